This design comes from an exercise in tuning for small area on the open sky130 flow, not from production work.
Where RTL was checked, it was by simulation tests only, not by an equivalence proof against the original.
The runs stand in the order in which they began. Some may have run side by side, so a run need not build on the results above it, and the first need not be the original design.
Some runs may be left out. An edit can pass the tests and still lose a function that they never use.
The RTL of runs 1 to 5 and 8 to 10 was laid out without a check of its function.
Power figures rest on the tool's default switching activity, not on a simulated workload.

**flow/config.mk**
```make
export PLATFORM = sky130hd
export DESIGN_NAME = router_top
export DESIGN_NICKNAME = router_top
export VERILOG_FILES = /design/flow/design.v
export SDC_FILE = /design/flow/constraint.sdc
export NUM_CORES = 4
export LEC_CHECK = 0
export CAP_MARGIN = 20
export CORE_MARGIN = 2
export CORE_UTILIZATION = 40
export SLEW_MARGIN = 20
```
**flow/constraint.sdc**
```tcl
create_clock -name core_clock -period 5.0 [get_ports {clock}]
set_input_delay 1.0000 -clock core_clock [delete_from_list [all_inputs] [get_ports {clock}]]
set_output_delay 1.0000 -clock core_clock [all_outputs]
set_load 0.01 [all_outputs]
```
**flow/design.v**
```verilog
module fifo_router (
    input           clock,
    input           resetn,
    input           write_enb,
    input           soft_reset,
    input           read_enb,
    input           lfd_state,
    input [7:0]     data_in,
    output          empty,
    output          full,
    output reg [7:0]data_out
);
    reg [8:0] mem [0:15];
    reg [4:0] wr_ptr, re_ptr;
    reg [7:0] fifo_counter;
    reg lfd_state_s;
    integer i;
    always @(posedge clock) begin
        if (!resetn) 
            lfd_state_s <= 1'b0;
        else
            lfd_state_s <= lfd_state;
    end
    always @(posedge clock) begin
        if (!resetn) 
            {wr_ptr, re_ptr} <= 0;
        else if (soft_reset) 
            {wr_ptr, re_ptr} <= 0;
        else begin
            if (write_enb && !full)
                wr_ptr <= wr_ptr + 1; 
            else
                wr_ptr <= wr_ptr;
            if (read_enb && !empty) 
                re_ptr <= re_ptr + 1;
            else
                re_ptr <= re_ptr;
        end
    end
    always @(posedge clock) begin
        if (!resetn) begin
            fifo_counter <= 0;
        end
        else if (soft_reset) begin
            fifo_counter <= 0;
        end
        else if (read_enb && ! empty) begin
            if (mem[re_ptr[3:0]][8] == 1) begin
                fifo_counter <= mem [re_ptr[3:0]][7:2] + 1;
            end
            else if (fifo_counter != 0) begin
                fifo_counter <= fifo_counter - 1;
            end
        end
    end
    always @(posedge clock) begin
        if (!resetn) begin
            data_out <= 0;
        end
        else if (soft_reset) begin
            data_out <= 8'h00;
        end
        else if (fifo_counter == 0 && data_out != 0) begin
            data_out <= 8'h00;
        end
        else if (read_enb && !empty) begin
            data_out <= mem[re_ptr[3:0]];
        end
    end
    always @(posedge clock) begin
        if (!resetn) begin
            for (i = 0; i < 16; i = i + 1) begin
                mem[i] <= 0;
            end
        end
        else if (soft_reset) begin
            for (i = 0; i < 16; i = i + 1) begin
                mem[i] <= 0;
            end
        end
        else if (write_enb && !full) begin
            mem [wr_ptr[3:0]] <= {lfd_state_s, data_in};
        end
    end
    assign full = (wr_ptr == {~re_ptr[4], re_ptr[3:0]});
    assign empty = (wr_ptr == re_ptr);
endmodule
module router_sync(input [1:0]data_in,input detect_add,write_enb_reg,clk,rst,read_enb_0,read_enb_1,read_enb_2,
empty_1,empty_0,empty_2,full_0,full_1,full_2, 
			output reg[2:0] write_enb,
			output reg fifo_full,
			output vld_out_0,vld_out_1,vld_out_2,
			output reg soft_reset_0,soft_reset_1,soft_reset_2);
reg[1:0] fifo_address;       
reg [4:0] count_fifo_0_sft_rst,
			count_fifo_1_sft_rst,
			count_fifo_2_sft_rst;
always@(posedge clk)
begin
if(!rst)
fifo_address <= 2'd0;
else if(detect_add)
fifo_address<=data_in;
end
always@(posedge clk)
begin
if(write_enb_reg)
begin
case(fifo_address)
	 2'b00: write_enb<=3'b001;
         2'b01: write_enb<=3'b010;
         2'b10: write_enb<=3'b100;
         default: write_enb<=3'b000;
	endcase
	end
else
	write_enb <= 3'b000;
	end
	always@(*)
begin
case(fifo_address)
	2'b00:fifo_full = full_0;
	2'b01:fifo_full = full_1;
	2'b10:fifo_full = full_2;
	default:fifo_full = 0;
	endcase
	end
 assign vld_out_0 = !empty_0;
 assign vld_out_1 = !empty_1;
 assign vld_out_2 = !empty_2;
always@(posedge clk)
begin
if(!rst)
begin
soft_reset_0 <= 0;
count_fifo_0_sft_rst<=0;
end
else if(!vld_out_0)
begin
soft_reset_0 <= 0;
count_fifo_0_sft_rst<=0;
end
else if(read_enb_0)
begin
soft_reset_0 <= 0;
count_fifo_0_sft_rst<=0;
end
else if (count_fifo_0_sft_rst <= 5'd29)
begin
soft_reset_0 <=0;
count_fifo_0_sft_rst <= count_fifo_0_sft_rst+1;
end 
else
begin
soft_reset_0 <= 1;
count_fifo_0_sft_rst <= 0;
end
end
always@(posedge clk)
begin
if(!rst)
begin
soft_reset_1 <= 0;
count_fifo_1_sft_rst<=0;
end
else if(!vld_out_1)
begin
soft_reset_1 <= 0;
count_fifo_1_sft_rst<=0;
end
else if(read_enb_1)
begin
soft_reset_1 <= 0;
count_fifo_1_sft_rst<=0;
end
else if (count_fifo_1_sft_rst <= 5'd29)
begin
soft_reset_1 <=0;
count_fifo_1_sft_rst <= count_fifo_1_sft_rst+1;
end 
else
begin
soft_reset_1 <= 1;
count_fifo_1_sft_rst <= 0;
end
end
	always@(posedge clk)
begin
if(!rst)
begin
soft_reset_2 <= 0;
count_fifo_2_sft_rst<=0;
end
else if(!vld_out_2)
begin
soft_reset_2 <= 0;
count_fifo_2_sft_rst<=0;
end
else if(read_enb_2)
begin
soft_reset_2 <= 0;
count_fifo_2_sft_rst<=0;
end
else if (count_fifo_2_sft_rst <= 5'd29)
begin
soft_reset_2 <=0;
count_fifo_2_sft_rst <= count_fifo_2_sft_rst+1;
end 
else
begin
soft_reset_2 <= 1;
count_fifo_2_sft_rst <= 0;
end
end
endmodule	
module router_reg(
    clk, rst, pkt_valid, data_in, fifo_full, rst_int_reg, detect_add, ld_state, 
    laf_state, full_state, lfd_state, parity_done, low_pkt_valid, error, dout
);
    input [7:0] data_in;
    input clk, rst, pkt_valid, fifo_full, rst_int_reg, detect_add, ld_state, laf_state, full_state, lfd_state;
    output reg parity_done, low_pkt_valid, error;
    output reg [7:0] dout;
    reg [7:0] header_byte, fifo_full_state_byte, internal_parity, packet_parity_byte;
    always @(posedge clk) begin
        if (!rst) begin
            header_byte <= 0;
            fifo_full_state_byte <= 0;
        end else if (detect_add && pkt_valid && data_in[1:0] != 2'b11) begin
            header_byte <= data_in;
        end else if (ld_state && fifo_full) begin
            fifo_full_state_byte <= data_in;
        end
    end
    always @(posedge clk) begin
        if (!rst) begin
            dout <= 0;
        end else if (lfd_state) begin
            dout <= header_byte;
        end else if (ld_state && !fifo_full) begin
            dout <= data_in;  
        end else if (laf_state) begin
            dout <= fifo_full_state_byte;
        end else begin
            dout <= dout;
        end
    end
    always @(posedge clk) begin
        if (!rst) begin
            packet_parity_byte <= 0;
            parity_done <= 0;
        end else if (detect_add) begin
            packet_parity_byte <= 0;
            parity_done <= 0;
        end else if (rst_int_reg) begin
            packet_parity_byte <= 0;
            parity_done <= 0;
        end else if ((ld_state && !fifo_full && !pkt_valid) || (laf_state && !parity_done && low_pkt_valid)) begin
            packet_parity_byte <= data_in;
            parity_done <= 1;
        end
    end
    always @(posedge clk) begin
        if (!rst) begin
            low_pkt_valid <= 0;
        end else if (ld_state && !pkt_valid) begin
            low_pkt_valid <= 1;
        end
    end
    always @(posedge clk) begin
        if (!rst) begin
            internal_parity <= 0;
        end else if (detect_add) begin
            internal_parity <= 0;
        end else if (rst_int_reg) begin
            internal_parity <= 0;   
        end else if (lfd_state) begin
            internal_parity <= internal_parity ^ header_byte;   
        end else if (ld_state && !fifo_full && pkt_valid) begin
            internal_parity <= internal_parity ^ data_in;   
        end else begin
            internal_parity <= internal_parity;   
        end
    end
    always @(posedge clk) begin
        if (!rst) begin
            error <= 0;
        end else if (!parity_done) begin
            error <= 0;
        end else if (internal_parity != packet_parity_byte) begin
            error <= 1;
        end else begin
            error <= 0;
        end
    end
endmodule
module router_fsm (
    input           clock,              
    input           resetn,
    input           pkt_valid,
    input           parity_done,
    input           soft_reset_0,
    input           soft_reset_1,
    input           soft_reset_2,
    input           fifo_full,
    input           low_pkt_valid,
    input           fifo_empty_0,
    input           fifo_empty_1,
    input           fifo_empty_2,
    input [1:0]     data_in,
    output          busy,
    output          detect_add,
    output          ld_state,
    output          laf_state,
    output          full_state,
    output          write_enb_reg,
    output          rst_int_reg,
    output          lfd_state);
    reg [2:0]       present_state, next_state;
    reg [1:0]       fsm_addr;
    parameter       DECODE_ADDRESS      =   3'b000;
    parameter       LOAD_FIRST_DATA     =   3'b001;
    parameter       LOAD_DATA           =   3'b010;
    parameter       FIFO_FULL_STATE     =   3'b011;
    parameter       LOAD_AFTER_FULL     =   3'b100;
    parameter       LOAD_PARITY         =   3'b101;
    parameter       CHECK_PARITY_ERROR  =   3'b110;
    parameter       WAIT_TILL_EMPTY     =   3'b111;
    always @(posedge clock) begin
        if (!resetn) begin
            fsm_addr <= 2'b00;
        end
        else if (detect_add) begin
            fsm_addr <= data_in;
        end
    end
    always @(posedge clock) begin
        if (!resetn) begin
            present_state <= DECODE_ADDRESS;
        end
        else if ((soft_reset_0 && fsm_addr == 2'b00) ||
                 (soft_reset_1 && fsm_addr == 2'b01) ||
                 (soft_reset_2 && fsm_addr == 2'b10)  ) begin
            present_state <= DECODE_ADDRESS;
        end
        else
            present_state <= next_state;
    end
    always @(*) begin
        case (present_state)
            DECODE_ADDRESS    : begin
                                    if ((pkt_valid && (data_in[1:0] == 0) && fifo_empty_0) ||
                                        (pkt_valid && (data_in[1:0] == 1) && fifo_empty_1) ||
                                        (pkt_valid && (data_in[1:0] == 2) && fifo_empty_2) ) begin
                                        next_state     =   LOAD_FIRST_DATA;
                                    end
                                    else if ((pkt_valid && (data_in[1:0] == 0) && !fifo_empty_0) ||
                                        (pkt_valid && (data_in[1:0] == 1) && !fifo_empty_1) ||
                                        (pkt_valid && (data_in[1:0] == 2) && !fifo_empty_2) ) begin
                                        next_state     =   WAIT_TILL_EMPTY;
                                    end
                                    else
                                        next_state     =   DECODE_ADDRESS;
                                end 
            LOAD_FIRST_DATA   : begin
                                    next_state         =  LOAD_DATA;
                                end
            LOAD_DATA         : begin
                                    if (fifo_full) begin
                                        next_state     =   FIFO_FULL_STATE;
                                    end
                                    else if (!fifo_full && !pkt_valid) begin
                                        next_state     =   LOAD_PARITY;
                                    end
                                    else
                                        next_state     =   LOAD_DATA;
                                end
            FIFO_FULL_STATE   : begin
                                    if (!fifo_full) begin
                                        next_state     =   LOAD_AFTER_FULL;
                                    end
                                    else
                                        next_state     =   FIFO_FULL_STATE;
                                end
            LOAD_AFTER_FULL   : begin
                                    if (parity_done) begin
                                        next_state     =   DECODE_ADDRESS;
                                    end
                                    else if (!parity_done && low_pkt_valid) begin
                                        next_state     =   LOAD_PARITY;
                                    end
                                    else if (!parity_done && !low_pkt_valid) begin
                                        next_state     =   LOAD_DATA;
                                    end
                                    else
                                        next_state     =   LOAD_AFTER_FULL;
                                end
            LOAD_PARITY       : begin
                                        next_state     =   CHECK_PARITY_ERROR;
                                end 
            CHECK_PARITY_ERROR: begin
                                    if (!fifo_full) begin
                                        next_state     =   DECODE_ADDRESS;
                                    end
                                    else
                                        next_state     =   CHECK_PARITY_ERROR;
                                end 
            WAIT_TILL_EMPTY   : begin
                                    if ((fifo_empty_0 && (fsm_addr == 0)) ||
                                        (fifo_empty_1 && (fsm_addr == 1)) ||
                                        (fifo_empty_2 && (fsm_addr == 2)) ) begin
                                        next_state     =   LOAD_FIRST_DATA;
                                    end
                                    else
                                        next_state     =   WAIT_TILL_EMPTY;
                                end 
            default           :         next_state     =   DECODE_ADDRESS;
        endcase
    end
    assign  busy        =   ((present_state ==  LOAD_FIRST_DATA) ||
                             (present_state ==  LOAD_PARITY) ||
                             (present_state ==  FIFO_FULL_STATE) ||
                             (present_state ==  LOAD_AFTER_FULL) ||
                             (present_state ==  WAIT_TILL_EMPTY) ||
                             (present_state ==  CHECK_PARITY_ERROR))    ? 1 : 0;
    assign  detect_add  =   ((present_state ==  DECODE_ADDRESS))        ? 1 : 0;
    assign  lfd_state   =   ((present_state ==  LOAD_FIRST_DATA))       ? 1 : 0;
    assign  ld_state    =   ((present_state ==  LOAD_DATA))             ? 1 : 0;
    assign  write_enb_reg=  ((present_state ==  LOAD_DATA) ||
                             (present_state ==  LOAD_AFTER_FULL) ||
                             (present_state ==  LOAD_PARITY))           ? 1 : 0;
    assign  full_state  =   ((present_state ==  FIFO_FULL_STATE))       ? 1 : 0;
    assign  laf_state   =   ((present_state ==  LOAD_AFTER_FULL))       ? 1 : 0;
    assign  rst_int_reg =   ((present_state ==  CHECK_PARITY_ERROR))    ? 1 : 0;
endmodule
module router_top (
    input           clock,
    input           resetn,
    input           read_enb_0,
    input           read_enb_1,
    input           read_enb_2,
    input           pkt_valid,
    input[7:0]      data_in,
    output          valid_out_0,
    output          valid_out_1,
    output          valid_out_2,
    output          error,
    output          busy,
    output[7:0]     data_out_0,
    output[7:0]     data_out_1,
    output[7:0]     data_out_2
);
    wire            fifo_full, rst_int_reg, detect_add, ld_state, laf_state, full_0, full_1, full_2;
    wire            full_state, lfd_state, parity_done, low_pkt_valid, write_enb_reg;
    wire [7:0]      dout;
    wire            soft_reset_0, soft_reset_1, soft_reset_2, fifo_empty_0, fifo_empty_1, fifo_empty_2;
    wire [2:0]      write_enb;
    router_reg register (
        .clk          (clock),
        .rst         (resetn),
        .pkt_valid      (pkt_valid),
        .fifo_full      (fifo_full),
        .rst_int_reg    (rst_int_reg),
        .detect_add     (detect_add),
        .ld_state       (ld_state),
        .laf_state      (laf_state),
        .full_state     (full_state),
        .lfd_state      (lfd_state),
        .data_in        (data_in),
        .parity_done    (parity_done),
        .low_pkt_valid  (low_pkt_valid),
        .error            (error),
        .dout           (dout)
    );
    router_fsm fsm (
        .clock          (clock),
        .resetn         (resetn),
        .pkt_valid      (pkt_valid),
        .parity_done    (parity_done),
        .soft_reset_0   (soft_reset_0),
        .soft_reset_1   (soft_reset_1),
        .soft_reset_2   (soft_reset_2),
        .fifo_full      (fifo_full),
        .low_pkt_valid  (low_pkt_valid),
        .fifo_empty_0   (fifo_empty_0),
        .fifo_empty_1   (fifo_empty_1),
        .fifo_empty_2   (fifo_empty_2),
        .data_in        (data_in[1:0]),
        .busy           (busy),
        .detect_add     (detect_add),
        .ld_state       (ld_state),
        .laf_state      (laf_state),
        .full_state     (full_state),
        .write_enb_reg  (write_enb_reg),
        .rst_int_reg    (rst_int_reg),
        .lfd_state      (lfd_state)
    );
    router_sync synchronizer (
        .detect_add     (detect_add),
        .write_enb_reg  (write_enb_reg),
        .clk         (clock),
        .rst         (resetn),
        .read_enb_0     (read_enb_0),
        .read_enb_1     (read_enb_1),
        .read_enb_2     (read_enb_2),
        .empty_0        (fifo_empty_0),
        .empty_1        (fifo_empty_1),
        .empty_2        (fifo_empty_2),
        .full_0         (full_0),
        .full_1         (full_1),
        .full_2         (full_2),
        .data_in        (data_in[1:0]),
        .vld_out_0      (valid_out_0),
        .vld_out_1      (valid_out_1),
        .vld_out_2      (valid_out_2),
        .soft_reset_0   (soft_reset_0),
        .soft_reset_1   (soft_reset_1),
        .soft_reset_2   (soft_reset_2),
        .fifo_full      (fifo_full),
        .write_enb      (write_enb)
    );
    fifo_router fifo_0 (
        .clock          (clock),
        .resetn         (resetn),
        .write_enb      (write_enb[0]),
        .soft_reset     (soft_reset_0),
        .read_enb       (read_enb_0),
        .lfd_state      (lfd_state),
        .data_in        (dout),
        .full           (full_0),
        .empty          (fifo_empty_0),
        .data_out       (data_out_0)
    );
    fifo_router fifo_1 (
        .clock          (clock),
        .resetn         (resetn),
        .write_enb      (write_enb[1]),
        .soft_reset     (soft_reset_1),
        .read_enb       (read_enb_1),
        .lfd_state      (lfd_state),
        .data_in        (dout),
        .full           (full_1),
        .empty          (fifo_empty_1),
        .data_out       (data_out_1)
    );
    fifo_router fifo_2 (
        .clock          (clock),
        .resetn         (resetn),
        .write_enb      (write_enb[2]),
        .soft_reset     (soft_reset_2),
        .read_enb       (read_enb_2),
        .lfd_state      (lfd_state),
        .data_in        (dout),
        .full           (full_2),
        .empty          (fifo_empty_2),
        .data_out       (data_out_2)
    );
endmodule
```
**flow/run.sh**
```bash
#!/bin/bash
# synth_recipe.tcl (not shown) runs the flow's synth.tcl, then flattens the netlist and writes it again
# the make line also repeats each setting of config.mk as NAME=value (left out here)
make -C /OpenROAD-flow-scripts/flow DESIGN_CONFIG=/design/flow/config.mk WORK_HOME=/design/flow/orfs CLKGATE_MAP_FILE= SYNTH_SCRIPT=/design/flow/synth_recipe.tcl finish
```
==> flow_summary.json, run 1 <==
{
  "r2r_end": "fifo_1.fifo_counter[4]",
  "final.min_clock_period_ns": 3.892,
  "cts_max_level": 2,
  "comb_power_share": 0.146,
  "finalSetupViolCount": 0,
  "synth_cells": 2111,
  "slowest_delay_ns": 0.61,
  "leakagePower_uw": 0.01101,
  "crit_family": "simple AND/OR/NAND/NOR gates",
  "grt_usage": 0.1865,
  "clockPowerShare": 0.388,
  "clock_skew_ns": 0.01323,
  "rsz0062_at_grt": "no",
  "start_util": 0.4040,
  "final_cells": 3091,
  "critPathMaxFanout": 10,
  "antenna_found_initial": 0,
  "placed_cells": 2974,
  "clock-root-buffer": "clkbuf_16",
  "overflow": 0,
  "ys_ff_latch": 592,
  "port_buffers": 42,
  "die_x_um": 264.5,
  "ff_latch_area_mm2": 0.01620,
  "clockBufferDepth": 3,
  "synth_edf_count": 432,
  "vias": 16650,
  "cts_setup_buffers": 0,
  "syn-num-nets": 2155,
  "ys.flop_type": "edfxtp_1",
  "critPathLaunchType": "flip-flop",
  "tightestPinTransition_ns": 1.054,
  "synthArstFlopShare": 0,
  "seq_area_frac_synth": 0.5961,
  "grt_max_degree": 50,
  "cts.sinks": 592,
  "ys.warnings.count": 4,
  "p_per_area_mw_per_mm2": 404.5,
  "die_h_um": 264.5,
  "tritoncts": "built",
  "avgRoutedWirePerCell_um": 20.86,
  "cts.clk_slew.worst_paths_ns": 0.06,
  "finish.utilization": 0.4591,
  "syn_area_per_cell_um2": 12.85,
  "synth_cell_type_count": 61,
  "num-nets-final": 2209,
  "cts-buffers-inserted": 61,
  "grt_pass1_vias": 16840,
  "p_int_uw": 9143,
  "drt_iter0_drc": 1287,
  "viasPerCell": 5.387,
  "hold_buffers": 0,
  "place_congestion": 0.8343,
  "path_depth": 5,
  "n_fill_cell": 5912,
  "dieArea_mm2": 0.06993,
  "rows": 95,
  "max_freq_ghz": 0.2569,
  "cts_resized": 0,
  "layout-drive-gt1-share": 0.1402,
  "syn-cell-area_mm2": 0.02713,
  "multi_input_area_mm2": 0.01034,
  "ir_drop_v": 0.0003240,
  "area_growth_pct": 13.64,
  "cp.required_ns": 4.00,
  "endpoint_kind": "output port",
  "reg2reg_slack_ns": 1.51,
  "switching_power_uw": 3328,
  "period_share": 0.7784,
  "maxSlewViolCount": 0,
  "path_cells": "xnor2_1 > nand4_1 > nor2_1 > inv_1 > clkdlybuf4s50_1",
  "drc_errors": 0,
  "cp-endpoint": "valid_out_1",
  "dp_hpwl_um": 41980,
  "drtAntennaViolNets": 0,
  "insertion_delay_ns": 0.63,
  "cp_data_arrival_time_ns": 2.89,
  "p_seq_frac": 0.466,
  "drt_wl_total_um": 64480,
  "top_regs": "fifo_0.mem: 144 flops, fifo_1.mem: 144 flops, fifo_2.mem: 144 flops",
  "swShare": 0.2669,
  "worstSetupPathType": "reg -> out",
  "hold_viol_final": 0,
  "antennaDiodeCount": 0,
  "cp.buffers_inverters": 2,
  "cp_slowest_cell": "dfxtp_1",
  "drv_cap": 0,
  "maxSlewHeadroom": 0.2775,
  "status": "timing/DRC/antenna clean",
  "fin_tns_setup_ns": 0,
  "core_area_mm2": 0.06716,
  "worst_r2r_path_depth": 7,
  "grt_pass1_wl_um": 100700,
  "dr.pass1.iters": 5,
  "crit_start": "fifo_1.wr_ptr[2]",
  "holdCritPathClass": "reg -> reg",
  "io_pins": 43
}
-- cell families (layout without fill, tap and decap cells) --
group,after synthesis,after routing,synth area share
simple gates,883,883,0.1775
flops,592,592,0.5961
compound gates,218,218,0.04989
mux,161,161,0.1143
buf+inv,149,256,0.02319
xor+xnor,78,78,0.02518
fa+ha+maj,30,30,0.01383
-- final cells by class --
cell class	count	share of cell area
multi-input combinational	1370	0.3353
clock inverter	46	0.01794
inverter	28	0.003409
clock buffer	70	0.05125
timing repair buffer	112	0.03133
tap	873	0.03543
sequential	592	0.5253
-- worst reg2reg max path: cells and delay by family (launching register included) --
kind	cells	cell delay, ns
AO/OA/AOI/OAI	3	0.82
flip-flops	1	1.02
multiplexers	3	1.38
AND/OR/NAND/NOR	1	0.18
-- power by group through the flow --
stage	Combinational [uW]	Clock (uW)	Sequential [uW]
after floorplan	1390	0	5700
after global placement	1780	0	5910
after detailed placement	1810	0	5920
after CTS	1820	4930	5820
after global routing	2000	5100	5850
final	1820	4840	5810
-- metrics by stage --
| step | area (um2) | total power [uW] | hold slack, ns | worst slack, ns |
|---|---|---|---|---|
| after floorplan | 27130 | 7085 | 0.4368 | 2.294 |
| after global placement | 28660 | 7690 | 0.4583 | 0.9866 |
| after detailed placement | 28660 | 7735 | 0.4615 | 0.8152 |
| after CTS | 30790 | 12570 | 0.4709 | 1.092 |
| after global routing | 30830 | 12960 | 0.4903 | 0.9266 |
| final | 30830 | 12470 | 0.4684 | 1.108 |
-- worst min-delay path by stage --
stage,startpoint,to,slack (ns),cells after the start
final,fifo_2.data_out[7],fifo_2.data_out[7],0.47,2
after global routing,fifo_0.wr_ptr[4],fifo_0.wr_ptr[4],0.49,1
after CTS,fifo_2.data_out[7],fifo_2.data_out[7],0.47,2
after detailed placement,fifo_2.data_out[7],fifo_2.data_out[7],0.46,2
after global placement,fifo_0.data_out[7],fifo_0.data_out[7],0.46,2
after floorplan,register.low_pkt_valid,register.low_pkt_valid,0.44,2
-- synthesized netlist by cell type (5+ instances only) --
cell type / number / area [um2]
nand2b_1: 24 / 150.1
a22oi_1: 30 / 225.2
xor2_1: 54 / 473.0
ha_1: 30 / 375.4
nor2b_1: 10 / 62.56
or4_1: 8 / 60.06
o21ai_0: 50 / 250.2
edfxtp_1: 432 / 12970
and2_1: 438 / 2740
mux4_2: 119 / 2680
dfxtp_1: 160 / 3203
buf_4: 6 / 45.04
nor3_1: 38 / 190.2
nand3_1: 30 / 150.1
nand4_1: 18 / 112.6
buf_1: 6 / 22.52
nor4_1: 5 / 31.28
nor2_1: 166 / 623.1
nand4b_1: 7 / 61.31
o21a_1: 6 / 45.04
inv_1: 28 / 105.1
a22o_1: 8 / 70.07
a32oi_1: 9 / 78.83
clkbuf_1: 81 / 304.0
o21ai_1: 19 / 95.09
xnor2_1: 24 / 210.2
a21oi_1: 57 / 285.3
mux2i_1: 42 / 420.4
buf_2: 26 / 130.1
nand2_1: 114 / 427.9
a31oi_1: 12 / 75.07
-- cell usage in the layout (no fill, tap or decap), drive strengths merged, types with 6 or more instances in the layout --
cell             n
nand2          114
dfxtp          160
buf             70
mux2i           42
nand2b          25
nand4b           7
nor2b           10
nor3            39
edfxtp         432
nor2           167
nand3           30
a32oi            9
xnor2           24
bufinv          12
or4              8
nand4           18
and2           440
clkdlybuf4s50   42
a31oi           12
clkbuf          70
nor4             6
o21ai           70
o21a             6
a22o             8
inv             31
ha              30
a22oi           30
mux4           119
a21oi           57
xor2            54
clkinv          28
-- routing by layer --
layer / global-route usage / vias up / wire length, um
li1: - / 7756 / -
met1: 0.2598 / 8365 / 28810
met2: 0.3064 / 432 / 30780
met3: 0.02387 / 97 / 3301
met4: 0.05482 / 0 / 1591
met5: 0 / - / 0
==> inputs of run 2 (changes only) <==
==> flow/design.v (replaced) <==
module fifo_router (
    input            clock,
    input            resetn,
    input            write_enb,
    input            soft_reset,
    input            read_enb,
    input      [7:0] data_in,
    output           empty,
    output           full,
    output     [7:0] data_out
);
    reg [7:0] mem [0:15];
    reg [4:0] wr_ptr, rd_ptr;
    reg       out_vld;
    assign empty = (wr_ptr == rd_ptr);
    assign full  = (wr_ptr == {~rd_ptr[4], rd_ptr[3:0]});
    wire push = write_enb & ~full;
    wire pop  = read_enb & ~empty;
    wire [7:0] rd_data = mem[rd_ptr[3:0]];
    assign data_out = out_vld ? rd_data : 8'h00;
    always @(posedge clock) begin
        if (!resetn || soft_reset) begin
            wr_ptr <= 5'h1f;
            rd_ptr <= 5'h1f;
        end else begin
            wr_ptr <= wr_ptr + push;
            rd_ptr <= rd_ptr + pop;
        end
    end
    always @(posedge clock) begin
        if (!resetn || soft_reset)
            out_vld <= 1'b0;
        else
            out_vld <= pop & ~(|data_out);
    end
    integer i;
    always @(posedge clock) begin
        for (i = 0; i < 16; i = i + 1)
            if (push && wr_ptr[3:0] == ((i + 15) % 16))
                mem[i] <= data_in;
    end
endmodule
module router_sync (
    input      clock,
    input      resetn,
    input      vld,
    input      read_enb,
    output reg soft_reset
);
    reg [4:0] count;
    always @(posedge clock) begin
        if (!resetn || !vld || read_enb) begin
            soft_reset <= 1'b0;
            count      <= 5'd0;
        end else if (count <= 5'd29) begin
            soft_reset <= 1'b0;
            count      <= count + 5'd1;
        end else begin
            soft_reset <= 1'b1;
            count      <= 5'd0;
        end
    end
endmodule
module router_reg (
    input            clock,
    input            resetn,
    input            pkt_valid,
    input      [7:0] data_in,
    input            fifo_full,
    input            detect_add,
    input            ld_state,
    input            laf_state,
    input            rst_int_reg,
    output reg       parity_done,
    output reg       low_pkt_valid,
    output reg       error,
    output reg [7:0] dout
);
    reg [7:0] full_byte, parity;
    wire ld_ok   = ld_state & ~fifo_full;
    wire par_in  = (ld_ok & ~pkt_valid) | (laf_state & ~parity_done & low_pkt_valid);
    always @(posedge clock)
        if (ld_state && fifo_full)
            full_byte <= data_in;
    always @(posedge clock) begin
        if (!resetn)
            dout <= 8'h00;
        else if (ld_ok)
            dout <= data_in;
        else if (laf_state)
            dout <= full_byte;
    end
    always @(posedge clock) begin
        if (detect_add)
            parity <= data_in;
        else if (ld_ok || par_in)
            parity <= parity ^ data_in;
    end
    always @(posedge clock) begin
        if (!resetn || detect_add || rst_int_reg)
            parity_done <= 1'b0;
        else if (par_in)
            parity_done <= 1'b1;
    end
    always @(posedge clock) begin
        if (!resetn)
            low_pkt_valid <= 1'b0;
        else if (ld_state && !pkt_valid)
            low_pkt_valid <= 1'b1;
    end
    always @(posedge clock) begin
        if (!resetn)
            error <= 1'b0;
        else
            error <= parity_done & (|parity);
    end
endmodule
module router_fsm (
    input        clock,
    input        resetn,
    input        pkt_valid,
    input        parity_done,
    input  [2:0] soft_reset,
    input        low_pkt_valid,
    input  [2:0] fifo_empty,
    input  [2:0] fifo_full_n,
    input  [1:0] data_in,
    output       busy,
    output       detect_add,
    output       ld_state,
    output       laf_state,
    output       rst_int_reg,
    output       fifo_full,
    output reg [1:0] wr_sel
);
    localparam DECODE_ADDRESS     = 3'b000;
    localparam LOAD_FIRST_DATA    = 3'b001;
    localparam LOAD_DATA          = 3'b010;
    localparam FIFO_FULL_STATE    = 3'b011;
    localparam LOAD_AFTER_FULL    = 3'b100;
    localparam LOAD_PARITY        = 3'b101;
    localparam CHECK_PARITY_ERROR = 3'b110;
    localparam WAIT_TILL_EMPTY    = 3'b111;
    reg [2:0] state, next_state;
    reg [1:0] addr;
    wire addr_empty = (addr == 2'd0) ? fifo_empty[0] :
                      (addr == 2'd1) ? fifo_empty[1] :
                      (addr == 2'd2) ? fifo_empty[2] : 1'b0;
    assign fifo_full = (addr == 2'd0) ? fifo_full_n[0] :
                       (addr == 2'd1) ? fifo_full_n[1] :
                       (addr == 2'd2) ? fifo_full_n[2] : 1'b0;
    wire addr_sr    = (addr == 2'd0) ? soft_reset[0] :
                      (addr == 2'd1) ? soft_reset[1] :
                      (addr == 2'd2) ? soft_reset[2] : 1'b0;
    wire in_empty   = (data_in == 2'd0) ? fifo_empty[0] :
                      (data_in == 2'd1) ? fifo_empty[1] : fifo_empty[2];
    assign detect_add  = (state == DECODE_ADDRESS);
    assign ld_state    = (state == LOAD_DATA);
    assign laf_state   = (state == LOAD_AFTER_FULL);
    assign rst_int_reg = (state == CHECK_PARITY_ERROR);
    assign busy        = !(detect_add || ld_state);
    wire write_enb_reg = ld_state || laf_state || (state == LOAD_PARITY);
    always @(posedge clock) begin
        if (!resetn)
            addr <= 2'b00;
        else if (detect_add)
            addr <= data_in;
    end
    always @(posedge clock)
        wr_sel <= write_enb_reg ? addr : 2'b11;
    always @(posedge clock) begin
        if (!resetn || addr_sr)
            state <= DECODE_ADDRESS;
        else
            state <= next_state;
    end
    always @(*) begin
        case (state)
            DECODE_ADDRESS:
                if (pkt_valid && data_in != 2'b11)
                    next_state = in_empty ? LOAD_FIRST_DATA : WAIT_TILL_EMPTY;
                else
                    next_state = DECODE_ADDRESS;
            LOAD_FIRST_DATA:
                next_state = LOAD_DATA;
            LOAD_DATA:
                if (fifo_full)
                    next_state = FIFO_FULL_STATE;
                else if (!pkt_valid)
                    next_state = LOAD_PARITY;
                else
                    next_state = LOAD_DATA;
            FIFO_FULL_STATE:
                next_state = fifo_full ? FIFO_FULL_STATE : LOAD_AFTER_FULL;
            LOAD_AFTER_FULL:
                if (parity_done)
                    next_state = DECODE_ADDRESS;
                else if (low_pkt_valid)
                    next_state = LOAD_PARITY;
                else
                    next_state = LOAD_DATA;
            LOAD_PARITY:
                next_state = CHECK_PARITY_ERROR;
            CHECK_PARITY_ERROR:
                next_state = fifo_full ? CHECK_PARITY_ERROR : DECODE_ADDRESS;
            default:  
                next_state = addr_empty ? LOAD_FIRST_DATA : WAIT_TILL_EMPTY;
        endcase
    end
endmodule
module router_top (
    input           clock,
    input           resetn,
    input           read_enb_0,
    input           read_enb_1,
    input           read_enb_2,
    input           pkt_valid,
    input  [7:0]    data_in,
    output          valid_out_0,
    output          valid_out_1,
    output          valid_out_2,
    output          error,
    output          busy,
    output [7:0]    data_out_0,
    output [7:0]    data_out_1,
    output [7:0]    data_out_2
);
    wire       fifo_full, detect_add, ld_state, laf_state, rst_int_reg;
    wire       parity_done, low_pkt_valid;
    wire [7:0] dout;
    wire [1:0] wr_sel;
    wire [2:0] empty, full, soft_reset;
    assign valid_out_0 = ~empty[0];
    assign valid_out_1 = ~empty[1];
    assign valid_out_2 = ~empty[2];
    router_reg register (
        .clock(clock), .resetn(resetn), .pkt_valid(pkt_valid), .data_in(data_in),
        .fifo_full(fifo_full), .detect_add(detect_add), .ld_state(ld_state),
        .laf_state(laf_state), .rst_int_reg(rst_int_reg), .parity_done(parity_done),
        .low_pkt_valid(low_pkt_valid), .error(error), .dout(dout));
    router_fsm fsm (
        .clock(clock), .resetn(resetn), .pkt_valid(pkt_valid), .parity_done(parity_done),
        .soft_reset(soft_reset), .low_pkt_valid(low_pkt_valid), .fifo_empty(empty),
        .fifo_full_n(full), .data_in(data_in[1:0]), .busy(busy), .detect_add(detect_add),
        .ld_state(ld_state), .laf_state(laf_state), .rst_int_reg(rst_int_reg),
        .fifo_full(fifo_full), .wr_sel(wr_sel));
    router_sync sync_0 (.clock(clock), .resetn(resetn), .vld(~empty[0]), .read_enb(read_enb_0), .soft_reset(soft_reset[0]));
    router_sync sync_1 (.clock(clock), .resetn(resetn), .vld(~empty[1]), .read_enb(read_enb_1), .soft_reset(soft_reset[1]));
    router_sync sync_2 (.clock(clock), .resetn(resetn), .vld(~empty[2]), .read_enb(read_enb_2), .soft_reset(soft_reset[2]));
    fifo_router fifo_0 (.clock(clock), .resetn(resetn), .write_enb(wr_sel == 2'd0), .soft_reset(soft_reset[0]),
        .read_enb(read_enb_0), .data_in(dout), .empty(empty[0]), .full(full[0]), .data_out(data_out_0));
    fifo_router fifo_1 (.clock(clock), .resetn(resetn), .write_enb(wr_sel == 2'd1), .soft_reset(soft_reset[1]),
        .read_enb(read_enb_1), .data_in(dout), .empty(empty[1]), .full(full[1]), .data_out(data_out_1));
    fifo_router fifo_2 (.clock(clock), .resetn(resetn), .write_enb(wr_sel == 2'd2), .soft_reset(soft_reset[2]),
        .read_enb(read_enb_2), .data_in(dout), .empty(empty[2]), .full(full[2]), .data_out(data_out_2));
endmodule
==> run 2 against run 1 <==
  * Still clean on timing, DRC and antenna
  * Wire length down 23%
  * Core utilization is 0.48 points higher
  * Area after synthesis fell by 27%
  * Clock skew grew 0.0067 ns
  * Synthesized cell count is 32% lower
  * Register-to-register slack worse by 0.22 ns
  * Sequential power about the same
  * Clock-buffer cell count is 7 lower
  * Design area fell by 26%
  * Combinational power increased by 74%
  * Flip-flop and latch count decreased by 123
==> flow_summary.json, run 2 <==
{
  "status": "timing/DRC/antenna clean",
  "maxSlewHeadroom": 0.2838,
  "top_regs": "fifo_0.mem: 128 flops, fifo_1.mem: 128 flops, fifo_2.mem: 128 flops",
  "final_common_cell": "edfxtp_1",
  "hold_buffers": 0,
  "core_area_mm2": 0.04885,
  "max_freq_ghz": 0.2219,
  "synthTopCellsByArea": "edfxtp_1 (61%), dfxtp_1 (7.0%), mux2i_1 (3.2%), nand3_1 (1.7%), nand2_1 (1.6%)",
  "cts.clk_slew.worst_paths_ns": 0.06,
  "grt_max_degree": 50,
  "hold_viol_final": 0,
  "p_seq_frac": 0.456,
  "vias": 12300,
  "syn_area_per_cell_um2": 13.76,
  "holdCritPathClass": "reg -> reg",
  "finalSetupViolCount": 0,
  "die_x_um": 226.5,
  "clockPowerShare": 0.296,
  "avgRoutedWirePerCell_um": 22.73,
  "drt_iter0_drc": 1312,
  "r2r-start": "fifo_1.rd_ptr[3]",
  "switching_power_uw": 4211,
  "swShare": 0.3312,
  "worstSetupPathType": "reg -> out",
  "cp.required_ns": 4.00,
  "endpoint_kind": "output port",
  "cts.sinks": 469,
  "clock_skew_ns": 0.01990,
  "port_buffers": 42,
  "drt_wl_total_um": 49820,
  "grt_pass1_wl_um": 74810,
  "place_congestion": 0.9149,
  "hold_path_startpoint": "register.parity_done",
  "p_per_area_mw_per_mm2": 560.9,
  "drv_cap": 0,
  "clockBufferDepth": 3,
  "die_h_um": 226.5,
  "synth_most_common_cell": "edfxtp_1",
  "cp_data_arrival_time_ns": 3.51,
  "start_util": 0.4053,
  "rsz0062_at_grt": "no",
  "maxSlewViolCount": 0,
  "dieArea_mm2": 0.05129,
  "worst_r2r_path_depth": 7,
  "grt_usage": 0.1943,
  "period_share": 0.9013,
  "p_int_uw": 8502,
  "synth_cell_type_count": 81,
  "cts_max_level": 2,
  "critPathLaunchType": "flip-flop",
  "synth_cells": 1439,
  "crit_start": "fifo_2.rd_ptr[1]",
  "fin_tns_setup_ns": 0,
  "finish.utilization": 0.4639,
  "ys.warnings.count": 5,
  "antenna_found_initial": 0,
  "synth_top_area_cell": "edfxtp_1",
  "synth_edf_count": 400,
  "whs_path_depth": 2,
  "insertion_delay_ns": 0.59,
  "overflow": 0,
  "dp_hpwl_um": 30850,
  "post-synth-top-area-fraction": 0.6068,
  "syn-cell-area_mm2": 0.01980,
  "comb_power_share": 0.248,
  "ys_ff_latch": 469,
  "rows": 81,
  "mostFrequentLayoutCells": "edfxtp_1 (400), nand2_1 (84), nor2_1 (82), nand3_1 (66), mux2i_1 (64)",
  "cts_resized": 0,
  "leakagePower_uw": 0.007743,
  "antennaDiodeCount": 0,
  "syn-num-nets": 1471,
  "ir_drop_v": 0.0002850,
  "synthArstFlopShare": 0,
  "tightestPinTransition_ns": 1.074,
  "drc_errors": 0,
  "seq_area_frac_synth": 0.6765,
  "tritoncts": "built",
  "cts-buffers-inserted": 50,
  "dr.pass1.iters": 5,
  "io_pins": 43,
  "drtAntennaViolNets": 0,
  "viasPerCell": 5.612,
  "clock-root-buffer": "clkbuf_16",
  "num-nets-final": 1522,
  "synthTopCellsByCount": "edfxtp_1 (400), nand2_1 (84), nor2_1 (83)",
  "layout-drive-gt1-share": 0.1243,
  "grt_pass1_vias": 12230,
  "reg2reg_slack_ns": 1.29,
  "critPathMaxFanout": 35,
  "cts_setup_buffers": 0,
  "worst_hold_slack_ns": 0.4731,
  "ys.flop_type": "edfxtp_1",
  "final.min_clock_period_ns": 4.506,
  "area_growth_pct": 14.48
}
run 2: critical path: stages, from the launching register on:
cell,delay (ns)
dfxtp_2,0.84
nor2b_1,0.54
a221oi_1,0.15
or3_1,0.39
a41oi_1,0.35
clkdlybuf4s50_1,0.61
run 2: power by group through the flow:
stage          combinational (uW)  clock [uW]  sequential [uW]
2_1_floorplan                2290           0             5390
4_1_cts                      3160        3840             5800
3_3_place_gp                 3110           0             5850
6_report                     3160        3770             5790
3_5_place_dp                 3130           0             5890
5_1_grt                      3440        3970             5880
run 2: final cells by class:
type | instances | area (um2)
Clock buffer | 63 | 1446
Clock inverter | 27 | 242.7
Fill cell | 4293 | 26190
Inverter | 23 | 86.33
Multi-Input combinational cell | 867 | 5939
Sequential cell | 469 | 13420
Tap cell | 664 | 830.8
Timing Repair Buffer | 79 | 698.2
run 2: worst paths after layout:
check | to
max | data_out_2[7]
min reg2reg | register.error
min | register.error
max reg2reg | fifo_1.mem[9][6]
run 2: logic make-up (layout without fill, tap and decap cells):
family          Yosys count  after routing  share of synthesized area
flops                   469            469                     0.6765
simple gates            441            441                     0.1212
compound gates          268            268                    0.09626
buf+inv                 103            192                    0.02408
mux                      91             91                    0.04886
xor+xnor                 49             49                    0.02168
fa+ha+maj                18             18                    0.01138
run 2: metal layers:
metal / share of wire / global-route usage / vias up
li1: - / - / 5650
met1: 0.43 / 0.2630 / 6128
met2: 0.48 / 0.3160 / 442
met3: 0.064 / 0.03240 / 82
met4: 0.025 / 0.07025 / 0
met5: 0 / 0 / -
run 2: stage by stage:
| step | power [uW] | setup slack (ns) | instances | instance area, um2 |
|---|---|---|---|---|
| 2_1_floorplan | 7685 | 2.172 | 1439 | 19800 |
| 3_3_place_gp | 8962 | 1.197 | 2102 | 20960 |
| 3_5_place_dp | 9018 | 1.167 | 2102 | 20960 |
| 4_1_cts | 12790 | 0.4976 | 2192 | 22650 |
| 5_1_grt | 13290 | 0.3061 | 2192 | 22660 |
| 6_report | 12710 | 0.4937 | 2192 | 22660 |
==> inputs of run 3 (changes only) <==
--- a/flow/design.v
+++ b/flow/design.v
@@ -11,19 +11,24 @@
 );
     reg [7:0] mem [0:15];
-    reg [4:0] wr_ptr, rd_ptr;
+    reg [3:0] wr_ptr, rd_ptr;
+    reg       last_push;
     reg       out_vld;
-    assign empty = (wr_ptr == rd_ptr);
-    assign full  = (wr_ptr == {~rd_ptr[4], rd_ptr[3:0]});
+    wire same = (wr_ptr == rd_ptr);
+    assign empty = same & ~last_push;
+    assign full  = same & last_push;
     wire push = write_enb & ~full;
     wire pop  = read_enb & ~empty;
-    wire [7:0] rd_data = mem[rd_ptr[3:0]];
+    wire [7:0] rd_data = mem[rd_ptr];
     assign data_out = out_vld ? rd_data : 8'h00;
     always @(posedge clock) begin
         if (!resetn || soft_reset) begin
-            wr_ptr <= 5'h1f;
-            rd_ptr <= 5'h1f;
+            wr_ptr    <= 4'h0;
+            rd_ptr    <= 4'h0;
+            last_push <= 1'b0;
         end else begin
             wr_ptr <= wr_ptr + push;
             rd_ptr <= rd_ptr + pop;
+            if (push != pop)
+                last_push <= push;
         end
     end
@@ -37,5 +42,5 @@
     always @(posedge clock) begin
         for (i = 0; i < 16; i = i + 1)
-            if (push && wr_ptr[3:0] == ((i + 15) % 16))
+            if (push && wr_ptr == ((i + 15) % 16))
                 mem[i] <= data_in;
     end
--- a/flow/config.mk
+++ b/flow/config.mk
@@ -6,4 +6,5 @@
 export NUM_CORES = 4
 export LEC_CHECK = 0
+export ABC_AREA = 1
 export CAP_MARGIN = 20
 export CORE_MARGIN = 2
==> run 3 against run 2 <==
  * Wire length is 5.8% lower
  * Non-clock buffer count fell by 30
  * Critical endpoint is now data_out_2[1]
  * Clock power down 9.3%
  * Area after synthesis shrank 4.9%
  * Critical path depth grew 5
==> flow_summary.json, run 3 <==
{
  "grt_usage": 0.1916,
  "top_regs": "fifo_0.mem: 128 flops, fifo_1.mem: 128 flops, fifo_2.mem: 128 flops",
  "antenna_found_initial": 0,
  "maxSlewHeadroom": 0.3002,
  "seq_area_frac_synth": 0.7079,
  "cts.clk_slew.worst_paths_ns": 0.06,
  "maxSlewViolCount": 0,
  "slowest_delay_ns": 0.60,
  "drt_iter0_drc": 1280,
  "avgRoutedWirePerCell_um": 18.98,
  "drtAntennaViolNets": 0,
  "dieArea_mm2": 0.04884,
  "holdPathEnd": "register.low_pkt_valid",
  "path_cells": "nand2_1 > nor2_1 > nand2_1 > nand2_1 > nor2_1 > nand4_1 > nor2_1 > or2_1 > inv_1 > clkdlybuf4s50_1",
  "r2r-start": "fifo_0.wr_ptr[2]",
  "ys.flop_type": "edfxtp_1",
  "status": "timing/DRC/antenna clean",
  "power_uw": 9727,
  "area_growth_pct": 14.30,
  "start_util": 0.4046,
  "synth_top_area_cell": "edfxtp_1",
  "rows": 79,
  "leakagePower_uw": 0.008045,
  "hold_viol_final": 0,
  "whs_path_depth": 2,
  "cts.sinks": 466,
  "synth_edf_count": 400,
  "overflow": 0,
  "n_fill_cell": 4276,
  "place_area_mm2": 0.02001,
  "grt_pass1_vias": 12220,
  "syn_area_per_cell_um2": 10.87,
  "synth_cells": 1733,
  "dp_hpwl_um": 30700,
  "layout-drive-gt1-share": 0.05359,
  "cp.buffers_inverters": 2,
  "core_area_mm2": 0.04656,
  "post-synth-top-area-fraction": 0.6377,
  "ys.warnings.count": 5,
  "die_x_um": 221.0,
  "ir_drop_v": 0.0003008,
  "grt_pass1_wl_um": 71890,
  "mostFrequentLayoutCells": "nand2_1 (591), edfxtp_1 (400), nor2_1 (270), inv_1 (135), dfxtp_1 (58)",
  "fin_area_mm2": 0.02153,
  "insertion_delay_ns": 0.60,
  "antennaDiodeCount": 0,
  "cts_resized": 0,
  "synth_most_common_cell": "nand2_1",
  "die_h_um": 221.0,
  "num-nets-final": 1856,
  "r2r_end": "fifo_0.mem[2][4]",
  "period_share": 0.8450,
  "p_per_area_mw_per_mm2": 451.8,
  "crit_family": "simple AND/OR/NAND/NOR gates",
  "cts_setup_buffers": 0,
  "io_pins": 43,
  "critPathLaunchType": "flip-flop",
  "critPathMaxFanout": 8,
  "viasPerCell": 5.080,
  "worstSetupPathType": "reg -> out",
  "cp.required_ns": 4.00,
  "syn-num-nets": 1765,
  "hold_buffers": 0,
  "synthTopCellsByArea": "edfxtp_1 (64%), nand2_1 (12%), dfxtp_1 (7.0%), nor2_1 (5.4%), inv_1 (2.7%)",
  "hold_path_startpoint": "register.low_pkt_valid",
  "max_freq_ghz": 0.2367,
  "endpoint_kind": "output port",
  "tightestPinTransition_ns": 1.046,
  "synth_cell_type_count": 38,
  "cp_slowest_cell": "nor2_1",
  "reg2reg_slack_ns": 2.54,
  "syn-cell-area_mm2": 0.01883,
  "rsz0062_at_grt": "no",
  "drv_cap": 0,
  "drt_wl_total_um": 46940,
  "pre_cts_ws_ns": 1.447,
  "holdCritPathClass": "reg -> reg",
  "final_common_cell": "nand2_1",
  "finalSetupViolCount": 0,
  "dr.pass1.iters": 5,
  "clockBufferDepth": 3,
  "ys_ff_latch": 466,
  "tritoncts": "built",
  "worst_r2r_path_depth": 9,
  "cts-buffers-inserted": 50,
  "cp_data_arrival_time_ns": 3.23,
  "port_buffers": 42,
  "finish.utilization": 0.4624,
  "clock-root-buffer": "clkbuf_16",
  "clock_skew_ns": 0.04498,
  "cts_max_level": 2,
  "setup_ws_ns": 0.7750,
  "vias": 12560,
  "place_congestion": 0.8939,
  "fin_tns_setup_ns": 0,
  "synthArstFlopShare": 0,
  "drc_errors": 0,
  "synthTopCellsByCount": "nand2_1 (591), edfxtp_1 (400), nor2_1 (270)",
  "grt_max_degree": 50,
  "final.min_clock_period_ns": 4.225
}
run 3: cell types whose count changed after synthesis, moves of 35 or more:
cell	change
inv_1	+118
nor2b_1	-35
nand4_1	+42
mux2i_1	-64
nand2_1	+507
nand2b_1	-38
nor2_1	+187
run 3: power breakdown:
part | total, uW | switching (uW) | internal (uW)
combinational | 1390 | 1020 | 367
sequential | 4910 | 204 | 4710
clock | 3420 | 1490 | 1930
total | 9730 | 2720 | 7010
run 3: worst max-delay path by stage:
stage	cells after the start	slack, ns	startpoint	endpoint
finish	10	0.77	fifo_2.rd_ptr[2]	data_out_2[1]
detailed placement	10	1.45	fifo_2.rd_ptr[2]	data_out_2[1]
global route	10	0.61	fifo_2.rd_ptr[2]	data_out_2[1]
CTS	10	0.79	fifo_2.rd_ptr[2]	data_out_2[1]
floorplan	9	2.59	fifo_2.rd_ptr[1]	data_out_2[1]
global placement	10	1.41	fifo_2.rd_ptr[2]	data_out_2[1]
run 3: cell families after synthesis:
group	synth area share
fa+ha+maj	0.01196
compound gates	0.02358
buf+inv	0.03162
xor+xnor	0.01302
flops	0.7079
mux	0.0005978
simple gates	0.2113
run 3: per-layer routing:
layer / GRT usage / wire length, um / vias to the layer above
met5: 0 / 0 / -
met4: 0.05845 / 1027 / 0
met3: 0.03320 / 3506 / 65
met2: 0.3089 / 21850 / 477
met1: 0.2656 / 20560 / 6025
li1: - / - / 5997
run 3: worst min-delay path: stages (launching register included):
cell and delay (ns):
dfxtp_1 0.31, inv_1 0.06, a21oi_1 0.06
run 3: layout make-up:
cell class | count | area, um2 | area share
clock buffer | 73 | 1388 | 0.06445
clock inverter | 21 | 130.1 | 0.006044
inverter | 140 | 526.8 | 0.02447
tap | 607 | 759.5 | 0.03528
sequential | 466 | 13350 | 0.6199
multi-input combinational | 1117 | 4906 | 0.2279
timing repair buffer | 49 | 473.0 | 0.02197
run 3: stage by stage:
| step | std cells | hold WS (ns) |
|---|---|---|
| finish | 2473 | 0.4774 |
| global route | 2473 | 0.5131 |
| CTS | 2473 | 0.4817 |
| detailed placement | 2379 | 0.4736 |
| global placement | 2379 | 0.4593 |
| floorplan | 1733 | 0.4450 |
==> inputs of run 4 (changes only) <==
--- a/flow/design.v
+++ b/flow/design.v
@@ -11,25 +11,19 @@
 );
     reg [7:0] mem [0:15];
-    reg [3:0] wr_ptr, rd_ptr;
-    reg       last_push;
+    reg [4:0] count;
     reg       out_vld;
-    wire same = (wr_ptr == rd_ptr);
-    assign empty = same & ~last_push;
-    assign full  = same & last_push;
+    assign empty = (count == 5'd0);
+    assign full  = count[4];
     wire push = write_enb & ~full;
     wire pop  = read_enb & ~empty;
-    wire [7:0] rd_data = mem[rd_ptr];
+    wire [7:0] rd_data = mem[count[3:0]];
     assign data_out = out_vld ? rd_data : 8'h00;
     always @(posedge clock) begin
-        if (!resetn || soft_reset) begin
-            wr_ptr    <= 4'h0;
-            rd_ptr    <= 4'h0;
-            last_push <= 1'b0;
-        end else begin
-            wr_ptr <= wr_ptr + push;
-            rd_ptr <= rd_ptr + pop;
-            if (push != pop)
-                last_push <= push;
-        end
+        if (!resetn || soft_reset)
+            count <= 5'd0;
+        else if (push && !pop)
+            count <= count + 5'd1;
+        else if (pop && !push)
+            count <= count - 5'd1;
     end
     always @(posedge clock) begin
@@ -41,7 +35,9 @@
     integer i;
     always @(posedge clock) begin
-        for (i = 0; i < 16; i = i + 1)
-            if (push && wr_ptr == ((i + 15) % 16))
-                mem[i] <= data_in;
+        if (push) begin
+            mem[0] <= data_in;
+            for (i = 1; i < 16; i = i + 1)
+                mem[i] <= mem[i - 1];
+        end
     end
 endmodule
@@ -58,10 +54,7 @@
             soft_reset <= 1'b0;
             count      <= 5'd0;
-        end else if (count <= 5'd29) begin
-            soft_reset <= 1'b0;
-            count      <= count + 5'd1;
         end else begin
-            soft_reset <= 1'b1;
-            count      <= 5'd0;
+            soft_reset <= (count == 5'b10000);
+            count      <= {count[3:0], ~(count[4] ^ count[2])};
         end
     end
--- a/flow/config.mk
+++ b/flow/config.mk
@@ -10,3 +10,4 @@
 export CORE_MARGIN = 2
 export CORE_UTILIZATION = 40
+export CTS_BUF_LIST = sky130_fd_sc_hd__clkbuf_4 sky130_fd_sc_hd__clkbuf_8 sky130_fd_sc_hd__clkbuf_16
 export SLEW_MARGIN = 20
==> run 4 against run 3 <==
  * Still clean
  * Synthesized cell count is 4.3% lower
  * Sequential share of layout area is 0.10 points higher
  * Power is 25% higher
  * Design area is 2.0% lower
  * Clock power is 6% higher
  * Setup slack worse by 0.071 ns
  * Flip-flop and latch count is 12 lower
  * Critical path type unchanged
  * Critical endpoint is now data_out_2[3]
  * Largest cell class unchanged
==> flow_summary.json, run 4 <==
{
  "status": "timing/DRC/antenna clean",
  "max_freq_ghz": 0.2328,
  "leakagePower_uw": 0.008182,
  "rows": 78,
  "antennaDiodeCount": 0,
  "final_common_cell": "nand2_1",
  "swShare": 0.3321,
  "antenna_found_initial": 0,
  "top_regs": "fifo_0.mem: 128 flops, fifo_1.mem: 128 flops, fifo_2.mem: 128 flops",
  "critPathLaunchType": "flip-flop",
  "fin_area_mm2": 0.02109,
  "drtAntennaViolNets": 0,
  "layout-drive-gt1-share": 0.05826,
  "syn_area_per_cell_um2": 11.00,
  "ir_drop_v": 0.0003064,
  "port_buffers": 42,
  "num-nets-final": 1775,
  "maxSlewViolCount": 0,
  "p_per_area_mw_per_mm2": 577.2,
  "place_congestion": 0.8464,
  "clockBufferDepth": 3,
  "dr.pass1.iters": 8,
  "p_int_uw": 8130,
  "drt_iter0_drc": 1199,
  "cts_resized": 0,
  "dieArea_mm2": 0.04737,
  "cp.required_ns": 4.00,
  "synth_top_area_cell": "edfxtp_1",
  "synth_most_common_cell": "nand2_1",
  "reg2reg_slack_ns": 1.51,
  "clock-root-buffer": "clkbuf_16",
  "die_h_um": 217.6,
  "viasPerCell": 5.079,
  "avgRoutedWirePerCell_um": 17.61,
  "grt_pass1_vias": 11540,
  "ys.flop_type": "edfxtp_1",
  "rsz0062_at_grt": "no",
  "syn-cell-area_mm2": 0.01826,
  "io_pins": 43,
  "worstSetupPathType": "reg -> out",
  "comb_power_share": 0.256,
  "syn-num-nets": 1688,
  "dp_hpwl_um": 27570,
  "grt_max_degree": 86,
  "hold_buffers": 0,
  "cp_data_arrival_time_ns": 3.30,
  "final.min_clock_period_ns": 4.296,
  "period_share": 0.8591,
  "post-synth-top-area-fraction": 0.6579,
  "cts_max_level": 2,
  "tightestPinTransition_ns": 1.089,
  "endpoint_kind": "output port",
  "grt_pass1_wl_um": 65260,
  "ys.warnings.count": 5,
  "cts.clk_slew.worst_paths_ns": 0.06,
  "worst_hold_slack_ns": 0.4348,
  "tritoncts": "built",
  "start_util": 0.4040,
  "insertion_delay_ns": 0.58,
  "finalSetupViolCount": 0,
  "maxSlewHeadroom": 0.2738,
  "mostFrequentLayoutCells": "nand2_1 (580), edfxtp_1 (400), nor2_1 (237), nand3_1 (123), inv_1 (88)",
  "synth_cell_type_count": 33,
  "drt_wl_total_um": 42010,
  "drc_errors": 0,
  "grt_usage": 0.1783,
  "hold_viol_final": 0,
  "clockPowerShare": 0.296,
  "cts_setup_buffers": 0,
  "synthTopCellsByCount": "nand2_1 (580), edfxtp_1 (400), nor2_1 (238)",
  "synthArstFlopShare": 0,
  "clock_skew_ns": 0.01743,
  "ys_ff_latch": 454,
  "seq_area_frac_synth": 0.7172,
  "drv_cap": 0,
  "place_area_mm2": 0.01949,
  "p_seq_frac": 0.448,
  "die_x_um": 217.6,
  "cts.sinks": 454,
  "synth_cells": 1659,
  "vias": 12110,
  "overflow": 0,
  "cts-buffers-inserted": 48,
  "critPathMaxFanout": 16,
  "area_growth_pct": 15.52,
  "switching_power_uw": 4043,
  "core_area_mm2": 0.04519,
  "synth_edf_count": 400,
  "synthTopCellsByArea": "edfxtp_1 (66%), nand2_1 (12%), dfxtp_1 (5.9%), nor2_1 (4.9%), nand3_1 (3.4%)",
  "holdCritPathClass": "reg -> reg"
}
-- run 4: cell types whose count changed in the layout (fill, tap and decap cells not counted), sizes merged, moves of 13 or more --
cell | previous run | this run
xor2 | 18 | 5
nor2 | 275 | 242
nand4 | 47 | 6
inv | 142 | 93
nand3 | 57 | 123
nand2 | 595 | 580
-- run 4: area by class of cell --
class	instances	area [um2]
sequential	454	13100
multi-input combinational	1098	4807
fill	4088	24100
clock buffer	64	1351
timing repair buffer	51	488.0
inverter	93	349.1
tap	600	750.7
clock inverter	25	247.7
-- run 4: worst max-delay path: stages, from the launching register on --
cell	delay (ns)
dfxtp_1	0.36
nor2_1	0.60
nand2_1	0.56
nand2_1	0.23
nor2_1	0.05
nand2_1	0.05
nor2_1	0.05
nor2_1	0.22
clkdlybuf4s50_1	0.59
-- run 4: worst paths after layout --
check / start / end / cells after the start
max: fifo_2.count[3] / data_out_2[3] / 8
min: sync_1.count[1] / sync_1.count[2] / 2
max reg2reg: fifo_1.count[1] / fifo_1.count[4] / 17
min reg2reg: sync_1.count[1] / sync_1.count[2] / 2
-- run 4: per-stage QoR --
| stage | util | worst slack, ns | total power, uW | setup TNS (ns) | cells |
|---|---|---|---|---|---|
| after floorplan | - | -0.1299 | 7503 | -0.2148 | 1659 |
| after global placement | 0.4313 | 1.391 | 8567 | 0 | 2296 |
| after detailed placement | 0.4313 | 1.331 | 8612 | 0 | 2296 |
| after CTS | 0.4667 | 0.6895 | 12250 | 0 | 2385 |
| after global routing | 0.4667 | 0.4722 | 12870 | 0 | 2385 |
| final | 0.4667 | 0.7043 | 12170 | 0 | 2385 |
-- run 4: routing by layer --
| layer | global-route usage | vias up | wire length (um) |
|---|---|---|---|
| met5 | 0 | - | 0 |
| met4 | 0.05548 | 0 | 991 |
| met3 | 0.03529 | 71 | 2819 |
| met2 | 0.2638 | 416 | 18330 |
| met1 | 0.2645 | 5823 | 19870 |
| li1 | - | 5804 | - |
-- run 4: kinds of logic (layout without fill, tap and decap cells) --
kind of cell | count (synthesis) | in the layout | share of synthesized area
compound gates | 93 | 93 | 0.02831
xor+xnor | 14 | 14 | 0.006717
fa+ha+maj | 15 | 15 | 0.01151
buf+inv | 107 | 233 | 0.02303
flops | 454 | 454 | 0.7172
simple gates | 976 | 976 | 0.2133
-- run 4: power groups by stage --
stage / combinational, uW / sequential (uW) / clock, uW
CTS: 3110 / 5450 / 3680
global route: 3510 / 5530 / 3830
detailed placement: 3090 / 5520 / 0
finish: 3120 / 5450 / 3610
global placement: 3060 / 5510 / 0
floorplan: 2130 / 5370 / 0
==> inputs of run 5 (changes only) <==
--- a/flow/config.mk
+++ b/flow/config.mk
@@ -10,4 +10,6 @@
 export CORE_MARGIN = 2
 export CORE_UTILIZATION = 40
-export CTS_BUF_LIST = sky130_fd_sc_hd__clkbuf_4 sky130_fd_sc_hd__clkbuf_8 sky130_fd_sc_hd__clkbuf_16
+export CTS_BUF_LIST = sky130_fd_sc_hd__clkbuf_8
+export CTS_CLUSTER_DIAMETER = 60
+export CTS_CLUSTER_SIZE = 16
 export SLEW_MARGIN = 20
==> run 5 against run 4 <==
  * Sequential power is essentially flat
  * Still clean on timing, DRC and antenna
  * Clock-buffer cell count shrank 25
  * Flip-flop and latch count stayed put
  * Die area unchanged
  * Synthesized cell count is the same
  * Core utilization is 1.9 points lower
  * Register-to-register slack hardly changed
  * Largest cell class unchanged
  * Sequential share of layout area increased by 2.7 points
  * Global-route usage down 0.090 points
  * Via count decreased by 0.84%
==> flow_summary.json, run 5 <==
{
  "status": "timing/DRC/antenna clean",
  "drv_cap": 0,
  "cp_slowest_cell": "nor2_1",
  "die_h_um": 217.6,
  "crit_start": "fifo_1.count[2]",
  "clock_skew_ns": 0.04351,
  "grt_usage": 0.1774,
  "path_cells": "nand2_1 > nor2_1 > nand2_1 > nand2_1 > nor2_1 > nand2_1 > nor2_1 > nor2_1 > clkdlybuf4s50_1",
  "max_freq_ghz": 0.2310,
  "worstSetupPathType": "reg -> out",
  "dp_hpwl_um": 27570,
  "synthArstFlopShare": 0,
  "cp_data_arrival_time_ns": 3.33,
  "drc_errors": 0,
  "cts-buffers-inserted": 38,
  "die_x_um": 217.6,
  "clockBufferDepth": 3,
  "area_growth_pct": 10.75,
  "slowest_delay_ns": 0.82,
  "rsz0062_at_grt": "no",
  "syn-cell-area_mm2": 0.01826,
  "cp.required_ns": 4.00,
  "cts.sinks": 454,
  "synthTopCellsByArea": "edfxtp_1 (66%), nand2_1 (12%), dfxtp_1 (5.9%), nor2_1 (4.9%), nand3_1 (3.4%)",
  "antennaDiodeCount": 0,
  "core_area_mm2": 0.04519,
  "cts_resized": 0,
  "drt_wl_total_um": 41600,
  "grt_pass1_vias": 11380,
  "fin_tns_setup_ns": 0,
  "post-synth-top-area-fraction": 0.6579,
  "rows": 78,
  "avgRoutedWirePerCell_um": 17.60,
  "final_common_cell": "nand2_1",
  "cts_max_level": 2,
  "synth_most_common_cell": "nand2_1",
  "hold_buffers": 0,
  "critPathLaunchType": "flip-flop",
  "clock-root-buffer": "clkbuf_8",
  "ys_ff_latch": 454,
  "vias": 12010,
  "reg2reg_slack_ns": 1.52,
  "num-nets-final": 1765,
  "ir_drop_v": 0.0002296,
  "port_buffers": 42,
  "synth_cell_type_count": 33,
  "dr.pass1.iters": 5,
  "final.min_clock_period_ns": 4.329,
  "cts.clk_slew.worst_paths_ns": 0.09,
  "ys.warnings.count": 5,
  "synthTopCellsByCount": "nand2_1 (580), edfxtp_1 (400), nor2_1 (238)",
  "start_util": 0.4040,
  "hold_path_startpoint": "sync_1.count[1]",
  "finalSetupViolCount": 0,
  "n_fill_cell": 4197,
  "critPathMaxFanout": 7,
  "drt_iter0_drc": 1172,
  "antenna_found_initial": 0,
  "synth_top_area_cell": "edfxtp_1",
  "power_uw": 10640,
  "dieArea_mm2": 0.04737,
  "endpoint_kind": "output port",
  "top_regs": "fifo_0.mem: 128 flops, fifo_1.mem: 128 flops, fifo_2.mem: 128 flops",
  "insertion_delay_ns": 0.64,
  "layout-drive-gt1-share": 0.04535,
  "grt_max_degree": 86,
  "period_share": 0.8658,
  "tightestPinTransition_ns": 1.084,
  "holdCritPathClass": "reg -> reg",
  "hold_viol_final": 0,
  "overflow": 0,
  "multi_input_area_mm2": 0.004807,
  "synth_cells": 1659,
  "io_pins": 43,
  "place_congestion": 0.8464,
  "syn_area_per_cell_um2": 11.00,
  "seq_area_frac_synth": 0.7172,
  "leakagePower_uw": 0.007785,
  "synth_edf_count": 400,
  "drtAntennaViolNets": 0,
  "cts_setup_buffers": 0,
  "maxSlewHeadroom": 0.2774,
  "tritoncts": "built",
  "mostFrequentLayoutCells": "nand2_1 (580), edfxtp_1 (400), nor2_1 (237), nand3_1 (123), inv_1 (100)",
  "syn-num-nets": 1688,
  "grt_pass1_wl_um": 64870,
  "r2r-start": "fifo_1.count[1]",
  "ys.flop_type": "edfxtp_1",
  "viasPerCell": 5.081,
  "ff_latch_area_mm2": 0.01310,
  "maxSlewViolCount": 0,
  "p_per_area_mw_per_mm2": 526.4
}
[run 5: cell counts after synthesis]
Identical to the previous run, type by type.
[run 5: cells by family (layout without fill, tap and decap cells)]
group	after synthesis	after routing	share of synthesized area
AO/OA/AOI/OAI	93	93	0.02831
XOR/XNOR	14	14	0.006717
adder cells (fa/ha/maj)	15	15	0.01151
buffers and inverters	107	212	0.02303
flip-flops	454	454	0.7172
AND/OR/NAND/NOR	976	976	0.2133
[run 5: cell type report]
cell class,instances,share of cell area
clock inverters,29,0.009468
flip-flops and latches,454,0.6477
multi-input cells,1098,0.2378
inverters,93,0.01727
clock buffers,39,0.02655
repair buffers,51,0.02414
well taps,600,0.03713
[run 5: path summary, 6_finish.rpt]
kind / end / cells past startpoint
worst min register to register: sync_1.count[2] / 2
worst min-delay path: sync_1.count[2] / 2
worst max-delay path: data_out_1[3] / 9
worst max register to register: fifo_1.count[4] / 17
[run 5: layer usage]
metal / GRT usage / wire [um] / vias to the layer above / share of wire
met3: 0.02762 / 3002 / 70 / 0.072
li1: - / - / 5760 / -
met1: 0.2637 / 19300 / 5736 / 0.46
met4: 0.06119 / 1051 / 0 / 0.025
met2: 0.2648 / 18240 / 446 / 0.44
met5: 0 / 0 / - / 0
[run 5: per-stage QoR]
stage,worst slack [ns],hold WS [ns],std cells,utilization,area (um2)
floorplan,-0.1299,0.4153,1659,-,18320
global placement,1.391,0.4214,2296,0.4313,19490
detailed placement,1.331,0.4281,2296,0.4313,19490
CTS,0.6418,0.4419,2364,0.4474,20220
global route,0.4139,0.4608,2364,0.4474,20220
finish,0.6711,0.4402,2364,0.4474,20220
[run 5: worst max-delay path: cells and delay by family, from the launching register on]
family / cells / cell delay (ns)
and+or+nand+nor: 8 / 1.62
buffers and inverters: 1 / 0.60
DFF: 1 / 0.47
[run 5: where the power goes]
part           total (uW)  internal [uW]  switching [uW]
clock network        2100            812            1290
logic                3110            956            2150
registers            5440           5010             431
total               10600           6770            3870
==> inputs of run 6 (changes only) <==
--- a/flow/design.v
+++ b/flow/design.v
@@ -130,5 +130,5 @@
     output       rst_int_reg,
     output       fifo_full,
-    output reg [1:0] wr_sel
+    output [2:0] write_enb
 );
     localparam DECODE_ADDRESS     = 3'b000;
@@ -159,12 +159,13 @@
     assign busy        = !(detect_add || ld_state);
     wire write_enb_reg = ld_state || laf_state || (state == LOAD_PARITY);
-    always @(posedge clock) begin
-        if (!resetn)
-            addr <= 2'b00;
-        else if (detect_add)
+    always @(posedge clock)
+        if (detect_add)
             addr <= data_in;
-    end
+    reg write_d;
     always @(posedge clock)
-        wr_sel <= write_enb_reg ? addr : 2'b11;
+        write_d <= write_enb_reg;
+    assign write_enb[0] = write_d && addr == 2'd0;
+    assign write_enb[1] = write_d && addr == 2'd1;
+    assign write_enb[2] = write_d && addr == 2'd2;
     always @(posedge clock) begin
         if (!resetn || addr_sr)
@@ -227,5 +228,5 @@
     wire       parity_done, low_pkt_valid;
     wire [7:0] dout;
-    wire [1:0] wr_sel;
+    wire [2:0] write_enb;
     wire [2:0] empty, full, soft_reset;
     assign valid_out_0 = ~empty[0];
@@ -242,13 +243,13 @@
         .fifo_full_n(full), .data_in(data_in[1:0]), .busy(busy), .detect_add(detect_add),
         .ld_state(ld_state), .laf_state(laf_state), .rst_int_reg(rst_int_reg),
-        .fifo_full(fifo_full), .wr_sel(wr_sel));
+        .fifo_full(fifo_full), .write_enb(write_enb));
     router_sync sync_0 (.clock(clock), .resetn(resetn), .vld(~empty[0]), .read_enb(read_enb_0), .soft_reset(soft_reset[0]));
     router_sync sync_1 (.clock(clock), .resetn(resetn), .vld(~empty[1]), .read_enb(read_enb_1), .soft_reset(soft_reset[1]));
     router_sync sync_2 (.clock(clock), .resetn(resetn), .vld(~empty[2]), .read_enb(read_enb_2), .soft_reset(soft_reset[2]));
-    fifo_router fifo_0 (.clock(clock), .resetn(resetn), .write_enb(wr_sel == 2'd0), .soft_reset(soft_reset[0]),
+    fifo_router fifo_0 (.clock(clock), .resetn(resetn), .write_enb(write_enb[0]), .soft_reset(soft_reset[0]),
         .read_enb(read_enb_0), .data_in(dout), .empty(empty[0]), .full(full[0]), .data_out(data_out_0));
-    fifo_router fifo_1 (.clock(clock), .resetn(resetn), .write_enb(wr_sel == 2'd1), .soft_reset(soft_reset[1]),
+    fifo_router fifo_1 (.clock(clock), .resetn(resetn), .write_enb(write_enb[1]), .soft_reset(soft_reset[1]),
         .read_enb(read_enb_1), .data_in(dout), .empty(empty[1]), .full(full[1]), .data_out(data_out_1));
-    fifo_router fifo_2 (.clock(clock), .resetn(resetn), .write_enb(wr_sel == 2'd2), .soft_reset(soft_reset[2]),
+    fifo_router fifo_2 (.clock(clock), .resetn(resetn), .write_enb(write_enb[2]), .soft_reset(soft_reset[2]),
         .read_enb(read_enb_2), .data_in(dout), .empty(empty[2]), .full(full[2]), .data_out(data_out_2));
 endmodule
==> flow/flow/run.sh (new file) <==
#!/bin/bash
# Standard layout, with plain buf_1 port buffers and a clock tree of its own settings.
export BUFFER_PORTS_ARGS="-buffer_cell sky130_fd_sc_hd__buf_1"
export CTS_ARGS="-sink_clustering_enable -repair_clock_nets -dont_use_dummy_load -buf_list sky130_fd_sc_hd__clkbuf_16 -sink_clustering_size 30 -sink_clustering_max_diameter 100"
bash standard.sh > standard.log 2>&1
==> flow/standard.sh (new file) <==
#!/bin/bash
# synth_recipe.tcl (not shown) runs the flow's synth.tcl, then flattens the netlist and writes it again
# the make line also repeats each setting of config.mk as NAME=value (left out here)
make -C /OpenROAD-flow-scripts/flow DESIGN_CONFIG=/design/flow/config.mk WORK_HOME=/design/flow/orfs CLKGATE_MAP_FILE= SYNTH_SCRIPT=/design/flow/synth_recipe.tcl "${@:-finish}"
--- a/flow/config.mk
+++ b/flow/config.mk
@@ -10,6 +10,3 @@
 export CORE_MARGIN = 2
 export CORE_UTILIZATION = 40
-export CTS_BUF_LIST = sky130_fd_sc_hd__clkbuf_8
-export CTS_CLUSTER_DIAMETER = 60
-export CTS_CLUSTER_SIZE = 16
 export SLEW_MARGIN = 20
removed: flow/run.sh
==> run 6 against run 5 <==
  * Combinational power shrank 9.0%
  * Critical endpoint is now data_out_0[3]
  * Clock power shrank 15%
  * Cell count shrank 3.2%
  * Non-clock buffer count shrank 3
  * First-iteration DRC count shrank 13%
  * Sequential share of layout area grew 2.0 points
  * Die area shrank 0.45%
  * Wire length shrank 0.93%
  * Clock-buffer cell count shrank 20
  * Worst hold slack lost 0.066 ns
==> flow_summary.json, run 6 <==
{
  "status": "timing/DRC/antenna clean",
  "die_h_um": 217.2,
  "rows": 78,
  "critPathLaunchType": "flip-flop",
  "finish.utilization": 0.4347,
  "critPathMaxFanout": 16,
  "synthTopCellsByCount": "nand2_1 (586), edfxtp_1 (402), nor2_1 (225)",
  "drtAntennaViolNets": 0,
  "drv_cap": 0,
  "viasPerCell": 5.069,
  "n_fill_cell": 4200,
  "clock_skew_ns": 0.06106,
  "synthTopCellsByArea": "edfxtp_1 (66%), nand2_1 (12%), dfxtp_1 (5.6%), nor2_1 (4.6%), nand3_1 (2.9%)",
  "dp_hpwl_um": 27610,
  "tritoncts": "built",
  "synth_most_common_cell": "nand2_1",
  "port_buffers": 42,
  "cp.buffers_inverters": 1,
  "r2r_end": "fifo_0.count[4]",
  "ff_latch_area_mm2": 0.01309,
  "fin_area_mm2": 0.01960,
  "grt_pass1_wl_um": 63360,
  "clockBufferDepth": 3,
  "tightestPinTransition_ns": 1.068,
  "path_cells": "nor2_1 > nand2_1 > nand2_1 > nor2_1 > nand2_1 > nor2_1 > nor2_1 > buf_1",
  "maxSlewViolCount": 0,
  "endpoint_kind": "output port",
  "mostFrequentLayoutCells": "nand2_1 (585), edfxtp_1 (402), nor2_1 (225), nand3_1 (106), inv_1 (83)",
  "period_share": 0.8159,
  "overflow": 0,
  "leakagePower_uw": 0.007376,
  "core_area_mm2": 0.04509,
  "ir_drop_v": 0.0002332,
  "place_congestion": 0.8585,
  "crit_path_frequent_cell": "nor2_1",
  "syn-cell-area_mm2": 0.01817,
  "drt_wl_total_um": 41210,
  "grt_max_degree": 69,
  "crit_family": "simple AND/OR/NAND/NOR gates",
  "hold_path_startpoint": "fifo_0.mem[5][7]",
  "area_growth_pct": 7.842,
  "seq_area_frac_synth": 0.7204,
  "dr.pass1.iters": 5,
  "cp_data_arrival_time_ns": 3.08,
  "clock-root-buffer": "clkbuf_16",
  "crit_start": "fifo_0.count[2]",
  "max_freq_ghz": 0.2451,
  "post-synth-top-area-fraction": 0.6642,
  "p_per_area_mw_per_mm2": 501.3,
  "ys.warnings.count": 5,
  "grt_pass1_vias": 11090,
  "hold_viol_final": 0,
  "hold_buffers": 0,
  "cp.required_ns": 4.00,
  "die_x_um": 217.2,
  "cts_setup_buffers": 0,
  "final.min_clock_period_ns": 4.079,
  "layout-drive-gt1-share": 0.02784,
  "io_pins": 43,
  "cp_slowest_cell": "nor2_1",
  "cts.sinks": 453,
  "maxSlewHeadroom": 0.2851,
  "place_area_mm2": 0.01912,
  "top_regs": "fifo_0.mem: 128 flops, fifo_1.mem: 128 flops, fifo_2.mem: 128 flops",
  "syn-num-nets": 1663,
  "worst_hold_slack_ns": 0.3746,
  "num-nets-final": 1719,
  "vias": 11600,
  "dieArea_mm2": 0.04715,
  "drt_iter0_drc": 1014,
  "holdPathEnd": "fifo_0.mem[6][7]",
  "multi_input_area_mm2": 0.004748,
  "drc_errors": 0,
  "synth_cells": 1634,
  "cts_max_level": 1,
  "cts.clk_slew.worst_paths_ns": 0.12,
  "cts-buffers-inserted": 19,
  "whs_path_depth": 0,
  "slowest_delay_ns": 0.69,
  "insertion_delay_ns": 0.55,
  "rsz0062_at_grt": "no",
  "ys.flop_type": "edfxtp_1",
  "avgRoutedWirePerCell_um": 18.00,
  "grt_usage": 0.1731,
  "ys_ff_latch": 453,
  "reg2reg_slack_ns": 1.36,
  "cts_resized": 0,
  "synth_edf_count": 402,
  "worstSetupPathType": "reg -> out",
  "synthArstFlopShare": 0,
  "finalSetupViolCount": 0,
  "holdCritPathClass": "reg -> reg",
  "synth_cell_type_count": 33,
  "antenna_found_initial": 1,
  "final_common_cell": "nand2_1",
  "worst_r2r_path_depth": 14,
  "synth_top_area_cell": "edfxtp_1",
  "r2r-start": "fifo_0.count[2]",
  "start_util": 0.4031,
  "syn_area_per_cell_um2": 11.12
}
## run 6: cell types whose count changed after synthesis, moves of 3 or more
cell     delta
a21oi_1     -6
dfxtp_1     -3
nand3_1    -17
inv_1       -5
nor2_1     -13
nand2_1     +6
nor2_2      +6
buf_2       -3
## run 6: worst max path at each step
stage / endpoint / slack [ns] / depth (start not counted)
5_1_grt: data_out_0[7] / 0.60 / 6
3_5_place_dp: fifo_0.count[3] / 1.38 / 14
3_3_place_gp: fifo_0.count[4] / 1.45 / 14
2_1_floorplan: fifo_2.count[4] / -0.35 / 13
6_report: data_out_0[3] / 0.92 / 8
4_1_cts: data_out_0[3] / 0.87 / 8
## run 6: area by class of cell
class / count / share of cell area
clock buffers: 19 / 0.02426
inverters: 87 / 0.01666
repair buffers: 48 / 0.01034
multi-input cells: 1081 / 0.2423
well taps: 600 / 0.03830
flip-flops and latches: 453 / 0.6680
diodes: 1 / 0.0001277
## run 6: report_power, final
part           internal [uW]  total, uW  switching, uW
Clock                    691       1790           1100
Sequential              4820       5210            391
Combinational            803       2830           2020
## run 6: kinds of logic (layout without fill, tap and decap cells)
logic type,count (synthesis),in the layout,synth area share
buffers and inverters,100,154,0.02162
AO/OA/AOI/OAI,91,91,0.02816
XOR/XNOR,16,16,0.007711
AND/OR/NAND/NOR,959,959,0.2105
other,0,1,0
flip-flops,453,453,0.7204
adder cells (fa/ha/maj),15,15,0.01157
## run 6: metal layers
metal	GRT usage	wire length, um	vias up
li1	-	-	5609
met3	0.02739	2481	60
met5	0	0	-
met1	0.2425	18580	5591
met2	0.2784	19140	343
met4	0.05342	1011	0
## run 6: per-stage QoR
step                      TNS (ns)  cells  setup WS [ns]  total power, uW
after floorplan             -2.060   1634        -0.3532             7190
after global placement           0   2269          1.450             8050
after detailed placement         0   2269          1.377             8104
after CTS                        0   2288         0.8678             9879
after global routing             0   2289         0.5989            10390
final                            0   2289         0.9207             9825
==> inputs of run 7 (changes only) <==
==> flow/flow/run.sh (replaced) <==
#!/bin/bash
# Standard layout, with plain buf_1 port buffers and a clock tree of its own settings.
export BUFFER_PORTS_ARGS="-buffer_cell sky130_fd_sc_hd__buf_1"
export CTS_ARGS="-sink_clustering_enable -repair_clock_nets -dont_use_dummy_load -buf_list sky130_fd_sc_hd__clkbuf_8 -sink_clustering_size 16 -sink_clustering_max_diameter 60"
bash standard.sh > standard.log 2>&1
==> run 7 against run 6 <==
  * Wire length grew 0.81%
  * Clock-buffer cell count grew 19
  * Cell count grew 0.83%
  * Combinational power is essentially flat
  * Critical path depth is the same
  * Largest power group unchanged
==> flow_summary.json, run 7 <==
{
  "drc_errors": 0,
  "endpoint_kind": "output port",
  "max_freq_ghz": 0.2419,
  "placed_cells": 2269,
  "viasPerCell": 5.087,
  "fin_tns_setup_ns": 0,
  "rsz0062_at_grt": "no",
  "met3_usage": 0.03354,
  "clock_skew_ns": 0.08010,
  "ir_drop_v": 0.0002641,
  "vias": 11740,
  "syn-cell-area_mm2": 0.01817,
  "place_congestion": 0.8585,
  "cp.required_ns": 4.00,
  "synth_top_area_cell": "edfxtp_1",
  "slowest_delay_ns": 0.71,
  "critPathLaunchType": "flip-flop",
  "drt_wl_total_um": 41540,
  "ys.flop_type": "edfxtp_1",
  "critPathMaxFanout": 16,
  "cts-buffers-inserted": 38,
  "use_met1": 0.2435,
  "hold_buffers": 0,
  "synth_cell_type_count": 33,
  "grtUsageMet2": 0.2798,
  "final.min_clock_period_ns": 4.134,
  "core_area_mm2": 0.04509,
  "drtAntennaViolNets": 0,
  "busiest_layer": "met2",
  "final_cells": 2308,
  "num-nets-final": 1738,
  "synthArstFlopShare": 0,
  "grt_pass1_vias": 11240,
  "rows": 78,
  "die_x_um": 217.2,
  "overflow": 0,
  "layout-drive-gt1-share": 0.03866,
  "grt_usage": 0.1767,
  "tightestPinTransition_ns": 1.073,
  "synth_edf_count": 402,
  "die_h_um": 217.2,
  "grt_pass1_wl_um": 64020,
  "post-synth-top-area-fraction": 0.6642,
  "cts_resized": 0,
  "dr.pass1.iters": 5,
  "hold_viol_final": 0,
  "port_buffers": 42,
  "crit_path_frequent_cell": "nor2_1",
  "period_share": 0.8268,
  "synthTopCellsByCount": "nand2_1 (586), edfxtp_1 (402), nor2_1 (225)",
  "drv_cap": 0,
  "tritoncts": "built",
  "synth_most_common_cell": "nand2_1",
  "dieArea_mm2": 0.04715,
  "cp_data_arrival_time_ns": 3.13,
  "io_pins": 43,
  "top_regs": "fifo_0.mem: 128 flops, fifo_1.mem: 128 flops, fifo_2.mem: 128 flops",
  "start_util": 0.4031,
  "cts_max_level": 2,
  "status": "timing/DRC/antenna clean",
  "holdCritPathClass": "reg -> reg",
  "antenna_found_initial": 1,
  "clock-root-buffer": "clkbuf_8",
  "mostFrequentLayoutCells": "nand2_1 (585), edfxtp_1 (402), nor2_1 (225), nand3_1 (106), inv_1 (83)",
  "insertion_delay_ns": 0.62,
  "cts.clk_slew.worst_paths_ns": 0.09,
  "cts_setup_buffers": 0,
  "dp_hpwl_um": 27610,
  "avgRoutedWirePerCell_um": 18.00,
  "cts.sinks": 453,
  "grt_max_degree": 69,
  "maxSlewViolCount": 0,
  "syn-num-nets": 1663,
  "cp_slowest_cell": "nor2_1",
  "worstSetupPathType": "reg -> out",
  "p_per_area_mw_per_mm2": 502.4,
  "ys_ff_latch": 453,
  "seq_area_frac_synth": 0.7204,
  "finalSetupViolCount": 0,
  "area_growth_pct": 8.103,
  "clockBufferDepth": 3,
  "ys.warnings.count": 5,
  "final_common_cell": "nand2_1",
  "synthTopCellsByArea": "edfxtp_1 (66%), nand2_1 (12%), dfxtp_1 (5.6%), nor2_1 (4.6%), nand3_1 (2.9%)",
  "finish.utilization": 0.4357,
  "path_cells": "nor2_1 > nand2_1 > nand2_1 > nor2_1 > nand2_1 > nor2_1 > nor2_1 > buf_1",
  "syn_area_per_cell_um2": 11.12,
  "maxSlewHeadroom": 0.2823,
  "leakagePower_uw": 0.007415,
  "drt_iter0_drc": 1069,
  "synth_cells": 1634
}
run 7: cells by family (layout without fill, tap and decap cells):
logic type | count (synthesis) | after routing | share of synthesized area
XOR/XNOR | 16 | 16 | 0.007711
buffers and inverters | 100 | 173 | 0.02162
AND/OR/NAND/NOR | 959 | 959 | 0.2105
other | 0 | 1 | 0
adder cells (fa/ha/maj) | 15 | 15 | 0.01157
flip-flops | 453 | 453 | 0.7204
AO/OA/AOI/OAI | 91 | 91 | 0.02816
run 7: final cells by class:
type,count,area [um2]
Timing Repair Buffer,48,202.7
Fill cell,4205,25440
Antenna cell,1,2.502
Sequential cell,453,13090
Clock buffer,38,523.0
Multi-Input combinational cell,1081,4748
Tap cell,600,750.7
Inverter,87,326.6
run 7: power by group:
group / internal, uW / leakage (uW) / total (uW) / switching (uW)
combinational: 803 / 0.00307 / 2820 / 2020
sequential: 4820 / 0.00408 / 5210 / 394
clock: 684 / 0.000273 / 1830 / 1150
run 7: through the flow:
step	power, uW	area [um2]	hold slack, ns	setup slack, ns
CTS	9946	19640	0.4196	0.7997
finish	9870	19650	0.4207	0.8661
global route	10460	19650	0.4336	0.5541
floorplan	7190	18230	0.4153	-0.3532
global placement	8050	19120	0.4234	1.450
detailed placement	8104	19120	0.4326	1.377
run 7: worst paths after layout:
| check | startpoint | end | slack (ns) | depth (start not counted) |
|---|---|---|---|---|
| worst max-delay path | fifo_0.count[2] | data_out_0[3] | 0.87 | 8 |
| worst min-delay path | sync_2.count[0] | sync_2.count[1] | 0.42 | 2 |
| worst max register to register | fifo_0.count[2] | fifo_0.count[4] | 1.33 | 14 |
| worst min register to register | sync_2.count[0] | sync_2.count[1] | 0.42 | 2 |
run 7: layer usage:
layer / part of all wire / vias up / wire length, um
li1: - / 5653 / -
met1: 0.44 / 5628 / 18350
met2: 0.46 / 383 / 19160
met3: 0.070 / 77 / 2894
met4: 0.027 / 0 / 1134
met5: 0 / - / 0
run 7: worst max-delay path: cells and delay by family (launching register included):
family | cells | cell delay [ns]
buffers and inverters | 1 | 0.19
AND/OR/NAND/NOR | 7 | 1.97
flip-flops | 1 | 0.37
==> inputs of run 8 (changes only) <==
--- a/flow/design.v
+++ b/flow/design.v
@@ -17,5 +17,10 @@
     wire push = write_enb & ~full;
     wire pop  = read_enb & ~empty;
-    wire [7:0] rd_data = mem[count[3:0]];
+    wire [3:0] a = count[3:0];
+    wire [7:0] m0 = a[1] ? (a[0] ? mem[3]  : mem[2])  : (a[0] ? mem[1]  : mem[0]);
+    wire [7:0] m1 = a[1] ? (a[0] ? mem[7]  : mem[6])  : (a[0] ? mem[5]  : mem[4]);
+    wire [7:0] m2 = a[1] ? (a[0] ? mem[11] : mem[10]) : (a[0] ? mem[9]  : mem[8]);
+    wire [7:0] m3 = a[1] ? (a[0] ? mem[15] : mem[14]) : (a[0] ? mem[13] : mem[12]);
+    wire [7:0] rd_data = a[3] ? (a[2] ? m3 : m2) : (a[2] ? m1 : m0);
     assign data_out = out_vld ? rd_data : 8'h00;
     always @(posedge clock) begin
==> flow/flow/run.sh (replaced) <==
#!/bin/bash
# The standard layout with three changes:
#  - synthesis covers multiplexer trees with 4:1 multiplexer cells before ABC maps
#    the rest (registers are mapped exactly as in the standard synthesis);
#  - port buffers are plain buf_1 cells;
#  - the clock tree uses clkbuf_8 buffers in small clusters, without dummy loads.
# Each tool's output goes to a log file here; ORFS keeps its own logs under orfs/logs.
set -uo pipefail
HERE=$PWD

# Synthesis script: synth_recipe.tcl with ORFS's synth.tcl replaced by a copy
# that runs muxcover before ABC.
sed 's|^  log_cmd abc {\*}\$abc_args$|  muxcover -mux4\n  techmap -map '"$HERE"'/flow/mux4_map.v\n  log_cmd abc {*}$abc_args|' \
    "$FLOW_HOME/scripts/synth.tcl" > "$HERE/flow_synth.tcl"
if ! grep -q '^  muxcover -mux4$' "$HERE/flow_synth.tcl"; then
    echo "run.sh: could not patch synth.tcl" >&2
    exit 1
fi
sed 's|^source \$::env(SCRIPTS_DIR)/synth.tcl$|source '"$HERE"'/flow_synth.tcl|' synth_recipe.tcl > "$HERE/flow_synth_recipe.tcl"
if ! grep -q "flow_synth.tcl" "$HERE/flow_synth_recipe.tcl"; then
    echo "run.sh: could not patch synth_recipe.tcl" >&2
    exit 1
fi
sed 's|SYNTH_SCRIPT=[^ ]*synth_recipe.tcl|SYNTH_SCRIPT='"$HERE"'/flow_synth_recipe.tcl|' standard.sh > "$HERE/flow_standard.sh"
if ! grep -q "flow_synth_recipe.tcl" "$HERE/flow_standard.sh"; then
    echo "run.sh: could not patch standard.sh" >&2
    exit 1
fi

export BUFFER_PORTS_ARGS="-buffer_cell sky130_fd_sc_hd__buf_1"
export CTS_ARGS="-sink_clustering_enable -repair_clock_nets -dont_use_dummy_load -buf_list sky130_fd_sc_hd__clkbuf_8 -sink_clustering_size 16 -sink_clustering_max_diameter 60"
bash "$HERE/flow_standard.sh" > "$HERE/flow_standard.log" 2>&1
==> flow/flow/mux4_map.v (new file) <==
// Maps Yosys's 4:1 multiplexer cell (from muxcover) to the platform's mux4.
module \$_MUX4_ (A, B, C, D, S, T, Y);
    input A, B, C, D, S, T;
    output Y;
    sky130_fd_sc_hd__mux4_2 _TECHMAP_REPLACE_ (.A0(A), .A1(B), .A2(C), .A3(D), .S0(S), .S1(T), .X(Y));
endmodule
==> run 8 against run 7 <==
  * Worst hold slack better by 0.0060 ns
  * Still clean on timing, DRC and antenna
  * Wire length fell by 27%
  * Flip-flop and latch count did not move
  * Synthesized cell count decreased by 42%
  * Clock power fell by 3%
==> flow_summary.json, run 8 <==
{
  "status": "timing/DRC/antenna clean",
  "clock-root-buffer": "clkbuf_8",
  "crit_family": "multiplexers",
  "cts-buffers-inserted": 37,
  "p_int_uw": 6884,
  "ff_latch_area_mm2": 0.01310,
  "cts.sinks": 453,
  "slowest_delay_ns": 0.57,
  "insertion_delay_ns": 0.60,
  "cp_data_arrival_time_ns": 3.01,
  "multi_input_area_mm2": 0.004359,
  "area_growth_pct": 9.304,
  "cp.required_ns": 4.00,
  "synth_most_common_cell": "edfxtp_1",
  "clockPowerShare": 0.177,
  "leakagePower_uw": 0.006260,
  "die_h_um": 214.2,
  "maxSlewHeadroom": 0.3333,
  "tightestPinTransition_ns": 0.9987,
  "layout-drive-gt1-share": 0.1927,
  "grt_pass1_wl_um": 48690,
  "final_cells": 1632,
  "ys_ff_latch": 453,
  "max_freq_ghz": 0.2493,
  "critPathLaunchType": "flip-flop",
  "rows": 77,
  "swShare": 0.3109,
  "n_fill_cell": 3845,
  "cp.buffers_inverters": 3,
  "pre_cts_ws_ns": 1.536,
  "synth_top_area_cell": "edfxtp_1",
  "overflow": 0,
  "top_regs": "fifo_0.mem: 128 flops, fifo_1.mem: 128 flops, fifo_2.mem: 128 flops",
  "p_seq_frac": 0.539,
  "core_area_mm2": 0.04393,
  "final_common_cell": "edfxtp_1",
  "dr.pass1.iters": 5,
  "clock_skew_ns": 0.05094,
  "switching_power_uw": 3106,
  "cts_setup_buffers": 0,
  "synthTopCellsByCount": "edfxtp_1 (402), mux4_2 (120), nand2_1 (111)",
  "dp_hpwl_um": 19070,
  "period_share": 0.8022,
  "endpoint_kind": "output port",
  "seq_area_frac_synth": 0.7409,
  "mostFrequentLayoutCells": "edfxtp_1 (402), mux4_2 (120), nand2_1 (111), inv_1 (71), nor2_1 (51)",
  "die_x_um": 214.2,
  "cts.clk_slew.worst_paths_ns": 0.10,
  "place_congestion": 0.7868,
  "tritoncts": "built",
  "synth_cells": 951,
  "path_cells": "buf_4 > mux4_2 > mux4_2 > nand2_1 > inv_1 > buf_1",
  "worst_hold_slack_ns": 0.4266,
  "syn-num-nets": 981,
  "synth_cell_type_count": 28,
  "hold_buffers": 0,
  "cp_slowest_cell": "mux4_2",
  "drt_iter0_drc": 725,
  "synth_edf_count": 402,
  "cts_max_level": 2,
  "post-synth-top-area-fraction": 0.6831,
  "drv_cap": 0,
  "comb_power_share": 0.284,
  "maxSlewViolCount": 0,
  "finalSetupViolCount": 0,
  "drtAntennaViolNets": 0,
  "port_buffers": 42,
  "cts_resized": 0,
  "p_per_area_mw_per_mm2": 517.2,
  "finish.utilization": 0.4397,
  "antenna_found_initial": 1,
  "hold_viol_final": 0,
  "syn_area_per_cell_um2": 18.58,
  "grt_max_degree": 97,
  "ir_drop_v": 0.0001787,
  "critPathMaxFanout": 29,
  "holdCritPathClass": "reg -> reg",
  "grt_pass1_vias": 8378,
  "synthTopCellsByArea": "edfxtp_1 (68%), mux4_2 (15%), dfxtp_1 (5.8%), nand2_1 (2.4%), inv_1 (1.7%)",
  "num-nets-final": 1070,
  "syn-cell-area_mm2": 0.01767,
  "ys.flop_type": "edfxtp_1",
  "synthArstFlopShare": 0,
  "final.min_clock_period_ns": 4.011,
  "drt_wl_total_um": 30400,
  "crit_path_frequent_cell": "mux4_2",
  "worstSetupPathType": "reg -> out",
  "vias": 8350,
  "io_pins": 43,
  "setup_ws_ns": 0.9890,
  "fin_tns_setup_ns": 0,
  "placed_cells": 1593,
  "clockBufferDepth": 3,
  "drc_errors": 0,
  "start_util": 0.4022,
  "viasPerCell": 5.116,
  "grt_usage": 0.1347,
  "ys.warnings.count": 5,
  "rsz0062_at_grt": "no",
  "dieArea_mm2": 0.04587,
  "avgRoutedWirePerCell_um": 18.63
}
[run 8: changes by cell type after synthesis, sizes merged, moves of 6 or more]
cell,delta
nor3,-11
nand3,-81
o21ai,-38
buf,-6
nand2,-474
nor2,-180
mux4,+120
[run 8: worst paths after layout]
| path | startpoint | endpoint | slack [ns] | cells past startpoint |
|---|---|---|---|---|
| worst max-delay path | fifo_0.count[0] | data_out_0[1] | 0.99 | 6 |
| worst max register to register | fifo_0.count[0] | fifo_0.count[4] | 1.96 | 13 |
| worst min-delay path | sync_1.count[0] | sync_1.count[1] | 0.43 | 2 |
| worst min register to register | sync_1.count[0] | sync_1.count[1] | 0.43 | 2 |
[run 8: worst register-to-register path: cells and delay by family (launching register included)]
family,cells,cell delay [ns]
DFF,1,0.52
and+or+nand+nor,6,0.87
xor gates and xnor gates,1,0.15
buffers and inverters,2,0.64
adders and majority gates,2,0.49
AOI/OAI and AO/OA,2,0.28
[run 8: per-stage QoR]
stage | cell area (um2) | total power [uW]
2_1_floorplan | 17790 | 7540
3_3_place_gp | 18800 | 8330
3_5_place_dp | 18800 | 8374
4_1_cts | 19310 | 10180
5_1_grt | 19310 | 10610
6_report | 19310 | 9990
[run 8: layer usage]
metal  track usage  share of wire  up-vias
li1              -              -     3862
met1        0.2020           0.48     4294
met2        0.2006           0.46      153
met3       0.02340          0.041       41
met4       0.04491          0.020        0
met5             0              0        -
[run 8: area by class of cell]
class | count | share of cell area
flip-flops and latches | 453 | 0.6780
well taps | 592 | 0.03835
repair buffers | 55 | 0.01535
multi-input cells | 411 | 0.2257
clock buffers | 37 | 0.02637
inverters | 82 | 0.01594
diodes | 2 | 0.0002591
[run 8: cell families (layout without fill, tap and decap cells)]
kind of cell | after synthesis | in the layout | share of synthesized area
simple gates | 217 | 217 | 0.05318
fa+ha+maj | 16 | 16 | 0.01260
buf+inv | 87 | 174 | 0.01890
flops | 453 | 453 | 0.7409
mux | 120 | 120 | 0.1529
other cells | 0 | 2 | 0
compound gates | 41 | 41 | 0.01303
xor+xnor | 17 | 17 | 0.008426
[run 8: power by group through the flow]
stage / combinational, uW / sequential, uW / clock [uW]
after global routing: 3130 / 5480 / 2000
after CTS: 2900 / 5410 / 1880
after global placement: 2850 / 5480 / 0
after detailed placement: 2890 / 5490 / 0
after floorplan: 2110 / 5430 / 0
final: 2840 / 5380 / 1770
==> inputs of run 9 (changes only) <==
--- a/flow/design.v
+++ b/flow/design.v
@@ -17,11 +17,12 @@
     wire push = write_enb & ~full;
     wire pop  = read_enb & ~empty;
-    wire [3:0] a = count[3:0];
-    wire [7:0] m0 = a[1] ? (a[0] ? mem[3]  : mem[2])  : (a[0] ? mem[1]  : mem[0]);
-    wire [7:0] m1 = a[1] ? (a[0] ? mem[7]  : mem[6])  : (a[0] ? mem[5]  : mem[4]);
-    wire [7:0] m2 = a[1] ? (a[0] ? mem[11] : mem[10]) : (a[0] ? mem[9]  : mem[8]);
-    wire [7:0] m3 = a[1] ? (a[0] ? mem[15] : mem[14]) : (a[0] ? mem[13] : mem[12]);
-    wire [7:0] rd_data = a[3] ? (a[2] ? m3 : m2) : (a[2] ? m1 : m0);
-    assign data_out = out_vld ? rd_data : 8'h00;
+    wire [127:0] mem_flat;
+    genvar g;
+    generate
+        for (g = 0; g < 16; g = g + 1) begin : flat
+            assign mem_flat[g*8 +: 8] = mem[g];
+        end
+    endgenerate
+    fifo_rdmux rdmux (.d(mem_flat), .sel(count[3:0]), .en(out_vld), .y(data_out));
     always @(posedge clock) begin
         if (!resetn || soft_reset)
@@ -46,4 +47,12 @@
         end
     end
+endmodule
+module fifo_rdmux (
+    input  [127:0] d,
+    input  [3:0]   sel,
+    input          en,
+    output [7:0]   y
+);
+    assign y = en ? d[sel*8 +: 8] : 8'h00;
 endmodule
 module router_sync (
--- a/flow/flow/run.sh
+++ b/flow/flow/run.sh
@@ -1,6 +1,8 @@
 #!/bin/bash
 # The standard layout with three changes:
-#  - synthesis covers multiplexer trees with 4:1 multiplexer cells before ABC maps
-#    the rest (registers are mapped exactly as in the standard synthesis);
+#  - synthesis replaces the FIFO read multiplexer module (fifo_rdmux) with the
+#    gate-level version in flow/fifo_rdmux_gates.v (same function, made by
+#    gen/gen_rdmux.py); everything else, registers included, is synthesized
+#    exactly as in the standard synthesis;
 #  - port buffers are plain buf_1 cells;
 #  - the clock tree uses clkbuf_8 buffers in small clusters, without dummy loads.
@@ -10,8 +12,8 @@
 
 # Synthesis script: synth_recipe.tcl with ORFS's synth.tcl replaced by a copy
-# that runs muxcover before ABC.
-sed 's|^  log_cmd abc {\*}\$abc_args$|  muxcover -mux4\n  techmap -map '"$HERE"'/flow/mux4_map.v\n  log_cmd abc {*}$abc_args|' \
+# that reads the gate-level multiplexer over the RTL one.
+sed 's|^read_checkpoint \$::env(RESULTS_DIR)/1_1_yosys_canonicalize.rtlil$|&\nread_verilog -overwrite '"$HERE"'/flow/fifo_rdmux_gates.v|' \
     "$FLOW_HOME/scripts/synth.tcl" > "$HERE/flow_synth.tcl"
-if ! grep -q '^  muxcover -mux4$' "$HERE/flow_synth.tcl"; then
+if ! grep -q 'fifo_rdmux_gates.v' "$HERE/flow_synth.tcl"; then
     echo "run.sh: could not patch synth.tcl" >&2
     exit 1
==> flow/flow/fifo_rdmux_gates.v (new file) <==
// Generated by gen/gen_rdmux.py; gate-level version of fifo_rdmux.
module fifo_rdmux (
    input  [127:0] d,
    input  [3:0]   sel,
    input          en,
    output [7:0]   y
);
    wire [3:0] nsel;
    wire [3:0] nlo, nhi;
    wire [15:0] s;
    wire [47:0] t;
    wire [15:0] u;
    sky130_fd_sc_hd__inv_1 g1 (.A(sel[0]), .Y(nsel[0]));
    sky130_fd_sc_hd__inv_1 g2 (.A(sel[1]), .Y(nsel[1]));
    sky130_fd_sc_hd__inv_1 g3 (.A(sel[2]), .Y(nsel[2]));
    sky130_fd_sc_hd__inv_1 g4 (.A(sel[3]), .Y(nsel[3]));
    sky130_fd_sc_hd__nand2_1 g5 (.A(nsel[0]), .B(nsel[1]), .Y(nlo[0]));
    sky130_fd_sc_hd__nand2_1 g6 (.A(sel[0]), .B(nsel[1]), .Y(nlo[1]));
    sky130_fd_sc_hd__nand2_1 g7 (.A(nsel[0]), .B(sel[1]), .Y(nlo[2]));
    sky130_fd_sc_hd__nand2_1 g8 (.A(sel[0]), .B(sel[1]), .Y(nlo[3]));
    sky130_fd_sc_hd__nand3_1 g9 (.A(en), .B(nsel[2]), .C(nsel[3]), .Y(nhi[0]));
    sky130_fd_sc_hd__nand3_1 g10 (.A(en), .B(sel[2]), .C(nsel[3]), .Y(nhi[1]));
    sky130_fd_sc_hd__nand3_1 g11 (.A(en), .B(nsel[2]), .C(sel[3]), .Y(nhi[2]));
    sky130_fd_sc_hd__nand3_1 g12 (.A(en), .B(sel[2]), .C(sel[3]), .Y(nhi[3]));
    sky130_fd_sc_hd__nor2_1 g13 (.A(nhi[0]), .B(nlo[0]), .Y(s[0]));
    sky130_fd_sc_hd__nor2_1 g14 (.A(nhi[0]), .B(nlo[1]), .Y(s[1]));
    sky130_fd_sc_hd__nor2_1 g15 (.A(nhi[0]), .B(nlo[2]), .Y(s[2]));
    sky130_fd_sc_hd__nor2_1 g16 (.A(nhi[0]), .B(nlo[3]), .Y(s[3]));
    sky130_fd_sc_hd__nor2_1 g17 (.A(nhi[1]), .B(nlo[0]), .Y(s[4]));
    sky130_fd_sc_hd__nor2_1 g18 (.A(nhi[1]), .B(nlo[1]), .Y(s[5]));
    sky130_fd_sc_hd__nor2_1 g19 (.A(nhi[1]), .B(nlo[2]), .Y(s[6]));
    sky130_fd_sc_hd__nor2_1 g20 (.A(nhi[1]), .B(nlo[3]), .Y(s[7]));
    sky130_fd_sc_hd__nor2_1 g21 (.A(nhi[2]), .B(nlo[0]), .Y(s[8]));
    sky130_fd_sc_hd__nor2_1 g22 (.A(nhi[2]), .B(nlo[1]), .Y(s[9]));
    sky130_fd_sc_hd__nor2_1 g23 (.A(nhi[2]), .B(nlo[2]), .Y(s[10]));
    sky130_fd_sc_hd__nor2_1 g24 (.A(nhi[2]), .B(nlo[3]), .Y(s[11]));
    sky130_fd_sc_hd__nor2_1 g25 (.A(nhi[3]), .B(nlo[0]), .Y(s[12]));
    sky130_fd_sc_hd__nor2_1 g26 (.A(nhi[3]), .B(nlo[1]), .Y(s[13]));
    sky130_fd_sc_hd__nor2_1 g27 (.A(nhi[3]), .B(nlo[2]), .Y(s[14]));
    sky130_fd_sc_hd__nor2_1 g28 (.A(nhi[3]), .B(nlo[3]), .Y(s[15]));
    sky130_fd_sc_hd__a222oi_1 g29 (.A1(s[0]), .A2(d[0]), .B1(s[1]), .B2(d[8]), .C1(s[2]), .C2(d[16]), .Y(t[0]));
    sky130_fd_sc_hd__a222oi_1 g30 (.A1(s[3]), .A2(d[24]), .B1(s[4]), .B2(d[32]), .C1(s[5]), .C2(d[40]), .Y(t[1]));
    sky130_fd_sc_hd__a222oi_1 g31 (.A1(s[6]), .A2(d[48]), .B1(s[7]), .B2(d[56]), .C1(s[8]), .C2(d[64]), .Y(t[2]));
    sky130_fd_sc_hd__a222oi_1 g32 (.A1(s[9]), .A2(d[72]), .B1(s[10]), .B2(d[80]), .C1(s[11]), .C2(d[88]), .Y(t[3]));
    sky130_fd_sc_hd__a222oi_1 g33 (.A1(s[12]), .A2(d[96]), .B1(s[13]), .B2(d[104]), .C1(s[14]), .C2(d[112]), .Y(t[4]));
    sky130_fd_sc_hd__nand2_1 g34 (.A(s[15]), .B(d[120]), .Y(t[5]));
    sky130_fd_sc_hd__nand3_1 g35 (.A(t[0]), .B(t[1]), .C(t[2]), .Y(u[0]));
    sky130_fd_sc_hd__nand3_1 g36 (.A(t[3]), .B(t[4]), .C(t[5]), .Y(u[1]));
    sky130_fd_sc_hd__or2_1 g37 (.A(u[0]), .B(u[1]), .X(y[0]));
    sky130_fd_sc_hd__a222oi_1 g38 (.A1(s[0]), .A2(d[1]), .B1(s[1]), .B2(d[9]), .C1(s[2]), .C2(d[17]), .Y(t[6]));
    sky130_fd_sc_hd__a222oi_1 g39 (.A1(s[3]), .A2(d[25]), .B1(s[4]), .B2(d[33]), .C1(s[5]), .C2(d[41]), .Y(t[7]));
    sky130_fd_sc_hd__a222oi_1 g40 (.A1(s[6]), .A2(d[49]), .B1(s[7]), .B2(d[57]), .C1(s[8]), .C2(d[65]), .Y(t[8]));
    sky130_fd_sc_hd__a222oi_1 g41 (.A1(s[9]), .A2(d[73]), .B1(s[10]), .B2(d[81]), .C1(s[11]), .C2(d[89]), .Y(t[9]));
    sky130_fd_sc_hd__a222oi_1 g42 (.A1(s[12]), .A2(d[97]), .B1(s[13]), .B2(d[105]), .C1(s[14]), .C2(d[113]), .Y(t[10]));
    sky130_fd_sc_hd__nand2_1 g43 (.A(s[15]), .B(d[121]), .Y(t[11]));
    sky130_fd_sc_hd__nand3_1 g44 (.A(t[6]), .B(t[7]), .C(t[8]), .Y(u[2]));
    sky130_fd_sc_hd__nand3_1 g45 (.A(t[9]), .B(t[10]), .C(t[11]), .Y(u[3]));
    sky130_fd_sc_hd__or2_1 g46 (.A(u[2]), .B(u[3]), .X(y[1]));
    sky130_fd_sc_hd__a222oi_1 g47 (.A1(s[0]), .A2(d[2]), .B1(s[1]), .B2(d[10]), .C1(s[2]), .C2(d[18]), .Y(t[12]));
    sky130_fd_sc_hd__a222oi_1 g48 (.A1(s[3]), .A2(d[26]), .B1(s[4]), .B2(d[34]), .C1(s[5]), .C2(d[42]), .Y(t[13]));
    sky130_fd_sc_hd__a222oi_1 g49 (.A1(s[6]), .A2(d[50]), .B1(s[7]), .B2(d[58]), .C1(s[8]), .C2(d[66]), .Y(t[14]));
    sky130_fd_sc_hd__a222oi_1 g50 (.A1(s[9]), .A2(d[74]), .B1(s[10]), .B2(d[82]), .C1(s[11]), .C2(d[90]), .Y(t[15]));
    sky130_fd_sc_hd__a222oi_1 g51 (.A1(s[12]), .A2(d[98]), .B1(s[13]), .B2(d[106]), .C1(s[14]), .C2(d[114]), .Y(t[16]));
    sky130_fd_sc_hd__nand2_1 g52 (.A(s[15]), .B(d[122]), .Y(t[17]));
    sky130_fd_sc_hd__nand3_1 g53 (.A(t[12]), .B(t[13]), .C(t[14]), .Y(u[4]));
    sky130_fd_sc_hd__nand3_1 g54 (.A(t[15]), .B(t[16]), .C(t[17]), .Y(u[5]));
    sky130_fd_sc_hd__or2_1 g55 (.A(u[4]), .B(u[5]), .X(y[2]));
    sky130_fd_sc_hd__a222oi_1 g56 (.A1(s[0]), .A2(d[3]), .B1(s[1]), .B2(d[11]), .C1(s[2]), .C2(d[19]), .Y(t[18]));
    sky130_fd_sc_hd__a222oi_1 g57 (.A1(s[3]), .A2(d[27]), .B1(s[4]), .B2(d[35]), .C1(s[5]), .C2(d[43]), .Y(t[19]));
    sky130_fd_sc_hd__a222oi_1 g58 (.A1(s[6]), .A2(d[51]), .B1(s[7]), .B2(d[59]), .C1(s[8]), .C2(d[67]), .Y(t[20]));
    sky130_fd_sc_hd__a222oi_1 g59 (.A1(s[9]), .A2(d[75]), .B1(s[10]), .B2(d[83]), .C1(s[11]), .C2(d[91]), .Y(t[21]));
    sky130_fd_sc_hd__a222oi_1 g60 (.A1(s[12]), .A2(d[99]), .B1(s[13]), .B2(d[107]), .C1(s[14]), .C2(d[115]), .Y(t[22]));
    sky130_fd_sc_hd__nand2_1 g61 (.A(s[15]), .B(d[123]), .Y(t[23]));
    sky130_fd_sc_hd__nand3_1 g62 (.A(t[18]), .B(t[19]), .C(t[20]), .Y(u[6]));
    sky130_fd_sc_hd__nand3_1 g63 (.A(t[21]), .B(t[22]), .C(t[23]), .Y(u[7]));
    sky130_fd_sc_hd__or2_1 g64 (.A(u[6]), .B(u[7]), .X(y[3]));
    sky130_fd_sc_hd__a222oi_1 g65 (.A1(s[0]), .A2(d[4]), .B1(s[1]), .B2(d[12]), .C1(s[2]), .C2(d[20]), .Y(t[24]));
    sky130_fd_sc_hd__a222oi_1 g66 (.A1(s[3]), .A2(d[28]), .B1(s[4]), .B2(d[36]), .C1(s[5]), .C2(d[44]), .Y(t[25]));
    sky130_fd_sc_hd__a222oi_1 g67 (.A1(s[6]), .A2(d[52]), .B1(s[7]), .B2(d[60]), .C1(s[8]), .C2(d[68]), .Y(t[26]));
    sky130_fd_sc_hd__a222oi_1 g68 (.A1(s[9]), .A2(d[76]), .B1(s[10]), .B2(d[84]), .C1(s[11]), .C2(d[92]), .Y(t[27]));
    sky130_fd_sc_hd__a222oi_1 g69 (.A1(s[12]), .A2(d[100]), .B1(s[13]), .B2(d[108]), .C1(s[14]), .C2(d[116]), .Y(t[28]));
    sky130_fd_sc_hd__nand2_1 g70 (.A(s[15]), .B(d[124]), .Y(t[29]));
    sky130_fd_sc_hd__nand3_1 g71 (.A(t[24]), .B(t[25]), .C(t[26]), .Y(u[8]));
    sky130_fd_sc_hd__nand3_1 g72 (.A(t[27]), .B(t[28]), .C(t[29]), .Y(u[9]));
    sky130_fd_sc_hd__or2_1 g73 (.A(u[8]), .B(u[9]), .X(y[4]));
    sky130_fd_sc_hd__a222oi_1 g74 (.A1(s[0]), .A2(d[5]), .B1(s[1]), .B2(d[13]), .C1(s[2]), .C2(d[21]), .Y(t[30]));
    sky130_fd_sc_hd__a222oi_1 g75 (.A1(s[3]), .A2(d[29]), .B1(s[4]), .B2(d[37]), .C1(s[5]), .C2(d[45]), .Y(t[31]));
    sky130_fd_sc_hd__a222oi_1 g76 (.A1(s[6]), .A2(d[53]), .B1(s[7]), .B2(d[61]), .C1(s[8]), .C2(d[69]), .Y(t[32]));
    sky130_fd_sc_hd__a222oi_1 g77 (.A1(s[9]), .A2(d[77]), .B1(s[10]), .B2(d[85]), .C1(s[11]), .C2(d[93]), .Y(t[33]));
    sky130_fd_sc_hd__a222oi_1 g78 (.A1(s[12]), .A2(d[101]), .B1(s[13]), .B2(d[109]), .C1(s[14]), .C2(d[117]), .Y(t[34]));
    sky130_fd_sc_hd__nand2_1 g79 (.A(s[15]), .B(d[125]), .Y(t[35]));
    sky130_fd_sc_hd__nand3_1 g80 (.A(t[30]), .B(t[31]), .C(t[32]), .Y(u[10]));
    sky130_fd_sc_hd__nand3_1 g81 (.A(t[33]), .B(t[34]), .C(t[35]), .Y(u[11]));
    sky130_fd_sc_hd__or2_1 g82 (.A(u[10]), .B(u[11]), .X(y[5]));
    sky130_fd_sc_hd__a222oi_1 g83 (.A1(s[0]), .A2(d[6]), .B1(s[1]), .B2(d[14]), .C1(s[2]), .C2(d[22]), .Y(t[36]));
    sky130_fd_sc_hd__a222oi_1 g84 (.A1(s[3]), .A2(d[30]), .B1(s[4]), .B2(d[38]), .C1(s[5]), .C2(d[46]), .Y(t[37]));
    sky130_fd_sc_hd__a222oi_1 g85 (.A1(s[6]), .A2(d[54]), .B1(s[7]), .B2(d[62]), .C1(s[8]), .C2(d[70]), .Y(t[38]));
    sky130_fd_sc_hd__a222oi_1 g86 (.A1(s[9]), .A2(d[78]), .B1(s[10]), .B2(d[86]), .C1(s[11]), .C2(d[94]), .Y(t[39]));
    sky130_fd_sc_hd__a222oi_1 g87 (.A1(s[12]), .A2(d[102]), .B1(s[13]), .B2(d[110]), .C1(s[14]), .C2(d[118]), .Y(t[40]));
    sky130_fd_sc_hd__nand2_1 g88 (.A(s[15]), .B(d[126]), .Y(t[41]));
    sky130_fd_sc_hd__nand3_1 g89 (.A(t[36]), .B(t[37]), .C(t[38]), .Y(u[12]));
    sky130_fd_sc_hd__nand3_1 g90 (.A(t[39]), .B(t[40]), .C(t[41]), .Y(u[13]));
    sky130_fd_sc_hd__or2_1 g91 (.A(u[12]), .B(u[13]), .X(y[6]));
    sky130_fd_sc_hd__a222oi_1 g92 (.A1(s[0]), .A2(d[7]), .B1(s[1]), .B2(d[15]), .C1(s[2]), .C2(d[23]), .Y(t[42]));
    sky130_fd_sc_hd__a222oi_1 g93 (.A1(s[3]), .A2(d[31]), .B1(s[4]), .B2(d[39]), .C1(s[5]), .C2(d[47]), .Y(t[43]));
    sky130_fd_sc_hd__a222oi_1 g94 (.A1(s[6]), .A2(d[55]), .B1(s[7]), .B2(d[63]), .C1(s[8]), .C2(d[71]), .Y(t[44]));
    sky130_fd_sc_hd__a222oi_1 g95 (.A1(s[9]), .A2(d[79]), .B1(s[10]), .B2(d[87]), .C1(s[11]), .C2(d[95]), .Y(t[45]));
    sky130_fd_sc_hd__a222oi_1 g96 (.A1(s[12]), .A2(d[103]), .B1(s[13]), .B2(d[111]), .C1(s[14]), .C2(d[119]), .Y(t[46]));
    sky130_fd_sc_hd__nand2_1 g97 (.A(s[15]), .B(d[127]), .Y(t[47]));
    sky130_fd_sc_hd__nand3_1 g98 (.A(t[42]), .B(t[43]), .C(t[44]), .Y(u[14]));
    sky130_fd_sc_hd__nand3_1 g99 (.A(t[45]), .B(t[46]), .C(t[47]), .Y(u[15]));
    sky130_fd_sc_hd__or2_1 g100 (.A(u[14]), .B(u[15]), .X(y[7]));
endmodule
removed: flow/flow/mux4_map.v
==> run 9 against run 8 <==
  * Highest routed layer unchanged
  * Still clean on timing, DRC and antenna
  * Non-clock buffer count shrank 7
  * Critical path type unchanged
  * Global-route usage rose by 2.1 points
  * Worst hold slack lost 0.064 ns
  * Clock skew grew 0.024 ns
  * Sequential power fell by 3%
  * Largest power group unchanged
  * Via count up 16%
  * Core utilization about the same
  * Critical endpoint is now data_out_0[5]
==> flow_summary.json, run 9 <==
{
  "rows": 75,
  "clockPowerShare": 0.202,
  "hold_path_startpoint": "sync_1.count[1]",
  "rsz0062_at_grt": "no",
  "cts.clk_slew.worst_paths_ns": 0.10,
  "comb_power_share": 0.209,
  "cts.sinks": 453,
  "start_util": 0.4035,
  "tightestPinTransition_ns": 0.9951,
  "grt_pass1_wl_um": 53610,
  "place_congestion": 0.8402,
  "grt_usage": 0.1554,
  "worst_hold_slack_ns": 0.3628,
  "hold_viol_final": 0,
  "grt_max_degree": 91,
  "core_area_mm2": 0.04185,
  "period_share": 0.7587,
  "insertion_delay_ns": 0.62,
  "seq_area_frac_synth": 0.7753,
  "clock_skew_ns": 0.07509,
  "max_freq_ghz": 0.2636,
  "synthArstFlopShare": 0,
  "fin_tns_setup_ns": 0,
  "layout-drive-gt1-share": 0.07732,
  "port_buffers": 42,
  "area_growth_pct": 8.861,
  "drt_wl_total_um": 34310,
  "r2r-start": "fifo_0.count[2]",
  "synth_top_area_cell": "edfxtp_1",
  "drv_cap": 0,
  "tritoncts": "built",
  "worstSetupPathType": "reg -> out",
  "finalSetupViolCount": 0,
  "cts-buffers-inserted": 37,
  "holdCritPathClass": "reg -> reg",
  "syn_area_per_cell_um2": 15.61,
  "place_area_mm2": 0.01787,
  "io_pins": 43,
  "grt_pass1_vias": 9303,
  "avgRoutedWirePerCell_um": 20.15,
  "synth_most_common_cell": "edfxtp_1",
  "drtAntennaViolNets": 0,
  "maxSlewViolCount": 0,
  "fin_area_mm2": 0.01838,
  "synth_cell_type_count": 35,
  "dieArea_mm2": 0.04388,
  "critPathLaunchType": "flip-flop",
  "n_fill_cell": 3743,
  "crit_start": "fifo_0.count[2]",
  "syn-num-nets": 1112,
  "syn-cell-area_mm2": 0.01689,
  "p_seq_frac": 0.589,
  "die_h_um": 209.5,
  "drt_iter0_drc": 1403,
  "dp_hpwl_um": 22720,
  "cts_max_level": 2,
  "ys.warnings.count": 5,
  "final.min_clock_period_ns": 3.793,
  "multi_input_area_mm2": 0.003654,
  "clockBufferDepth": 3,
  "swShare": 0.3138,
  "ys.flop_type": "edfxtp_1",
  "final_common_cell": "edfxtp_1",
  "maxSlewHeadroom": 0.3366,
  "antennaDiodeCount": 0,
  "dr.pass1.iters": 9,
  "synthTopCellsByCount": "edfxtp_1 (402), a222oi_1 (120), nand2_1 (112)",
  "clock-root-buffer": "clkbuf_8",
  "cp_data_arrival_time_ns": 2.79,
  "cts_resized": 0,
  "overflow": 0,
  "die_x_um": 209.5,
  "power_uw": 8870,
  "status": "timing/DRC/antenna clean",
  "ys_ff_latch": 453,
  "drc_errors": 0,
  "synth_cells": 1082,
  "mostFrequentLayoutCells": "edfxtp_1 (402), a222oi_1 (120), nand2_1 (109), nor2_1 (103), nand3_1 (81)",
  "viasPerCell": 5.681,
  "cts_setup_buffers": 0,
  "post-synth-top-area-fraction": 0.7148,
  "synth_edf_count": 402,
  "vias": 9675,
  "finish.utilization": 0.4393,
  "leakagePower_uw": 0.005988,
  "cp.required_ns": 4.00,
  "critPathMaxFanout": 8,
  "synthTopCellsByArea": "edfxtp_1 (71%), a222oi_1 (7.1%), dfxtp_1 (6.0%), nand2_1 (2.5%), nand3_1 (2.4%)",
  "endpoint_kind": "output port",
  "hold_buffers": 0,
  "switching_power_uw": 2783,
  "num-nets-final": 1196,
  "ff_latch_area_mm2": 0.01309,
  "top_regs": "fifo_0.mem: 128 flops, fifo_1.mem: 128 flops, fifo_2.mem: 128 flops",
  "p_per_area_mw_per_mm2": 482.5,
  "antenna_found_initial": 0,
  "ir_drop_v": 0.0002478,
  "p_int_uw": 6086
}
[run 9: power groups by stage]
stage / logic, uW / registers, uW / clock network (uW)
after CTS: 1870 / 5240 / 1880
final: 1850 / 5230 / 1790
after detailed placement: 1860 / 5310 / 0
after floorplan: 1360 / 5180 / 0
after global placement: 1830 / 5300 / 0
after global routing: 2080 / 5300 / 2020
[run 9: layout make-up]
class	instances	share of cell area
timing repair buffer	48	0.01123
tap	539	0.03668
inverter	66	0.01348
clock buffer	37	0.02770
multi-input combinational	560	0.1987
sequential	453	0.7122
[run 9: worst paths after layout]
kind	to	cells after the start	slack (ns)
worst max-delay path	data_out_0[5]	7	1.21
worst min-delay path	sync_1.count[2]	2	0.36
worst max register to register	fifo_0.out_vld	9	2.18
worst min register to register	sync_1.count[2]	2	0.36
[run 9: per-layer routing]
layer | GRT usage | part of all wire
met5 | 0 | 0
met1 | 0.2349 | 0.47
met3 | 0.03202 | 0.067
met2 | 0.2307 | 0.45
met4 | 0.03815 | 0.017
[run 9: cells by family (layout without fill, tap and decap cells)]
logic type               Yosys count  count (layout)  share of synthesized area
flip-flops                       453             453                     0.7753
AND/OR/NAND/NOR                  362             362                     0.1001
adder cells (fa/ha/maj)           16              16                    0.01319
AO/OA/AOI/OAI                    160             160                    0.08402
buffers and inverters             69             151                    0.01600
XOR/XNOR                          22              22                    0.01141
[run 9: through the flow]
step           worst slack (ns)  std cells
2_1_floorplan           -0.2242       1082
6_report                  1.207       1703
3_5_place_dp              1.915       1666
3_3_place_gp              1.921       1666
4_1_cts                   1.231       1703
5_1_grt                   1.123       1703
[run 9: worst max-delay path, cell delays in order, from the launching register on]
cell      delay (ns)
dfxtp_1         0.56
inv_1           0.11
nand3_1         0.18
nor2_1          0.19
a222oi_1        0.52
nand3_1         0.19
or2_1           0.31
buf_1           0.14
==> inputs of run 10 (changes only) <==
--- a/flow/design.v
+++ b/flow/design.v
@@ -91,5 +91,5 @@
     reg [7:0] full_byte, parity;
     wire ld_ok   = ld_state & ~fifo_full;
-    wire par_in  = (ld_ok & ~pkt_valid) | (laf_state & ~parity_done & low_pkt_valid);
+    wire par_in  = (ld_ok & ~pkt_valid) | (laf_state & low_pkt_valid);
     always @(posedge clock)
         if (ld_state && fifo_full)
@@ -207,10 +207,5 @@
                 next_state = fifo_full ? FIFO_FULL_STATE : LOAD_AFTER_FULL;
             LOAD_AFTER_FULL:
-                if (parity_done)
-                    next_state = DECODE_ADDRESS;
-                else if (low_pkt_valid)
-                    next_state = LOAD_PARITY;
-                else
-                    next_state = LOAD_DATA;
+                next_state = low_pkt_valid ? LOAD_PARITY : LOAD_DATA;
             LOAD_PARITY:
                 next_state = CHECK_PARITY_ERROR;
==> flow/flow/fifo_rdmux_gates.v (replaced) <==
// Generated by gen/gen_rdmux.py; gate-level version of fifo_rdmux.
module fifo_rdmux (
    input  [127:0] d,
    input  [3:0]   sel,
    input          en,
    output [7:0]   y
);
    wire [3:0] nsel;
    wire [3:0] nlo, nhi;
    wire [15:0] s;
    wire [47:0] t;
    wire [7:0] u;
    sky130_fd_sc_hd__inv_1 g1 (.A(sel[0]), .Y(nsel[0]));
    sky130_fd_sc_hd__inv_1 g2 (.A(sel[1]), .Y(nsel[1]));
    sky130_fd_sc_hd__inv_1 g3 (.A(sel[2]), .Y(nsel[2]));
    sky130_fd_sc_hd__inv_1 g4 (.A(sel[3]), .Y(nsel[3]));
    sky130_fd_sc_hd__nand2_1 g5 (.A(nsel[0]), .B(nsel[1]), .Y(nlo[0]));
    sky130_fd_sc_hd__nand2_1 g6 (.A(sel[0]), .B(nsel[1]), .Y(nlo[1]));
    sky130_fd_sc_hd__nand2_1 g7 (.A(nsel[0]), .B(sel[1]), .Y(nlo[2]));
    sky130_fd_sc_hd__nand2_1 g8 (.A(sel[0]), .B(sel[1]), .Y(nlo[3]));
    sky130_fd_sc_hd__nand3_1 g9 (.A(en), .B(nsel[2]), .C(nsel[3]), .Y(nhi[0]));
    sky130_fd_sc_hd__nand3_1 g10 (.A(en), .B(sel[2]), .C(nsel[3]), .Y(nhi[1]));
    sky130_fd_sc_hd__nand3_1 g11 (.A(en), .B(nsel[2]), .C(sel[3]), .Y(nhi[2]));
    sky130_fd_sc_hd__nand3_1 g12 (.A(en), .B(sel[2]), .C(sel[3]), .Y(nhi[3]));
    sky130_fd_sc_hd__nor2_1 g13 (.A(nhi[0]), .B(nlo[0]), .Y(s[0]));
    sky130_fd_sc_hd__nor2_1 g14 (.A(nhi[0]), .B(nlo[1]), .Y(s[1]));
    sky130_fd_sc_hd__nor2_1 g15 (.A(nhi[0]), .B(nlo[2]), .Y(s[2]));
    sky130_fd_sc_hd__nor2_1 g16 (.A(nhi[0]), .B(nlo[3]), .Y(s[3]));
    sky130_fd_sc_hd__nor2_1 g17 (.A(nhi[1]), .B(nlo[0]), .Y(s[4]));
    sky130_fd_sc_hd__nor2_1 g18 (.A(nhi[1]), .B(nlo[1]), .Y(s[5]));
    sky130_fd_sc_hd__nor2_1 g19 (.A(nhi[1]), .B(nlo[2]), .Y(s[6]));
    sky130_fd_sc_hd__nor2_1 g20 (.A(nhi[1]), .B(nlo[3]), .Y(s[7]));
    sky130_fd_sc_hd__nor2_1 g21 (.A(nhi[2]), .B(nlo[0]), .Y(s[8]));
    sky130_fd_sc_hd__nor2_1 g22 (.A(nhi[2]), .B(nlo[1]), .Y(s[9]));
    sky130_fd_sc_hd__nor2_1 g23 (.A(nhi[2]), .B(nlo[2]), .Y(s[10]));
    sky130_fd_sc_hd__nor2_1 g24 (.A(nhi[2]), .B(nlo[3]), .Y(s[11]));
    sky130_fd_sc_hd__nor2_1 g25 (.A(nhi[3]), .B(nlo[0]), .Y(s[12]));
    sky130_fd_sc_hd__nor2_1 g26 (.A(nhi[3]), .B(nlo[1]), .Y(s[13]));
    sky130_fd_sc_hd__nor2_1 g27 (.A(nhi[3]), .B(nlo[2]), .Y(s[14]));
    sky130_fd_sc_hd__nor2_1 g28 (.A(nhi[3]), .B(nlo[3]), .Y(s[15]));
    sky130_fd_sc_hd__a222oi_1 g29 (.A1(s[0]), .A2(d[0]), .B1(s[1]), .B2(d[8]), .C1(s[2]), .C2(d[16]), .Y(t[0]));
    sky130_fd_sc_hd__a222oi_1 g30 (.A1(s[3]), .A2(d[24]), .B1(s[4]), .B2(d[32]), .C1(s[5]), .C2(d[40]), .Y(t[1]));
    sky130_fd_sc_hd__a222oi_1 g31 (.A1(s[6]), .A2(d[48]), .B1(s[7]), .B2(d[56]), .C1(s[8]), .C2(d[64]), .Y(t[2]));
    sky130_fd_sc_hd__a222oi_1 g32 (.A1(s[9]), .A2(d[72]), .B1(s[10]), .B2(d[80]), .C1(s[11]), .C2(d[88]), .Y(t[3]));
    sky130_fd_sc_hd__a222oi_1 g33 (.A1(s[12]), .A2(d[96]), .B1(s[13]), .B2(d[104]), .C1(s[14]), .C2(d[112]), .Y(t[4]));
    sky130_fd_sc_hd__nand2_1 g34 (.A(s[15]), .B(d[120]), .Y(t[5]));
    sky130_fd_sc_hd__and3_1 g35 (.A(t[0]), .B(t[1]), .C(t[2]), .X(u[0]));
    sky130_fd_sc_hd__nand4_1 g36 (.A(t[3]), .B(t[4]), .C(t[5]), .D(u[0]), .Y(y[0]));
    sky130_fd_sc_hd__a222oi_1 g37 (.A1(s[0]), .A2(d[1]), .B1(s[1]), .B2(d[9]), .C1(s[2]), .C2(d[17]), .Y(t[6]));
    sky130_fd_sc_hd__a222oi_1 g38 (.A1(s[3]), .A2(d[25]), .B1(s[4]), .B2(d[33]), .C1(s[5]), .C2(d[41]), .Y(t[7]));
    sky130_fd_sc_hd__a222oi_1 g39 (.A1(s[6]), .A2(d[49]), .B1(s[7]), .B2(d[57]), .C1(s[8]), .C2(d[65]), .Y(t[8]));
    sky130_fd_sc_hd__a222oi_1 g40 (.A1(s[9]), .A2(d[73]), .B1(s[10]), .B2(d[81]), .C1(s[11]), .C2(d[89]), .Y(t[9]));
    sky130_fd_sc_hd__a222oi_1 g41 (.A1(s[12]), .A2(d[97]), .B1(s[13]), .B2(d[105]), .C1(s[14]), .C2(d[113]), .Y(t[10]));
    sky130_fd_sc_hd__nand2_1 g42 (.A(s[15]), .B(d[121]), .Y(t[11]));
    sky130_fd_sc_hd__and3_1 g43 (.A(t[6]), .B(t[7]), .C(t[8]), .X(u[1]));
    sky130_fd_sc_hd__nand4_1 g44 (.A(t[9]), .B(t[10]), .C(t[11]), .D(u[1]), .Y(y[1]));
    sky130_fd_sc_hd__a222oi_1 g45 (.A1(s[0]), .A2(d[2]), .B1(s[1]), .B2(d[10]), .C1(s[2]), .C2(d[18]), .Y(t[12]));
    sky130_fd_sc_hd__a222oi_1 g46 (.A1(s[3]), .A2(d[26]), .B1(s[4]), .B2(d[34]), .C1(s[5]), .C2(d[42]), .Y(t[13]));
    sky130_fd_sc_hd__a222oi_1 g47 (.A1(s[6]), .A2(d[50]), .B1(s[7]), .B2(d[58]), .C1(s[8]), .C2(d[66]), .Y(t[14]));
    sky130_fd_sc_hd__a222oi_1 g48 (.A1(s[9]), .A2(d[74]), .B1(s[10]), .B2(d[82]), .C1(s[11]), .C2(d[90]), .Y(t[15]));
    sky130_fd_sc_hd__a222oi_1 g49 (.A1(s[12]), .A2(d[98]), .B1(s[13]), .B2(d[106]), .C1(s[14]), .C2(d[114]), .Y(t[16]));
    sky130_fd_sc_hd__nand2_1 g50 (.A(s[15]), .B(d[122]), .Y(t[17]));
    sky130_fd_sc_hd__and3_1 g51 (.A(t[12]), .B(t[13]), .C(t[14]), .X(u[2]));
    sky130_fd_sc_hd__nand4_1 g52 (.A(t[15]), .B(t[16]), .C(t[17]), .D(u[2]), .Y(y[2]));
    sky130_fd_sc_hd__a222oi_1 g53 (.A1(s[0]), .A2(d[3]), .B1(s[1]), .B2(d[11]), .C1(s[2]), .C2(d[19]), .Y(t[18]));
    sky130_fd_sc_hd__a222oi_1 g54 (.A1(s[3]), .A2(d[27]), .B1(s[4]), .B2(d[35]), .C1(s[5]), .C2(d[43]), .Y(t[19]));
    sky130_fd_sc_hd__a222oi_1 g55 (.A1(s[6]), .A2(d[51]), .B1(s[7]), .B2(d[59]), .C1(s[8]), .C2(d[67]), .Y(t[20]));
    sky130_fd_sc_hd__a222oi_1 g56 (.A1(s[9]), .A2(d[75]), .B1(s[10]), .B2(d[83]), .C1(s[11]), .C2(d[91]), .Y(t[21]));
    sky130_fd_sc_hd__a222oi_1 g57 (.A1(s[12]), .A2(d[99]), .B1(s[13]), .B2(d[107]), .C1(s[14]), .C2(d[115]), .Y(t[22]));
    sky130_fd_sc_hd__nand2_1 g58 (.A(s[15]), .B(d[123]), .Y(t[23]));
    sky130_fd_sc_hd__and3_1 g59 (.A(t[18]), .B(t[19]), .C(t[20]), .X(u[3]));
    sky130_fd_sc_hd__nand4_1 g60 (.A(t[21]), .B(t[22]), .C(t[23]), .D(u[3]), .Y(y[3]));
    sky130_fd_sc_hd__a222oi_1 g61 (.A1(s[0]), .A2(d[4]), .B1(s[1]), .B2(d[12]), .C1(s[2]), .C2(d[20]), .Y(t[24]));
    sky130_fd_sc_hd__a222oi_1 g62 (.A1(s[3]), .A2(d[28]), .B1(s[4]), .B2(d[36]), .C1(s[5]), .C2(d[44]), .Y(t[25]));
    sky130_fd_sc_hd__a222oi_1 g63 (.A1(s[6]), .A2(d[52]), .B1(s[7]), .B2(d[60]), .C1(s[8]), .C2(d[68]), .Y(t[26]));
    sky130_fd_sc_hd__a222oi_1 g64 (.A1(s[9]), .A2(d[76]), .B1(s[10]), .B2(d[84]), .C1(s[11]), .C2(d[92]), .Y(t[27]));
    sky130_fd_sc_hd__a222oi_1 g65 (.A1(s[12]), .A2(d[100]), .B1(s[13]), .B2(d[108]), .C1(s[14]), .C2(d[116]), .Y(t[28]));
    sky130_fd_sc_hd__nand2_1 g66 (.A(s[15]), .B(d[124]), .Y(t[29]));
    sky130_fd_sc_hd__and3_1 g67 (.A(t[24]), .B(t[25]), .C(t[26]), .X(u[4]));
    sky130_fd_sc_hd__nand4_1 g68 (.A(t[27]), .B(t[28]), .C(t[29]), .D(u[4]), .Y(y[4]));
    sky130_fd_sc_hd__a222oi_1 g69 (.A1(s[0]), .A2(d[5]), .B1(s[1]), .B2(d[13]), .C1(s[2]), .C2(d[21]), .Y(t[30]));
    sky130_fd_sc_hd__a222oi_1 g70 (.A1(s[3]), .A2(d[29]), .B1(s[4]), .B2(d[37]), .C1(s[5]), .C2(d[45]), .Y(t[31]));
    sky130_fd_sc_hd__a222oi_1 g71 (.A1(s[6]), .A2(d[53]), .B1(s[7]), .B2(d[61]), .C1(s[8]), .C2(d[69]), .Y(t[32]));
    sky130_fd_sc_hd__a222oi_1 g72 (.A1(s[9]), .A2(d[77]), .B1(s[10]), .B2(d[85]), .C1(s[11]), .C2(d[93]), .Y(t[33]));
    sky130_fd_sc_hd__a222oi_1 g73 (.A1(s[12]), .A2(d[101]), .B1(s[13]), .B2(d[109]), .C1(s[14]), .C2(d[117]), .Y(t[34]));
    sky130_fd_sc_hd__nand2_1 g74 (.A(s[15]), .B(d[125]), .Y(t[35]));
    sky130_fd_sc_hd__and3_1 g75 (.A(t[30]), .B(t[31]), .C(t[32]), .X(u[5]));
    sky130_fd_sc_hd__nand4_1 g76 (.A(t[33]), .B(t[34]), .C(t[35]), .D(u[5]), .Y(y[5]));
    sky130_fd_sc_hd__a222oi_1 g77 (.A1(s[0]), .A2(d[6]), .B1(s[1]), .B2(d[14]), .C1(s[2]), .C2(d[22]), .Y(t[36]));
    sky130_fd_sc_hd__a222oi_1 g78 (.A1(s[3]), .A2(d[30]), .B1(s[4]), .B2(d[38]), .C1(s[5]), .C2(d[46]), .Y(t[37]));
    sky130_fd_sc_hd__a222oi_1 g79 (.A1(s[6]), .A2(d[54]), .B1(s[7]), .B2(d[62]), .C1(s[8]), .C2(d[70]), .Y(t[38]));
    sky130_fd_sc_hd__a222oi_1 g80 (.A1(s[9]), .A2(d[78]), .B1(s[10]), .B2(d[86]), .C1(s[11]), .C2(d[94]), .Y(t[39]));
    sky130_fd_sc_hd__a222oi_1 g81 (.A1(s[12]), .A2(d[102]), .B1(s[13]), .B2(d[110]), .C1(s[14]), .C2(d[118]), .Y(t[40]));
    sky130_fd_sc_hd__nand2_1 g82 (.A(s[15]), .B(d[126]), .Y(t[41]));
    sky130_fd_sc_hd__and3_1 g83 (.A(t[36]), .B(t[37]), .C(t[38]), .X(u[6]));
    sky130_fd_sc_hd__nand4_1 g84 (.A(t[39]), .B(t[40]), .C(t[41]), .D(u[6]), .Y(y[6]));
    sky130_fd_sc_hd__a222oi_1 g85 (.A1(s[0]), .A2(d[7]), .B1(s[1]), .B2(d[15]), .C1(s[2]), .C2(d[23]), .Y(t[42]));
    sky130_fd_sc_hd__a222oi_1 g86 (.A1(s[3]), .A2(d[31]), .B1(s[4]), .B2(d[39]), .C1(s[5]), .C2(d[47]), .Y(t[43]));
    sky130_fd_sc_hd__a222oi_1 g87 (.A1(s[6]), .A2(d[55]), .B1(s[7]), .B2(d[63]), .C1(s[8]), .C2(d[71]), .Y(t[44]));
    sky130_fd_sc_hd__a222oi_1 g88 (.A1(s[9]), .A2(d[79]), .B1(s[10]), .B2(d[87]), .C1(s[11]), .C2(d[95]), .Y(t[45]));
    sky130_fd_sc_hd__a222oi_1 g89 (.A1(s[12]), .A2(d[103]), .B1(s[13]), .B2(d[111]), .C1(s[14]), .C2(d[119]), .Y(t[46]));
    sky130_fd_sc_hd__nand2_1 g90 (.A(s[15]), .B(d[127]), .Y(t[47]));
    sky130_fd_sc_hd__and3_1 g91 (.A(t[42]), .B(t[43]), .C(t[44]), .X(u[7]));
    sky130_fd_sc_hd__nand4_1 g92 (.A(t[45]), .B(t[46]), .C(t[47]), .D(u[7]), .Y(y[7]));
endmodule
==> run 10 against run 9 <==
  * Worst hold slack gained 0.026 ns
  * Largest power group unchanged
  * Highest routed layer unchanged
  * Synthesized cell count shrank 1.3%
  * Still clean
  * Flip-flop and latch count is the same
  * Die area shrank 0.86%
==> flow_summary.json, run 10 <==
{
  "status": "timing/DRC/antenna clean",
  "critPathMaxFanout": 8,
  "tritoncts": "built",
  "worstSetupPathType": "reg -> out",
  "wl_met3_um": 2358,
  "drt-met1-wl_um": 15950,
  "cts.sinks": 453,
  "final.min_clock_period_ns": 3.822,
  "synth_most_common_cell": "edfxtp_1",
  "syn-cell-area_mm2": 0.01674,
  "rows": 74,
  "cts-buffers-inserted": 38,
  "avgRoutedWirePerCell_um": 19.83,
  "drc_errors": 0,
  "core_area_mm2": 0.04111,
  "holdCritPathClass": "reg -> reg",
  "grt_max_degree": 79,
  "cts_resized": 0,
  "synth_cell_type_count": 31,
  "syn-num-nets": 1098,
  "cp.required_ns": 4.00,
  "ys.flop_type": "edfxtp_1",
  "rsz0062_at_grt": "no",
  "tightestPinTransition_ns": 0.9719,
  "p_int_uw": 6044,
  "grt_usage": 0.1504,
  "cts_setup_buffers": 0,
  "ir_drop_v": 0.0001929,
  "ys_ff_latch": 453,
  "swShare": 0.3045,
  "hold_viol_final": 0,
  "maxSlewHeadroom": 0.3521,
  "die_h_um": 208.6,
  "comb_power_share": 0.200,
  "slowest_delay_ns": 0.57,
  "finalSetupViolCount": 0,
  "synth_edf_count": 402,
  "p_per_area_mw_per_mm2": 475.2,
  "clockPowerShare": 0.206,
  "post-synth-top-area-fraction": 0.7211,
  "wl_met2_um": 14430,
  "clock-root-buffer": "clkbuf_8",
  "layout-drive-gt1-share": 0.07478,
  "clockBufferDepth": 3,
  "cts_max_level": 2,
  "cts.clk_slew.worst_paths_ns": 0.10,
  "switching_power_uw": 2646,
  "viasPerCell": 5.703,
  "max_freq_ghz": 0.2616,
  "insertion_delay_ns": 0.61,
  "syn_area_per_cell_um2": 15.67,
  "synthTopCellsByArea": "edfxtp_1 (72%), a222oi_1 (7.2%), dfxtp_1 (6.1%), nand2_1 (2.6%), nor2_1 (2.6%)",
  "drt_wl_total_um": 33360,
  "num-nets-final": 1182,
  "top_layer": "met4",
  "final_common_cell": "edfxtp_1",
  "synthTopCellsByCount": "edfxtp_1 (402), a222oi_1 (120), nand2_1 (115)",
  "synth_top_area_cell": "edfxtp_1",
  "leakagePower_uw": 0.005763,
  "cp_slowest_cell": "dfxtp_1",
  "io_pins": 43,
  "fin_area_mm2": 0.01829,
  "hold_buffers": 0,
  "port_buffers": 42,
  "antennaDiodeCount": 0,
  "overflow": 0,
  "pre_cts_ws_ns": 1.857,
  "p_seq_frac": 0.594,
  "synth_cells": 1068,
  "die_x_um": 208.6,
  "critPathLaunchType": "flip-flop",
  "dr.pass1.iters": 10,
  "place_area_mm2": 0.01776,
  "path_cells": "inv_1 > nand3_1 > nor2_1 > a222oi_1 > and3_1 > nand4_1 > buf_1",
  "top_regs": "fifo_0.mem: 128 flops, fifo_1.mem: 128 flops, fifo_2.mem: 128 flops",
  "start_util": 0.4072,
  "period_share": 0.7645,
  "mostFrequentLayoutCells": "edfxtp_1 (402), a222oi_1 (120), nor2_1 (113), nand2_1 (111), inv_1 (66)",
  "maxSlewViolCount": 0,
  "antenna_found_initial": 0,
  "grt_pass1_vias": 9067,
  "cp_data_arrival_time_ns": 2.82,
  "drv_cap": 0,
  "drt_iter0_drc": 1374,
  "vias": 9592,
  "clock_skew_ns": 0.08891,
  "area_growth_pct": 9.246,
  "synthArstFlopShare": 0,
  "place_congestion": 0.7927,
  "setup_ws_ns": 1.178,
  "dp_hpwl_um": 21970,
  "grt_pass1_wl_um": 51850,
  "endpoint_kind": "output port",
  "ys.warnings.count": 5,
  "seq_area_frac_synth": 0.7821,
  "dieArea_mm2": 0.04350,
  "drtAntennaViolNets": 0
}
[run 10: cell types whose count changed in the layout (fill, tap and decap cells not counted), sizes merged, moves of 7 or more]
cell	change
or2	-24
nor2	+11
inv	+10
nand3	-53
xnor2	-7
nand4	+27
and3	+24
[run 10: layout make-up]
class	count	area (um2)
Fill cell	3699	22820
Sequential cell	453	13090
Multi-Input combinational cell	536	3522
Tap cell	532	665.6
Clock buffer	38	523.0
Inverter	75	281.5
Timing Repair Buffer	48	202.7
[run 10: path summary, 6_finish.rpt]
check                   from              end  slack, ns  depth (start not counted)
max          fifo_0.count[2]    data_out_0[5]       1.18                          7
min          sync_2.count[3]  sync_2.count[4]       0.39                          2
max reg2reg      fsm.addr[1]  fifo_0.count[4]       2.06                         13
min reg2reg  sync_2.count[3]  sync_2.count[4]       0.39                          2
[run 10: cell families after synthesis]
group,Yosys count,synth area share
flip-flops,453,0.7821
AND/OR/NAND/NOR,339,0.09089
buffers and inverters,79,0.01846
AO/OA/AOI/OAI,163,0.08581
XOR/XNOR,18,0.009418
adder cells (fa/ha/maj),16,0.01330
[run 10: per-stage QoR]
step                power [uW]  hold WS [ns]  utilization  setup TNS, ns  instances
finish                    8690        0.3890       0.4449              0       1682
global route              9178        0.4105       0.4449              0       1682
CTS                       8793        0.3893       0.4449              0       1682
detailed placement        6993        0.4326       0.4321              0       1644
global placement          6934        0.4227       0.4321              0       1644
floorplan                 6406        0.4153            -        -0.9960       1068
[run 10: power by group through the flow]
| stage | Combinational (uW) | Sequential [uW] | Clock [uW] |
|---|---|---|---|
| floorplan | 1280 | 5130 | 0 |
| global placement | 1710 | 5230 | 0 |
| detailed placement | 1750 | 5240 | 0 |
| CTS | 1750 | 5160 | 1880 |
| global route | 1940 | 5230 | 2010 |
| finish | 1740 | 5160 | 1790 |
[run 10: per-layer routing]
metal,global-route usage,up-vias
li1,-,4414
met1,0.2347,4783
met2,0.2124,354
met3,0.02825,41
met4,0.04704,0
met5,0,-
[run 10: worst max-delay path: cells and delay by family, from the launching register on]
family                 cells  cell delay [ns]
AND/OR/NAND/NOR            4             0.83
AO/OA/AOI/OAI              1             0.53
buffers and inverters      2             0.29
flip-flops                 1             0.57
==> inputs of run 11 (changes only) <==
--- a/flow/design.v
+++ b/flow/design.v
@@ -25,11 +25,17 @@
     endgenerate
     fifo_rdmux rdmux (.d(mem_flat), .sel(count[3:0]), .en(out_vld), .y(data_out));
+    wire up = push & ~pop;
+    wire dn = pop & ~push;
+    wire [4:0] tog;
+    assign tog[0] = up | dn;
+    assign tog[1] = (up & count[0]) | (dn & ~count[0]);
+    assign tog[2] = (up & &count[1:0]) | (dn & ~|count[1:0]);
+    assign tog[3] = (up & &count[2:0]) | (dn & ~|count[2:0]);
+    assign tog[4] = (up & &count[3:0]) | (dn & ~|count[3:0]);
     always @(posedge clock) begin
         if (!resetn || soft_reset)
             count <= 5'd0;
-        else if (push && !pop)
-            count <= count + 5'd1;
-        else if (pop && !push)
-            count <= count - 5'd1;
+        else
+            count <= count ^ tog;
     end
     always @(posedge clock) begin
==> run 11 against run 10 <==
  * Clock skew decreased by 0.031 ns
  * Area after synthesis fell by 1.2%
  * Worst hold slack better by 0.0089 ns
  * Wire length is 0.65% lower
  * Die area shrank 1.2%
  * Power decreased by 3.2%
  * First-iteration DRC count down 7.2%
  * Clock-buffer cell count shrank 1
  * Non-clock buffer count fell by 1
  * Design area is 1.9% lower
  * Fmax is 5.4% higher
==> flow_summary.json, run 11 <==
{
  "maxSlewViolCount": 0,
  "p_int_uw": 5891,
  "vias": 9411,
  "synth_cells": 1042,
  "dr.pass1.iters": 10,
  "clock_skew_ns": 0.05832,
  "dieArea_mm2": 0.04300,
  "cts_max_level": 2,
  "io_pins": 43,
  "tightestPinTransition_ns": 0.9731,
  "p_per_area_mw_per_mm2": 468.7,
  "hold_viol_final": 0,
  "synth_top_area_cell": "edfxtp_1",
  "drtAntennaViolNets": 0,
  "cts.sinks": 453,
  "num-nets-final": 1145,
  "post-synth-top-area-fraction": 0.7297,
  "clockBufferDepth": 3,
  "core_area_mm2": 0.04083,
  "max_freq_ghz": 0.2757,
  "ir_drop_v": 0.0001620,
  "fin_tns_setup_ns": 0,
  "cts_setup_buffers": 0,
  "comb_power_share": 0.182,
  "avgRoutedWirePerCell_um": 20.03,
  "clock-root-buffer": "clkbuf_8",
  "p_seq_frac": 0.610,
  "grt_pass1_wl_um": 52150,
  "drt_wl_total_um": 33140,
  "area_growth_pct": 8.487,
  "insertion_delay_ns": 0.58,
  "worstSetupPathType": "reg -> out",
  "holdCritPathClass": "reg -> reg",
  "syn-num-nets": 1062,
  "overflow": 0,
  "synthTopCellsByArea": "edfxtp_1 (73%), a222oi_1 (7.3%), dfxtp_1 (6.2%), nand2_1 (2.5%), nor2_1 (2.3%)",
  "port_buffers": 42,
  "drv_cap": 0,
  "grt_usage": 0.1516,
  "cts.clk_slew.worst_paths_ns": 0.10,
  "ys.warnings.count": 5,
  "reg2reg_slack_ns": 2.18,
  "placed_cells": 1618,
  "place_congestion": 0.7856,
  "switching_power_uw": 2520,
  "synthArstFlopShare": 0,
  "critPathMaxFanout": 8,
  "start_util": 0.4051,
  "tritoncts": "built",
  "clockPowerShare": 0.209,
  "layout-drive-gt1-share": 0.05966,
  "finalSetupViolCount": 0,
  "synthTopCellsByCount": "edfxtp_1 (402), a222oi_1 (120), nand2_1 (111)",
  "antenna_found_initial": 0,
  "rows": 74,
  "status": "timing/DRC/antenna clean",
  "ys_ff_latch": 453,
  "synth_most_common_cell": "edfxtp_1",
  "final.min_clock_period_ns": 3.627,
  "mostFrequentLayoutCells": "edfxtp_1 (402), a222oi_1 (120), nand2_1 (111), nor2_1 (102), inv_1 (66)",
  "grt_max_degree": 131,
  "endpoint_kind": "output port",
  "critPathLaunchType": "flip-flop",
  "drc_errors": 0,
  "ys.flop_type": "edfxtp_1",
  "syn_area_per_cell_um2": 15.88,
  "synth_edf_count": 402,
  "final_common_cell": "edfxtp_1",
  "viasPerCell": 5.686,
  "cp.required_ns": 4.00,
  "swShare": 0.2996,
  "leakagePower_uw": 0.005570,
  "final_cells": 1655,
  "rsz0062_at_grt": "no",
  "power_uw": 8412,
  "cts-buffers-inserted": 37,
  "antennaDiodeCount": 0,
  "cts_resized": 0,
  "hold_buffers": 0,
  "seq_area_frac_synth": 0.7915,
  "top_regs": "fifo_0.mem: 128 flops, fifo_1.mem: 128 flops, fifo_2.mem: 128 flops",
  "synth_cell_type_count": 35,
  "die_h_um": 207.4,
  "maxSlewHeadroom": 0.3489,
  "syn-cell-area_mm2": 0.01654,
  "cp_data_arrival_time_ns": 2.63,
  "grt_pass1_vias": 9105,
  "dp_hpwl_um": 21360,
  "die_x_um": 207.4,
  "drt_iter0_drc": 1275,
  "period_share": 0.7254
}
-- run 11: logic make-up (layout without fill, tap and decap cells) --
family                     Yosys count  after routing  share of synthesized area
adders and majority gates            6              6                   0.004538
AOI/OAI and AO/OA                  167            167                    0.08857
buffers and inverters               74            155                    0.01709
and+or+nand+nor                    332            332                    0.09303
xor gates and xnor gates            10             10                   0.005295
DFF                                453            453                     0.7915
-- run 11: power groups by stage --
stage | logic [uW] | registers [uW] | clock network [uW]
floorplan | 1080 | 5100 | 0
global placement | 1520 | 5190 | 0
detailed placement | 1550 | 5210 | 0
CTS | 1550 | 5130 | 1840
global route | 1720 | 5200 | 1970
finish | 1530 | 5130 | 1760
-- run 11: stage by stage --
step	utilization	setup WS (ns)	cell area (um2)	hold slack, ns
after floorplan	-	0.1429	16580	0.4153
after global placement	0.4269	2.083	17430	0.4226
after detailed placement	0.4270	2.032	17440	0.4279
after CTS	0.4395	1.370	17950	0.3968
after global routing	0.4395	1.183	17950	0.4256
final	0.4395	1.373	17950	0.3979
-- run 11: critical path: stages (launching register included) --
cell	delay [ns]
dfxtp_1	0.48
nand2_1	0.17
nor2_1	0.59
a222oi_1	0.25
and3_1	0.26
nand4_1	0.13
buf_1	0.16
-- run 11: area by class of cell --
class                      count  area [um2]
fill                        3580       22890
tap                          532       665.6
timing repair buffer          47       211.5
inverter                      71       266.5
sequential                   453       13090
multi-input combinational    515        3201
clock buffer                  37       509.2
-- run 11: metal layers --
layer  track usage  share of wire  routed length, um
met1        0.2287           0.46              15320
met4       0.04729          0.024                785
met3       0.02496          0.074               2455
met2        0.2252           0.44              14580
met5             0              0                  0
-- run 11: worst paths after layout --
path | start | cells past startpoint | to
worst min register to register | sync_1.count[0] | 2 | sync_1.count[1]
worst min-delay path | sync_1.count[0] | 2 | sync_1.count[1]
worst max register to register | fifo_0.count[3] | 9 | fifo_0.out_vld
worst max-delay path | fifo_2.count[0] | 6 | data_out_2[1]
==> inputs of run 12 (changes only) <==
--- a/flow/config.mk
+++ b/flow/config.mk
@@ -9,4 +9,4 @@
 export CAP_MARGIN = 20
 export CORE_MARGIN = 2
-export CORE_UTILIZATION = 40
+export CORE_UTILIZATION = 60
 export SLEW_MARGIN = 20
==> run 12 against run 11 <==
  * Still clean on timing, DRC and antenna
  * Worst hold slack improved by 0.036 ns
  * Non-clock buffer count decreased by 1
  * Clock power is 3% lower
  * Via count decreased by 1.5%
  * Clock-buffer cell count decreased by 1
  * Largest power group unchanged
  * Sequential share of layout area rose by 1.0 points
  * Area after synthesis unchanged
  * Design area decreased by 1.4%
==> flow_summary.json, run 12 <==
{
  "status": "timing/DRC/antenna clean",
  "synth_cells": 1042,
  "cts_max_level": 2,
  "critPathMaxFanout": 8,
  "viasPerCell": 6.341,
  "clock_skew_ns": 0.05277,
  "drt_wl_total_um": 30630,
  "synthArstFlopShare": 0,
  "avgRoutedWirePerCell_um": 20.95,
  "synthTopCellsByCount": "edfxtp_1 (402), a222oi_1 (120), nand2_1 (111)",
  "post-synth-top-area-fraction": 0.7297,
  "grt_pass1_wl_um": 47690,
  "syn-num-nets": 1062,
  "synth_edf_count": 402,
  "r2r-start": "fsm.addr[0]",
  "place_congestion": 0.7941,
  "p_seq_frac": 0.614,
  "r2r_end": "fifo_0.mem[10][7]",
  "synth_most_common_cell": "edfxtp_1",
  "grt_pass1_vias": 8684,
  "leakagePower_uw": 0.005559,
  "ys.flop_type": "edfxtp_1",
  "clock-root-buffer": "clkbuf_8",
  "io_pins": 43,
  "comb_power_share": 0.182,
  "hold_viol_final": 0,
  "maxSlewHeadroom": 0.3336,
  "finalSetupViolCount": 0,
  "drv_cap": 0,
  "endpoint_kind": "output port",
  "hold_path_startpoint": "fifo_2.mem[6][1]",
  "grt_max_degree": 131,
  "worst_r2r_path_depth": 5,
  "worst_hold_slack_ns": 0.4337,
  "max_freq_ghz": 0.2772,
  "die_x_um": 170.0,
  "die_h_um": 170.0,
  "worstSetupPathType": "reg -> out",
  "cts.clk_slew.worst_paths_ns": 0.10,
  "cts-buffers-inserted": 36,
  "vias": 9271,
  "seq_area_frac_synth": 0.7915,
  "syn_area_per_cell_um2": 15.88,
  "whs_path_depth": 0,
  "synth_fa_ha_area_frac": 0.004538,
  "dieArea_mm2": 0.02891,
  "core_area_mm2": 0.02703,
  "swShare": 0.2972,
  "synth-compound-area-share": 0.08857,
  "grt_usage": 0.2121,
  "clockPowerShare": 0.204,
  "area_growth_pct": 6.966,
  "drtAntennaViolNets": 0,
  "fin_area_mm2": 0.01769,
  "cts_setup_buffers": 0,
  "place_area_mm2": 0.01720,
  "synth-xor-area-share": 0.005295,
  "p_per_area_mw_per_mm2": 472.4,
  "dp_hpwl_um": 20320,
  "fin_tns_setup_ns": 0,
  "switching_power_uw": 2485,
  "synth_top_area_cell": "edfxtp_1",
  "mostFrequentLayoutCells": "edfxtp_1 (402), a222oi_1 (120), nand2_1 (111), nor2_1 (102), inv_1 (66)",
  "cts_resized": 0,
  "ys.warnings.count": 5,
  "p_int_uw": 5875,
  "maxSlewViolCount": 0,
  "drt_iter0_drc": 1394,
  "synth-simple-area-share": 0.09303,
  "cp_data_arrival_time_ns": 2.61,
  "port_buffers": 42,
  "synthMuxAreaShare": 0,
  "antennaDiodeCount": 0,
  "tightestPinTransition_ns": 0.9996,
  "clockBufferDepth": 3,
  "rows": 60,
  "insertion_delay_ns": 0.55,
  "synthTopCellsByArea": "edfxtp_1 (73%), a222oi_1 (7.3%), dfxtp_1 (6.2%), nand2_1 (2.5%), nor2_1 (2.3%)",
  "drc_errors": 0,
  "dr.pass1.iters": 9,
  "num-nets-final": 1143,
  "synth_cell_type_count": 35,
  "synth_top_family_by_area": "simple AND/OR/NAND/NOR gates",
  "holdCritPathClass": "reg -> reg",
  "rsz0062_at_grt": "no",
  "syn-cell-area_mm2": 0.01654,
  "antenna_found_initial": 0,
  "final_common_cell": "edfxtp_1",
  "cp.required_ns": 4.00,
  "ys_ff_latch": 453,
  "critPathLaunchType": "flip-flop",
  "start_util": 0.6121,
  "tritoncts": "built",
  "reg2reg_slack_ns": 2.24,
  "cts.sinks": 453,
  "ir_drop_v": 0.0003112,
  "period_share": 0.7216,
  "top_regs": "fifo_0.mem: 128 flops, fifo_1.mem: 128 flops, fifo_2.mem: 128 flops",
  "final.min_clock_period_ns": 3.608,
  "layout-drive-gt1-share": 0.05798,
  "hold_buffers": 0,
  "overflow": 0,
  "holdPathEnd": "fifo_2.mem[7][1]"
}
==> run 12: changes by cell type in the layout (fill, tap and decap cells not counted), sizes merged <==
| cell | before | now |
|---|---|---|
| clkbuf | 37 | 36 |
| buf | 47 | 46 |
==> run 12: power groups by stage <==
stage	Clock, uW	Combinational, uW	Sequential [uW]
global route	1890	1700	5190
CTS	1770	1530	5130
detailed placement	0	1530	5200
floorplan	0	1080	5100
finish	1710	1520	5130
global placement	0	1500	5190
==> run 12: cell families (layout without fill, tap and decap cells) <==
logic type / Yosys count / after routing
AND/OR/NAND/NOR: 332 / 332
buffers and inverters: 74 / 153
AO/OA/AOI/OAI: 167 / 167
adder cells (fa/ha/maj): 6 / 6
XOR/XNOR: 10 / 10
flip-flops: 453 / 453
==> run 12: worst max-delay path by stage <==
| stage | startpoint | end | slack [ns] | cells after the start |
|---|---|---|---|---|
| 2_1_floorplan | fsm.addr[0] | fifo_2.count[4] | 0.14 | 10 |
| 3_3_place_gp | fifo_0.count[1] | data_out_0[2] | 2.10 | 7 |
| 3_5_place_dp | fifo_0.count[1] | data_out_0[5] | 2.09 | 7 |
| 4_1_cts | fifo_0.count[1] | data_out_0[5] | 1.47 | 7 |
| 5_1_grt | fifo_0.count[1] | data_out_0[5] | 1.28 | 7 |
| 6_report | fifo_0.count[1] | data_out_0[5] | 1.39 | 7 |
==> run 12: cell type report <==
class	count	area (um2)
Multi-Input combinational cell	515	3201
Tap cell	341	426.7
Timing Repair Buffer	46	212.7
Clock buffer	36	495.5
Inverter	71	266.5
Fill cell	1927	9331
Sequential cell	453	13090
==> run 12: per-layer routing <==
layer	GRT usage	vias to the layer above	wire length (um)
met2	0.3238	313	13900
met5	0	-	0
met4	0.05463	0	588
met1	0.3258	4587	14280
li1	-	4325	-
met3	0.03186	46	1858
==> run 12: stage by stage <==
step	util	total power [uW]	cells	setup slack (ns)
final	0.6547	8360	1462	1.392
after floorplan	-	6182	1042	0.1429
after global placement	0.6364	6687	1426	2.103
after CTS	0.6547	8425	1462	1.468
after global routing	0.6547	8788	1462	1.285
after detailed placement	0.6364	6733	1426	2.094
==> run 12: critical path, cell delays in order, from the launching register on <==
cell and delay, ns:
dfxtp_1 0.48, inv_1 0.09, nand2_1 0.16, nor2_1 0.18, a222oi_1 0.54, and3_1 0.27, nand4_1 0.16, buf_1 0.17
==> inputs of run 13 (changes only) <==
--- a/flow/design.v
+++ b/flow/design.v
@@ -152,12 +152,12 @@
     output [2:0] write_enb
 );
-    localparam DECODE_ADDRESS     = 3'b000;
-    localparam LOAD_FIRST_DATA    = 3'b001;
-    localparam LOAD_DATA          = 3'b010;
-    localparam FIFO_FULL_STATE    = 3'b011;
-    localparam LOAD_AFTER_FULL    = 3'b100;
-    localparam LOAD_PARITY        = 3'b101;
-    localparam CHECK_PARITY_ERROR = 3'b110;
-    localparam WAIT_TILL_EMPTY    = 3'b111;
+    localparam DECODE_ADDRESS = 3'd0;
+    localparam LOAD_FIRST_DATA = 3'd1;
+    localparam LOAD_DATA = 3'd6;
+    localparam FIFO_FULL_STATE = 3'd3;
+    localparam LOAD_AFTER_FULL = 3'd4;
+    localparam LOAD_PARITY = 3'd2;
+    localparam CHECK_PARITY_ERROR = 3'd7;
+    localparam WAIT_TILL_EMPTY = 3'd5;
     reg [2:0] state, next_state;
     reg [1:0] addr;
--- a/flow/flow/run.sh
+++ b/flow/flow/run.sh
@@ -3,6 +3,6 @@
 #  - synthesis replaces the FIFO read multiplexer module (fifo_rdmux) with the
 #    gate-level version in flow/fifo_rdmux_gates.v (same function, made by
-#    gen/gen_rdmux.py); everything else, registers included, is synthesized
-#    exactly as in the standard synthesis;
+#    gen/gen_rdmux.py), and ABC maps the rest with flow/abc_amap.script;
+#    registers are mapped exactly as in the standard synthesis;
 #  - port buffers are plain buf_1 cells;
 #  - the clock tree uses clkbuf_8 buffers in small clusters, without dummy loads.
@@ -12,8 +12,10 @@
 
 # Synthesis script: synth_recipe.tcl with ORFS's synth.tcl replaced by a copy
-# that reads the gate-level multiplexer over the RTL one.
-sed 's|^read_checkpoint \$::env(RESULTS_DIR)/1_1_yosys_canonicalize.rtlil$|&\nread_verilog -overwrite '"$HERE"'/flow/fifo_rdmux_gates.v|' \
+# that reads the gate-level multiplexer over the RTL one and maps the
+# combinational logic with an area-oriented ABC script (flow/abc_amap.script).
+sed -e 's|^read_checkpoint \$::env(RESULTS_DIR)/1_1_yosys_canonicalize.rtlil$|&\nread_verilog -overwrite '"$HERE"'/flow/fifo_rdmux_gates.v|' \
+    -e 's|^  log_cmd abc {\*}\$abc_args$|  set abc_args [lreplace $abc_args 1 1 '"$HERE"'/flow/abc_amap.script]\n&|' \
     "$FLOW_HOME/scripts/synth.tcl" > "$HERE/flow_synth.tcl"
-if ! grep -q 'fifo_rdmux_gates.v' "$HERE/flow_synth.tcl"; then
+if ! grep -q 'fifo_rdmux_gates.v' "$HERE/flow_synth.tcl" || ! grep -q 'abc_amap.script' "$HERE/flow_synth.tcl"; then
     echo "run.sh: could not patch synth.tcl" >&2
     exit 1
@@ -31,4 +33,4 @@
 
 export BUFFER_PORTS_ARGS="-buffer_cell sky130_fd_sc_hd__buf_1"
-export CTS_ARGS="-sink_clustering_enable -repair_clock_nets -dont_use_dummy_load -buf_list sky130_fd_sc_hd__clkbuf_8 -sink_clustering_size 16 -sink_clustering_max_diameter 60"
+export CTS_ARGS="-sink_clustering_enable -repair_clock_nets -dont_use_dummy_load -buf_list sky130_fd_sc_hd__clkbuf_8 -sink_clustering_size 20 -sink_clustering_max_diameter 45"
 bash "$HERE/flow_standard.sh" > "$HERE/flow_standard.log" 2>&1
==> flow/flow/abc_amap.script (new file) <==
strash
dch -f
amap
topo
stime -c
--- a/flow/config.mk
+++ b/flow/config.mk
@@ -6,7 +6,7 @@
 export NUM_CORES = 4
 export LEC_CHECK = 0
-export ABC_AREA = 1
-export CAP_MARGIN = 20
+export ABC_AREA = 0
+export CAP_MARGIN = 0
 export CORE_MARGIN = 2
-export CORE_UTILIZATION = 60
-export SLEW_MARGIN = 20
+export CORE_UTILIZATION = 40
+export SLEW_MARGIN = 0
==> run 13 against run 12 <==
  * Still clean on timing, DRC and antenna
  * First-iteration DRC count up 12%
  * Core utilization fell by 21 points
  * Clock-buffer cell count increased by 13
  * Combinational power is 7% higher
  * Critical path type unchanged
  * Critical endpoint unchanged
  * Highest routed layer unchanged
==> flow_summary.json, run 13 <==
{
  "worstSetupPathType": "reg -> out",
  "synth_cell_type_count": 27,
  "syn-cell-area_mm2": 0.01629,
  "seq_area_frac_synth": 0.8036,
  "synth_cells": 975,
  "final.min_clock_period_ns": 3.670,
  "dieArea_mm2": 0.04236,
  "num-nets-final": 1094,
  "drv_cap": 0,
  "status": "timing/DRC/antenna clean",
  "place_area_mm2": 0.01719,
  "grt_max_degree": 78,
  "holdCritPathClass": "reg -> reg",
  "finalSetupViolCount": 0,
  "cts.clk_slew.worst_paths_ns": 0.10,
  "synth_edf_count": 402,
  "cts.sinks": 453,
  "cts_setup_buffers": 0,
  "io_pins": 43,
  "leakagePower_uw": 0.005401,
  "post-synth-top-area-fraction": 0.7409,
  "critPathMaxFanout": 8,
  "drt_iter0_drc": 1560,
  "top_regs": "fifo_0.mem: 128 flops, fifo_1.mem: 128 flops, fifo_2.mem: 128 flops",
  "maxSlewViolCount": 0,
  "clockPowerShare": 0.223,
  "p_int_uw": 6306,
  "p_seq_frac": 0.596,
  "worst_r2r_path_depth": 8,
  "critPathLaunchType": "flip-flop",
  "rsz0062_at_grt": "no",
  "clock-root-buffer": "clkbuf_8",
  "vias": 9387,
  "ir_drop_v": 0.0002811,
  "worst_hold_slack_ns": 0.3618,
  "avgRoutedWirePerCell_um": 20.59,
  "start_util": 0.4073,
  "p_per_area_mw_per_mm2": 506.1,
  "grt_pass1_vias": 8948,
  "drc_errors": 0,
  "synth_top_area_cell": "edfxtp_1",
  "viasPerCell": 5.878,
  "antenna_found_initial": 0,
  "insertion_delay_ns": 0.62,
  "synth_most_common_cell": "edfxtp_1",
  "rows": 73,
  "holdPathEnd": "sync_0.count[3]",
  "layout-drive-gt1-share": 0.05410,
  "drt_wl_total_um": 32880,
  "hold_path_startpoint": "sync_0.count[2]",
  "cp_data_arrival_time_ns": 2.67,
  "place_congestion": 0.8088,
  "dr.pass1.iters": 10,
  "die_x_um": 205.8,
  "cts_resized": 0,
  "synthArstFlopShare": 0,
  "reg2reg_slack_ns": 2.18,
  "area_growth_pct": 9.622,
  "die_h_um": 205.8,
  "switching_power_uw": 2733,
  "cts_max_level": 2,
  "cp.required_ns": 4.00,
  "setup_ws_ns": 1.330,
  "drtAntennaViolNets": 0,
  "tightestPinTransition_ns": 0.9572,
  "clock_skew_ns": 0.07207,
  "max_freq_ghz": 0.2725,
  "dp_hpwl_um": 21520,
  "pre_cts_ws_ns": 1.999,
  "period_share": 0.7340,
  "hold_buffers": 0,
  "syn_area_per_cell_um2": 16.71,
  "comb_power_share": 0.180,
  "r2r-start": "fifo_0.count[3]",
  "port_buffers": 42,
  "mostFrequentLayoutCells": "edfxtp_1 (402), a222oi_1 (128), nor2_1 (102), nand2_1 (57), clkinv_1 (54)",
  "swShare": 0.3024,
  "clockBufferDepth": 3,
  "overflow": 0,
  "ys.flop_type": "edfxtp_1",
  "fin_area_mm2": 0.01786,
  "cts-buffers-inserted": 49,
  "core_area_mm2": 0.04001,
  "ys_ff_latch": 453,
  "syn-num-nets": 995,
  "endpoint_kind": "output port",
  "whs_path_depth": 2,
  "r2r_end": "fifo_0.out_vld",
  "synthTopCellsByCount": "edfxtp_1 (402), a222oi_1 (128), nor2_1 (102)",
  "fin_tns_setup_ns": 0,
  "grt_pass1_wl_um": 50690,
  "tritoncts": "built",
  "final_common_cell": "edfxtp_1",
  "synthTopCellsByArea": "edfxtp_1 (74%), a222oi_1 (7.9%), dfxtp_1 (6.3%), nor2_1 (2.3%), nand2_1 (1.3%)",
  "antennaDiodeCount": 0,
  "hold_viol_final": 0,
  "maxSlewHeadroom": 0.3618,
  "ys.warnings.count": 5,
  "grt_usage": 0.1539
}
## run 13: how the worst max path moves through the flow
stage / from / to / slack, ns / depth (start not counted)
6_report: fifo_0.count[3] / data_out_0[5] / 1.33 / 7
5_1_grt: fifo_0.count[2] / data_out_0[6] / 1.13 / 7
4_1_cts: fifo_0.count[3] / data_out_0[0] / 1.32 / 7
3_5_place_dp: fifo_0.count[3] / data_out_0[6] / 2.00 / 7
3_3_place_gp: fifo_0.count[3] / data_out_0[0] / 2.02 / 7
2_1_floorplan: fsm.addr[1] / fifo_0.count[4] / 0.03 / 10
## run 13: cells by family after synthesis
| family | count (synthesis) | share of synthesized area |
|---|---|---|
| DFF | 453 | 0.8036 |
| and+or+nand+nor | 257 | 0.07288 |
| AOI/OAI and AO/OA | 193 | 0.1037 |
| buffers and inverters | 66 | 0.01520 |
| adders and majority gates | 6 | 0.004607 |
## run 13: power groups by stage
stage               registers (uW)  logic [uW]  clock network, uW
finish                        5390        1630               2020
global route                  5470        1810               2230
CTS                           5390        1640               2110
detailed placement            5460        1630                  0
global placement              5450        1590                  0
floorplan                     5340        1110                  0
## run 13: layout make-up
type / count / area [um2]
Fill cell: 3494 / 22150
Tap cell: 525 / 656.9
Clock buffer: 49 / 674.4
Sequential cell: 453 / 13090
Inverter: 66 / 247.7
Multi-Input combinational cell: 456 / 2987
Timing Repair Buffer: 48 / 202.7
## run 13: worst max-delay path: stages (launching register included)
cell and delay [ns]:
dfxtp_1 0.44, inv_1 0.09, nand3_1 0.15, nor2_1 0.19, a222oi_1 0.64, and3_1 0.28, nand4_1 0.13, buf_1 0.16
## run 13: metal layers
layer  track usage  vias up  part of all wire
li1              -     4260                 -
met1        0.2347     4651              0.47
met2        0.2205      419              0.43
met3       0.02882       57             0.076
met4       0.05281        0             0.023
met5             0        -                 0
## run 13: stage by stage
step             util  total power, uW  std cells
4_1_cts        0.4465             9135       1597
3_3_place_gp   0.4296             7041       1548
2_1_floorplan       -             6450        975
5_1_grt        0.4465             9509       1597
6_report       0.4465             9039       1597
3_5_place_dp   0.4296             7097       1548
==> inputs of run 14 (changes only) <==
--- a/flow/flow/run.sh
+++ b/flow/flow/run.sh
@@ -33,4 +33,4 @@
 
 export BUFFER_PORTS_ARGS="-buffer_cell sky130_fd_sc_hd__buf_1"
-export CTS_ARGS="-sink_clustering_enable -repair_clock_nets -dont_use_dummy_load -buf_list sky130_fd_sc_hd__clkbuf_8 -sink_clustering_size 20 -sink_clustering_max_diameter 45"
+export CTS_ARGS="-sink_clustering_enable -repair_clock_nets -dont_use_dummy_load -buf_list sky130_fd_sc_hd__clkbuf_8 -sink_clustering_size 16 -sink_clustering_max_diameter 60"
 bash "$HERE/flow_standard.sh" > "$HERE/flow_standard.log" 2>&1
==> run 14 against run 13 <==
  * Cell count fell by 0.75%
  * Sequential share of layout area rose by 0.68 points
  * Via count rose by 0.94%
  * First-iteration DRC count rose by 5.4%
==> flow_summary.json, run 14 <==
{
  "status": "timing/DRC/antenna clean",
  "syn-num-nets": 995,
  "clock_skew_ns": 0.05592,
  "clock-root-buffer": "clkbuf_8",
  "syn-cell-area_mm2": 0.01629,
  "clockBufferDepth": 3,
  "syn_area_per_cell_um2": 16.71,
  "drtAntennaViolNets": 0,
  "antennaDiodeCount": 0,
  "synthTopCellsByCount": "edfxtp_1 (402), a222oi_1 (128), nor2_1 (102)",
  "cts.sinks": 453,
  "fin_tns_setup_ns": 0,
  "crit_start": "fifo_0.count[3]",
  "tritoncts": "built",
  "critPathMaxFanout": 8,
  "period_share": 0.7339,
  "die_x_um": 205.8,
  "synthTopCellsByArea": "edfxtp_1 (74%), a222oi_1 (7.9%), dfxtp_1 (6.3%), nor2_1 (2.3%), nand2_1 (1.3%)",
  "final.min_clock_period_ns": 3.669,
  "synth_most_common_cell": "edfxtp_1",
  "grt_pass1_vias": 8876,
  "ys.warnings.count": 5,
  "core_area_mm2": 0.04001,
  "grt_usage": 0.1537,
  "fin_area_mm2": 0.01770,
  "synth_edf_count": 402,
  "cp_slowest_cell": "a222oi_1",
  "dr.pass1.iters": 9,
  "rows": 73,
  "start_util": 0.4073,
  "drt_wl_total_um": 32720,
  "synth_top_area_cell": "edfxtp_1",
  "tightestPinTransition_ns": 0.9611,
  "drt_iter0_drc": 1644,
  "seq_area_frac_synth": 0.8036,
  "antenna_found_initial": 0,
  "hold_path_startpoint": "sync_2.count[3]",
  "num-nets-final": 1082,
  "overflow": 0,
  "post-synth-top-area-fraction": 0.7409,
  "maxSlewViolCount": 0,
  "cts_setup_buffers": 0,
  "ir_drop_v": 0.0002207,
  "vias": 9475,
  "area_growth_pct": 8.608,
  "cts_max_level": 2,
  "mostFrequentLayoutCells": "edfxtp_1 (402), a222oi_1 (128), nor2_1 (102), nand2_1 (57), clkinv_1 (54)",
  "critPathLaunchType": "flip-flop",
  "avgRoutedWirePerCell_um": 20.64,
  "dieArea_mm2": 0.04236,
  "layout-drive-gt1-share": 0.04340,
  "crit_family": "simple AND/OR/NAND/NOR gates",
  "dp_hpwl_um": 21520,
  "worstSetupPathType": "reg -> out",
  "viasPerCell": 5.978,
  "slowest_delay_ns": 0.62,
  "power_uw": 8791,
  "cts.clk_slew.worst_paths_ns": 0.10,
  "cp.required_ns": 4.00,
  "place_congestion": 0.8088,
  "reg2reg_slack_ns": 2.18,
  "port_buffers": 42,
  "finalSetupViolCount": 0,
  "drc_errors": 0,
  "rsz0062_at_grt": "no",
  "synth_cells": 975,
  "cts-buffers-inserted": 37,
  "grt_max_degree": 78,
  "io_pins": 43,
  "drv_cap": 0,
  "die_h_um": 205.8,
  "r2r-start": "fifo_0.count[3]",
  "grt_pass1_wl_um": 50520,
  "cts_resized": 0,
  "hold_viol_final": 0,
  "p_per_area_mw_per_mm2": 496.8,
  "insertion_delay_ns": 0.60,
  "top_regs": "fifo_0.mem: 128 flops, fifo_1.mem: 128 flops, fifo_2.mem: 128 flops",
  "path_cells": "inv_1 > nand3_1 > nor2_1 > a222oi_1 > and3_1 > nand4_1 > buf_1",
  "endpoint_kind": "output port",
  "cp.buffers_inverters": 2,
  "place_area_mm2": 0.01719,
  "cp_data_arrival_time_ns": 2.67,
  "max_freq_ghz": 0.2725,
  "synth_cell_type_count": 27,
  "final_common_cell": "edfxtp_1",
  "hold_buffers": 0,
  "maxSlewHeadroom": 0.3593,
  "holdCritPathClass": "reg -> reg",
  "ys_ff_latch": 453,
  "ys.flop_type": "edfxtp_1",
  "synthArstFlopShare": 0,
  "leakagePower_uw": 0.005314
}
## run 14: layout make-up
cell class,instances,area [um2]
Fill cell,3528,22310
Sequential cell,453,13090
Multi-Input combinational cell,456,2987
Tap cell,525,656.9
Clock buffer,37,509.2
Inverter,66,247.7
Timing Repair Buffer,48,202.7
## run 14: worst paths after layout
kind / endpoint / cells after the start
max: data_out_0[5] / 7
min: sync_2.soft_reset / 1
max reg2reg: fifo_0.out_vld / 8
min reg2reg: sync_2.soft_reset / 1
## run 14: kinds of logic after synthesis
kind of cell             synth area share
buffers and inverters             0.01520
adder cells (fa/ha/maj)          0.004607
AO/OA/AOI/OAI                      0.1037
flip-flops                         0.8036
AND/OR/NAND/NOR                   0.07288
## run 14: metrics by stage
stage,hold slack (ns),util,std cells,setup slack [ns]
3_3_place_gp,0.4043,0.4296,1548,2.018
4_1_cts,0.3748,0.4423,1585,1.301
5_1_grt,0.4006,0.4423,1585,1.151
6_report,0.3724,0.4423,1585,1.331
3_5_place_dp,0.4022,0.4296,1548,1.999
2_1_floorplan,0.3900,-,975,0.03187
## run 14: worst reg2reg max path: cells and delay by family, from the launching register on
family / cells / cell delay, ns
flip-flops: 1 / 0.46
buffers and inverters: 1 / 0.09
AO/OA/AOI/OAI: 1 / 0.60
AND/OR/NAND/NOR: 6 / 1.60
## run 14: per-layer routing
| layer | vias to the layer above | wire, um | track usage |
|---|---|---|---|
| li1 | 4231 | - | - |
| met1 | 4785 | 15290 | 0.2351 |
| met2 | 412 | 14130 | 0.2210 |
| met3 | 47 | 2655 | 0.03342 |
| met4 | 0 | 635 | 0.04184 |
| met5 | - | 0 | 0 |
## run 14: where the power goes
group / internal [uW] / switching (uW) / leakage, uW
Sequential: 4980 / 408 / 0.00408
Combinational: 456 / 1180 / 0.000965
Clock: 666 / 1110 / 0.000266
Total: 6100 / 2690 / 0.00531
==> inputs of run 15 (changes only) <==
--- a/flow/design.v
+++ b/flow/design.v
@@ -67,15 +67,13 @@
     input      vld,
     input      read_enb,
-    output reg soft_reset
+    output     soft_reset
 );
     reg [4:0] count;
-    always @(posedge clock) begin
-        if (!resetn || !vld || read_enb) begin
-            soft_reset <= 1'b0;
-            count      <= 5'd0;
-        end else begin
-            soft_reset <= (count == 5'b10000);
-            count      <= {count[3:0], ~(count[4] ^ count[2])};
-        end
+    assign soft_reset = (count == 5'b10000);
+    always @(posedge clock) begin
+        if (!resetn || !vld || read_enb)
+            count <= 5'd0;
+        else
+            count <= {count[3:0], ~(count[4] ^ count[2]) ^ (&count[3:0])};
     end
 endmodule
@@ -152,12 +150,12 @@
     output [2:0] write_enb
 );
-    localparam DECODE_ADDRESS = 3'd0;
+    localparam DECODE_ADDRESS = 3'd5;
     localparam LOAD_FIRST_DATA = 3'd1;
-    localparam LOAD_DATA = 3'd6;
+    localparam LOAD_DATA = 3'd2;
     localparam FIFO_FULL_STATE = 3'd3;
-    localparam LOAD_AFTER_FULL = 3'd4;
-    localparam LOAD_PARITY = 3'd2;
-    localparam CHECK_PARITY_ERROR = 3'd7;
-    localparam WAIT_TILL_EMPTY = 3'd5;
+    localparam LOAD_AFTER_FULL = 3'd7;
+    localparam LOAD_PARITY = 3'd6;
+    localparam CHECK_PARITY_ERROR = 3'd4;
+    localparam WAIT_TILL_EMPTY = 3'd0;
     reg [2:0] state, next_state;
     reg [1:0] addr;
==> run 15 against run 14 <==
  * Fmax grew 1.3%
  * Worst hold slack gained 0.031 ns
  * Core utilization is essentially flat
  * Clock skew is essentially flat
  * Combinational power shrank 23%
  * Register-to-register slack lost 0.23 ns
  * Non-clock buffer count is the same
  * Largest cell class unchanged
  * Largest power group unchanged
  * Highest routed layer unchanged
==> flow_summary.json, run 15 <==
{
  "status": "timing/DRC/antenna clean",
  "cp.required_ns": 4.00,
  "clockBufferDepth": 3,
  "path_cells": "inv_1 > nand3_1 > nor2_1 > a222oi_1 > and3_1 > nand4_1 > buf_1",
  "switching_power_uw": 2280,
  "ys_ff_latch": 450,
  "pre_cts_ws_ns": 2.007,
  "ys.flop_type": "edfxtp_1",
  "synth_top_area_cell": "edfxtp_1",
  "clockPowerShare": 0.225,
  "drtAntennaViolNets": 0,
  "tightestPinTransition_ns": 0.9916,
  "grt_pass1_vias": 8817,
  "port_buffers": 42,
  "synthTopCellsByArea": "edfxtp_1 (74%), a222oi_1 (8.0%), dfxtp_1 (5.9%), nor2_1 (2.3%), nand2_1 (1.3%)",
  "synthArstFlopShare": 0,
  "drv_cap": 0,
  "final_cells": 1575,
  "p_seq_frac": 0.616,
  "power_uw": 7897,
  "synthTopCellsByCount": "edfxtp_1 (402), a222oi_1 (130), nor2_1 (101)",
  "place_congestion": 0.7976,
  "io_pins": 43,
  "r2r-start": "fifo_2.count[0]",
  "ys.warnings.count": 5,
  "mostFrequentLayoutCells": "edfxtp_1 (402), a222oi_1 (130), nor2_1 (99), nand2_1 (55), dfxtp_1 (48)",
  "dr.pass1.iters": 10,
  "seq_area_frac_synth": 0.8040,
  "clock-root-buffer": "clkbuf_8",
  "drt_iter0_drc": 1301,
  "grt_max_degree": 83,
  "tritoncts": "built",
  "crit_family": "simple AND/OR/NAND/NOR gates",
  "cp-endpoint": "data_out_2[2]",
  "dieArea_mm2": 0.04215,
  "swShare": 0.2887,
  "reg2reg_slack_ns": 1.95,
  "final_common_cell": "edfxtp_1",
  "n_fill_cell": 3542,
  "die_h_um": 205.3,
  "num-nets-final": 1072,
  "layout-drive-gt1-share": 0.05048,
  "synth_cell_type_count": 29,
  "vias": 9172,
  "endpoint_kind": "output port",
  "fin_tns_setup_ns": 0,
  "cts.sinks": 450,
  "die_x_um": 205.3,
  "grt_pass1_wl_um": 50960,
  "cts_resized": 0,
  "avgRoutedWirePerCell_um": 20.83,
  "cts_setup_buffers": 0,
  "post-synth-top-area-fraction": 0.7447,
  "area_growth_pct": 8.754,
  "drt_wl_total_um": 32810,
  "maxSlewViolCount": 0,
  "cp_data_arrival_time_ns": 2.62,
  "hold_viol_final": 0,
  "crit_start": "fifo_2.count[2]",
  "path_depth": 7,
  "p_int_uw": 5617,
  "r2r_end": "fifo_2.count[4]",
  "syn_area_per_cell_um2": 16.80,
  "ir_drop_v": 0.0002490,
  "slowest_delay_ns": 0.61,
  "clock_skew_ns": 0.05625,
  "antenna_found_initial": 0,
  "critPathMaxFanout": 8,
  "holdCritPathClass": "reg -> reg",
  "cts-buffers-inserted": 37,
  "synth_edf_count": 402,
  "top_regs": "fifo_0.mem: 128 flops, fifo_1.mem: 128 flops, fifo_2.mem: 128 flops",
  "rsz0062_at_grt": "no",
  "rows": 73,
  "max_freq_ghz": 0.2760,
  "final.min_clock_period_ns": 3.623,
  "cp.buffers_inverters": 2,
  "finish.utilization": 0.4427,
  "worst_r2r_path_depth": 11,
  "hold_buffers": 0,
  "synth_most_common_cell": "edfxtp_1",
  "core_area_mm2": 0.03982,
  "worstSetupPathType": "reg -> out",
  "cp_slowest_cell": "nor2_1",
  "antennaDiodeCount": 0,
  "placed_cells": 1538,
  "comb_power_share": 0.160,
  "dp_hpwl_um": 21370,
  "finalSetupViolCount": 0,
  "maxSlewHeadroom": 0.3390,
  "start_util": 0.4070,
  "syn-cell-area_mm2": 0.01621,
  "p_per_area_mw_per_mm2": 448.0,
  "cts.clk_slew.worst_paths_ns": 0.10,
  "synth_cells": 965,
  "cts_max_level": 2,
  "insertion_delay_ns": 0.60,
  "grt_usage": 0.1567,
  "syn-num-nets": 985,
  "overflow": 0,
  "viasPerCell": 5.823,
  "drc_errors": 0,
  "leakagePower_uw": 0.005265,
  "critPathLaunchType": "flip-flop",
  "period_share": 0.7246,
  "setup_ws_ns": 1.377
}
==> run 15: changes by cell type after synthesis, moves of 2 or more <==
| cell | change |
|---|---|
| a221oi_1 | -2 |
| a222oi_1 | +2 |
| a21oi_1 | +9 |
| dfxtp_1 | -3 |
| nor3_1 | +9 |
| nor2b_1 | +6 |
| or4_1 | -4 |
| a211oi_1 | -7 |
| nand2_1 | -2 |
| or3_1 | +2 |
| o21ai_0 | -8 |
| clkinv_1 | -14 |
==> run 15: cells by family (layout without fill, tap and decap cells) <==
family | after synthesis | count (layout) | share of synthesized area
and+or+nand+nor | 267 | 267 | 0.07649
DFF | 450 | 450 | 0.8040
AOI/OAI and AO/OA | 189 | 189 | 0.1023
xor gates and xnor gates | 1 | 1 | 0.0005404
buffers and inverters | 52 | 137 | 0.01204
adders and majority gates | 6 | 6 | 0.004631
==> run 15: cell type report <==
type	instances	area, um2	share of cell area
flip-flops and latches	450	13030	0.7393
multi-input cells	463	3028	0.1718
well taps	525	656.9	0.03726
clock buffers	37	509.2	0.02889
repair buffers	48	202.7	0.01150
inverters	52	198.9	0.01129
==> run 15: worst min path at each step <==
stage / from / endpoint / slack, ns / cells after the start
floorplan: sync_0.count[2] / sync_0.count[3] / 0.42 / 2
CTS: fifo_1.mem[9][7] / fifo_1.mem[10][7] / 0.41 / 0
detailed placement: fifo_0.mem[9][2] / fifo_0.mem[10][2] / 0.43 / 0
finish: fifo_0.mem[1][2] / fifo_0.mem[2][2] / 0.40 / 0
global placement: fifo_2.mem[12][1] / fifo_2.mem[13][1] / 0.43 / 0
global route: fifo_0.mem[1][2] / fifo_0.mem[2][2] / 0.42 / 0
==> run 15: power by group through the flow <==
stage / Clock (uW) / Combinational (uW) / Sequential (uW)
after floorplan: 0 / 878 / 4860
after global routing: 1990 / 1410 / 4910
final: 1780 / 1260 / 4860
after detailed placement: 0 / 1260 / 4940
after CTS: 1870 / 1260 / 4860
after global placement: 0 / 1230 / 4930
==> run 15: per-layer routing <==
layer  up-vias  track usage  part of all wire
met4         0      0.06552             0.030
met3        55      0.03215             0.073
met1      4521       0.2339              0.46
li1       4201            -                 -
met5         -            0                 0
met2       395       0.2225              0.43
==> run 15: stage by stage <==
stage / instance area [um2] / hold slack, ns
2_1_floorplan: 16260 / 0.4180
3_3_place_gp: 17120 / 0.4289
3_5_place_dp: 17120 / 0.4343
4_1_cts: 17630 / 0.4086
5_1_grt: 17630 / 0.4209
6_report: 17630 / 0.4038
==> inputs of run 16 (changes only) <==
--- a/flow/config.mk
+++ b/flow/config.mk
@@ -9,4 +9,5 @@
 export CAP_MARGIN = 0
 export CORE_MARGIN = 2
-export CORE_UTILIZATION = 40
+export CORE_UTILIZATION = 60
+export PLACE_DENSITY = 0.75
 export SLEW_MARGIN = 0
==> run 16 against run 15 <==
  * Cell count is 12% lower
  * Non-clock buffer count is 1 lower
  * Still clean
  * Critical endpoint is now data_out_0[5]
  * Fmax is 2.0% higher
  * Flip-flop and latch count stayed put
  * Largest power group unchanged
==> flow_summary.json, run 16 <==
{
  "rsz0062_at_grt": "no",
  "grt_usage": 0.2104,
  "max_freq_ghz": 0.2815,
  "critPathLaunchType": "flip-flop",
  "drtAntennaViolNets": 0,
  "synth-xor-area-share": 0.0005403,
  "synth_cells": 965,
  "overflow": 0,
  "drt_wl_total_um": 30120,
  "critPathMaxFanout": 8,
  "drt_iter0_drc": 1741,
  "insertion_delay_ns": 0.56,
  "synth_most_common_cell": "edfxtp_1",
  "p_int_uw": 5583,
  "reg2reg_slack_ns": 2.15,
  "die_h_um": 168.4,
  "mostFrequentLayoutCells": "edfxtp_1 (402), a222oi_1 (130), nor2_1 (99), nand2_1 (55), dfxtp_1 (48)",
  "switching_power_uw": 2218,
  "grt_max_degree": 131,
  "vias": 9284,
  "avgRoutedWirePerCell_um": 21.70,
  "ir_drop_v": 0.0003119,
  "maxSlewViolCount": 0,
  "wl_met3_um": 2326,
  "ys.flop_type": "edfxtp_1",
  "hold_viol_final": 0,
  "p_per_area_mw_per_mm2": 449.0,
  "core_area_mm2": 0.02673,
  "clock-root-buffer": "clkbuf_8",
  "fin_area_mm2": 0.01738,
  "synth_fa_ha_area_frac": 0.004631,
  "hold_buffers": 0,
  "port_buffers": 42,
  "drv_cap": 0,
  "io_pins": 43,
  "area_growth_pct": 7.194,
  "cts_setup_buffers": 0,
  "dr.pass1.iters": 12,
  "rows": 60,
  "maxSlewHeadroom": 0.2519,
  "start_util": 0.6065,
  "syn-num-nets": 985,
  "ys.warnings.count": 5,
  "cts.sinks": 450,
  "drt-met1-wl_um": 13430,
  "ys_ff_latch": 450,
  "place_area_mm2": 0.01689,
  "synth_cell_type_count": 29,
  "tritoncts": "built",
  "syn_area_per_cell_um2": 16.80,
  "synthTopCellsByArea": "edfxtp_1 (74%), a222oi_1 (8.0%), dfxtp_1 (5.9%), nor2_1 (2.3%), nand2_1 (1.3%)",
  "cts.clk_slew.worst_paths_ns": 0.10,
  "synth_top_family_by_area": "compound AO/OA/AOI/OAI gates",
  "num-nets-final": 1069,
  "status": "timing/DRC/antenna clean",
  "drc_errors": 0,
  "final.min_clock_period_ns": 3.553,
  "synth-simple-area-share": 0.07650,
  "tightestPinTransition_ns": 1.122,
  "die_x_um": 168.4,
  "period_share": 0.7106,
  "antenna_found_initial": 0,
  "leakagePower_uw": 0.005248,
  "synthTopCellsByCount": "edfxtp_1 (402), a222oi_1 (130), nor2_1 (101)",
  "cts-buffers-inserted": 35,
  "layout-drive-gt1-share": 0.04776,
  "top_regs": "fifo_0.mem: 128 flops, fifo_1.mem: 128 flops, fifo_2.mem: 128 flops",
  "endpoint_kind": "output port",
  "synth_top_area_cell": "edfxtp_1",
  "seq_area_frac_synth": 0.8040,
  "synthArstFlopShare": 0,
  "clockPowerShare": 0.215,
  "synth-compound-area-share": 0.1023,
  "finalSetupViolCount": 0,
  "post-synth-top-area-fraction": 0.7447,
  "antennaDiodeCount": 0,
  "syn-cell-area_mm2": 0.01621,
  "clockBufferDepth": 3,
  "viasPerCell": 6.689,
  "holdCritPathClass": "reg -> reg",
  "comb_power_share": 0.161,
  "place_congestion": 0.8294,
  "grt_pass1_wl_um": 47070,
  "swShare": 0.2843,
  "synth_edf_count": 402,
  "cts_max_level": 2,
  "final_common_cell": "edfxtp_1",
  "dp_hpwl_um": 19980,
  "dieArea_mm2": 0.02835,
  "p_seq_frac": 0.624,
  "wl_met2_um": 13670,
  "cp.required_ns": 4.00,
  "clock_skew_ns": 0.03522,
  "top_layer": "met4",
  "fin_tns_setup_ns": 0,
  "worstSetupPathType": "reg -> out",
  "grt_pass1_vias": 8788,
  "cts_resized": 0,
  "cp_data_arrival_time_ns": 2.55,
  "synthMuxAreaShare": 0
}
-- run 16: worst paths after layout --
path | start | to | depth (start not counted)
max | fifo_0.count[2] | data_out_0[5] | 7
min | fifo_0.mem[14][2] | fifo_0.mem[15][2] | 0
max reg2reg | fsm.addr[1] | register.dout[0] | 9
min reg2reg | fifo_0.mem[14][2] | fifo_0.mem[15][2] | 0
-- run 16: layout make-up --
class | instances | area, um2
Clock buffer | 35 | 481.7
Fill cell | 1841 | 9350
Sequential cell | 450 | 13030
Tap cell | 341 | 426.7
Multi-Input combinational cell | 463 | 3028
Timing Repair Buffer | 47 | 207.7
Inverter | 52 | 198.9
-- run 16: logic make-up (layout without fill, tap and decap cells) --
logic type	Yosys count	in the layout
compound gates	189	189
buf+inv	52	134
flops	450	450
fa+ha+maj	6	6
simple gates	267	267
xor+xnor	1	1
-- run 16: metal layers --
metal,vias up,global-route usage
li1,4199,-
met1,4568,0.3210
met2,464,0.3212
met3,53,0.03056
met4,0,0.06297
met5,-,0
-- run 16: per-stage QoR --
step	worst slack [ns]	hold WS [ns]	cells	utilization	total power [uW]
final	1.447	0.4251	1388	0.6501	7801
after global routing	1.312	0.4310	1388	0.6501	8162
after CTS	1.422	0.4223	1388	0.6501	7845
after detailed placement	2.043	0.4319	1353	0.6321	6189
after global placement	2.061	0.4279	1353	0.6321	6119
after floorplan	-0.02741	0.4180	965	-	5734
-- run 16: worst max-delay path: stages (launching register included) --
cell and delay (ns):
dfxtp_1 0.48, inv_1 0.10, nand3_1 0.17, nor2_1 0.18, a222oi_1 0.49, and3_1 0.28, nand4_1 0.14, buf_1 0.16
-- run 16: power by group through the flow --
| stage | clock network, uW | registers (uW) | logic [uW] |
|---|---|---|---|
| 5_1_grt | 1860 | 4910 | 1390 |
| 3_3_place_gp | 0 | 4920 | 1200 |
| 6_report | 1680 | 4870 | 1250 |
| 2_1_floorplan | 0 | 4860 | 878 |
| 4_1_cts | 1730 | 4860 | 1250 |
| 3_5_place_dp | 0 | 4940 | 1250 |
==> inputs of run 17 (changes only) <==
--- a/flow/flow/run.sh
+++ b/flow/flow/run.sh
@@ -33,4 +33,4 @@
 
 export BUFFER_PORTS_ARGS="-buffer_cell sky130_fd_sc_hd__buf_1"
-export CTS_ARGS="-sink_clustering_enable -repair_clock_nets -dont_use_dummy_load -buf_list sky130_fd_sc_hd__clkbuf_8 -sink_clustering_size 16 -sink_clustering_max_diameter 60"
+export CTS_ARGS="-sink_clustering_enable -repair_clock_nets -dont_use_dummy_load -buf_list sky130_fd_sc_hd__clkbuf_8 -sink_clustering_size 18 -sink_clustering_max_diameter 70"
 bash "$HERE/flow_standard.sh" > "$HERE/flow_standard.log" 2>&1
--- a/flow/config.mk
+++ b/flow/config.mk
@@ -9,5 +9,4 @@
 export CAP_MARGIN = 0
 export CORE_MARGIN = 2
-export CORE_UTILIZATION = 60
-export PLACE_DENSITY = 0.75
+export CORE_UTILIZATION = 40
 export SLEW_MARGIN = 0
==> run 17 against run 16 <==
  * Critical endpoint is now data_out_2[2]
  * Register-to-register slack lost 0.15 ns
  * Die area grew 49%
  * Non-clock buffer count grew 1
  * Wire length grew 8.7%
  * Worst hold slack lost 0.036 ns
  * Via count shrank 1.3%
  * Design area grew 1.2%
  * Setup slack lost 0.11 ns
  * Still clean on timing, DRC and antenna
  * Fmax shrank 3.0%
  * Sequential power is essentially flat
  * Critical path type unchanged
  * Combinational power is essentially flat
==> flow_summary.json, run 17 <==
{
  "syn-cell-area_mm2": 0.01621,
  "worstSetupPathType": "reg -> out",
  "synthTopCellsByArea": "edfxtp_1 (74%), a222oi_1 (8.0%), dfxtp_1 (5.9%), nor2_1 (2.3%), nand2_1 (1.3%)",
  "placed_cells": 1538,
  "hold_viol_final": 0,
  "area_growth_pct": 8.499,
  "antennaDiodeCount": 0,
  "maxSlewViolCount": 0,
  "fin_area_mm2": 0.01759,
  "num-nets-final": 1069,
  "grt_pass1_vias": 8789,
  "drt_iter0_drc": 1231,
  "cts.sinks": 450,
  "drtAntennaViolNets": 0,
  "clockBufferDepth": 3,
  "cts.clk_slew.worst_paths_ns": 0.10,
  "slowest_delay_ns": 0.62,
  "synth_top_area_cell": "edfxtp_1",
  "synthArstFlopShare": 0,
  "status": "timing/DRC/antenna clean",
  "top_regs": "fifo_0.mem: 128 flops, fifo_1.mem: 128 flops, fifo_2.mem: 128 flops",
  "post-synth-top-area-fraction": 0.7447,
  "cts_max_level": 2,
  "grt_usage": 0.1561,
  "p_per_area_mw_per_mm2": 444.3,
  "hold_buffers": 0,
  "die_h_um": 205.3,
  "cts_setup_buffers": 0,
  "viasPerCell": 5.828,
  "holdPathEnd": "fifo_2.mem[14][3]",
  "vias": 9162,
  "drt_wl_total_um": 32740,
  "critPathLaunchType": "flip-flop",
  "reg2reg_slack_ns": 2.00,
  "grt_pass1_wl_um": 50880,
  "clock-root-buffer": "clkbuf_8",
  "synth_cells": 965,
  "clock_skew_ns": 0.09857,
  "switching_power_uw": 2249,
  "p_seq_frac": 0.622,
  "synth_edf_count": 402,
  "die_x_um": 205.3,
  "fin_tns_setup_ns": 0,
  "ys_ff_latch": 450,
  "mostFrequentLayoutCells": "edfxtp_1 (402), a222oi_1 (130), nor2_1 (99), nand2_1 (55), dfxtp_1 (48)",
  "overflow": 0,
  "ys.warnings.count": 5,
  "crit_start": "fifo_2.count[2]",
  "hold_path_startpoint": "fifo_2.mem[13][3]",
  "start_util": 0.4070,
  "critPathMaxFanout": 8,
  "seq_area_frac_synth": 0.8040,
  "final_common_cell": "edfxtp_1",
  "place_area_mm2": 0.01712,
  "rsz0062_at_grt": "no",
  "holdCritPathClass": "reg -> reg",
  "r2r_end": "fifo_2.count[4]",
  "dieArea_mm2": 0.04215,
  "core_area_mm2": 0.03982,
  "grt_max_degree": 83,
  "final_cells": 1572,
  "rows": 73,
  "pre_cts_ws_ns": 2.007,
  "endpoint_kind": "output port",
  "synthTopCellsByCount": "edfxtp_1 (402), a222oi_1 (130), nor2_1 (101)",
  "place_congestion": 0.7976,
  "leakagePower_uw": 0.005243,
  "power_uw": 7813,
  "p_int_uw": 5565,
  "synth_cell_type_count": 29,
  "clockPowerShare": 0.217,
  "syn-num-nets": 985,
  "insertion_delay_ns": 0.61,
  "period_share": 0.7326,
  "ys.flop_type": "edfxtp_1",
  "comb_power_share": 0.161,
  "avgRoutedWirePerCell_um": 20.82,
  "syn_area_per_cell_um2": 16.80,
  "crit_family": "simple AND/OR/NAND/NOR gates",
  "synth_most_common_cell": "edfxtp_1",
  "final.min_clock_period_ns": 3.663,
  "io_pins": 43,
  "swShare": 0.2878,
  "finalSetupViolCount": 0,
  "r2r-start": "fifo_2.count[0]",
  "maxSlewHeadroom": 0.3392,
  "max_freq_ghz": 0.2730,
  "dp_hpwl_um": 21370,
  "layout-drive-gt1-share": 0.04776,
  "tritoncts": "built",
  "cts_resized": 0,
  "cp.buffers_inverters": 2,
  "setup_ws_ns": 1.337,
  "drv_cap": 0,
  "cp_slowest_cell": "a222oi_1",
  "cts-buffers-inserted": 34,
  "port_buffers": 42,
  "worst_r2r_path_depth": 11,
  "path_cells": "inv_1 > nand3_1 > nor2_1 > a222oi_1 > and3_1 > nand4_1 > buf_1",
  "tightestPinTransition_ns": 0.9912,
  "whs_path_depth": 0,
  "ir_drop_v": 0.0002116,
  "cp.required_ns": 4.00,
  "antenna_found_initial": 0,
  "cp_data_arrival_time_ns": 2.66,
  "dr.pass1.iters": 9,
  "drc_errors": 0
}
[run 17: cell counts after synthesis]
Identical to the previous run, type by type.
[run 17: stage by stage]
step | util | hold slack [ns]
after global routing | 0.4416 | 0.3896
after CTS | 0.4416 | 0.3901
after floorplan | - | 0.4180
after global placement | 0.4299 | 0.4289
final | 0.4416 | 0.3895
after detailed placement | 0.4299 | 0.4343
[run 17: worst max-delay path by stage]
stage	endpoint	slack, ns	cells past startpoint
2_1_floorplan	fifo_2.count[4]	-0.03	11
3_3_place_gp	fifo_2.count[4]	2.02	11
3_5_place_dp	data_out_2[2]	2.01	7
4_1_cts	data_out_0[6]	1.35	7
5_1_grt	data_out_2[2]	1.18	7
6_report	data_out_2[2]	1.34	7
[run 17: kinds of logic after synthesis]
logic type               count (synthesis)  share of synthesized area
AND/OR/NAND/NOR                        267                    0.07649
adder cells (fa/ha/maj)                  6                   0.004631
flip-flops                             450                     0.8040
buffers and inverters                   52                    0.01204
XOR/XNOR                                 1                  0.0005404
AO/OA/AOI/OAI                          189                     0.1023
[run 17: power by group through the flow]
stage / clock (uW) / sequential, uW / combinational [uW]
after floorplan: 0 / 4860 / 878
after global placement: 0 / 4930 / 1230
after detailed placement: 0 / 4940 / 1260
after CTS: 1790 / 4860 / 1260
after global routing: 1920 / 4910 / 1410
final: 1700 / 4860 / 1250
[run 17: layout make-up]
type	count	area, um2
clock buffer	34	467.9
fill	3537	22240
inverter	52	198.9
multi-input combinational	463	3028
sequential	450	13030
tap	525	656.9
timing repair buffer	48	202.7
[run 17: metal layers]
layer  GRT usage  up-vias  part of all wire
met5           0        -                 0
met4     0.05498        0             0.027
met3     0.03674       63             0.072
met2      0.2225      358              0.44
met1      0.2336     4546              0.46
li1            -     4195                 -
==> inputs of run 18 (changes only) <==
--- a/flow/config.mk
+++ b/flow/config.mk
@@ -9,4 +9,5 @@
 export CAP_MARGIN = 0
 export CORE_MARGIN = 2
-export CORE_UTILIZATION = 40
+export CORE_UTILIZATION = 60
+export PLACE_DENSITY = 0.75
 export SLEW_MARGIN = 0
==> run 18 against run 17 <==
  * Via count rose by 1.3%
  * Sequential power about the same
  * Clock-buffer cell count is 5 lower
  * Non-clock buffer count down 1
  * Design area down 1.7%
  * Worst hold slack improved by 0.046 ns
  * Global-route usage up 5.2 points
  * Wire length is 8.2% lower
  * Synthesized cell count unchanged
  * Cell count shrank 12%
  * Critical path type unchanged
==> flow_summary.json, run 18 <==
{
  "status": "timing/DRC/antenna clean",
  "cts-buffers-inserted": 29,
  "io_pins": 43,
  "cts_max_level": 1,
  "rsz0062_at_grt": "no",
  "grt_usage": 0.2081,
  "finish.utilization": 0.6471,
  "comb_power_share": 0.164,
  "final.min_clock_period_ns": 3.600,
  "cts.sinks": 450,
  "synthArstFlopShare": 0,
  "die_x_um": 168.4,
  "num-nets-final": 1063,
  "maxSlewHeadroom": 0.2509,
  "maxSlewViolCount": 0,
  "viasPerCell": 6.716,
  "mostFrequentLayoutCells": "edfxtp_1 (402), a222oi_1 (130), nor2_1 (99), nand2_1 (55), dfxtp_1 (48)",
  "holdCritPathClass": "reg -> reg",
  "whs_path_depth": 0,
  "grt_pass1_wl_um": 46870,
  "antenna_found_initial": 0,
  "synthTopCellsByCount": "edfxtp_1 (402), a222oi_1 (130), nor2_1 (101)",
  "tightestPinTransition_ns": 1.124,
  "rows": 60,
  "insertion_delay_ns": 0.60,
  "drt_iter0_drc": 1749,
  "p_per_area_mw_per_mm2": 443.3,
  "p_int_uw": 5470,
  "post-synth-top-area-fraction": 0.7447,
  "worst_r2r_path_depth": 8,
  "syn-cell-area_mm2": 0.01621,
  "core_area_mm2": 0.02673,
  "clock_skew_ns": 0.02850,
  "antennaDiodeCount": 0,
  "final_common_cell": "edfxtp_1",
  "reg2reg_slack_ns": 2.16,
  "cts.clk_slew.worst_paths_ns": 0.10,
  "ys.warnings.count": 5,
  "seq_area_frac_synth": 0.8040,
  "place_congestion": 0.8294,
  "dr.pass1.iters": 9,
  "fin_area_mm2": 0.01729,
  "p_seq_frac": 0.635,
  "dp_hpwl_um": 19980,
  "ir_drop_v": 0.0002923,
  "drt_wl_total_um": 30040,
  "synthTopCellsByArea": "edfxtp_1 (74%), a222oi_1 (8.0%), dfxtp_1 (5.9%), nor2_1 (2.3%), nand2_1 (1.3%)",
  "vias": 9281,
  "endpoint_kind": "output port",
  "hold_viol_final": 0,
  "top_regs": "fifo_0.mem: 128 flops, fifo_1.mem: 128 flops, fifo_2.mem: 128 flops",
  "clockPowerShare": 0.202,
  "finalSetupViolCount": 0,
  "syn-num-nets": 985,
  "avgRoutedWirePerCell_um": 21.74,
  "max_freq_ghz": 0.2778,
  "worst_hold_slack_ns": 0.4358,
  "tritoncts": "built",
  "ys_ff_latch": 450,
  "cts_setup_buffers": 0,
  "drv_cap": 0,
  "swShare": 0.2863,
  "switching_power_uw": 2195,
  "clockBufferDepth": 3,
  "ys.flop_type": "edfxtp_1",
  "synth_cell_type_count": 29,
  "overflow": 0,
  "critPathMaxFanout": 8,
  "port_buffers": 42,
  "place_area_mm2": 0.01689,
  "layout-drive-gt1-share": 0.04227,
  "worstSetupPathType": "reg -> out",
  "hold_buffers": 0,
  "leakagePower_uw": 0.005205,
  "dieArea_mm2": 0.02835,
  "die_h_um": 168.4,
  "start_util": 0.6065,
  "critPathLaunchType": "flip-flop",
  "synth_cells": 965,
  "area_growth_pct": 6.684,
  "syn_area_per_cell_um2": 16.80,
  "cts_resized": 0,
  "synth_most_common_cell": "edfxtp_1",
  "clock-root-buffer": "clkbuf_8",
  "period_share": 0.7200,
  "drtAntennaViolNets": 0,
  "cp.required_ns": 4.00,
  "synth_edf_count": 402,
  "grt_max_degree": 131,
  "cp_data_arrival_time_ns": 2.60,
  "grt_pass1_vias": 8697,
  "synth_top_area_cell": "edfxtp_1",
  "drc_errors": 0
}
==> run 18: cell types whose count changed in the layout (fill, tap and decap cells not counted), sizes merged <==
cell	delta
buf	-1
clkbuf	-5
==> run 18: routing by layer <==
layer | vias to the layer above | part of all wire | wire (um) | global-route usage
met5 | - | 0 | 0 | 0
met2 | 494 | 0.45 | 13520 | 0.3190
met4 | 0 | 0.024 | 729 | 0.05622
met1 | 4542 | 0.44 | 13370 | 0.3199
met3 | 54 | 0.081 | 2422 | 0.02868
li1 | 4191 | - | - | -
==> run 18: per-stage QoR <==
step                      cells  worst slack [ns]   TNS, ns  total power, uW
after floorplan             965          -0.02741  -0.05801             5734
after global placement     1353             2.061         0             6119
after detailed placement   1353             2.043         0             6189
after CTS                  1382             1.372         0             7702
after global routing       1382             1.232         0             8015
final                      1382             1.400         0             7665
==> run 18: final timing paths <==
| kind | startpoint | to |
|---|---|---|
| setup / recovery | fifo_0.count[2] | data_out_0[5] |
| hold / removal | fifo_0.mem[11][2] | fifo_0.mem[12][2] |
| setup reg to reg | fsm.addr[0] | register.dout[1] |
| hold reg to reg | fifo_0.mem[11][2] | fifo_0.mem[12][2] |
==> run 18: kinds of logic after synthesis <==
logic type / Yosys count / share of synthesized area
fa+ha+maj: 6 / 0.004631
compound gates: 189 / 0.1023
simple gates: 267 / 0.07649
xor+xnor: 1 / 0.0005404
buf+inv: 52 / 0.01204
flops: 450 / 0.8040
==> run 18: power groups by stage <==
stage / combinational, uW / sequential (uW) / clock (uW)
floorplan: 878 / 4860 / 0
global placement: 1200 / 4920 / 0
detailed placement: 1250 / 4940 / 0
CTS: 1250 / 4860 / 1590
global route: 1390 / 4910 / 1720
finish: 1260 / 4860 / 1550
==> run 18: area by class of cell <==
| type | instances | area, um2 |
|---|---|---|
| clock buffer | 29 | 399.1 |
| sequential | 450 | 13030 |
| inverter | 52 | 198.9 |
| fill | 1858 | 9433 |
| timing repair buffer | 47 | 207.7 |
| multi-input combinational | 463 | 3028 |
| tap | 341 | 426.7 |
==> run 18: worst max-delay path, cell delays in order, from the launching register on <==
cell      delay, ns
dfxtp_1        0.49
inv_1          0.10
nand3_1        0.17
nor2_1         0.18
a222oi_1       0.48
and3_1         0.28
nand4_1        0.15
buf_1          0.16
==> inputs of run 19 (changes only) <==
--- a/flow/flow/run.sh
+++ b/flow/flow/run.sh
@@ -33,4 +33,4 @@
 
 export BUFFER_PORTS_ARGS="-buffer_cell sky130_fd_sc_hd__buf_1"
-export CTS_ARGS="-sink_clustering_enable -repair_clock_nets -dont_use_dummy_load -buf_list sky130_fd_sc_hd__clkbuf_8 -sink_clustering_size 18 -sink_clustering_max_diameter 70"
+export CTS_ARGS="-sink_clustering_enable -repair_clock_nets -dont_use_dummy_load -buf_list sky130_fd_sc_hd__clkbuf_8 -sink_clustering_size 20 -sink_clustering_max_diameter 70"
 bash "$HERE/flow_standard.sh" > "$HERE/flow_standard.log" 2>&1
==> run 19 against run 18 <==
  * Cell count down 0.14%
  * Non-clock buffer count unchanged
  * Register-to-register slack got worse by 0.04 ns
  * Fmax decreased by 0.32%
  * Global-route usage is essentially flat
  * Core utilization down 0.10 points
  * Critical path depth is the same
  * Worst hold slack about the same
  * Combinational power barely moved
  * Setup slack got worse by 0.012 ns
  * First-iteration DRC count down 5.9%
  * Design area shrank 0.16%
==> flow_summary.json, run 19 <==
{
  "cts_max_level": 1,
  "clockPowerShare": 0.196,
  "syn-num-nets": 985,
  "finalSetupViolCount": 0,
  "die_h_um": 168.4,
  "synth_top_area_cell": "edfxtp_1",
  "hold_viol_final": 0,
  "cts_resized": 0,
  "core_area_mm2": 0.02673,
  "drt_wl_total_um": 30000,
  "dp_hpwl_um": 19980,
  "worstSetupPathType": "reg -> out",
  "grt_usage": 0.2079,
  "fin_area_mm2": 0.01727,
  "p_per_area_mw_per_mm2": 441.2,
  "seq_area_frac_synth": 0.8040,
  "multi_input_area_mm2": 0.003028,
  "overflow": 0,
  "cts.clk_slew.worst_paths_ns": 0.11,
  "critPathMaxFanout": 8,
  "ys.flop_type": "edfxtp_1",
  "grt_max_degree": 131,
  "fin_tns_setup_ns": 0,
  "antennaDiodeCount": 0,
  "synth_cell_type_count": 29,
  "clock-root-buffer": "clkbuf_8",
  "final_common_cell": "edfxtp_1",
  "maxSlewHeadroom": 0.2586,
  "viasPerCell": 6.712,
  "cts.sinks": 450,
  "mostFrequentLayoutCells": "edfxtp_1 (402), a222oi_1 (130), nor2_1 (99), nand2_1 (55), dfxtp_1 (48)",
  "clock_skew_ns": 0.03346,
  "die_x_um": 168.4,
  "area_growth_pct": 6.515,
  "ff_latch_area_mm2": 0.01303,
  "insertion_delay_ns": 0.60,
  "io_pins": 43,
  "hold_buffers": 0,
  "setup_ws_ns": 1.389,
  "cts_setup_buffers": 0,
  "synthTopCellsByCount": "edfxtp_1 (402), a222oi_1 (130), nor2_1 (101)",
  "synth_edf_count": 402,
  "clockBufferDepth": 3,
  "p_int_uw": 5437,
  "n_fill_cell": 1844,
  "pre_cts_ws_ns": 2.043,
  "tightestPinTransition_ns": 1.112,
  "synthTopCellsByArea": "edfxtp_1 (74%), a222oi_1 (8.0%), dfxtp_1 (5.9%), nor2_1 (2.3%), nand2_1 (1.3%)",
  "status": "timing/DRC/antenna clean",
  "avgRoutedWirePerCell_um": 21.74,
  "tritoncts": "built",
  "port_buffers": 42,
  "period_share": 0.7223,
  "synth_cells": 965,
  "synthArstFlopShare": 0,
  "drtAntennaViolNets": 0,
  "grt_pass1_vias": 8696,
  "holdCritPathClass": "reg -> reg",
  "place_area_mm2": 0.01689,
  "drc_errors": 0,
  "synth_most_common_cell": "edfxtp_1",
  "drt_iter0_drc": 1645,
  "max_freq_ghz": 0.2769,
  "rows": 60,
  "cp.required_ns": 4.00,
  "vias": 9263,
  "top_regs": "fifo_0.mem: 128 flops, fifo_1.mem: 128 flops, fifo_2.mem: 128 flops",
  "leakagePower_uw": 0.005190,
  "ys.warnings.count": 5,
  "cts-buffers-inserted": 27,
  "grt_pass1_wl_um": 46800,
  "critPathLaunchType": "flip-flop",
  "antenna_found_initial": 0,
  "syn-cell-area_mm2": 0.01621,
  "final_cells": 1380,
  "num-nets-final": 1061,
  "cp_data_arrival_time_ns": 2.61,
  "worst_hold_slack_ns": 0.4355,
  "final.min_clock_period_ns": 3.611,
  "endpoint_kind": "output port",
  "swShare": 0.2862,
  "comb_power_share": 0.165,
  "layout-drive-gt1-share": 0.04042,
  "maxSlewViolCount": 0,
  "start_util": 0.6065,
  "ys_ff_latch": 450,
  "dieArea_mm2": 0.02835,
  "placed_cells": 1353,
  "p_seq_frac": 0.639,
  "ir_drop_v": 0.0003040,
  "dr.pass1.iters": 7,
  "drv_cap": 0,
  "syn_area_per_cell_um2": 16.80,
  "rsz0062_at_grt": "no",
  "post-synth-top-area-fraction": 0.7447,
  "switching_power_uw": 2180,
  "place_congestion": 0.8294
}
## run 19: routing by layer
metal	wire [um]	global-route usage	vias to the layer above
met5	0	0	-
met4	701	0.05397	0
met3	2528	0.02938	58
met2	13550	0.3206	523
met1	13220	0.3182	4488
li1	-	-	4194
## run 19: kinds of logic (layout without fill, tap and decap cells)
| logic type | Yosys count | after routing | synth area share |
|---|---|---|---|
| compound gates | 189 | 189 | 0.1023 |
| xor+xnor | 1 | 1 | 0.0005404 |
| fa+ha+maj | 6 | 6 | 0.004631 |
| buf+inv | 52 | 126 | 0.01204 |
| flops | 450 | 450 | 0.8040 |
| simple gates | 267 | 267 | 0.07649 |
## run 19: area by class of cell
type,count,share of cell area
inverters,52,0.01152
multi-input cells,463,0.1754
flip-flops and latches,450,0.7548
repair buffers,47,0.01203
clock buffers,27,0.02152
well taps,341,0.02471
## run 19: worst paths after layout
path,startpoint,end,slack [ns],depth (start not counted)
worst max-delay path,fifo_0.count[3],data_out_0[5],1.39,7
worst min-delay path,fifo_1.mem[11][0],fifo_1.mem[12][0],0.44,0
worst max register to register,fsm.addr[0],register.dout[1],2.12,8
worst min register to register,fifo_1.mem[11][0],fifo_1.mem[12][0],0.44,0
## run 19: power by group through the flow
stage	registers [uW]	logic (uW)	clock network, uW
floorplan	4860	878	0
global placement	4920	1200	0
detailed placement	4940	1250	0
CTS	4860	1250	1530
global route	4910	1390	1650
finish	4860	1260	1490
## run 19: worst max-delay path, cell delays in order (launching register included)
cell and delay, ns:
dfxtp_1 0.48, inv_1 0.10, nand3_1 0.16, nor2_1 0.18
a222oi_1 0.49, and3_1 0.30, nand4_1 0.15, buf_1 0.16
## run 19: per-stage QoR
step,total power [uW],util
floorplan,5734,-
global placement,6119,0.6321
detailed placement,6189,0.6321
CTS,7643,0.6460
global route,7955,0.6460
finish,7617,0.6460
==> inputs of run 20 (changes only) <==
--- a/flow/config.mk
+++ b/flow/config.mk
@@ -9,5 +9,5 @@
 export CAP_MARGIN = 0
 export CORE_MARGIN = 2
-export CORE_UTILIZATION = 60
-export PLACE_DENSITY = 0.75
+export CORE_UTILIZATION = 70
+export PLACE_DENSITY = 0.85
 export SLEW_MARGIN = 0
==> run 20 against run 19 <==
  * Die area down 14%
  * Critical endpoint is now data_out_2[5]
  * Area after synthesis unchanged
  * Still clean on timing, DRC and antenna
  * Clock-buffer cell count down 1
  * Setup slack worse by 0.0079 ns
==> flow_summary.json, run 20 <==
{
  "reg2reg_slack_ns": 2.08,
  "crit_family": "simple AND/OR/NAND/NOR gates",
  "overflow": 0,
  "top_layer": "met4",
  "drtAntennaViolNets": 0,
  "cp.required_ns": 4.00,
  "synth_cells": 965,
  "drt-met1-wl_um": 12700,
  "clockBufferDepth": 3,
  "dp_hpwl_um": 20990,
  "synth_most_common_cell": "edfxtp_1",
  "core_area_mm2": 0.02271,
  "final_common_cell": "edfxtp_1",
  "finish.utilization": 0.7568,
  "vias": 9504,
  "synthTopCellsByArea": "edfxtp_1 (74%), a222oi_1 (8.0%), dfxtp_1 (5.9%), nor2_1 (2.3%), nand2_1 (1.3%)",
  "rows": 55,
  "wl_met3_um": 3248,
  "seq_area_frac_synth": 0.8040,
  "period_share": 0.7239,
  "maxSlewHeadroom": 0.3675,
  "worstSetupPathType": "reg -> out",
  "tritoncts": "built",
  "max_freq_ghz": 0.2763,
  "io_pins": 43,
  "hold_viol_final": 0,
  "drt_wl_total_um": 31440,
  "wl_met2_um": 14630,
  "synth_edf_count": 402,
  "dr.pass1.iters": 14,
  "switching_power_uw": 2199,
  "ir_drop_v": 0.0004365,
  "area_growth_pct": 6.029,
  "maxSlewViolCount": 0,
  "dieArea_mm2": 0.02439,
  "clockPowerShare": 0.193,
  "grt_pass1_vias": 8927,
  "leakagePower_uw": 0.005180,
  "num-nets-final": 1059,
  "swShare": 0.2885,
  "cts.clk_slew.worst_paths_ns": 0.12,
  "cts_resized": 0,
  "endpoint_kind": "output port",
  "cp.buffers_inverters": 2,
  "antennaDiodeCount": 0,
  "drt_iter0_drc": 1785,
  "cp_data_arrival_time_ns": 2.62,
  "holdPathEnd": "fifo_0.mem[9][0]",
  "layout-drive-gt1-share": 0.03857,
  "critPathLaunchType": "flip-flop",
  "hold_buffers": 0,
  "synth_top_area_cell": "edfxtp_1",
  "synthArstFlopShare": 0,
  "grt_max_degree": 116,
  "synthTopCellsByCount": "edfxtp_1 (402), a222oi_1 (130), nor2_1 (101)",
  "syn-num-nets": 985,
  "rsz0062_at_grt": "no",
  "cts.sinks": 450,
  "pre_cts_ws_ns": 2.065,
  "ys.flop_type": "edfxtp_1",
  "n_fill_cell": 1267,
  "slowest_delay_ns": 0.50,
  "path_cells": "inv_1 > nand2_1 > nor2_1 > a222oi_1 > and3_1 > nand4_1 > buf_1",
  "power_uw": 7622,
  "viasPerCell": 7.189,
  "top_regs": "fifo_0.mem: 128 flops, fifo_1.mem: 128 flops, fifo_2.mem: 128 flops",
  "die_h_um": 156.2,
  "whs_path_depth": 0,
  "avgRoutedWirePerCell_um": 23.78,
  "r2r-start": "fsm.addr[1]",
  "critPathMaxFanout": 8,
  "setup_ws_ns": 1.381,
  "post-synth-top-area-fraction": 0.7447,
  "start_util": 0.7138,
  "p_int_uw": 5423,
  "place_congestion": 0.8514,
  "port_buffers": 42,
  "syn_area_per_cell_um2": 16.80,
  "p_seq_frac": 0.639,
  "clock_skew_ns": 0.03939,
  "drv_cap": 0,
  "tightestPinTransition_ns": 0.9488,
  "placed_cells": 1296,
  "final_cells": 1322,
  "r2r_end": "register.dout[1]",
  "status": "timing/DRC/antenna clean",
  "finalSetupViolCount": 0,
  "cp_slowest_cell": "dfxtp_1",
  "comb_power_share": 0.167,
  "die_x_um": 156.2,
  "mostFrequentLayoutCells": "edfxtp_1 (402), a222oi_1 (130), nor2_1 (99), nand2_1 (55), dfxtp_1 (48)",
  "final.min_clock_period_ns": 3.619,
  "synth_cell_type_count": 29,
  "cts_setup_buffers": 0,
  "ys_ff_latch": 450,
  "syn-cell-area_mm2": 0.01621,
  "holdCritPathClass": "reg -> reg",
  "grt_usage": 0.2566,
  "cts_max_level": 1,
  "grt_pass1_wl_um": 48330,
  "hold_path_startpoint": "fifo_0.mem[8][0]",
  "clock-root-buffer": "clkbuf_8",
  "p_per_area_mw_per_mm2": 443.5,
  "worst_r2r_path_depth": 9,
  "drc_errors": 0,
  "antenna_found_initial": 0,
  "ys.warnings.count": 5,
  "cts-buffers-inserted": 26,
  "ff_latch_area_mm2": 0.01303,
  "multi_input_area_mm2": 0.003028,
  "insertion_delay_ns": 0.58
}
-- run 20: cell counts after synthesis --
Identical to the previous run, type by type.
-- run 20: per-layer routing --
metal	vias up	track usage
met5	-	0
met4	0	0.06815
li1	4179	-
met2	652	0.4052
met3	72	0.03833
met1	4601	0.3864
-- run 20: worst max path at each step --
| stage | slack [ns] | cells past startpoint | startpoint | to |
|---|---|---|---|---|
| after global placement | 2.20 | 7 | fifo_0.count[2] | data_out_0[2] |
| final | 1.38 | 7 | fifo_2.count[0] | data_out_2[5] |
| after detailed placement | 2.07 | 7 | fifo_2.count[2] | data_out_2[5] |
| after CTS | 1.42 | 7 | fifo_2.count[2] | data_out_2[5] |
| after global routing | 1.29 | 7 | fifo_2.count[2] | data_out_2[5] |
| after floorplan | -0.03 | 11 | fsm.addr[1] | fifo_2.count[4] |
-- run 20: logic make-up after synthesis --
kind of cell    synth area share
compound gates            0.1023
flops                     0.8040
fa+ha+maj               0.004631
xor+xnor               0.0005404
buf+inv                  0.01204
simple gates             0.07649
-- run 20: area by class of cell --
| cell class | instances | area share |
|---|---|---|
| Timing Repair Buffer | 46 | 0.01238 |
| Sequential cell | 450 | 0.7583 |
| Multi-Input combinational cell | 463 | 0.1762 |
| Tap cell | 285 | 0.02075 |
| Clock buffer | 26 | 0.02082 |
| Inverter | 52 | 0.01158 |
-- run 20: power by group through the flow --
stage / clock network (uW) / registers (uW) / logic [uW]
final: 1470 / 4870 / 1280
after floorplan: 0 / 4860 / 878
after detailed placement: 0 / 4940 / 1260
after global routing: 1610 / 4910 / 1420
after global placement: 0 / 4920 / 1190
after CTS: 1500 / 4860 / 1260
-- run 20: through the flow --
step	hold WS, ns	instance area, um2	TNS (ns)
floorplan	0.4180	16260	-0.05801
global placement	0.4280	16830	0
detailed placement	0.4343	16830	0
CTS	0.4375	17190	0
global route	0.4466	17190	0
finish	0.4465	17190	0
==> inputs of run 21 (changes only) <==
--- a/flow/config.mk
+++ b/flow/config.mk
@@ -9,5 +9,7 @@
 export CAP_MARGIN = 0
 export CORE_MARGIN = 2
-export CORE_UTILIZATION = 70
-export PLACE_DENSITY = 0.85
+export CORE_UTILIZATION = 60
+export GPL_ROUTABILITY_DRIVEN = 0
+export GPL_TIMING_DRIVEN = 0
+export PLACE_DENSITY = 0.75
 export SLEW_MARGIN = 0
==> run 21 against run 20 <==
  * Core utilization shrank 9.4 points
  * Critical path depth did not move
  * Sequential share of layout area fell by 2.2 points
  * Area after synthesis unchanged
  * Flip-flop and latch count did not move
  * Register-to-register slack improved by 0.02 ns
  * First-iteration DRC count is 13% lower
  * Clock skew is 0.0041 ns higher
  * Clock power is 3% higher
  * Via count fell by 1.5%
  * Power grew 1.5%
  * Largest power group unchanged
==> flow_summary.json, run 21 <==
{
  "status": "timing/DRC/antenna clean",
  "dr.pass1.iters": 9,
  "tritoncts": "built",
  "reg2reg_slack_ns": 2.10,
  "antennaDiodeCount": 0,
  "ir_drop_v": 0.0003619,
  "synthTopCellsByCount": "edfxtp_1 (402), a222oi_1 (130), nor2_1 (101)",
  "period_share": 0.7340,
  "ys_ff_latch": 450,
  "final_cells": 1398,
  "ys.warnings.count": 5,
  "finalSetupViolCount": 0,
  "worst_r2r_path_depth": 9,
  "worst_hold_slack_ns": 0.4118,
  "cts_setup_buffers": 0,
  "viasPerCell": 6.699,
  "cts_resized": 0,
  "comb_power_share": 0.177,
  "mostFrequentLayoutCells": "edfxtp_1 (402), a222oi_1 (130), nor2_1 (99), nand2_1 (55), dfxtp_1 (48)",
  "layout-drive-gt1-share": 0.05676,
  "cts.sinks": 450,
  "synth_top_area_cell": "edfxtp_1",
  "rows": 60,
  "crit_family": "simple AND/OR/NAND/NOR gates",
  "synth_most_common_cell": "edfxtp_1",
  "drt_iter0_drc": 1561,
  "switching_power_uw": 2208,
  "max_freq_ghz": 0.2725,
  "fin_tns_setup_ns": 0,
  "synthArstFlopShare": 0,
  "cp.buffers_inverters": 2,
  "drc_errors": 0,
  "cts.clk_slew.worst_paths_ns": 0.12,
  "cp_data_arrival_time_ns": 2.67,
  "overflow": 0,
  "cp.required_ns": 4.00,
  "placed_cells": 1370,
  "grt_usage": 0.2167,
  "p_seq_frac": 0.627,
  "num-nets-final": 1079,
  "dp_hpwl_um": 21380,
  "cp_slowest_cell": "dfxtp_1",
  "syn_area_per_cell_um2": 16.80,
  "cts-buffers-inserted": 28,
  "die_h_um": 168.4,
  "leakagePower_uw": 0.005377,
  "post-synth-top-area-fraction": 0.7447,
  "avgRoutedWirePerCell_um": 22.05,
  "final_common_cell": "edfxtp_1",
  "holdCritPathClass": "reg -> reg",
  "syn-cell-area_mm2": 0.01621,
  "drv_cap": 0,
  "syn-num-nets": 985,
  "die_x_um": 168.4,
  "critPathMaxFanout": 8,
  "endpoint_kind": "output port",
  "vias": 9365,
  "worstSetupPathType": "reg -> out",
  "final.min_clock_period_ns": 3.670,
  "rsz0062_at_grt": "no",
  "seq_area_frac_synth": 0.8040,
  "swShare": 0.2854,
  "top_regs": "fifo_0.mem: 128 flops, fifo_1.mem: 128 flops, fifo_2.mem: 128 flops",
  "io_pins": 43,
  "path_depth": 7,
  "path_cells": "inv_1 > nand3_1 > nor2_1 > a222oi_1 > and3_1 > nand4_1 > buf_1",
  "synth_cells": 965,
  "grt_max_degree": 24,
  "tightestPinTransition_ns": 0.8275,
  "p_per_area_mw_per_mm2": 436.8,
  "drt_wl_total_um": 30830,
  "crit_start": "fifo_0.count[2]",
  "grt_pass1_wl_um": 48550,
  "slowest_delay_ns": 0.49,
  "ys.flop_type": "edfxtp_1",
  "antenna_found_initial": 0,
  "grt_pass1_vias": 8897,
  "clockPowerShare": 0.196,
  "clock-root-buffer": "clkbuf_8",
  "hold_viol_final": 0,
  "hold_buffers": 0,
  "maxSlewViolCount": 0,
  "p_int_uw": 5528,
  "area_growth_pct": 9.255,
  "maxSlewHeadroom": 0.4465,
  "r2r_end": "register.dout[7]",
  "synthTopCellsByArea": "edfxtp_1 (74%), a222oi_1 (8.0%), dfxtp_1 (5.9%), nor2_1 (2.3%), nand2_1 (1.3%)",
  "core_area_mm2": 0.02673,
  "drtAntennaViolNets": 0,
  "clock_skew_ns": 0.04350,
  "synth_edf_count": 402,
  "n_fill_cell": 1779,
  "dieArea_mm2": 0.02835,
  "critPathLaunchType": "flip-flop",
  "cts_max_level": 1,
  "r2r-start": "fsm.addr[1]",
  "clockBufferDepth": 3,
  "port_buffers": 42,
  "synth_cell_type_count": 29,
  "insertion_delay_ns": 0.60,
  "start_util": 0.6065,
  "cp-endpoint": "data_out_0[3]"
}
-- run 21: how the worst min path moves through the flow --
| stage | startpoint | slack [ns] | cells past startpoint | endpoint |
|---|---|---|---|---|
| floorplan | sync_0.count[2] | 0.42 | 2 | sync_0.count[3] |
| global placement | fifo_2.mem[6][3] | 0.43 | 0 | fifo_2.mem[7][3] |
| detailed placement | fifo_1.mem[12][5] | 0.43 | 0 | fifo_1.mem[13][5] |
| CTS | fifo_1.mem[11][2] | 0.42 | 0 | fifo_1.mem[12][2] |
| global route | fifo_1.mem[13][1] | 0.43 | 0 | fifo_1.mem[14][1] |
| finish | fifo_1.mem[11][2] | 0.41 | 0 | fifo_1.mem[12][2] |
-- run 21: cell families after synthesis --
family	count (synthesis)	share of synthesized area
xor gates and xnor gates	1	0.0005404
DFF	450	0.8040
AOI/OAI and AO/OA	189	0.1023
and+or+nand+nor	267	0.07649
buffers and inverters	52	0.01204
adders and majority gates	6	0.004631
-- run 21: through the flow --
| step | worst slack, ns | util | cell area, um2 | total power [uW] |
|---|---|---|---|---|
| after global routing | 1.137 | 0.6626 | 17710 | 8079 |
| after global placement | -1.092 | 0.6302 | 16840 | 6137 |
| after floorplan | -0.02741 | - | 16260 | 5734 |
| after detailed placement | 1.989 | 0.6482 | 17320 | 6292 |
| final | 1.330 | 0.6626 | 17710 | 7736 |
| after CTS | 1.308 | 0.6626 | 17710 | 7773 |
-- run 21: metal layers --
metal  GRT usage  vias to the layer above  wire (um)
met1      0.3275                     4628      13530
met2      0.3410                      463      14350
met3     0.03220                       41       2327
met4     0.04910                        0        618
met5           0                        -          0
li1            -                     4233          -
-- run 21: power groups by stage --
stage	Sequential (uW)	Combinational [uW]	Clock (uW)
2_1_floorplan	4860	878	0
3_3_place_gp	4950	1190	0
3_5_place_dp	4930	1360	0
4_1_cts	4850	1360	1560
5_1_grt	4900	1520	1660
6_report	4850	1370	1510
-- run 21: cell type report --
| class | instances | area, um2 | share of cell area |
|---|---|---|---|
| clock buffers | 28 | 385.4 | 0.02176 |
| inverters | 52 | 198.9 | 0.01123 |
| multi-input cells | 463 | 3028 | 0.1710 |
| flip-flops and latches | 450 | 13030 | 0.7359 |
| well taps | 341 | 426.7 | 0.02409 |
| repair buffers | 64 | 638.1 | 0.03603 |

==> what the ideal ports hide <==
No port has a modelled driver above. Below, the same layouts with a new extraction and two added sets of constraints.
Step 1 sets driving cells, clkbuf_16 on the clock port and buf_2 on the other inputs (assumed; they add their load-dependent delay and slew).
Step 2 adds t to the input delays and takes it off the output delays; t is the mean of the earliest and latest rising clock arrival at the registers after step 1. Input paths then give back, and output paths get back, about the clock's delay inside the block.
Slacks: ideal / step 1 / step 2; pairs: ideal / step 1.
run	shift t [ns]	slack for setup (ns)	hold slack, ns
run 1	0.680	1.108 / 1.048 / 0.777	0.468 / 0.468 / 0.468
run 2	0.637	0.494 / 0.438 / 1.075	0.473 / 0.473 / 0.473
run 3	0.637	0.775 / 0.717 / 1.353	0.477 / 0.477 / 0.477
run 4	0.624	0.704 / 0.650 / 1.274	0.435 / 0.435 / 0.435
run 5	0.673	0.671 / 0.619 / 1.292	0.440 / 0.440 / 0.440
run 6	0.576	0.921 / 0.865 / 1.364	0.375 / 0.375 / 0.375
run 7	0.628	0.866 / 0.815 / 1.334	0.421 / 0.421 / 0.421
run 8	0.618	0.989 / 0.945 / 1.563	0.427 / 0.427 / 0.427
run 9	0.633	1.207 / 1.159 / 1.792	0.363 / 0.363 / 0.363
run 10	0.617	1.178 / 1.127 / 1.745	0.389 / 0.389 / 0.389
run 11	0.596	1.373 / 1.328 / 1.924	0.398 / 0.398 / 0.398
run 12	0.574	1.392 / 1.347 / 1.921	0.434 / 0.434 / 0.434
run 13	0.641	1.330 / 1.284 / 1.925	0.362 / 0.362 / 0.362
run 14	0.631	1.331 / 1.282 / 1.912	0.372 / 0.372 / 0.372
run 15	0.620	1.377 / 1.327 / 1.947	0.404 / 0.404 / 0.404
run 16	0.580	1.447 / 1.405 / 1.984	0.425 / 0.425 / 0.425
run 17	0.609	1.337 / 1.289 / 1.898	0.389 / 0.389 / 0.389
run 18	0.627	1.400 / 1.358 / 1.986	0.436 / 0.436 / 0.436
run 19	0.625	1.389 / 1.344 / 1.970	0.435 / 0.435 / 0.435
run 20	0.610	1.381 / 1.336 / 1.946	0.447 / 0.447 / 0.447
run 21	0.625	1.330 / 1.287 / 1.912	0.412 / 0.412 / 0.412
After both steps setup and hold are still met in every run listed. For run 1, which loses most, drivers alone change the setup slack by -0.060 ns; drivers and shift together by -0.331 ns.
